This design comes from an exercise in tuning for small area, a short achievable clock period and few clock cycles on the open sky130 flow, not from production work.
In this exercise RTL edits were held to simulation tests only and were not proved equivalent to the original.
Runs are listed by start time; runs that overlapped did not see each other's results, and the first one shown may already differ from the original design.
The series may have gaps, and a smaller design here may also do less where the tests do not look.
Power figures rest on the tool's default switching activity, not on a simulated workload.

===== flow/design.v =====
`timescale 1ns/1ns
module cpu(
        input Clk,
        input Reset_N,
        output i_readM,
        output i_writeM,
        output [15:0] i_address,
        input [15:0] i_data,
        output d_readM,
        output d_writeM,
        output [15:0] d_address,
        input [15:0] d_data_in,
        output [15:0] d_data_out,
        output reg [15:0] num_inst,
        output reg [15:0] output_port,
        output is_halted
);
    assign i_readM = 1'b1;
    assign i_writeM = 1'b0;
    reg [7:0]  pc;
    reg [15:0] ir;
    reg        v_ex;
    reg [8:0]  pcp1_ex;
    reg [15:0] res;
    reg [1:0]  rd_m;
    reg [1:0]  rt_m;
    reg        we_m, ld_m, st_m, wwd_m, hlt_m, cnt_m;
    reg [15:0] r0, r1, r2, r3;
    wire [8:0] pcp1 = {1'b0, pc} + 9'd1;
    wire if_jump = i_data[15] & ~i_data[14] & (i_data[13] | i_data[12]);
    wire [3:0] op  = ir[15:12];
    wire [5:0] fn  = ir[5:0];
    wire [1:0] rs  = ir[11:10];
    wire [1:0] rt  = ir[9:8];
    wire [1:0] rdf = ir[7:6];
    wire [7:0] imm = ir[7:0];
    wire [15:0] simm = {{8{imm[7]}}, imm};
    wire isR    = (op == 4'd15);
    wire r_alu  = isR & ~fn[4];
    wire r_jr   = isR & fn[4] & ~fn[2];           
    wire r_jrl  = r_jr & fn[1];
    wire r_wwd  = isR & fn[4] & fn[2] & ~fn[0];
    wire r_hlt  = isR & fn[4] & fn[2] & fn[0];
    wire isBr   = (op[3:2] == 2'b00);             
    wire isADI  = (op == 4'd4);
    wire isORI  = (op == 4'd5);
    wire isLHI  = (op == 4'd6);
    wire isLWD  = (op == 4'd7);
    wire isSWD  = (op == 4'd8);
    wire isJAL  = (op == 4'd10);
    wire isNOP  = (op == 4'd14);
    wire use_rs = ~(isLHI | isNOP | (op == 4'd9) | isJAL | r_hlt);
    wire use_rt = (r_alu & ~fn[2]) | (isBr & ~op[1]);
    reg [15:0] rf_a, rf_b;
    always @(*) begin
        case (rs)
            2'd0: rf_a = r0;
            2'd1: rf_a = r1;
            2'd2: rf_a = r2;
            default: rf_a = r3;
        endcase
        case (rt)
            2'd0: rf_b = r0;
            2'd1: rf_b = r1;
            2'd2: rf_b = r2;
            default: rf_b = r3;
        endcase
    end
    wire fwd_a = we_m & (rd_m == rs);
    wire fwd_b = we_m & (rd_m == rt);
    wire [15:0] A = fwd_a ? res : rf_a;
    wire [15:0] B = fwd_b ? res : rf_b;
    wire stall = v_ex & ld_m & ((use_rs & (rd_m == rs)) | (use_rt & (rd_m == rt)));
    wire is_sub = r_alu & (fn[2:0] == 3'd1);
    wire is_tcp = r_alu & (fn[2:0] == 3'd5);
    wire [15:0] opb = isR ? B : simm;
    wire [15:0] add_x = is_tcp ? 16'd0 : A;
    wire [15:0] add_y = is_sub ? ~B : is_tcp ? ~A : opb;
    wire [15:0] sum = add_x + add_y + {15'd0, is_sub | is_tcp};
    reg [15:0] alu;
    always @(*) begin
        if (isR) begin
            if (fn[4]) alu = fn[1] ? {7'd0, pcp1_ex} : A;    
            else case (fn[2:0])
                3'd2: alu = A & B;
                3'd3: alu = A | B;
                3'd4: alu = ~A;
                3'd6: alu = {A[14:0], 1'b0};
                3'd7: alu = {A[15], A[15:1]};
                default: alu = sum;                           
            endcase
        end else if (isORI) alu = A | simm;
        else if (isLHI) alu = {imm, 8'h00};
        else if (isJAL) alu = {7'd0, pcp1_ex};
        else alu = sum;                                       
    end
    wire a_eq_b = (A == B);
    wire a_nz = |A;
    reg br_cond;
    always @(*) begin
        case (op[1:0])
            2'd0: br_cond = ~a_eq_b;           
            2'd1: br_cond = a_eq_b;            
            2'd2: br_cond = ~A[15] & a_nz;     
            default: br_cond = A[15];          
        endcase
    end
    wire [7:0] br_target = pcp1_ex[7:0] + imm;
    wire go = v_ex & ~stall;
    wire redirect = go & ((isBr & br_cond) | r_jr);
    wire [7:0] target = r_jr ? A[7:0] : br_target;
    wire we_ex = r_alu | isADI | isORI | isLHI | isLWD | isJAL | r_jrl;
    wire [1:0] dst_ex = (isJAL | r_jrl) ? 2'd2 : isR ? rdf : rt;
    always @(posedge Clk) begin
        if (!Reset_N) pc <= 8'd0;
        else if (!stall) begin
            if (redirect) pc <= target;
            else if (if_jump) pc <= i_data[7:0];
            else pc <= pcp1[7:0];
        end
    end
    always @(posedge Clk) begin
        if (!Reset_N) v_ex <= 1'b0;
        else if (!stall) v_ex <= ~redirect;
        if (!stall) begin
            ir <= i_data;
            pcp1_ex <= pcp1;
        end
    end
    always @(posedge Clk) begin
        res   <= alu;
        rd_m  <= dst_ex;
        rt_m  <= rt;
        we_m  <= go & we_ex;
        ld_m  <= go & isLWD;
        st_m  <= go & isSWD;
        wwd_m <= go & r_wwd;
        hlt_m <= go & r_hlt;
        cnt_m <= go & ~isNOP & ~r_hlt;
    end
    wire [15:0] wdata = Reset_N ? (ld_m ? d_data_in : res) : 16'd0;
    always @(posedge Clk) begin
        if (!Reset_N || (we_m && rd_m == 2'd0)) r0 <= wdata;
        if (!Reset_N || (we_m && rd_m == 2'd1)) r1 <= wdata;
        if (!Reset_N || (we_m && rd_m == 2'd2)) r2 <= wdata;
        if (!Reset_N || (we_m && rd_m == 2'd3)) r3 <= wdata;
    end
    always @(posedge Clk) begin
        if (!Reset_N) num_inst <= 16'd0;
        else num_inst <= num_inst + {15'd0, cnt_m};
        if (wwd_m) output_port <= res;
    end
    reg [15:0] st_data;
    always @(*) begin
        case (rt_m)
            2'd0: st_data = r0;
            2'd1: st_data = r1;
            2'd2: st_data = r2;
            default: st_data = r3;
        endcase
    end
    assign i_address = {8'd0, pc};
    assign d_readM = ld_m;
    assign d_writeM = st_m;
    assign d_address = res;
    assign d_data_out = st_data;
    assign is_halted = hlt_m;
endmodule

===== flow/run.sh =====
#!/bin/bash
# synth_recipe.tcl (not shown) runs the flow's synth.tcl, then flattens the netlist and writes it again
# the make line also repeats each setting of config.mk as NAME=value (left out here)
make -C /OpenROAD-flow-scripts/flow DESIGN_CONFIG=/design/flow/config.mk WORK_HOME=/design/flow/orfs CLKGATE_MAP_FILE= SYNTH_SCRIPT=/design/flow/synth_recipe.tcl finish

===== flow/config.mk =====
export PLATFORM = sky130hd
export DESIGN_NAME = cpu
export DESIGN_NICKNAME = cpu
export VERILOG_FILES = /design/flow/design.v
export SDC_FILE = /design/flow/constraint.sdc
export NUM_CORES = 4
export LEC_CHECK = 0
export CAP_MARGIN = 20
export CORE_MARGIN = 2
export CORE_UTILIZATION = 40
export SLEW_MARGIN = 20

===== flow/constraint.sdc =====
create_clock -name core_clock -period 12.0 [get_ports {Clk}]
set_input_delay 2.4000 -clock core_clock [delete_from_list [all_inputs] [get_ports {Clk}]]
set_output_delay 2.4000 -clock core_clock [all_outputs]
set_load 0.01 [all_outputs]

==> impl_metrics.tcl, run 1 <==
set metrics [dict create \
    synth_edf_count 105 \
    clock_latency_ps 450 \
    cts_tree "yes" \
    ant_nets 0 \
    grt_pass1_vias 8899 \
    power_frac_comb_pct 35.4 \
    wl_per_cell_um 22.7 \
    drc_errors 0 \
    hold_viol_final 0 \
    start_util_pct 40.4 \
    post_cts_buffers 0 \
    cts_sinks 156 \
    final_common_cell "clkdlybuf4s50_1" \
    htree_num_levels 4 \
    port-buffer-count 108 \
    crit_type "reg -> reg" \
    cpPeakStageDelay_ps 790 \
    vdd_drop_max_v 0.0000806 \
    cap_violations 0 \
    drt_iter0_markers 921 \
    dpl.hpwl_um 24700 \
    grtUsageTotal_pct 24.1 \
    die_y_um 168 \
    path_buf_inv 0 \
    cp_data_arrival_time_ps 5840 \
    syn_area_mm2 0.0108 \
    status "no timing/DRC/antenna violations" \
    root_buffer "clkbuf_16" \
    syn_inst 1070 \
    seqPwrFrac_pct 37.8 \
    slew_headroom_pct 28.1 \
    netSwitchingFraction_pct 37.6 \
    fin_crit_sh_pct 45.8 \
    leakagePower_uw 0.00491 \
    worstSetupStartpointType "register" \
    cts_inserted_buffers 17 \
    p_total_uw 2080 \
    routed_wl_um 34300 \
    intPower_uw 1300 \
    pin_count 119 \
    drive_gt1_share_pct 11.9 \
    gr-total-overflow 0 \
    ys_ff_latch 156 \
    path_clk_slew_ps 90 \
    synthArstFlopShare_pct 0 \
    power_frac_clock_pct 26.7 \
    period_needed_ps 5500 \
    layout_common_cells "clkdlybuf4s50_1, edfxtp_1, o21ai_0" \
    p_per_area_mw_per_mm2 163 \
    grt_max_degree 52 \
    syn_to_final_growth_pct 18.2 \
    rsz0062_at_grt "no" \
    worst_pin_slew_ps 1080 \
    layout_setup_ws_ps 6500 \
    slowest_stage "nor2_1" \
    crit_chain "nand4_1 > nor2_1 > nand3_1 > nor2_1 > nand2_1 > o211ai_1 > ha_1 > o21a_1 > a21oi_1 > nor2_1 > a41oi_1 > o21ai_0 > xor2_1 > a31oi_1 > a211o_1 > o311ai_0" \
    diodes 0 \
    ys_warn_count 1 \
    crit_required_ps 12350 \
    setup_violations 0 \
    syn_area_per_cell_um2 10.1 \
    vias 9063 \
    endpoint_kind "register" \
    fin_worst_skew_ps 18.5 \
    worstHoldPathType "reg -> reg" \
    grt_pass1_wl_um 51800 \
    dr.pass1.iters 6 \
    crit_family "simple AND/OR/NAND/NOR gates" \
    finalNetCount 1249 \
    cts_resized 0 \
    synth_cell_type_count 77 \
    die_area_mm2 0.0283 \
    core_area_mm2 0.0267 \
    setup_tns_ps 0 \
    synth_flop_cell "edfxtp_1" \
    cts_buffer_depth 2 \
    die_w_um 168 \
    crit_path_frequent_cell "nor2_1" \
    vias_per_cell 6.00 \
    fp-row-count 60 \
    slew_violations 0 \
    ys_seq_area_share_pct 38.6 \
    antenna_found_initial 0 \
    place_ws_ps 6670 \
    cts_hold_buf 0 \
    fillers 2470 \
    power_switching_uw 783 \
    fmax_mhz 182 \
    crit_fanout 19 \
    gp_congestion 0.959 \
]
## tightest hold or removal path, delay by kind of cell (launching register included)
| kind | cells | cell delay, ps |
|---|---|---|
| AO/OA/AOI/OAI | 2 | 140 |
| flip-flops | 1 | 340 |
## registers in the layout, indices dropped and copies added, names as in the netlist, 8 cells and up
signal       count
r0              16
r1              16
res             16
pcp1_ex          9
num_inst        16
r2              16
ir              16
pc               8
r3              16
output_port     16
## cell type report
| type | instances | area (µm²) | share of cell area, % |
|---|---|---|---|
| clock buffer | 17 | 425 | 3.33 |
| clock inverter | 15 | 169 | 1.32 |
| inverter | 59 | 221 | 1.73 |
| multi-input combinational | 788 | 6080 | 47.6 |
| tap | 341 | 427 | 3.34 |
| sequential | 156 | 4170 | 32.7 |
| timing repair buffer | 134 | 1280 | 9.99 |
## final timing paths
path / start / to / slack (ps) / cells past startpoint
setup / recovery: ir[12]$_DFFE_PN_ / res[13]$_DFF_P_ / 6500 / 16
hold / removal: num_inst[10]$_SDFF_PN0_ / num_inst[10]$_SDFF_PN0_ / 530 / 2
setup reg to reg: ir[12]$_DFFE_PN_ / res[13]$_DFF_P_ / 6500 / 16
hold reg to reg: num_inst[10]$_SDFF_PN0_ / num_inst[10]$_SDFF_PN0_ / 530 / 2
## power by group through the flow
stage | logic, µW | clock network [µW] | registers (µW)
2_1_floorplan | 465 | 0 | 761
3_3_place_gp | 724 | 0 | 793
3_5_place_dp | 725 | 0 | 798
4_1_cts | 730 | 562 | 786
5_1_grt | 798 | 581 | 798
6_report | 737 | 556 | 787
## synth_stat cells, types with 3 or more instances
cell / number / area share (%)
edfxtp_1: 105 / 29
o21ai_0: 97 / 4.5
nand2_1: 74 / 2.6
nor2_1: 74 / 2.6
a21oi_1: 68 / 3.2
inv_1: 58 / 2.0
ha_1: 56 / 6.5
dfxtp_1: 51 / 9.5
mux4_2: 48 / 10
clkbuf_1: 45 / 1.6
mux2i_1: 41 / 3.8
xnor2_1: 33 / 2.7
nor2b_1: 25 / 1.4
nand3_1: 24 / 1.1
mux2_2: 19 / 2.0
and2_1: 16 / 0.93
o22ai_1: 15 / 0.87
nor4_1: 14 / 0.81
o211ai_1: 14 / 0.97
xor2_1: 14 / 1.1
a22oi_1: 13 / 0.90
buf_4: 12 / 0.83
nor3_1: 12 / 0.56
a21o_1: 11 / 0.76
nand2b_1: 11 / 0.64
a31oi_1: 8 / 0.46
buf_2: 7 / 0.32
buf_1: 6 / 0.21
nand4_1: 6 / 0.35
a221oi_1: 5 / 0.41
o21a_1: 5 / 0.35
a211oi_1: 4 / 0.28
a32oi_1: 4 / 0.32
and4_1: 4 / 0.32
buf_6: 4 / 0.42
o221ai_1: 4 / 0.32
a21boi_0: 3 / 0.21
and3_1: 3 / 0.17
fa_1: 3 / 0.56
o2111ai_1: 3 / 0.24
or3_1: 3 / 0.17
## metrics by stage
step / hold WS [ps] / utilization, % / instance area (µm²) / std cells
2_1_floorplan: 343 / - / 10800 / 1078
3_3_place_gp: 505 / 45.5 / 12200 / 1478
3_5_place_dp: 524 / 45.5 / 12200 / 1478
4_1_cts: 536 / 47.8 / 12800 / 1510
5_1_grt: 573 / 47.8 / 12800 / 1510
6_report: 531 / 47.8 / 12800 / 1510
## kinds of logic (layout without fill, tap and decap cells)
family | Yosys count | count (layout) | share of synthesized area, %
flip-flops | 156 | 156 | 38.6
XOR/XNOR | 47 | 47 | 3.81
adder cells (fa/ha/maj) | 59 | 59 | 7.04
other | 2 | 10 | 0.0695
buffers and inverters | 134 | 225 | 5.54
AO/OA/AOI/OAI | 286 | 286 | 16.5
multiplexers | 109 | 109 | 15.9
AND/OR/NAND/NOR | 277 | 277 | 12.5
## per-layer routing
metal  global-route usage, %  vias to the layer above  share of wire [%]
met2                    39.1                      390                 47
met3                    4.96                       87                7.2
li1                        -                     4153                  -
met5                       0                        -                  0
met4                    11.2                        0                4.0
met1                    31.0                     4433                 42
Testbench counts, summed over its fixed seeds: cycles 43,001.
==> inputs of run 2 (changes only) <==
==> flow/design.v (replaced) <==
`timescale 1ns/1ns
module cpu(
        input Clk,
        input Reset_N,
        output i_readM,
        output i_writeM,
        output [15:0] i_address,
        input [15:0] i_data,
        output d_readM,
        output d_writeM,
        output [15:0] d_address,
        input [15:0] d_data_in,
        output [15:0] d_data_out,
        output reg [15:0] num_inst,
        output reg [15:0] output_port,
        output is_halted
);
    assign i_readM = 1'b1;
    assign i_writeM = 1'b0;
    reg [7:0]  pc;
    reg [15:0] ir;
    reg        v_ex;
    reg [8:0]  pcp1_ex;
    reg        x_bimm, x_sub, x_tcp, x_br, x_jr;    
    reg        fwd_a, fwd_b;                        
    reg        haz;                                 
    reg [15:0] res;
    reg [15:0] sdata;
    reg [1:0]  rd_m;
    reg        we_m, ld_m, st_m, wwd_m, hlt_m, cnt_m;
    reg [15:0] r0, r1, r2, r3;
    wire [3:0] f_op = i_data[15:12];
    wire [5:0] f_fn = i_data[5:0];
    wire [1:0] f_rs = i_data[11:10];
    wire [1:0] f_rt = i_data[9:8];
    wire f_isR   = (f_op == 4'd15);
    wire f_r_alu = f_isR & ~f_fn[4];
    wire f_r_jr  = f_isR & f_fn[4] & ~f_fn[2];
    wire f_r_hlt = f_isR & f_fn[4] & f_fn[2] & f_fn[0];
    wire f_isBr  = (f_op[3:2] == 2'b00);
    wire f_jump  = f_op[3] & ~f_op[2] & (f_op[1] | f_op[0]);
    wire f_use_rs = ~((f_op == 4'd6) | (f_op == 4'd14) | f_jump | f_r_hlt);
    wire f_use_rt = (f_r_alu & ~f_fn[2]) | (f_isBr & ~f_op[1]) | (f_op == 4'd8);
    wire [8:0] pcp1 = {1'b0, pc} + 9'd1;
    wire [3:0] op  = ir[15:12];
    wire [5:0] fn  = ir[5:0];
    wire [1:0] rs  = ir[11:10];
    wire [1:0] rt  = ir[9:8];
    wire [1:0] rdf = ir[7:6];
    wire [7:0] imm = ir[7:0];
    wire [15:0] simm = {{8{imm[7]}}, imm};
    wire isR    = (op == 4'd15);
    wire r_alu  = isR & ~fn[4];
    wire r_jrl  = isR & fn[4] & ~fn[2] & fn[1];
    wire r_wwd  = isR & fn[4] & fn[2] & ~fn[0];
    wire r_hlt  = isR & fn[4] & fn[2] & fn[0];
    wire isADI  = (op == 4'd4);
    wire isORI  = (op == 4'd5);
    wire isLHI  = (op == 4'd6);
    wire isLWD  = (op == 4'd7);
    wire isSWD  = (op == 4'd8);
    wire isJAL  = (op == 4'd10);
    wire isNOP  = (op == 4'd14);
    wire stall = v_ex & haz;
    wire go = v_ex & ~haz;
    reg [15:0] rf_a, rf_b;
    always @(*) begin
        case (rs)
            2'd0: rf_a = r0;
            2'd1: rf_a = r1;
            2'd2: rf_a = r2;
            default: rf_a = r3;
        endcase
        case (rt)
            2'd0: rf_b = r0;
            2'd1: rf_b = r1;
            2'd2: rf_b = r2;
            default: rf_b = r3;
        endcase
    end
    wire [15:0] A = fwd_a ? res : rf_a;
    wire [15:0] B = fwd_b ? res : rf_b;
    wire [15:0] opb = x_bimm ? simm : B;
    wire [15:0] add_x = x_tcp ? 16'd0 : A;
    wire [15:0] add_y = x_sub ? ~B : x_tcp ? ~A : opb;
    wire cin = x_sub | x_tcp;
    wire [15:0] pg = add_x ^ add_y;
    wire [15:0] gg0 = (add_x & add_y) | {15'd0, pg[0] & cin};
    wire [15:0] gp0 = {pg[15:1], 1'b0};
    wire [15:0] gg1, gp1, gg2, gp2, gg3, gp3, gg4;
    genvar gi;
    generate
        for (gi = 0; gi < 16; gi = gi + 1) begin : pfx
            if (gi >= 1) begin : l1
                assign gg1[gi] = gg0[gi] | (gp0[gi] & gg0[gi-1]);
                assign gp1[gi] = gp0[gi] & gp0[gi-1];
            end else begin : l1n
                assign gg1[gi] = gg0[gi];
                assign gp1[gi] = gp0[gi];
            end
            if (gi >= 2) begin : l2
                assign gg2[gi] = gg1[gi] | (gp1[gi] & gg1[gi-2]);
                assign gp2[gi] = gp1[gi] & gp1[gi-2];
            end else begin : l2n
                assign gg2[gi] = gg1[gi];
                assign gp2[gi] = gp1[gi];
            end
            if (gi >= 4) begin : l3
                assign gg3[gi] = gg2[gi] | (gp2[gi] & gg2[gi-4]);
                assign gp3[gi] = gp2[gi] & gp2[gi-4];
            end else begin : l3n
                assign gg3[gi] = gg2[gi];
                assign gp3[gi] = gp2[gi];
            end
            if (gi >= 8) begin : l4
                assign gg4[gi] = gg3[gi] | (gp3[gi] & gg3[gi-8]);
            end else begin : l4n
                assign gg4[gi] = gg3[gi];
            end
        end
    endgenerate
    wire [15:0] sum = pg ^ {gg4[14:0], cin};
    reg [15:0] other;
    reg sel_sum;
    always @(*) begin
        sel_sum = 1'b0;
        other = A;                                             
        if (isR) begin
            if (fn[4]) begin
                if (fn[1]) other = {7'd0, pcp1_ex};            
            end else case (fn[2:0])
                3'd2: other = A & B;
                3'd3: other = A | B;
                3'd4: other = ~A;
                3'd6: other = {A[14:0], 1'b0};
                3'd7: other = {A[15], A[15:1]};
                default: sel_sum = 1'b1;                       
            endcase
        end else if (isORI) other = A | simm;
        else if (isLHI) other = {imm, 8'h00};
        else if (isJAL) other = {7'd0, pcp1_ex};
        else sel_sum = 1'b1;                                   
    end
    wire [15:0] alu = sel_sum ? sum : other;
    wire a_eq_b = (A == B);
    wire a_nz = |A;
    reg br_cond;
    always @(*) begin
        case (op[1:0])
            2'd0: br_cond = ~a_eq_b;           
            2'd1: br_cond = a_eq_b;            
            2'd2: br_cond = ~A[15] & a_nz;     
            default: br_cond = A[15];          
        endcase
    end
    wire [7:0] br_target = pcp1_ex[7:0] + imm;
    wire redirect = go & ((x_br & br_cond) | x_jr);
    wire [7:0] target = x_jr ? A[7:0] : br_target;
    wire we_ex = r_alu | isADI | isORI | isLHI | isLWD | isJAL | r_jrl;
    wire [1:0] dst_ex = (isJAL | r_jrl) ? 2'd2 : isR ? rdf : rt;
    always @(posedge Clk) begin
        if (!Reset_N) pc <= 8'd0;
        else if (redirect) pc <= target;
        else if (!stall) pc <= f_jump ? i_data[7:0] : pcp1[7:0];
    end
    always @(posedge Clk) begin
        if (!Reset_N) v_ex <= 1'b0;
        else if (!stall) v_ex <= ~redirect;
        if (!stall) begin
            ir <= i_data;
            pcp1_ex <= pcp1;
            x_bimm <= ~f_isR;
            x_sub <= f_r_alu & (f_fn[2:0] == 3'd1);
            x_tcp <= f_r_alu & (f_fn[2:0] == 3'd5);
            x_br <= f_isBr;
            x_jr <= f_r_jr;
        end
        fwd_a <= go & we_ex & (dst_ex == f_rs);
        fwd_b <= go & we_ex & (dst_ex == f_rt);
        haz <= go & isLWD & ((f_use_rs & (dst_ex == f_rs)) | (f_use_rt & (dst_ex == f_rt)));
    end
    always @(posedge Clk) begin
        res   <= alu;
        sdata <= B;
        rd_m  <= dst_ex;
        we_m  <= go & we_ex;
        ld_m  <= go & isLWD;
        st_m  <= go & isSWD;
        wwd_m <= go & r_wwd;
        hlt_m <= go & r_hlt;
        cnt_m <= go & ~isNOP & ~r_hlt;
    end
    wire [15:0] wdata = Reset_N ? (ld_m ? d_data_in : res) : 16'd0;
    always @(posedge Clk) begin
        if (!Reset_N || (we_m && rd_m == 2'd0)) r0 <= wdata;
        if (!Reset_N || (we_m && rd_m == 2'd1)) r1 <= wdata;
        if (!Reset_N || (we_m && rd_m == 2'd2)) r2 <= wdata;
        if (!Reset_N || (we_m && rd_m == 2'd3)) r3 <= wdata;
    end
    always @(posedge Clk) begin
        if (!Reset_N) num_inst <= 16'd0;
        else num_inst <= num_inst + {15'd0, cnt_m};
        if (wwd_m) output_port <= res;
    end
    assign i_address = {8'd0, pc};
    assign d_readM = ld_m;
    assign d_writeM = st_m;
    assign d_address = res;
    assign d_data_out = sdata;
    assign is_halted = hlt_m;
endmodule
--- a/flow/config.mk
+++ b/flow/config.mk
@@ -5,6 +5,7 @@
 export SDC_FILE = /design/flow/constraint.sdc
 export NUM_CORES = 4
 export LEC_CHECK = 0
+export ABC_CLOCK_PERIOD_IN_PS = 3000
 export CAP_MARGIN = 20
 export CORE_MARGIN = 2
 export CORE_UTILIZATION = 40
==> run 2 against run 1 <==
  * Die area is 1.3% lower
  * Sequential power up 11%
  * Via count decreased by 4.1%
  * Total power up 2.2%
  * Core utilization grew 0.42 points
  * Sequential share of layout area increased by 4.4 points
  * Synthesized area decreased by 1.4%
  * Final cell count decreased by 3.8%
  * Critical path type unchanged
  * Highest routed layer unchanged
==> impl_metrics.tcl, run 2 <==
set metrics [dict create \
    path_clk_slew_ps 80 \
    crit_type "reg -> reg" \
    vdd_drop_max_v 0.0000800 \
    syn_inst 1020 \
    drc_errors 0 \
    p_total_uw 2130 \
    hold_viol_final 0 \
    slew_violations 0 \
    start_util_pct 40.8 \
    fin_worst_skew_ps 17.4 \
    post_cts_buffers 0 \
    gp_congestion 0.949 \
    leakagePower_uw 0.00467 \
    cts_tree "yes" \
    drt_iter0_markers 851 \
    ys_top_cells_by_count "nor2_1, edfxtp_1, dfxtp_1, a21oi_1, nand2_1" \
    setup_tns_ps 0 \
    synth_edf_count 110 \
    slowest_stage "mux4_2" \
    fmax_mhz 223 \
    routed_wl_um 32300 \
    root_buffer "clkbuf_16" \
    worstHoldPathType "reg -> reg" \
    yosysTopAreaCellShare_pct 31.0 \
    synth_flop_cell "edfxtp_1" \
    grt_pass1_vias 8429 \
    cts_hold_buf 0 \
    synthArstFlopShare_pct 0 \
    syn_area_mm2 0.0107 \
    crit_family "compound AO/OA/AOI/OAI gates" \
    port-buffer-count 108 \
    ant_nets 0 \
    wl_per_cell_um 22.2 \
    cp_data_arrival_time_ps 4850 \
    cts_sinks 178 \
    dp.cells 1420 \
    slew_headroom_pct 35.2 \
    die_w_um 167 \
    grtUsageTotal_pct 23.3 \
    fin_crit_sh_pct 37.3 \
    cts_buffer_depth 2 \
    grt_pass1_wl_um 50200 \
    period_needed_ps 4480 \
    layout_common_cells "nor2_1, edfxtp_1, clkdlybuf4s50_1" \
    fp-row-count 59 \
    crit_path_frequent_cell "a21oi_1" \
    vias_per_cell 5.99 \
    fillers 2451 \
    hold_slack_ps 517 \
    worstSetupStartpointType "register" \
    synth_largest_area_cell "edfxtp_1" \
    p_per_area_mw_per_mm2 169 \
    drive_gt1_share_pct 11.8 \
    pin_count 119 \
    syn_to_final_growth_pct 18.2 \
    core_area_mm2 0.0261 \
    endpoint_kind "register" \
    cap_violations 0 \
    cpPeakStageDelay_ps 590 \
    final_common_cell "nor2_1" \
    cts_resized 0 \
    clock_latency_ps 440 \
    crit_chain "buf_4 > mux4_2 > mux2i_1 > nand2_1 > o21ai_0 > o21ai_1 > fa_1 > nand2b_1 > a21oi_1 > o211ai_1 > a21oi_1 > a211oi_1 > a21oi_1 > xnor2_1 > a22oi_1" \
    crit_required_ps 12370 \
    gr-total-overflow 0 \
    dpl.hpwl_um 22500 \
    fin_cells 1452 \
    antenna_found_initial 0 \
    ys_seq_area_share_pct 43.8 \
    setup_violations 0 \
    htree_num_levels 4 \
    worst_pin_slew_ps 970 \
    status "no timing/DRC/antenna violations" \
    synth_area_leaders "edfxtp_1, dfxtp_1, mux4_2, ha_1, nor2_1" \
    ys_ff_latch 178 \
    grt_max_degree 50 \
    die_y_um 167 \
    crit_fanout 25 \
    finalNetCount 1181 \
    synth_cell_type_count 81 \
    diodes 0 \
    vias 8694 \
    syn_area_per_cell_um2 10.4 \
    die_area_mm2 0.0280 \
    cts_inserted_buffers 17 \
    dr.pass1.iters 26 \
    synth_most_common_cell "nor2_1" \
    rsz0062_at_grt "no" \
    path_buf_inv 1 \
    ys_warn_count 1 \
]
run 2: changes by cell type in the layout (fill, tap and decap cells not counted), moves of 20 or more:
cell      change
nor3_1       +24
nor2_1       +52
inv_1        -38
nand2_1      -20
o21ai_0      -62
a211oi_1     +29
run 2: power by group:
group | internal [µW] | total (µW) | switching [µW]
sequential | 770 | 874 | 103
combinational | 309 | 688 | 379
clock | 299 | 564 | 265
total | 1380 | 2130 | 747
run 2: cells by family (layout without fill, tap and decap cells):
kind of cell    after synthesis  after routing  synth area share (%)
xor+xnor                     45             45                  3.70
flops                       178            178                  43.8
other cells                   2             10                0.0705
fa+ha+maj                    43             43                  5.26
buf+inv                     101            190                  4.23
simple gates                303            303                  13.2
compound gates              246            246                  15.7
mux                         102            102                  14.0
run 2: layer usage:
| metal | routed length (µm) | part of all wire (%) | global-route usage (%) |
|---|---|---|---|
| met1 | 14100 | 44 | 31.9 |
| met2 | 14700 | 46 | 36.2 |
| met3 | 2440 | 7.6 | 4.85 |
| met4 | 1060 | 3.3 | 9.26 |
| met5 | 0 | 0 | 0 |
run 2: worst register-to-register path: cells and delay by family (launching register included):
family                     cells  cell delay, ps
AOI/OAI and AO/OA              8            1640
xor gates and xnor gates       1             110
adders and majority gates      1             490
buffers and inverters          1             370
DFF                            1             320
muxes                          2            1180
and+or+nand+nor                2             300
run 2: final timing paths:
kind / end / slack (ps) / start / cells past startpoint
setup / recovery: res[15]$_DFF_P_ / 7520 / ir[10]$_DFFE_PN_ / 15
hold / removal: num_inst[15]$_SDFF_PN0_ / 520 / num_inst[15]$_SDFF_PN0_ / 2
setup reg to reg: res[15]$_DFF_P_ / 7520 / ir[10]$_DFFE_PN_ / 15
hold reg to reg: num_inst[15]$_SDFF_PN0_ / 520 / num_inst[15]$_SDFF_PN0_ / 2
run 2: through the flow:
step	worst slack (ps)	cell area [µm²]	util, %
after CTS	7570	12600	48.2
after detailed placement	7590	12000	45.9
after global routing	7090	12600	48.2
after floorplan	8040	10700	-
after global placement	7610	12000	45.9
final	7520	12600	48.2
run 2: area by class of cell:
class                   count  area [µm²]  area share [%]
clock inverters            11         111           0.884
inverters                  30         113           0.894
clock buffers              21         483            3.83
multi-input cells         749        5570            44.2
well taps                 335         419            3.33
flip-flops and latches    178        4670            37.0
repair buffers            128        1230            9.77
Testbench counts for the RTL of run 2, summed over its fixed seeds: cycles 43,033.
==> inputs of run 3 (changes only) <==
--- a/flow/design.v
+++ b/flow/design.v
@@ -21,18 +21,20 @@
     reg [15:0] ir;
     reg        v_ex;
     reg [8:0]  pcp1_ex;
-    reg        x_bimm, x_sub, x_tcp, x_br, x_jr;    
-    reg        fwd_a, fwd_b;                        
+    reg        m_b, m_nb, m_imm, m_tcp, m_cin;      
+    reg        x_br, x_jr, x_pt;                    
+    reg [4:0]  sel_a, sel_b;                        
     reg        haz;                                 
     reg [15:0] res;
     reg [15:0] sdata;
     reg [1:0]  rd_m;
-    reg        we_m, ld_m, st_m, wwd_m, hlt_m, cnt_m;
+    reg        we_m, ld_m, mem_m, st_m, wwd_m, hlt_m, cnt_m;
     reg [15:0] r0, r1, r2, r3;
     wire [3:0] f_op = i_data[15:12];
     wire [5:0] f_fn = i_data[5:0];
     wire [1:0] f_rs = i_data[11:10];
     wire [1:0] f_rt = i_data[9:8];
+    wire [7:0] f_imm = i_data[7:0];
     wire f_isR   = (f_op == 4'd15);
     wire f_r_alu = f_isR & ~f_fn[4];
     wire f_r_jr  = f_isR & f_fn[4] & ~f_fn[2];
@@ -41,7 +43,50 @@
     wire f_jump  = f_op[3] & ~f_op[2] & (f_op[1] | f_op[0]);
     wire f_use_rs = ~((f_op == 4'd6) | (f_op == 4'd14) | f_jump | f_r_hlt);
     wire f_use_rt = (f_r_alu & ~f_fn[2]) | (f_isBr & ~f_op[1]) | (f_op == 4'd8);
+    wire f_pt = f_isBr & f_imm[7];
     wire [8:0] pcp1 = {1'b0, pc} + 9'd1;
+    wire [7:0] t_p = pc ^ f_imm;
+    wire [7:0] t_g = pc & f_imm;
+    wire [7:0] tg0 = {t_g[7:1], pc[0] | f_imm[0]};
+    wire [7:0] tp0 = {t_p[7:1], 1'b0};
+    wire [7:0] tg1, tp1, tg2, tp2, tg3;
+    genvar ti;
+    generate
+        for (ti = 0; ti < 8; ti = ti + 1) begin : tpfx
+            if (ti >= 2) begin : l1
+                assign tg1[ti] = tg0[ti] | (tp0[ti] & tg0[ti-1]);
+                assign tp1[ti] = tp0[ti] & tp0[ti-1];
+            end else if (ti == 1) begin : l1b
+                assign tg1[ti] = t_g[1] | (t_p[1] & pc[0]) | (t_p[1] & f_imm[0]);
+                assign tp1[ti] = 1'b0;
+            end else begin : l1n
+                assign tg1[ti] = tg0[ti];
+                assign tp1[ti] = tp0[ti];
+            end
+            if (ti >= 2) begin : l2
+                assign tg2[ti] = tg1[ti] | (tp1[ti] & tg1[ti-2]);
+                assign tp2[ti] = tp1[ti] & tp1[ti-2];
+            end else begin : l2n
+                assign tg2[ti] = tg1[ti];
+                assign tp2[ti] = tp1[ti];
+            end
+            if (ti >= 4) begin : l3
+                assign tg3[ti] = tg2[ti] | (tp2[ti] & tg2[ti-4]);
+            end else begin : l3n
+                assign tg3[ti] = tg2[ti];
+            end
+        end
+    endgenerate
+    wire [7:0] f_btgt = {t_p[7:1], ~t_p[0]} ^ {tg3[6:0], 1'b0};
+    reg [7:0] f_rsv;
+    always @(*) begin
+        case (f_rs)
+            2'd0: f_rsv = r0[7:0];
+            2'd1: f_rsv = r1[7:0];
+            2'd2: f_rsv = r2[7:0];
+            default: f_rsv = r3[7:0];
+        endcase
+    end
     wire [3:0] op  = ir[15:12];
     wire [5:0] fn  = ir[5:0];
     wire [1:0] rs  = ir[11:10];
@@ -63,29 +108,14 @@
     wire isNOP  = (op == 4'd14);
     wire stall = v_ex & haz;
     wire go = v_ex & ~haz;
-    reg [15:0] rf_a, rf_b;
-    always @(*) begin
-        case (rs)
-            2'd0: rf_a = r0;
-            2'd1: rf_a = r1;
-            2'd2: rf_a = r2;
-            default: rf_a = r3;
-        endcase
-        case (rt)
-            2'd0: rf_b = r0;
-            2'd1: rf_b = r1;
-            2'd2: rf_b = r2;
-            default: rf_b = r3;
-        endcase
-    end
-    wire [15:0] A = fwd_a ? res : rf_a;
-    wire [15:0] B = fwd_b ? res : rf_b;
-    wire [15:0] opb = x_bimm ? simm : B;
-    wire [15:0] add_x = x_tcp ? 16'd0 : A;
-    wire [15:0] add_y = x_sub ? ~B : x_tcp ? ~A : opb;
-    wire cin = x_sub | x_tcp;
-    wire [15:0] pg = add_x ^ add_y;
-    wire [15:0] gg0 = (add_x & add_y) | {15'd0, pg[0] & cin};
+    wire [15:0] A = ({16{sel_a[0]}} & r0) | ({16{sel_a[1]}} & r1) | ({16{sel_a[2]}} & r2)
+                  | ({16{sel_a[3]}} & r3) | ({16{sel_a[4]}} & res);
+    wire [15:0] B = ({16{sel_b[0]}} & r0) | ({16{sel_b[1]}} & r1) | ({16{sel_b[2]}} & r2)
+                  | ({16{sel_b[3]}} & r3) | ({16{sel_b[4]}} & res);
+    wire [15:0] y = ({16{m_b}} & B) | ({16{m_nb}} & ~B) | ({16{m_imm}} & simm) | {16{m_tcp}};
+    wire [15:0] pg = A ^ y;
+    wire [15:0] gb = ({16{m_b}} & A & B) | ({16{m_nb}} & A & ~B) | ({16{m_imm}} & A & simm);
+    wire [15:0] gg0 = {gb[15:1], gb[0] | (pg[0] & m_cin)};
     wire [15:0] gp0 = {pg[15:1], 1'b0};
     wire [15:0] gg1, gp1, gg2, gp2, gg3, gp3, gg4;
     genvar gi;
@@ -119,7 +149,7 @@
             end
         end
     endgenerate
-    wire [15:0] sum = pg ^ {gg4[14:0], cin};
+    wire [15:0] sum = pg ^ {gg4[14:0], m_cin};
     reg [15:0] other;
     reg sel_sum;
     always @(*) begin
@@ -142,7 +172,7 @@
         else sel_sum = 1'b1;                                   
     end
     wire [15:0] alu = sel_sum ? sum : other;
-    wire a_eq_b = (A == B);
+    wire a_eq_b = &pg;
     wire a_nz = |A;
     reg br_cond;
     always @(*) begin
@@ -154,29 +184,39 @@
         endcase
     end
     wire [7:0] br_target = pcp1_ex[7:0] + imm;
-    wire redirect = go & ((x_br & br_cond) | x_jr);
-    wire [7:0] target = x_jr ? A[7:0] : br_target;
+    wire redirect = go & ((x_br & (br_cond ^ x_pt)) | (x_jr & (A[7:0] != pc)));
+    wire [7:0] target = x_jr ? A[7:0] : x_pt ? pcp1_ex[7:0] : br_target;
     wire we_ex = r_alu | isADI | isORI | isLHI | isLWD | isJAL | r_jrl;
     wire [1:0] dst_ex = (isJAL | r_jrl) ? 2'd2 : isR ? rdf : rt;
+    wire [7:0] f_next = f_pt ? f_btgt : f_jump ? f_imm : f_r_jr ? f_rsv : pcp1[7:0];
     always @(posedge Clk) begin
         if (!Reset_N) pc <= 8'd0;
         else if (redirect) pc <= target;
-        else if (!stall) pc <= f_jump ? i_data[7:0] : pcp1[7:0];
-    end
+        else if (!stall) pc <= f_next;
+    end
+    wire fwd_a_nx = go & we_ex & (dst_ex == f_rs);
+    wire fwd_b_nx = go & we_ex & (dst_ex == f_rt);
+    wire [1:0] nx_rs = stall ? rs : f_rs;
+    wire [1:0] nx_rt = stall ? rt : f_rt;
+    wire f_sub = f_isR & (f_fn[2:0] == 3'd1);
+    wire f_tcp = f_isR & (f_fn[2:0] == 3'd5);
     always @(posedge Clk) begin
         if (!Reset_N) v_ex <= 1'b0;
         else if (!stall) v_ex <= ~redirect;
         if (!stall) begin
             ir <= i_data;
             pcp1_ex <= pcp1;
-            x_bimm <= ~f_isR;
-            x_sub <= f_r_alu & (f_fn[2:0] == 3'd1);
-            x_tcp <= f_r_alu & (f_fn[2:0] == 3'd5);
-            x_br <= f_isBr;
+            m_b <= f_isR & (f_fn[2:0] == 3'd0);
+            m_nb <= f_sub | (f_isBr & ~f_op[1]);
+            m_imm <= ~f_isR & ~f_isBr;
+            m_tcp <= f_tcp;
+            m_cin <= f_sub | f_tcp;
+            x_br <= f_isBr & (|f_imm);
+            x_pt <= f_pt;
             x_jr <= f_r_jr;
         end
-        fwd_a <= go & we_ex & (dst_ex == f_rs);
-        fwd_b <= go & we_ex & (dst_ex == f_rt);
+        sel_a <= fwd_a_nx ? 5'b10000 : {1'b0, nx_rs == 2'd3, nx_rs == 2'd2, nx_rs == 2'd1, nx_rs == 2'd0};
+        sel_b <= fwd_b_nx ? 5'b10000 : {1'b0, nx_rt == 2'd3, nx_rt == 2'd2, nx_rt == 2'd1, nx_rt == 2'd0};
         haz <= go & isLWD & ((f_use_rs & (dst_ex == f_rs)) | (f_use_rt & (dst_ex == f_rt)));
     end
     always @(posedge Clk) begin
@@ -185,6 +225,7 @@
         rd_m  <= dst_ex;
         we_m  <= go & we_ex;
         ld_m  <= go & isLWD;
+        mem_m <= go & (isLWD | isSWD);
         st_m  <= go & isSWD;
         wwd_m <= go & r_wwd;
         hlt_m <= go & r_hlt;
@@ -203,7 +244,7 @@
         if (wwd_m) output_port <= res;
     end
     assign i_address = {8'd0, pc};
-    assign d_readM = ld_m;
+    assign d_readM = mem_m;
     assign d_writeM = st_m;
     assign d_address = res;
     assign d_data_out = sdata;
==> flow/flow/run.sh (new file) <==
#!/bin/bash
# The standard layout (standard.sh: ORFS from synthesis to the final
# layout, with config.mk's settings), with one change: every repair_timing
# step aims at a setup slack of 8.5 ns at the design's clock period, so gate
# sizing and buffering work on the paths that set the period the design
# achieves. The SDC, the clock period and the synthesis are the standard ones.
# make's output goes to standard_flow.log; each ORFS step writes its own log
# under orfs/logs/.
set -euo pipefail
bash standard.sh SETUP_SLACK_MARGIN=8.5 finish > standard_flow.log 2>&1
==> flow/standard.sh (new file) <==
#!/bin/bash
# synth_recipe.tcl (not shown) runs the flow's synth.tcl, then flattens the netlist and writes it again
# the make line also repeats each setting of config.mk as NAME=value (left out here)
make -C /OpenROAD-flow-scripts/flow DESIGN_CONFIG=/design/flow/config.mk WORK_HOME=/design/flow/orfs CLKGATE_MAP_FILE= SYNTH_SCRIPT=/design/flow/synth_recipe.tcl "${@:-finish}"
removed: flow/run.sh
==> run 3 against run 2 <==
  * Total power is 16% higher
  * Synthesized cell count is 22% higher
  * Clock power is 4.3% higher
  * Critical path type unchanged
==> impl_metrics.tcl, run 3 <==
set metrics [dict create \
    cts_inserted_buffers 17 \
    grtUsageTotal_pct 28.0 \
    vias_per_cell 6.33 \
    fin_worst_skew_ps 16.0 \
    setup_violations 0 \
    cpPeakStageDelay_ps 680 \
    drt_iter0_markers 1934 \
    ys_ff_latch 190 \
    crit_required_ps 12300 \
    synth_mux_area_share_pct 5.28 \
    period_needed_ps 3780 \
    worstHoldPathType "reg -> reg" \
    gp_congestion 0.978 \
    crit_type "reg -> reg" \
    multi_input_area_mm2 0.00674 \
    fin_crit_sh_pct 31.5 \
    die_area_mm2 0.0305 \
    ys_top_cells_by_count "nand2_1, edfxtp_1, dfxtp_1, a21oi_1, nor2_1" \
    leakagePower_uw 0.00558 \
    antenna_found_initial 0 \
    synth_edf_count 113 \
    final_common_cell "nand2_1" \
    slew_headroom_pct 40.8 \
    yosys.area_share.simple_pct 17.5 \
    cts_sinks 190 \
    fillers 2666 \
    hold_viol_final 0 \
    grt_pass1_vias 10300 \
    placed_area_mm2 0.0130 \
    syn_to_final_growth_pct 27.9 \
    seqCellArea_mm2 0.00506 \
    syn_inst 1243 \
    place_ws_ps 6780 \
    synth_most_common_cell "nand2_1" \
    synth_largest_area_cell "edfxtp_1" \
    grt_pass1_wl_um 64800 \
    synth_area_leaders "edfxtp_1, dfxtp_1, xnor2_1, nand2_1, a21oi_1" \
    gr-total-overflow 0 \
    root_buffer "clkbuf_16" \
    grt_max_degree 57 \
    dp.cells 1667 \
    clock_latency_ps 450 \
    synthXorXnorAreaFrac_pct 5.27 \
    layout_setup_ws_ps 8220 \
    yosysTopAreaCellShare_pct 29.1 \
    crit_chain "a22oi_1 > and3_1 > o21ai_1 > a2111o_1 > a32oi_2 > o32ai_2 > a211oi_4 > mux2_4 > nand2_8 > mux2i_1 > a21oi_1" \
    fin_cells 1796 \
    wl_per_cell_um 24.2 \
    final_design_area_no_fill_mm2 0.0149 \
    htree_num_levels 4 \
    start_util_pct 40.6 \
    syn_area_per_cell_um2 9.37 \
    cts_hold_buf 0 \
    cp_data_arrival_time_ps 4090 \
    finalNetCount 1453 \
    setup_tns_ps 0 \
    drive_gt1_share_pct 23.4 \
    synth_top_family_by_area "compound AO/OA/AOI/OAI gates" \
    cap_violations 0 \
    synthAdderAreaFrac_pct 2.21 \
    synth_flop_cell "edfxtp_1" \
    worstSetupStartpointType "register" \
    ant_nets 0 \
    fp-row-count 62 \
    diodes 0 \
    ys_warn_count 1 \
    endpoint_kind "register" \
    rsz0062_at_grt "yes" \
    port-buffer-count 108 \
    pin_count 119 \
    vias 11400 \
    ff2ff_setup_slack_ps 8220 \
    cts_buffer_depth 2 \
    syn_area_mm2 0.0116 \
    drc_errors 0 \
    core_area_mm2 0.0287 \
    die_y_um 175 \
    dr.pass1.iters 9 \
    synthArstFlopShare_pct 0 \
    path_clk_slew_ps 80 \
    worst_pin_slew_ps 885 \
    r2r-start "sel_b[0]$_SDFF_PP0_" \
    crit_fanout 13 \
    slew_violations 0 \
    cts_tree "yes" \
    slowest_stage "a22oi_1" \
    routed_wl_um 43500 \
    fmax_mhz 264 \
    status "no timing/DRC/antenna violations" \
    ys_seq_area_share_pct 42.4 \
    synth_compound_area_share_pct 22.9 \
    die_w_um 175 \
    p_per_area_mw_per_mm2 165 \
    hold_start "res[12]$_DFF_P_" \
    startpoint "sel_b[0]$_SDFF_PP0_" \
    vdd_drop_max_v 0.0000850 \
    layout_common_cells "nand2_1, edfxtp_1, buf_4" \
    synth_cell_type_count 73 \
    dpl.hpwl_um 29900 \
]
[run 3: cell types whose count changed after synthesis, moves of 16 or more]
cell	before	now
and2_1	7	26
mux4_2	33	9
mux2_2	18	2
o21ai_0	35	70
a222oi_1	5	36
xnor2_1	19	55
nand2_1	54	127
nand3_1	21	51
clkbuf_1	40	66
ha_1	40	19
nor2_1	126	72
a211oi_1	33	17
nor2b_1	8	25
a22oi_1	7	38
[run 3: path summary, 6_finish.rpt]
path | end | cells after the start
setup / recovery | pc[3]$_SDFFE_PN0P_ | 11
hold / removal | output_port[12]$_DFFE_PP_ | 0
setup reg to reg | pc[3]$_SDFFE_PN0P_ | 11
hold reg to reg | output_port[12]$_DFFE_PP_ | 0
[run 3: worst max-delay path: cells and delay by family, from the launching register on]
kind | cells | cell delay (ps)
flip-flops | 1 | 420
AND/OR/NAND/NOR | 2 | 440
AO/OA/AOI/OAI | 7 | 2180
multiplexers | 2 | 600
[run 3: metrics by stage]
stage	hold slack (ps)	util (%)	power, µW
2_1_floorplan	520	-	1390
3_3_place_gp	509	45.2	1710
3_5_place_dp	506	45.2	1710
4_1_cts	498	50.5	2380
5_1_grt	502	51.9	2560
6_report	499	51.9	2460
[run 3: layer usage]
metal	up-vias	wire length [µm]	track usage [%]
met2	784	18900	41.3
met5	-	0	0
li1	5048	-	-
met4	0	1420	9.90
met3	98	4730	5.16
met1	5440	18500	41.1
[run 3: what timing repair did]
item	in CTS	in global routing
pin swaps	53	32
gates resized for setup	298	103
endpoints found under the setup margin	107	126
setup buffers	71	26
[run 3: logic make-up (layout without fill, tap and decap cells)]
kind of cell / count (synthesis) / in the layout
DFF: 190 / 190
AOI/OAI and AO/OA: 382 / 382
xor gates and xnor gates: 70 / 70
muxes: 49 / 49
adders and majority gates: 20 / 20
buffers and inverters: 119 / 280
and+or+nand+nor: 411 / 411
other: 2 / 10
[run 3: power breakdown]
| group | switching [µW] | total [µW] | internal (µW) |
|---|---|---|---|
| registers | 124 | 959 | 835 |
| clock network | 282 | 588 | 306 |
| logic | 525 | 911 | 386 |
[run 3: layout make-up]
cell class	instances	share of cell area, %
clock buffers	20	3.29
clock inverters	12	0.782
inverters	25	0.630
multi-input cells	942	45.3
flip-flops and latches	190	34.0
well taps	384	3.23
repair buffers	223	12.8
Testbench counts for the RTL of run 3, summed over its fixed seeds: cycles 39,466.
==> inputs of run 4 (changes only) <==
==> flow/run.sh (new file) <==
#!/bin/bash
# synth_recipe.tcl (not shown) runs the flow's synth.tcl, then flattens the netlist and writes it again
# the make line also repeats each setting of config.mk as NAME=value (left out here)
make -C /OpenROAD-flow-scripts/flow DESIGN_CONFIG=/design/flow/config.mk WORK_HOME=/design/flow/orfs CLKGATE_MAP_FILE= SYNTH_SCRIPT=/design/flow/synth_recipe.tcl finish
removed: flow/flow/run.sh
removed: flow/standard.sh
==> run 4 against run 3 <==
  * Still clean
  * Via count fell by 5.6%
  * Sequential power fell by 0.4%
  * Total power fell by 6.4%
  * Setup slack got worse by 940 ps
  * Synthesized cell count did not move
  * Clock skew rose by 8.5 ps
  * Critical path type unchanged
==> impl_metrics.tcl, run 4 <==
set metrics [dict create \
    status "no timing/DRC/antenna violations" \
    cts_resized 0 \
    start_util_pct 40.6 \
    placed_area_mm2 0.0130 \
    die_area_mm2 0.0305 \
    fin_worst_skew_ps 24.6 \
    grt_max_degree 57 \
    grtUsageTotal_pct 27.0 \
    synthAdderAreaFrac_pct 2.21 \
    synthXorXnorAreaFrac_pct 5.27 \
    endpoint_kind "register" \
    reg2reg_depth 11 \
    worstHoldPathType "reg -> reg" \
    slew_violations 0 \
    syn_area_mm2 0.0116 \
    crit_path_frequent_cell "a32oi_1" \
    antenna_found_initial 2 \
    routed_wl_um 41700 \
    yosys.area_share.simple_pct 17.5 \
    hold_start "num_inst[10]$_SDFF_PN0_" \
    crit_chain "a222oi_1 > a32oi_1 > a311o_1 > o22a_1 > a32oi_1 > o32ai_1 > a211oi_2 > mux2_4 > nand2_4 > mux2i_1 > a21oi_1" \
    path_buf_inv 0 \
    synth_compound_area_share_pct 22.9 \
    met1_length_um 17600 \
    fp-row-count 62 \
    setup_violations 0 \
    route.met2.wl_um 18100 \
    cts_sinks 190 \
    diodes 0 \
    synth_mux_area_share_pct 5.28 \
    cts_tree "yes" \
    worst_pin_slew_ps 1110 \
    hold_viol_final 0 \
    rsz0062_at_grt "no" \
    hold_depth 2 \
    fmax_mhz 212 \
    final_design_area_no_fill_mm2 0.0136 \
    final_common_cell "nand2_1" \
    gp_congestion 0.949 \
    root_buffer "clkbuf_16" \
    synth_area_leaders "edfxtp_1, dfxtp_1, xnor2_1, nand2_1, a21oi_1" \
    pin_count 119 \
    htree_num_levels 4 \
    synth_flop_cell "edfxtp_1" \
    ys_top_cells_by_count "nand2_1, edfxtp_1, dfxtp_1, a21oi_1, nor2_1" \
    syn_to_final_growth_pct 16.4 \
    crit_type "reg -> reg" \
    cts_hold_buf 0 \
    period_needed_ps 4720 \
    drc_errors 0 \
    ys_ff_latch 190 \
    grt_pass1_vias 9821 \
    cts_buffer_depth 2 \
    cp.depth 11 \
    hold_slack_ps 531 \
    worstSetupStartpointType "register" \
    p_per_area_mw_per_mm2 170 \
    ant_nets 0 \
    synth_edf_count 113 \
    startpoint "sel_b[1]$_SDFF_PP0_" \
    vias_per_cell 6.32 \
    die_y_um 175 \
    syn_area_per_cell_um2 9.37 \
    layout_common_cells "nand2_1, edfxtp_1, clkdlybuf4s50_1" \
    synth_top_family_by_area "compound AO/OA/AOI/OAI gates" \
    crit_family "compound AO/OA/AOI/OAI gates" \
    synth_largest_area_cell "edfxtp_1" \
    dr.pass1.iters 9 \
    die_w_um 175 \
    crit_required_ps 12310 \
    grt_pass1_wl_um 62200 \
    core_area_mm2 0.0287 \
    vdd_drop_max_v 0.0000799 \
    wl_met3_um 4770 \
    fin_crit_sh_pct 39.3 \
    post_cts_buffers 0 \
    highest_layer "met5" \
    r2r-start "sel_b[1]$_SDFF_PP0_" \
    finalNetCount 1357 \
    synthArstFlopShare_pct 0 \
    crit_fanout 16 \
    path_clk_slew_ps 80 \
    leakagePower_uw 0.00484 \
    ys_warn_count 1 \
    port-buffer-count 108 \
    vias 10700 \
    drive_gt1_share_pct 5.93 \
    wl_per_cell_um 24.5 \
    setup_tns_ps 0 \
    clock_latency_ps 450 \
    cpPeakStageDelay_ps 1050 \
    synth_most_common_cell "nand2_1" \
    slew_headroom_pct 25.8 \
    yosysTopAreaCellShare_pct 29.1 \
    cts_inserted_buffers 17 \
    ys_seq_area_share_pct 42.4 \
    gr-total-overflow 0 \
    synth_cell_type_count 73 \
    dpl.hpwl_um 30000 \
    drt_iter0_markers 1851 \
    cp_data_arrival_time_ps 5030 \
    cap_violations 0 \
    syn_inst 1243 \
    slowest_stage "a222oi_1" \
]
run 4: path summary, 6_finish.rpt:
kind / to / slack (ps)
max: pc[4]$_SDFFE_PN0P_ / 7280
min: num_inst[10]$_SDFF_PN0_ / 530
max reg2reg: pc[4]$_SDFFE_PN0P_ / 7280
min reg2reg: num_inst[10]$_SDFF_PN0_ / 530
run 4: area by class of cell:
| class | instances | area, µm² |
|---|---|---|
| clock buffers | 17 | 425 |
| clock inverters | 15 | 168 |
| flip-flops and latches | 190 | 4940 |
| fillers | 2757 | 15100 |
| multi-input cells | 942 | 6230 |
| repair buffers | 127 | 1220 |
| inverters | 25 | 93.8 |
| well taps | 384 | 480 |
run 4: through the flow:
| stage | std cells | util (%) | setup slack [ps] | total power (µW) |
|---|---|---|---|---|
| finish | 1700 | 47.2 | 7280 | 2300 |
| global route | 1700 | 47.2 | 7130 | 2390 |
| CTS | 1699 | 47.2 | 7450 | 2280 |
| detailed placement | 1667 | 45.1 | 7010 | 1710 |
| global placement | 1667 | 45.1 | 7060 | 1700 |
| floorplan | 1251 | - | 7650 | 1380 |
run 4: power by group:
part           switching (µW)  internal [µW]
Sequential                138            817
Clock                     295            281
Combinational             450            319
Total                     884           1420
run 4: worst min-delay path: cells and delay by family, from the launching register on:
kind           cells  cell delay [ps]
flip-flops         1              340
AO/OA/AOI/OAI      2              140
run 4: kinds of logic (layout without fill, tap and decap cells):
logic type,after synthesis,after routing
AO/OA/AOI/OAI,382,382
XOR/XNOR,70,70
adder cells (fa/ha/maj),20,20
buffers and inverters,119,184
flip-flops,190,190
multiplexers,49,49
other,2,10
AND/OR/NAND/NOR,411,411
run 4: metal layers:
layer	up-vias	track usage, %
li1	4847	-
met1	5081	38.9
met2	725	40.5
met3	81	5.53
met4	2	9.31
met5	-	0
==> inputs of run 5 (changes only) <==
--- a/flow/design.v
+++ b/flow/design.v
@@ -24,7 +24,6 @@
     reg        m_b, m_nb, m_imm, m_tcp, m_cin;      
     reg        x_br, x_jr, x_pt;                    
     reg [4:0]  sel_a, sel_b;                        
-    reg        haz;                                 
     reg [15:0] res;
     reg [15:0] sdata;
     reg [1:0]  rd_m;
@@ -106,8 +105,7 @@
     wire isSWD  = (op == 4'd8);
     wire isJAL  = (op == 4'd10);
     wire isNOP  = (op == 4'd14);
-    wire stall = v_ex & haz;
-    wire go = v_ex & ~haz;
+    wire go = v_ex;
     wire [15:0] A = ({16{sel_a[0]}} & r0) | ({16{sel_a[1]}} & r1) | ({16{sel_a[2]}} & r2)
                   | ({16{sel_a[3]}} & r3) | ({16{sel_a[4]}} & res);
     wire [15:0] B = ({16{sel_b[0]}} & r0) | ({16{sel_b[1]}} & r1) | ({16{sel_b[2]}} & r2)
@@ -159,20 +157,20 @@
             if (fn[4]) begin
                 if (fn[1]) other = {7'd0, pcp1_ex};            
             end else case (fn[2:0])
-                3'd2: other = A & B;
-                3'd3: other = A | B;
+                3'd2: other = gb;
+                3'd3: other = gb | pg;
                 3'd4: other = ~A;
                 3'd6: other = {A[14:0], 1'b0};
                 3'd7: other = {A[15], A[15:1]};
                 default: sel_sum = 1'b1;                       
             endcase
-        end else if (isORI) other = A | simm;
+        end else if (isORI) other = gb | pg;
         else if (isLHI) other = {imm, 8'h00};
         else if (isJAL) other = {7'd0, pcp1_ex};
         else sel_sum = 1'b1;                                   
     end
     wire [15:0] alu = sel_sum ? sum : other;
-    wire a_eq_b = &pg;
+    wire a_eq_b = (A == B);
     wire a_nz = |A;
     reg br_cond;
     always @(*) begin
@@ -188,36 +186,37 @@
     wire [7:0] target = x_jr ? A[7:0] : x_pt ? pcp1_ex[7:0] : br_target;
     wire we_ex = r_alu | isADI | isORI | isLHI | isLWD | isJAL | r_jrl;
     wire [1:0] dst_ex = (isJAL | r_jrl) ? 2'd2 : isR ? rdf : rt;
-    wire [7:0] f_next = f_pt ? f_btgt : f_jump ? f_imm : f_r_jr ? f_rsv : pcp1[7:0];
-    always @(posedge Clk) begin
-        if (!Reset_N) pc <= 8'd0;
-        else if (redirect) pc <= target;
-        else if (!stall) pc <= f_next;
+    wire f_seq = ~(f_pt | f_jump | f_r_jr);
+    wire keep = ~redirect & ~haz;
+    wire s_red = Reset_N & redirect;
+    wire s_hold = Reset_N & ~redirect & haz;
+    wire s_bt = Reset_N & keep & f_pt;
+    wire s_j = Reset_N & keep & f_jump;
+    wire s_jr = Reset_N & keep & f_r_jr;
+    wire s_seq = Reset_N & keep & f_seq;
+    always @(posedge Clk) begin
+        pc <= ({8{s_red}} & target) | ({8{s_hold}} & pc) | ({8{s_bt}} & f_btgt)
+            | ({8{s_j}} & f_imm) | ({8{s_jr}} & f_rsv) | ({8{s_seq}} & pcp1[7:0]);
     end
     wire fwd_a_nx = go & we_ex & (dst_ex == f_rs);
     wire fwd_b_nx = go & we_ex & (dst_ex == f_rt);
-    wire [1:0] nx_rs = stall ? rs : f_rs;
-    wire [1:0] nx_rt = stall ? rt : f_rt;
+    wire haz = go & isLWD & ((f_use_rs & (dst_ex == f_rs)) | (f_use_rt & (dst_ex == f_rt)));
     wire f_sub = f_isR & (f_fn[2:0] == 3'd1);
     wire f_tcp = f_isR & (f_fn[2:0] == 3'd5);
     always @(posedge Clk) begin
-        if (!Reset_N) v_ex <= 1'b0;
-        else if (!stall) v_ex <= ~redirect;
-        if (!stall) begin
-            ir <= i_data;
-            pcp1_ex <= pcp1;
-            m_b <= f_isR & (f_fn[2:0] == 3'd0);
-            m_nb <= f_sub | (f_isBr & ~f_op[1]);
-            m_imm <= ~f_isR & ~f_isBr;
-            m_tcp <= f_tcp;
-            m_cin <= f_sub | f_tcp;
-            x_br <= f_isBr & (|f_imm);
-            x_pt <= f_pt;
-            x_jr <= f_r_jr;
-        end
-        sel_a <= fwd_a_nx ? 5'b10000 : {1'b0, nx_rs == 2'd3, nx_rs == 2'd2, nx_rs == 2'd1, nx_rs == 2'd0};
-        sel_b <= fwd_b_nx ? 5'b10000 : {1'b0, nx_rt == 2'd3, nx_rt == 2'd2, nx_rt == 2'd1, nx_rt == 2'd0};
-        haz <= go & isLWD & ((f_use_rs & (dst_ex == f_rs)) | (f_use_rt & (dst_ex == f_rt)));
+        v_ex <= Reset_N & ~redirect & ~haz;
+        ir <= i_data;
+        pcp1_ex <= pcp1;
+        m_b <= f_isR & ~f_fn[2] & (f_fn[1:0] != 2'd1);
+        m_nb <= f_sub;
+        m_imm <= ~f_isR & ~f_isBr;
+        m_tcp <= f_tcp;
+        m_cin <= f_sub | f_tcp;
+        x_br <= f_isBr & (|f_imm);
+        x_pt <= f_pt;
+        x_jr <= f_r_jr;
+        sel_a <= fwd_a_nx ? 5'b10000 : {1'b0, f_rs == 2'd3, f_rs == 2'd2, f_rs == 2'd1, f_rs == 2'd0};
+        sel_b <= fwd_b_nx ? 5'b10000 : {1'b0, f_rt == 2'd3, f_rt == 2'd2, f_rt == 2'd1, f_rt == 2'd0};
     end
     always @(posedge Clk) begin
         res   <= alu;
==> flow/flow/run.sh (new file) <==
#!/bin/bash
# The standard layout (standard.sh: ORFS from synthesis to the final
# layout, with config.mk's settings), with one change: every repair_timing
# step aims at a setup slack of 8.5 ns at the design's clock period, so gate
# sizing and buffering work on the paths that set the period the design
# achieves. The SDC, the clock period and the synthesis are the standard ones.
# make's output goes to standard_flow.log; each ORFS step writes its own log
# under orfs/logs/.
set -euo pipefail
bash standard.sh SETUP_SLACK_MARGIN=8.5 finish > standard_flow.log 2>&1
==> flow/standard.sh (new file) <==
#!/bin/bash
# synth_recipe.tcl (not shown) runs the flow's synth.tcl, then flattens the netlist and writes it again
# the make line also repeats each setting of config.mk as NAME=value (left out here)
make -C /OpenROAD-flow-scripts/flow DESIGN_CONFIG=/design/flow/config.mk WORK_HOME=/design/flow/orfs CLKGATE_MAP_FILE= SYNTH_SCRIPT=/design/flow/synth_recipe.tcl "${@:-finish}"
removed: flow/run.sh
==> run 5 against run 4 <==
  * Clock skew decreased by 3.7 ps
  * Register-to-register slack gained 860 ps
  * Non-clock buffer count up 92
  * Combinational power is about 10% higher
  * Sequential share of layout area decreased by 4.8 points
  * Clock power is 4.9% higher
  * Worst hold slack got worse by 40 ps
  * Wire length is 3.4% higher
  * Sequential power shrank 5.5%
==> impl_metrics.tcl, run 5 <==
set metrics [dict create \
    met1_length_um 17600 \
    dr.pass1.iters 8 \
    setup_tns_ps 0 \
    hold_viol_final 0 \
    setup_violations 0 \
    port-buffer-count 108 \
    grt_max_degree 59 \
    synth_largest_area_cell "edfxtp_1" \
    path_clk_slew_ps 80 \
    synth_area_leaders "edfxtp_1, dfxtp_1, xnor2_1, nand2_1, a21oi_1" \
    fp-row-count 61 \
    p_total_uw 2350 \
    vias_per_cell 6.22 \
    highest_layer "met5" \
    cts_inserted_buffers 17 \
    synth_flop_cell "dfxtp_1" \
    crit_chain "buf_4 > inv_1 > ha_4 > nor2b_4 > o21ai_1 > nand2b_1 > a21o_1 > a21o_1 > a21o_1 > a21oi_2 > xor2_1 > nor2_1 > o21ai_1 > a221o_1" \
    wl_per_cell_um 23.4 \
    fin_cells 1841 \
    path_buf_inv 2 \
    power_switching_uw 894 \
    cts_buffer_depth 2 \
    fin_crit_sh_pct 32.2 \
    grtUsageTotal_pct 27.8 \
    drive_gt1_share_pct 23.1 \
    synthArstFlopShare_pct 0 \
    slew_violations 0 \
    core_area_mm2 0.0280 \
    worstSetupStartpointType "input pin" \
    die_y_um 173 \
    power_frac_clock_pct 25.7 \
    power_frac_comb_pct 36.0 \
    die_area_mm2 0.0300 \
    route.met2.wl_um 19400 \
    rsz0062_at_grt "yes" \
    worst_pin_slew_ps 1060 \
    vdd_drop_max_v 0.000107 \
    fmax_mhz 258 \
    antenna_found_initial 2 \
    synth_cell_type_count 77 \
    finalNetCount 1504 \
    gp_congestion 0.911 \
    intPower_uw 1460 \
    ys_seq_area_share_pct 39.7 \
    syn_inst 1307 \
    fin_worst_skew_ps 20.9 \
    cp_data_arrival_time_ps 4210 \
    slowest_stage "a221o_1" \
    cpPeakStageDelay_ps 290 \
    crit_required_ps 12340 \
    leakagePower_uw 0.00562 \
    routed_wl_um 43100 \
    syn_to_final_growth_pct 29.0 \
    crit_path_frequent_cell "a21o_1" \
    cts_sinks 187 \
    synth_edf_count 80 \
    vias 11400 \
    cts_tree "yes" \
    netSwitchingFraction_pct 38.0 \
    drt_iter0_markers 1532 \
    crit_fanout 7 \
    clock_latency_ps 460 \
    drc_errors 0 \
    slew_headroom_pct 29.2 \
    crit_family "compound AO/OA/AOI/OAI gates" \
    syn_area_per_cell_um2 8.76 \
    synth_most_common_cell "nand2_1" \
    final_common_cell "nand2_1" \
    syn_area_mm2 0.0115 \
    wl_met3_um 4320 \
    start_util_pct 40.9 \
    diodes 0 \
    htree_num_levels 4 \
    placed_area_mm2 0.0128 \
    cap_violations 0 \
    p_per_area_mw_per_mm2 159 \
    grt_pass1_vias 10700 \
    crit_type "in -> reg" \
    ys_top_cells_by_count "nand2_1, dfxtp_1, nor2_1, a21oi_1, o21ai_0" \
    ant_nets 0 \
    dp.cells 1710 \
    endpoint_kind "register" \
    worstHoldPathType "reg -> reg" \
    yosysTopAreaCellShare_pct 21.0 \
    root_buffer "clkbuf_16" \
    die_w_um 173 \
    ys_ff_latch 187 \
    status "no timing/DRC/antenna violations" \
    layout_common_cells "nand2_1, nor2_1, buf_4" \
    pin_count 119 \
    seqPwrFrac_pct 38.3 \
    period_needed_ps 3870 \
    dpl.hpwl_um 29500 \
    ys_warn_count 1 \
    final_design_area_no_fill_mm2 0.0148 \
    gr-total-overflow 0 \
    grt_pass1_wl_um 64600 \
]
run 5: through the flow:
stage	util, %	worst slack [ps]	hold slack (ps)
floorplan	-	7880	521
global placement	45.7	7110	497
detailed placement	45.7	7050	508
CTS	51.0	8140	497
global route	52.8	8050	496
finish	52.8	8130	491
run 5: layout make-up:
| type | instances | area [µm²] |
|---|---|---|
| clock inverter | 14 | 190 |
| fill | 2585 | 13200 |
| inverter | 20 | 87.6 |
| tap | 378 | 473 |
| multi-input combinational | 1004 | 6970 |
| timing repair inverter | 1 | 5.00 |
| timing repair buffer | 219 | 1930 |
| clock buffer | 18 | 450 |
| sequential | 187 | 4670 |
run 5: what timing repair did:
| item | 4_1_cts | 5_1_grt |
|---|---|---|
| gates cloned | 2 | 1 |
| pin swaps | 45 | 52 |
| resized for setup | 318 | 104 |
| hold buffers | 0 | 0 |
| endpoints found under the setup margin | 168 | 57 |
| setup buffers | 62 | 34 |
run 5: cell families (layout without fill, tap and decap cells):
family,count (synthesis),after routing,synth area share [%]
simple gates,446,446,18.9
compound gates,397,398,23.4
flops,187,187,39.7
buf+inv,125,272,4.52
xor+xnor,93,93,7.11
mux,35,35,3.94
fa+ha+maj,22,22,2.44
other cells,2,10,0.0656
run 5: worst paths after layout:
kind                   startpoint                       end  slack, ps  cells past startpoint
hold reg to reg    res[1]$_DFF_P_  output_port[1]$_DFFE_PP_        490                      0
setup / recovery        i_data[0]             pc[7]$_DFF_P_       8130                     14
setup reg to reg  r1[0]$_DFFE_PP_             pc[7]$_DFF_P_       8140                     16
hold / removal     res[1]$_DFF_P_  output_port[1]$_DFFE_PP_        490                      0
run 5: power by group through the flow:
stage | Combinational [µW] | Clock [µW] | Sequential, µW
2_1_floorplan | 458 | 0 | 869
3_3_place_gp | 689 | 0 | 912
3_5_place_dp | 693 | 0 | 910
4_1_cts | 773 | 607 | 897
5_1_grt | 908 | 639 | 911
6_report | 848 | 604 | 902
run 5: layer usage:
| layer | up-vias | track usage, % |
|---|---|---|
| met5 | - | 0 |
| met3 | 134 | 5.94 |
| met1 | 5433 | 37.4 |
| met4 | 2 | 12.4 |
| li1 | 5142 | - |
| met2 | 738 | 42.8 |
Testbench counts for the RTL of run 5, summed over its fixed seeds: cycles 39,466.
==> inputs of run 6 (changes only) <==
--- a/flow/config.mk
+++ b/flow/config.mk
@@ -5,7 +5,7 @@
 export SDC_FILE = /design/flow/constraint.sdc
 export NUM_CORES = 4
 export LEC_CHECK = 0
-export ABC_CLOCK_PERIOD_IN_PS = 3000
+export ABC_CLOCK_PERIOD_IN_PS = 1500
 export CAP_MARGIN = 20
 export CORE_MARGIN = 2
 export CORE_UTILIZATION = 40
==> run 6 against run 5 <==
  * Still clean on timing, DRC and antenna
  * Maximum frequency unchanged
  * Largest cell class unchanged
  * Non-clock buffer count unchanged
  * Clock power about the same
  * Largest power group unchanged
  * Final cell count stayed put
  * Setup slack unchanged
  * Worst hold slack did not move
  * Register-to-register slack about the same
  * Critical endpoint unchanged
==> impl_metrics.tcl, run 6 <==
set metrics [dict create \
    syn_inst 1307 \
    antenna_found_initial 2 \
    routed_wl_um 43100 \
    syn_area_mm2 0.0115 \
    ys_seq_area_share_pct 39.7 \
    crit_required_ps 12340 \
    power_frac_clock_pct 25.7 \
    dr.pass1.iters 8 \
    diodes 0 \
    p_per_area_mw_per_mm2 159 \
    power_frac_comb_pct 36.0 \
    fin_worst_skew_ps 20.9 \
    die_w_um 173 \
    cts_tree "yes" \
    worst_pin_slew_ps 1060 \
    gr-total-overflow 0 \
    pin_count 119 \
    htree_num_levels 4 \
    slew_violations 0 \
    intPower_uw 1460 \
    cap_violations 0 \
    hold_depth 0 \
    ys_top_cells_by_count "nand2_1, dfxtp_1, nor2_1, a21oi_1, o21ai_0" \
    seqPwrFrac_pct 38.3 \
    synthArstFlopShare_pct 0 \
    syn_area_per_cell_um2 8.76 \
    clock_latency_ps 460 \
    period_needed_ps 3870 \
    wl_per_cell_um 23.4 \
    vdd_drop_max_v 0.000107 \
    yosysTopAreaCellShare_pct 21.0 \
    rsz0062_at_grt "yes" \
    cts_sinks 187 \
    worstHoldPathType "reg -> reg" \
    ys_ff_latch 187 \
    core_area_mm2 0.0280 \
    ant_nets 0 \
    ys_warn_count 1 \
    cts_inserted_buffers 17 \
    endpoint_kind "register" \
    grt_pass1_vias 10700 \
    power_switching_uw 894 \
    drt_iter0_markers 1532 \
    setup_violations 0 \
    die_y_um 173 \
    synth_flop_cell "dfxtp_1" \
    root_buffer "clkbuf_16" \
    synth_area_leaders "edfxtp_1, dfxtp_1, xnor2_1, nand2_1, a21oi_1" \
    vias_per_cell 6.22 \
    final_common_cell "nand2_1" \
    slew_headroom_pct 29.2 \
    cp_data_arrival_time_ps 4210 \
    fmax_mhz 258 \
    cts_hold_buf 0 \
    die_area_mm2 0.0300 \
    grt_max_degree 59 \
    grt_pass1_wl_um 64600 \
    start_util_pct 40.9 \
    synth_most_common_cell "nand2_1" \
    leakagePower_uw 0.00562 \
    crit_type "in -> reg" \
    cts_buffer_depth 2 \
    gp_congestion 0.911 \
    syn_to_final_growth_pct 29.0 \
    drive_gt1_share_pct 23.1 \
    path_clk_slew_ps 80 \
    hold_viol_final 0 \
    synth_cell_type_count 77 \
    status "no timing/DRC/antenna violations" \
    layout_common_cells "nand2_1, nor2_1, buf_4" \
    fin_crit_sh_pct 32.2 \
    hold_slack_ps 491 \
    crit_fanout 7 \
    vias 11400 \
    setup_tns_ps 0 \
    port-buffer-count 108 \
    drc_errors 0 \
    grtUsageTotal_pct 27.8 \
    worstSetupStartpointType "input pin" \
    synth_largest_area_cell "edfxtp_1" \
    fp-row-count 61 \
    finalNetCount 1504 \
    dpl.hpwl_um 29500 \
    reg2reg_depth 16 \
    netSwitchingFraction_pct 38.0 \
    synth_edf_count 80 \
]
[run 6: what timing repair did]
action / in CTS / in global routing
pin swaps: 45 / 52
gates cloned: 2 / 1
endpoints found under the setup margin: 168 / 57
buffers inserted: 62 / 34
gates resized for setup: 318 / 104
[run 6: worst max-delay path, stage by stage]
cell and delay (ps):
buf_4 150, inv_1 90, ha_4 160, nor2b_4 40
o21ai_1 120, nand2b_1 100, a21o_1 170, a21o_1 190
a21o_1 170, a21oi_2 120, xor2_1 70, nor2_1 90
o21ai_1 60, a221o_1 290
[run 6: power groups by stage]
stage / clock network (µW) / logic (µW) / registers (µW)
after floorplan: 0 / 458 / 869
after global placement: 0 / 689 / 912
after detailed placement: 0 / 693 / 910
after CTS: 607 / 773 / 897
after global routing: 639 / 908 / 911
final: 604 / 848 / 902
[run 6: per-stage QoR]
step                power (µW)  util, %  cell area (µm²)  std cells  worst slack [ps]
floorplan                 1330        -            11600       1315              7880
global placement          1600     45.7            12800       1710              7110
detailed placement        1600     45.7            12800       1710              7050
CTS                       2280     51.0            14300       1806              8140
global route              2460     52.8            14800       1841              8050
finish                    2350     52.8            14800       1841              8130
[run 6: cell type report]
class	instances	area, µm²
tap	378	473
clock inverter	14	190
timing repair buffer	219	1930
inverter	20	87.6
multi-input combinational	1004	6970
timing repair inverter	1	5.00
sequential	187	4670
fill	2585	13200
clock buffer	18	450
[run 6: cell families (layout without fill, tap and decap cells)]
group | count (synthesis) | in the layout | share of synthesized area (%)
AND/OR/NAND/NOR | 446 | 446 | 18.9
other | 2 | 10 | 0.0656
adder cells (fa/ha/maj) | 22 | 22 | 2.44
multiplexers | 35 | 35 | 3.94
flip-flops | 187 | 187 | 39.7
XOR/XNOR | 93 | 93 | 7.11
AO/OA/AOI/OAI | 397 | 398 | 23.4
buffers and inverters | 125 | 272 | 4.52
[run 6: path summary, 6_finish.rpt]
kind                                 startpoint                       end  slack (ps)
worst max-delay path                  i_data[0]             pc[7]$_DFF_P_        8130
worst min-delay path             res[1]$_DFF_P_  output_port[1]$_DFFE_PP_         490
worst max register to register  r1[0]$_DFFE_PP_             pc[7]$_DFF_P_        8140
worst min register to register   res[1]$_DFF_P_  output_port[1]$_DFFE_PP_         490
[run 6: layer usage]
| metal | vias to the layer above | global-route usage, % | wire, µm |
|---|---|---|---|
| met5 | - | 0 | 11 |
| met4 | 2 | 12.4 | 1900 |
| met3 | 134 | 5.94 | 4320 |
| met2 | 738 | 42.8 | 19400 |
| met1 | 5433 | 37.4 | 17600 |
| li1 | 5142 | - | - |
==> inputs of run 7 (changes only) <==
--- a/flow/design.v
+++ b/flow/design.v
@@ -42,41 +42,19 @@
     wire f_jump  = f_op[3] & ~f_op[2] & (f_op[1] | f_op[0]);
     wire f_use_rs = ~((f_op == 4'd6) | (f_op == 4'd14) | f_jump | f_r_hlt);
     wire f_use_rt = (f_r_alu & ~f_fn[2]) | (f_isBr & ~f_op[1]) | (f_op == 4'd8);
-    wire f_pt = f_isBr & f_imm[7];
+    wire f_pt = f_isBr & (f_imm[7:5] == 3'b111);
     wire [8:0] pcp1 = {1'b0, pc} + 9'd1;
-    wire [7:0] t_p = pc ^ f_imm;
-    wire [7:0] t_g = pc & f_imm;
-    wire [7:0] tg0 = {t_g[7:1], pc[0] | f_imm[0]};
-    wire [7:0] tp0 = {t_p[7:1], 1'b0};
-    wire [7:0] tg1, tp1, tg2, tp2, tg3;
-    genvar ti;
-    generate
-        for (ti = 0; ti < 8; ti = ti + 1) begin : tpfx
-            if (ti >= 2) begin : l1
-                assign tg1[ti] = tg0[ti] | (tp0[ti] & tg0[ti-1]);
-                assign tp1[ti] = tp0[ti] & tp0[ti-1];
-            end else if (ti == 1) begin : l1b
-                assign tg1[ti] = t_g[1] | (t_p[1] & pc[0]) | (t_p[1] & f_imm[0]);
-                assign tp1[ti] = 1'b0;
-            end else begin : l1n
-                assign tg1[ti] = tg0[ti];
-                assign tp1[ti] = tp0[ti];
-            end
-            if (ti >= 2) begin : l2
-                assign tg2[ti] = tg1[ti] | (tp1[ti] & tg1[ti-2]);
-                assign tp2[ti] = tp1[ti] & tp1[ti-2];
-            end else begin : l2n
-                assign tg2[ti] = tg1[ti];
-                assign tp2[ti] = tp1[ti];
-            end
-            if (ti >= 4) begin : l3
-                assign tg3[ti] = tg2[ti] | (tp2[ti] & tg2[ti-4]);
-            end else begin : l3n
-                assign tg3[ti] = tg2[ti];
-            end
-        end
-    endgenerate
-    wire [7:0] f_btgt = {t_p[7:1], ~t_p[0]} ^ {tg3[6:0], 1'b0};
+    wire [4:0] t_p = pc[4:0] ^ f_imm[4:0];
+    wire [4:0] t_g = pc[4:0] & f_imm[4:0];
+    wire c1 = pc[0] | f_imm[0];
+    wire c2 = t_g[1] | (t_p[1] & pc[0]) | (t_p[1] & f_imm[0]);
+    wire g32 = t_g[3] | (t_p[3] & t_g[2]);
+    wire p32 = t_p[3] & t_p[2];
+    wire c3 = t_g[2] | (t_p[2] & c2);
+    wire c4 = g32 | (p32 & c2);
+    wire c5 = t_g[4] | (t_p[4] & g32) | (t_p[4] & p32 & c2);
+    wire [2:0] pc_hi_m1 = pc[7:5] - 3'd1;
+    wire [7:0] f_btgt = {c5 ? pc[7:5] : pc_hi_m1, t_p ^ {c4, c3, c2, c1, 1'b1}};
     reg [7:0] f_rsv;
     always @(*) begin
         case (f_rs)
==> run 7 against run 6 <==
  * Maximum frequency is 2.0% lower
  * Wire length decreased by 3.8%
  * Non-clock buffer count decreased by 53
  * Clock skew fell by 9.4 ps
  * Final cell count is 2.9% lower
  * Sequential cell count unchanged
  * Sequential share of layout area up 1.6 points
==> impl_metrics.tcl, run 7 <==
set metrics [dict create \
    status "no timing/DRC/antenna violations" \
    ys_seq_area_share_pct 39.3 \
    fillers 2667 \
    finalNetCount 1444 \
    drt_iter0_markers 1337 \
    synth_edf_count 80 \
    port-buffer-count 108 \
    routed_wl_um 41500 \
    slew_headroom_pct 25.7 \
    clock_latency_ps 440 \
    fp-row-count 62 \
    dp.cells 1703 \
    power_switching_uw 843 \
    synth_cell_type_count 77 \
    grt_max_degree 55 \
    endpoint_kind "register" \
    synth_largest_area_cell "edfxtp_1" \
    pin_count 119 \
    synth_flop_cell "dfxtp_1" \
    cap_violations 0 \
    hold_slack_ps 479 \
    ys_top_cells_by_count "nand2_1, dfxtp_1, o21ai_0, a21oi_1, xnor2_1" \
    crit_type "reg -> reg" \
    rsz0062_at_grt "yes" \
    seqPwrFrac_pct 40.5 \
    syn_to_final_growth_pct 21.1 \
    final_design_area_no_fill_mm2 0.0140 \
    cts_hold_buf 0 \
    wl_per_cell_um 23.2 \
    cp_data_arrival_time_ps 4260 \
    crit_fanout 3 \
    fin_cells 1788 \
    die_w_um 174 \
    fin_worst_skew_ps 11.5 \
    grt_pass1_vias 10400 \
    cts_tree "yes" \
    fin_crit_sh_pct 32.9 \
    slew_violations 0 \
    yosysTopAreaCellShare_pct 20.8 \
    syn_area_per_cell_um2 8.88 \
    dpl.hpwl_um 30100 \
    intPower_uw 1410 \
    vias_per_cell 6.16 \
    grt_pass1_wl_um 63700 \
    leakagePower_uw 0.00518 \
    grt_use_met3_pct 4.40 \
    gr-usage-met1_pct 38.3 \
    synth_most_common_cell "nand2_1" \
    placed_area_mm2 0.0128 \
    power_frac_comb_pct 34.6 \
    syn_area_mm2 0.0116 \
    gp_congestion 0.927 \
    synthArstFlopShare_pct 0 \
    drive_gt1_share_pct 17.3 \
    cts_sinks 187 \
    die_area_mm2 0.0303 \
    grtUsageTotal_pct 27.2 \
    p_per_area_mw_per_mm2 161 \
    worstSetupStartpointType "register" \
    syn_inst 1303 \
    layout_setup_ws_ps 8050 \
    ys_warn_count 1 \
    grt_busiest_layer "met2" \
    netSwitchingFraction_pct 37.3 \
    worst_pin_slew_ps 1110 \
    ys_ff_latch 187 \
    antenna_found_initial 1 \
    grtUsageMet2_pct 41.7 \
    worstHoldPathType "reg -> reg" \
    place_ws_ps 7120 \
    die_y_um 174 \
    crit_required_ps 12310 \
    htree_num_levels 4 \
    power_frac_clock_pct 24.9 \
    setup_tns_ps 0 \
    final_common_cell "nand2_1" \
    core_area_mm2 0.0286 \
    vias 11000 \
    root_buffer "clkbuf_16" \
    setup_violations 0 \
    dr.pass1.iters 8 \
    cts_buffer_depth 2 \
    path_clk_slew_ps 80 \
    start_util_pct 40.4 \
    ff2ff_setup_slack_ps 8050 \
    layout_common_cells "nand2_1, o21ai_0, xnor2_1" \
    ant_nets 0 \
    fmax_mhz 253 \
    cts_inserted_buffers 17 \
    gr-total-overflow 0 \
    period_needed_ps 3950 \
    hold_viol_final 0 \
    vdd_drop_max_v 0.0000946 \
    drc_errors 0 \
    synth_area_leaders "edfxtp_1, dfxtp_1, xnor2_1, nand2_1, o21ai_0" \
]
## run 7: changes by cell type in the layout (fill, tap and decap cells not counted), sizes merged, moves of 7 or more
cell,delta
xnor2,+8
nand2,+15
nand3,-10
buf,-59
o21ai,+7
nor2,-19
## run 7: worst max-delay path: stages (launching register included)
cell	delay (ps)
edfxtp_1	440
a222oi_1	380
nand2_1	160
a221o_1	350
nor2_2	100
xnor2_1	130
ha_2	210
a21o_1	90
ha_2	170
inv_2	40
o31ai_4	60
o221ai_2	160
a22o_1	260
a311o_1	340
nor2_2	170
a31oi_4	120
a221oi_2	300
nor2_2	100
xnor2_1	160
a21oi_1	80
## run 7: repair_timing
action,CTS,global route
setup endpoints to repair,167,120
setup buffers,35,14
gates cloned,1,1
resized for setup,248,50
pin swaps,35,27
## run 7: layer usage
layer  wire length [µm]  share of wire, %  vias to the layer above
met5                  0                 0                        -
met4               1390               3.4                        0
met3               3690               8.9                       86
met2              18500                44                      684
met1              18000                43                     5229
li1                   -                 -                     5016
## run 7: layout make-up
type | count | area [µm²] | share of cell area [%]
Sequential cell | 187 | 4640 | 33.1
Tap cell | 384 | 480 | 3.43
Timing Repair inverter | 1 | 5.00 | 0.0357
Clock buffer | 20 | 447 | 3.19
Antenna cell | 2 | 5.00 | 0.0357
Clock inverter | 12 | 130 | 0.928
Multi-Input combinational cell | 997 | 6810 | 48.6
Inverter | 19 | 76.3 | 0.544
Timing Repair Buffer | 166 | 1420 | 10.1
## run 7: path summary, 6_finish.rpt
check,start,cells past startpoint,endpoint
max,r3[0]$_DFFE_PP_,19,res[12]$_DFF_P_
min,res[15]$_DFF_P_,0,output_port[15]$_DFFE_PP_
max reg2reg,r3[0]$_DFFE_PP_,19,res[12]$_DFF_P_
min reg2reg,res[15]$_DFF_P_,0,output_port[15]$_DFFE_PP_
## run 7: power by group through the flow
stage / logic, µW / registers (µW) / clock network (µW)
3_5_place_dp: 711 / 921 / 0
2_1_floorplan: 473 / 873 / 0
6_report: 780 / 915 / 563
4_1_cts: 745 / 914 / 574
5_1_grt: 837 / 925 / 598
3_3_place_gp: 709 / 924 / 0
## run 7: through the flow
stage | utilization, % | total power, µW
final | 49.0 | 2260
after global routing | 49.0 | 2360
after CTS | 48.6 | 2230
after detailed placement | 44.8 | 1630
after global placement | 44.8 | 1630
after floorplan | - | 1350
## run 7: cell families (layout without fill, tap and decap cells)
family	count (synthesis)	count (layout)	synth area share (%)
and+or+nand+nor	421	421	17.7
adders and majority gates	21	21	2.40
DFF	187	187	39.3
buffers and inverters	128	218	4.92
xor gates and xnor gates	101	101	7.64
AOI/OAI and AO/OA	408	409	24.1
muxes	35	35	3.95
other	2	12	0.0649
Testbench counts for the RTL of run 7, summed over its fixed seeds: cycles 39,466.
==> inputs of run 8 (changes only) <==
--- a/flow/design.v
+++ b/flow/design.v
@@ -23,12 +23,13 @@
     reg [8:0]  pcp1_ex;
     reg        m_b, m_nb, m_imm, m_tcp, m_cin;      
     reg        x_br, x_jr, x_pt;                    
-    reg [4:0]  sel_a, sel_b;                        
+    reg [15:0] A, B;                                
     reg [15:0] res;
     reg [15:0] sdata;
     reg [1:0]  rd_m;
     reg        we_m, ld_m, mem_m, st_m, wwd_m, hlt_m, cnt_m;
     reg [15:0] r0, r1, r2, r3;
+    wire [15:0] wdata = Reset_N ? (ld_m ? d_data_in : res) : 16'd0;
     wire [3:0] f_op = i_data[15:12];
     wire [5:0] f_fn = i_data[5:0];
     wire [1:0] f_rs = i_data[11:10];
@@ -55,15 +56,22 @@
     wire c5 = t_g[4] | (t_p[4] & g32) | (t_p[4] & p32 & c2);
     wire [2:0] pc_hi_m1 = pc[7:5] - 3'd1;
     wire [7:0] f_btgt = {c5 ? pc[7:5] : pc_hi_m1, t_p ^ {c4, c3, c2, c1, 1'b1}};
-    reg [7:0] f_rsv;
+    reg [15:0] rf_a, rf_b;
     always @(*) begin
         case (f_rs)
-            2'd0: f_rsv = r0[7:0];
-            2'd1: f_rsv = r1[7:0];
-            2'd2: f_rsv = r2[7:0];
-            default: f_rsv = r3[7:0];
+            2'd0: rf_a = r0;
+            2'd1: rf_a = r1;
+            2'd2: rf_a = r2;
+            default: rf_a = r3;
         endcase
-    end
+        case (f_rt)
+            2'd0: rf_b = r0;
+            2'd1: rf_b = r1;
+            2'd2: rf_b = r2;
+            default: rf_b = r3;
+        endcase
+    end
+    wire [7:0] f_rsv = rf_a[7:0];
     wire [3:0] op  = ir[15:12];
     wire [5:0] fn  = ir[5:0];
     wire [1:0] rs  = ir[11:10];
@@ -84,10 +92,6 @@
     wire isJAL  = (op == 4'd10);
     wire isNOP  = (op == 4'd14);
     wire go = v_ex;
-    wire [15:0] A = ({16{sel_a[0]}} & r0) | ({16{sel_a[1]}} & r1) | ({16{sel_a[2]}} & r2)
-                  | ({16{sel_a[3]}} & r3) | ({16{sel_a[4]}} & res);
-    wire [15:0] B = ({16{sel_b[0]}} & r0) | ({16{sel_b[1]}} & r1) | ({16{sel_b[2]}} & r2)
-                  | ({16{sel_b[3]}} & r3) | ({16{sel_b[4]}} & res);
     wire [15:0] y = ({16{m_b}} & B) | ({16{m_nb}} & ~B) | ({16{m_imm}} & simm) | {16{m_tcp}};
     wire [15:0] pg = A ^ y;
     wire [15:0] gb = ({16{m_b}} & A & B) | ({16{m_nb}} & A & ~B) | ({16{m_imm}} & A & simm);
@@ -176,8 +180,10 @@
         pc <= ({8{s_red}} & target) | ({8{s_hold}} & pc) | ({8{s_bt}} & f_btgt)
             | ({8{s_j}} & f_imm) | ({8{s_jr}} & f_rsv) | ({8{s_seq}} & pcp1[7:0]);
     end
-    wire fwd_a_nx = go & we_ex & (dst_ex == f_rs);
-    wire fwd_b_nx = go & we_ex & (dst_ex == f_rt);
+    wire fwd_ea = go & we_ex & (dst_ex == f_rs);
+    wire fwd_eb = go & we_ex & (dst_ex == f_rt);
+    wire fwd_ma = we_m & (rd_m == f_rs);
+    wire fwd_mb = we_m & (rd_m == f_rt);
     wire haz = go & isLWD & ((f_use_rs & (dst_ex == f_rs)) | (f_use_rt & (dst_ex == f_rt)));
     wire f_sub = f_isR & (f_fn[2:0] == 3'd1);
     wire f_tcp = f_isR & (f_fn[2:0] == 3'd5);
@@ -193,8 +199,8 @@
         x_br <= f_isBr & (|f_imm);
         x_pt <= f_pt;
         x_jr <= f_r_jr;
-        sel_a <= fwd_a_nx ? 5'b10000 : {1'b0, f_rs == 2'd3, f_rs == 2'd2, f_rs == 2'd1, f_rs == 2'd0};
-        sel_b <= fwd_b_nx ? 5'b10000 : {1'b0, f_rt == 2'd3, f_rt == 2'd2, f_rt == 2'd1, f_rt == 2'd0};
+        A <= fwd_ea ? alu : fwd_ma ? wdata : rf_a;
+        B <= fwd_eb ? alu : fwd_mb ? wdata : rf_b;
     end
     always @(posedge Clk) begin
         res   <= alu;
@@ -208,7 +214,6 @@
         hlt_m <= go & r_hlt;
         cnt_m <= go & ~isNOP & ~r_hlt;
     end
-    wire [15:0] wdata = Reset_N ? (ld_m ? d_data_in : res) : 16'd0;
     always @(posedge Clk) begin
         if (!Reset_N || (we_m && rd_m == 2'd0)) r0 <= wdata;
         if (!Reset_N || (we_m && rd_m == 2'd1)) r1 <= wdata;
==> run 8 against run 7 <==
  * Design area increased by 15%
  * Still clean on timing, DRC and antenna
  * Setup slack got worse by 37 ps
  * Synthesized cell count increased by 11%
==> impl_metrics.tcl, run 8 <==
set metrics [dict create \
    core_area_mm2 0.0323 \
    grt_pass1_wl_um 67100 \
    crit_required_ps 12350 \
    vias 11800 \
    fmax_mhz 251 \
    routed_wl_um 44300 \
    cap_violations 0 \
    slew_headroom_pct 25.6 \
    synth_edf_count 80 \
    syn_to_final_growth_pct 24.4 \
    cts_tree "yes" \
    p_per_area_mw_per_mm2 166 \
    die_area_mm2 0.0340 \
    cp_data_arrival_time_ps 4330 \
    dpl.hpwl_um 30300 \
    synth_flop_cell "dfxtp_1" \
    setup_tns_ps 0 \
    port-buffer-count 108 \
    grt_max_degree 56 \
    syn_inst 1445 \
    drive_gt1_share_pct 27.2 \
    rsz0062_at_grt "yes" \
    multi_input_area_mm2 0.00788 \
    die_w_um 184 \
    synth_area_leaders "dfxtp_1, edfxtp_1, mux4_2, xnor2_1, a21oi_1" \
    crit_chain "mux2i_4 > nand2_2 > nor2_4 > xnor2_1 > ha_2 > or2_4 > ha_4 > nor3_2 > a31oi_1 > o211a_1 > o211ai_4 > a2111o_1 > a211oi_4 > o211ai_4 > a311oi_4 > or2b_4 > a221oi_4" \
    clock_latency_ps 530 \
    leakagePower_uw 0.00623 \
    gr-total-overflow 0 \
    grt_pass1_vias 11100 \
    status "no timing/DRC/antenna violations" \
    vdd_drop_max_v 0.000130 \
    cts_inserted_buffers 22 \
    dr.pass1.iters 6 \
    yosysTopAreaCellShare_pct 19.9 \
    slew_violations 0 \
    drc_errors 0 \
    crit_family "compound AO/OA/AOI/OAI gates" \
    start_util_pct 40.3 \
    p_total_uw 2680 \
    crit_path_frequent_cell "o211ai_4" \
    diodes 0 \
    antenna_found_initial 0 \
    placed_area_mm2 0.0145 \
    cts_hold_buf 0 \
    slowest_stage "a311oi_4" \
    cpPeakStageDelay_ps 460 \
    path_buf_inv 0 \
    drt_iter0_markers 1656 \
    htree_num_levels 1 \
    cts_buffer_depth 3 \
    ys_warn_count 1 \
    period_needed_ps 3980 \
    syn_area_mm2 0.0130 \
    synth_most_common_cell "nor2_1" \
    root_buffer "clkbuf_16" \
    ant_nets 0 \
    die_y_um 184 \
    grtUsageTotal_pct 25.6 \
    fin_worst_skew_ps 36.5 \
    seqCellArea_mm2 0.00509 \
    fin_crit_sh_pct 33.2 \
    setup_violations 0 \
    endpoint_kind "register" \
    worstSetupStartpointType "register" \
    finalNetCount 1611 \
    pin_count 119 \
    layout_common_cells "nor2_1, nand2_1, a21oi_1" \
    ys_top_cells_by_count "nor2_1, dfxtp_1, nand2_1, a21oi_1, o21ai_0" \
    hold_slack_ps 407 \
    synth_cell_type_count 90 \
    hold_viol_final 0 \
    synth_largest_area_cell "dfxtp_1" \
    syn_area_per_cell_um2 9.00 \
    crit_fanout 4 \
    wl_per_cell_um 22.0 \
    cts_sinks 209 \
    synthArstFlopShare_pct 0 \
    gp_congestion 0.914 \
    worstHoldPathType "reg -> reg" \
    crit_type "reg -> reg" \
    fp-row-count 66 \
    path_clk_slew_ps 60 \
    ys_seq_area_share_pct 38.3 \
    fillers 2970 \
    final_design_area_no_fill_mm2 0.0162 \
    final_common_cell "nor2_1" \
    vias_per_cell 5.87 \
    ys_ff_latch 209 \
    worst_pin_slew_ps 1110 \
]
==> run 8: cell count changes after synthesis, moves of 15 or more <==
cell      change
a21oi_1      +21
a222oi_1     -25
a22oi_1      -41
and2_1       -15
dfxtp_1      +22
inv_1        +31
mux2_2       +23
mux2i_1      +16
mux4_2       +24
nand2_1      -37
nor2_1       +60
o211ai_1     +16
xnor2_1      -25
==> run 8: final timing paths <==
kind | start | to | slack [ps] | cells after the start
setup reg to reg | B[0]$_DFF_P_ | res[12]$_DFF_P_ | 8020 | 17
setup / recovery | B[0]$_DFF_P_ | res[12]$_DFF_P_ | 8020 | 17
hold / removal | B[13]$_DFF_P_ | sdata[13]$_DFF_P_ | 410 | 0
hold reg to reg | B[13]$_DFF_P_ | sdata[13]$_DFF_P_ | 410 | 0
==> run 8: layout make-up <==
class | count | area share (%)
Multi-Input combinational cell | 1072 | 48.8
Sequential cell | 209 | 31.5
Timing Repair Buffer | 199 | 10.2
Clock buffer | 26 | 3.56
Tap cell | 442 | 3.42
Clock inverter | 14 | 1.33
Inverter | 51 | 1.22
Timing Repair inverter | 1 | 0.0310
==> run 8: repair_timing <==
item	CTS	global route
endpoints found under the setup margin	132	73
resized for setup	448	55
hold endpoints to repair	0	0
buffers inserted	60	6
cloned	3	1
pin swaps	44	20
==> run 8: kinds of logic (layout without fill, tap and decap cells) <==
kind of cell,count (synthesis),after routing,share of synthesized area (%)
AO/OA/AOI/OAI,411,412,20.3
XOR/XNOR,91,91,6.25
adder cells (fa/ha/maj),21,21,2.14
buffers and inverters,173,291,6.09
flip-flops,209,209,38.3
multiplexers,98,98,10.9
other,2,10,0.0578
AND/OR/NAND/NOR,440,440,15.9
==> run 8: routing by layer <==
layer / global-route usage, % / vias to the layer above / wire length, µm
li1: - / 5478 / -
met1: 35.6 / 5705 / 19100
met2: 41.4 / 555 / 20700
met3: 3.71 / 75 / 3310
met4: 7.74 / 0 / 1140
met5: 0 / - / 0
==> run 8: stage by stage <==
step	setup WS, ps	util [%]	std cells
after floorplan	7960	-	1453
after global placement	6800	44.8	1904
after global routing	7880	50.1	2014
after detailed placement	6790	44.8	1904
final	8020	50.1	2014
after CTS	8080	49.8	2007
==> run 8: where the power goes <==
part	switching (µW)	total [µW]	internal [µW]
Clock	286	740	454
Combinational	501	902	401
Sequential	153	1040	890
==> run 8: worst reg2reg max path: stages, from the launching register on <==
cell	delay (ps)
dfxtp_4	380
mux2i_4	280
nand2_2	110
nor2_4	90
xnor2_1	120
ha_2	220
or2_4	130
ha_4	150
nor3_2	40
a31oi_1	210
o211a_1	230
o211ai_4	90
a2111o_1	430
a211oi_4	390
o211ai_4	180
a311oi_4	470
or2b_4	220
a221oi_4	70
Testbench counts for the RTL of run 8, summed over its fixed seeds: cycles 39,466.
==> inputs of run 9 (changes only) <==
--- a/flow/design.v
+++ b/flow/design.v
@@ -23,13 +23,12 @@
     reg [8:0]  pcp1_ex;
     reg        m_b, m_nb, m_imm, m_tcp, m_cin;      
     reg        x_br, x_jr, x_pt;                    
-    reg [15:0] A, B;                                
+    reg [4:0]  sel_a, sel_b;                        
     reg [15:0] res;
     reg [15:0] sdata;
     reg [1:0]  rd_m;
-    reg        we_m, ld_m, mem_m, st_m, wwd_m, hlt_m, cnt_m;
+    reg        we_m, ld_m, st_m, wwd_m, hlt_m, cnt_m;
     reg [15:0] r0, r1, r2, r3;
-    wire [15:0] wdata = Reset_N ? (ld_m ? d_data_in : res) : 16'd0;
     wire [3:0] f_op = i_data[15:12];
     wire [5:0] f_fn = i_data[5:0];
     wire [1:0] f_rs = i_data[11:10];
@@ -51,27 +50,20 @@
     wire c2 = t_g[1] | (t_p[1] & pc[0]) | (t_p[1] & f_imm[0]);
     wire g32 = t_g[3] | (t_p[3] & t_g[2]);
     wire p32 = t_p[3] & t_p[2];
-    wire c3 = t_g[2] | (t_p[2] & c2);
+    wire c3 = t_g[2] | (t_p[2] & t_g[1]) | (t_p[2] & t_p[1] & pc[0]) | (t_p[2] & t_p[1] & f_imm[0]);
     wire c4 = g32 | (p32 & c2);
     wire c5 = t_g[4] | (t_p[4] & g32) | (t_p[4] & p32 & c2);
     wire [2:0] pc_hi_m1 = pc[7:5] - 3'd1;
     wire [7:0] f_btgt = {c5 ? pc[7:5] : pc_hi_m1, t_p ^ {c4, c3, c2, c1, 1'b1}};
-    reg [15:0] rf_a, rf_b;
+    reg [7:0] f_rsv;
     always @(*) begin
         case (f_rs)
-            2'd0: rf_a = r0;
-            2'd1: rf_a = r1;
-            2'd2: rf_a = r2;
-            default: rf_a = r3;
+            2'd0: f_rsv = r0[7:0];
+            2'd1: f_rsv = r1[7:0];
+            2'd2: f_rsv = r2[7:0];
+            default: f_rsv = r3[7:0];
         endcase
-        case (f_rt)
-            2'd0: rf_b = r0;
-            2'd1: rf_b = r1;
-            2'd2: rf_b = r2;
-            default: rf_b = r3;
-        endcase
-    end
-    wire [7:0] f_rsv = rf_a[7:0];
+    end
     wire [3:0] op  = ir[15:12];
     wire [5:0] fn  = ir[5:0];
     wire [1:0] rs  = ir[11:10];
@@ -92,16 +84,25 @@
     wire isJAL  = (op == 4'd10);
     wire isNOP  = (op == 4'd14);
     wire go = v_ex;
+    wire [15:0] A = ({16{sel_a[0]}} & r0) | ({16{sel_a[1]}} & r1) | ({16{sel_a[2]}} & r2)
+                  | ({16{sel_a[3]}} & r3) | ({16{sel_a[4]}} & res);
+    wire [15:0] B = ({16{sel_b[0]}} & r0) | ({16{sel_b[1]}} & r1) | ({16{sel_b[2]}} & r2)
+                  | ({16{sel_b[3]}} & r3) | ({16{sel_b[4]}} & res);
     wire [15:0] y = ({16{m_b}} & B) | ({16{m_nb}} & ~B) | ({16{m_imm}} & simm) | {16{m_tcp}};
     wire [15:0] pg = A ^ y;
     wire [15:0] gb = ({16{m_b}} & A & B) | ({16{m_nb}} & A & ~B) | ({16{m_imm}} & A & simm);
-    wire [15:0] gg0 = {gb[15:1], gb[0] | (pg[0] & m_cin)};
+    wire c0x = (m_nb & (A[0] | ~B[0])) | (m_tcp & ~A[0]);
+    wire c1x = gb[0] | c0x;
+    wire [15:0] gg0 = {gb[15:1], c1x};
     wire [15:0] gp0 = {pg[15:1], 1'b0};
     wire [15:0] gg1, gp1, gg2, gp2, gg3, gp3, gg4;
     genvar gi;
     generate
         for (gi = 0; gi < 16; gi = gi + 1) begin : pfx
-            if (gi >= 1) begin : l1
+            if (gi == 1) begin : l1b
+                assign gg1[gi] = gb[1] | (pg[1] & gb[0]) | (pg[1] & c0x);
+                assign gp1[gi] = 1'b0;
+            end else if (gi >= 2) begin : l1
                 assign gg1[gi] = gg0[gi] | (gp0[gi] & gg0[gi-1]);
                 assign gp1[gi] = gp0[gi] & gp0[gi-1];
             end else begin : l1n
@@ -180,10 +181,8 @@
         pc <= ({8{s_red}} & target) | ({8{s_hold}} & pc) | ({8{s_bt}} & f_btgt)
             | ({8{s_j}} & f_imm) | ({8{s_jr}} & f_rsv) | ({8{s_seq}} & pcp1[7:0]);
     end
-    wire fwd_ea = go & we_ex & (dst_ex == f_rs);
-    wire fwd_eb = go & we_ex & (dst_ex == f_rt);
-    wire fwd_ma = we_m & (rd_m == f_rs);
-    wire fwd_mb = we_m & (rd_m == f_rt);
+    wire fwd_a_nx = go & we_ex & (dst_ex == f_rs);
+    wire fwd_b_nx = go & we_ex & (dst_ex == f_rt);
     wire haz = go & isLWD & ((f_use_rs & (dst_ex == f_rs)) | (f_use_rt & (dst_ex == f_rt)));
     wire f_sub = f_isR & (f_fn[2:0] == 3'd1);
     wire f_tcp = f_isR & (f_fn[2:0] == 3'd5);
@@ -199,8 +198,8 @@
         x_br <= f_isBr & (|f_imm);
         x_pt <= f_pt;
         x_jr <= f_r_jr;
-        A <= fwd_ea ? alu : fwd_ma ? wdata : rf_a;
-        B <= fwd_eb ? alu : fwd_mb ? wdata : rf_b;
+        sel_a <= fwd_a_nx ? 5'b10000 : {1'b0, f_rs == 2'd3, f_rs == 2'd2, f_rs == 2'd1, f_rs == 2'd0};
+        sel_b <= fwd_b_nx ? 5'b10000 : {1'b0, f_rt == 2'd3, f_rt == 2'd2, f_rt == 2'd1, f_rt == 2'd0};
     end
     always @(posedge Clk) begin
         res   <= alu;
@@ -208,12 +207,12 @@
         rd_m  <= dst_ex;
         we_m  <= go & we_ex;
         ld_m  <= go & isLWD;
-        mem_m <= go & (isLWD | isSWD);
         st_m  <= go & isSWD;
         wwd_m <= go & r_wwd;
         hlt_m <= go & r_hlt;
         cnt_m <= go & ~isNOP & ~r_hlt;
     end
+    wire [15:0] wdata = Reset_N ? (ld_m ? d_data_in : res) : 16'd0;
     always @(posedge Clk) begin
         if (!Reset_N || (we_m && rd_m == 2'd0)) r0 <= wdata;
         if (!Reset_N || (we_m && rd_m == 2'd1)) r1 <= wdata;
@@ -226,7 +225,7 @@
         if (wwd_m) output_port <= res;
     end
     assign i_address = {8'd0, pc};
-    assign d_readM = mem_m;
+    assign d_readM = ld_m;
     assign d_writeM = st_m;
     assign d_address = res;
     assign d_data_out = sdata;
==> run 9 against run 8 <==
  * Register-to-register slack better by 60 ps
  * Clock skew is 25 ps lower
  * Total power fell by 19%
  * Wire length shrank 7.6%
  * Sequential cell count decreased by 23
  * Setup slack improved by 29 ps
  * Largest cell class unchanged
  * Synthesized area decreased by 13%
  * Core utilization increased by 0.77 points
  * Via count is 7.0% lower
  * First-iteration DRC count is 9.9% lower
==> impl_metrics.tcl, run 9 <==
set metrics [dict create \
    crit_required_ps 12320 \
    cts_sinks 186 \
    gr-total-overflow 0 \
    pin_count 119 \
    diodes 0 \
    worstSetupStartpointType "input pin" \
    hold_slack_ps 479 \
    ys_ff_latch 186 \
    dpl.hpwl_um 28100 \
    path_clk_slew_ps 80 \
    grt_max_degree 48 \
    worstHoldPathType "reg -> reg" \
    fmax_mhz 253 \
    layout_setup_ws_ps 8050 \
    grtUsageTotal_pct 27.5 \
    dr.pass1.iters 6 \
    syn_area_mm2 0.0112 \
    grt_pass1_wl_um 60700 \
    crit_fanout 13 \
    wl_per_cell_um 23.0 \
    start_util_pct 40.6 \
    multi_input_area_mm2 0.00662 \
    gp_congestion 0.945 \
    grt_pass1_vias 10200 \
    cp_data_arrival_time_ps 4280 \
    routed_wl_um 41000 \
    status "no timing/DRC/antenna violations" \
    seqCellArea_mm2 0.00466 \
    layout_common_cells "nand2_1, nor2_1, edfxtp_1" \
    fillers 2631 \
    synth_flop_cell "dfxtp_1" \
    slowest_stage "or4_1" \
    port-buffer-count 108 \
    crit_type "in -> reg" \
    die_w_um 172 \
    leakagePower_uw 0.00541 \
    die_y_um 172 \
    vias 11000 \
    cap_violations 0 \
    ys_top_cells_by_count "nand2_1, dfxtp_1, nor2_1, o21ai_0, edfxtp_1" \
    fin_worst_skew_ps 11.6 \
    final_common_cell "nand2_1" \
    worst_pin_slew_ps 1060 \
    path_buf_inv 2 \
    setup_violations 0 \
    period_needed_ps 3950 \
    clock_latency_ps 450 \
    p_total_uw 2190 \
    drc_errors 0 \
    ant_nets 0 \
    syn_inst 1259 \
    hold_viol_final 0 \
    rsz0062_at_grt "yes" \
    syn_to_final_growth_pct 25.2 \
    slew_violations 0 \
    setup_tns_ps 0 \
    final_util_pct 50.8 \
    fp-row-count 61 \
    cts_tree "yes" \
    die_area_mm2 0.0295 \
    crit_chain "buf_2 > a22o_1 > o211ai_1 > a21boi_4 > o31ai_4 > nand3_2 > buf_6 > o21ai_1 > or4_1" \
    p_per_area_mw_per_mm2 155 \
    drt_iter0_markers 1492 \
    fin_crit_sh_pct 32.9 \
    cts_buffer_depth 2 \
    slew_headroom_pct 29.0 \
    synth_most_common_cell "nand2_1" \
    vias_per_cell 6.18 \
    htree_num_levels 4 \
    synthArstFlopShare_pct 0 \
    vdd_drop_max_v 0.0000867 \
    synth_edf_count 80 \
    cpPeakStageDelay_ps 500 \
    yosysTopAreaCellShare_pct 21.4 \
    root_buffer "clkbuf_16" \
    ys_seq_area_share_pct 40.2 \
    synth_area_leaders "edfxtp_1, dfxtp_1, xnor2_1, nand2_1, o21ai_0" \
    place_ws_ps 6230 \
    crit_family "compound AO/OA/AOI/OAI gates" \
    finalNetCount 1441 \
    ys_warn_count 1 \
    syn_area_per_cell_um2 8.93 \
    cts_inserted_buffers 17 \
    endpoint_kind "register" \
    antenna_found_initial 3 \
    synth_cell_type_count 82 \
    synth_largest_area_cell "edfxtp_1" \
    core_area_mm2 0.0277 \
    drive_gt1_share_pct 22.1 \
]
==> run 9: power by group <==
part           internal (µW)  switching, µW
sequential               785            111
clock                    299            280
combinational            304            408
==> run 9: timing repair <==
item	4_1_cts	5_1_grt
setup buffers	50	29
endpoints found under the setup margin	171	65
hold buffers	0	0
pin swaps	38	18
gates resized for setup	297	95
==> run 9: worst register-to-register path: cells and delay by family, from the launching register on <==
family                    cells  cell delay, ps
AOI/OAI and AO/OA             4            1470
xor gates and xnor gates      2             440
DFF                           1             470
and+or+nand+nor               4            1430
==> run 9: cell families after synthesis <==
kind of cell               share of synthesized area, %
AOI/OAI and AO/OA                                  24.0
xor gates and xnor gates                           6.38
adders and majority gates                          2.18
buffers and inverters                              4.84
DFF                                                40.2
muxes                                              3.83
other                                            0.0668
and+or+nand+nor                                    18.5
==> run 9: worst paths after layout <==
check	startpoint	endpoint	slack, ps	cells after the start
setup / recovery	i_data[11]	pc[7]$_DFF_P_	8050	9
setup reg to reg	sel_b[0]$_SDFF_PP0_	pc[7]$_DFF_P_	8080	10
hold / removal	res[1]$_DFF_P_	output_port[1]$_DFFE_PP_	480	0
hold reg to reg	res[1]$_DFF_P_	output_port[1]$_DFFE_PP_	480	0
==> run 9: metrics by stage <==
stage | std cells | area (µm²)
6_report | 1779 | 14100
3_5_place_dp | 1667 | 12500
3_3_place_gp | 1667 | 12500
5_1_grt | 1779 | 14100
2_1_floorplan | 1267 | 11300
4_1_cts | 1749 | 13800
==> run 9: routing by layer <==
layer  up-vias  global-route usage, %  share of wire, %
met2       647                   43.0                45
met1      5246                   36.3                41
met5         -                      0             0.066
met3       123                   5.80                10
li1       4967                      -                 -
met4         4                   12.9               4.3
==> run 9: cell type report <==
class	count	area share (%)
clock inverters	12	0.862
clock buffers	20	3.39
repair buffers	197	11.5
multi-input cells	959	47.0
well taps	378	3.36
inverters	27	0.862
flip-flops and latches	186	33.1
Testbench counts for the RTL of run 9, summed over its fixed seeds: cycles 39,466.
==> inputs of run 10 (changes only) <==
==> flow/flow/run.sh (replaced) <==
#!/bin/bash
# The standard layout (standard.sh: ORFS from synthesis to the final
# layout, with config.mk's settings), with one change: every repair_timing
# step aims at a setup slack of 8.0 ns at the design's clock period, so gate
# sizing and buffering work on the paths that set the period the design
# achieves. The SDC, the clock period and the synthesis are the standard ones.
# make's output goes to standard_flow.log; each ORFS step writes its own log
# under orfs/logs/.
set -euo pipefail
bash standard.sh SETUP_SLACK_MARGIN=8.0 finish > standard_flow.log 2>&1
==> run 10 against run 9 <==
  * Register-to-register slack got worse by 70 ps
  * Die area unchanged
  * Highest routed layer is now met4
  * Sequential cell count unchanged
  * Non-clock buffer count decreased by 51
  * Design area decreased by 4.5%
  * Largest power group unchanged
  * Critical path depth increased by 2
  * Final cell count decreased by 2.8%
  * Sequential power about the same
  * Setup slack got worse by 76 ps
  * Worst hold slack improved by 45 ps
  * Via count decreased by 3.4%
  * Still clean
  * Count of clock-buffer cells in the layout decreased by 3
==> impl_metrics.tcl, run 10 <==
set metrics [dict create \
    hold_viol_final 0 \
    synth_most_common_cell "nand2_1" \
    ant_nets 0 \
    core_area_mm2 0.0277 \
    fin_worst_skew_ps 21.9 \
    synth_flop_cell "dfxtp_1" \
    fmax_mhz 248 \
    final_common_cell "nand2_1" \
    power_switching_uw 786 \
    ys_ff_latch 186 \
    setup_tns_ps 0 \
    grt_pass1_wl_um 59500 \
    synth_edf_count 80 \
    final_design_area_no_fill_mm2 0.0134 \
    pin_count 119 \
    fin_crit_sh_pct 33.6 \
    dpl.hpwl_um 27800 \
    cts_inserted_buffers 17 \
    vias_per_cell 6.14 \
    gp_congestion 0.941 \
    cts_hold_buf 0 \
    cap_violations 0 \
    worst_pin_slew_ps 999 \
    crit_fanout 6 \
    endpoint_kind "register" \
    p_total_uw 2120 \
    power_frac_clock_pct 27.1 \
    drt_iter0_markers 1508 \
    layout_common_cells "nand2_1, clkdlybuf4s50_1, nor2_1, dfxtp_1, o21ai_0" \
    intPower_uw 1340 \
    synth_cell_type_count 82 \
    cpPeakStageDelay_ps 520 \
    clock_latency_ps 460 \
    crit_family "compound AO/OA/AOI/OAI gates" \
    htree_num_levels 4 \
    crit_required_ps 12330 \
    grtUsageTotal_pct 26.8 \
    cts_sinks 186 \
    ys_seq_area_share_pct 40.2 \
    cp_data_arrival_time_ps 4360 \
    vdd_drop_max_v 0.0000769 \
    dp.cells 1675 \
    slowest_stage "or4_1" \
    netSwitchingFraction_pct 37.0 \
    slew_violations 0 \
    leakagePower_uw 0.00496 \
    worstHoldPathType "reg -> reg" \
    period_needed_ps 4030 \
    drc_errors 0 \
    placed_area_mm2 0.0125 \
    synth_area_leaders "edfxtp_1, dfxtp_1, xnor2_1, nand2_1, o21ai_0" \
    yosysTopAreaCellShare_pct 21.4 \
    seqPwrFrac_pct 42.1 \
    fp-row-count 61 \
    path_clk_slew_ps 90 \
    antenna_found_initial 1 \
    slew_headroom_pct 33.4 \
    p_per_area_mw_per_mm2 158 \
    routed_wl_um 39400 \
    syn_to_final_growth_pct 19.6 \
    hold_slack_ps 525 \
    fin_cells 1729 \
    die_area_mm2 0.0295 \
    cts_tree "yes" \
    grt_max_degree 48 \
    wl_per_cell_um 22.8 \
    path_buf_inv 1 \
    synthArstFlopShare_pct 0 \
    rsz0062_at_grt "yes" \
    ys_top_cells_by_count "nand2_1, dfxtp_1, nor2_1, o21ai_0, edfxtp_1" \
    crit_type "in -> reg" \
    die_w_um 172 \
    syn_area_per_cell_um2 8.93 \
    power_frac_comb_pct 30.8 \
    ys_warn_count 1 \
    crit_chain "buf_8 > xor2_1 > a32o_1 > a32oi_2 > o21bai_4 > a21boi_4 > o31ai_4 > nand2_2 > nor2_4 > a22o_1 > or4_1" \
    synth_largest_area_cell "edfxtp_1" \
    gr-total-overflow 0 \
    dr.pass1.iters 8 \
    finalNetCount 1390 \
    status "no timing/DRC/antenna violations" \
    vias 10600 \
    ff2ff_setup_slack_ps 8010 \
    setup_violations 0 \
    drive_gt1_share_pct 11.3 \
    syn_inst 1259 \
    die_y_um 172 \
    grt_pass1_vias 9967 \
    syn_area_mm2 0.0112 \
    port-buffer-count 108 \
    worstSetupStartpointType "input pin" \
    root_buffer "clkbuf_16" \
    start_util_pct 40.6 \
    cts_buffer_depth 2 \
]
run 10: cell counts after synthesis:
No cell type changed its count.
run 10: worst min-delay path: stages, from the launching register on:
cell	delay [ps]
dfxtp_1	340
o21ai_0	70
a21boi_0	70
run 10: cell families after synthesis:
family                   share of synthesized area [%]
multiplexers                                      3.83
flip-flops                                        40.2
XOR/XNOR                                          6.38
other                                           0.0668
AO/OA/AOI/OAI                                     24.0
buffers and inverters                             4.84
AND/OR/NAND/NOR                                   18.5
adder cells (fa/ha/maj)                           2.18
run 10: repair_timing:
action / in CTS / in global routing
endpoints found under the setup margin: 24 / 18
pin swaps: 19 / 12
resized for setup: 71 / 36
setup buffers: 15 / 6
run 10: final cells by class:
class	instances	area, µm²
well taps	378	473
fillers	2610	14300
inverters	27	104
clock inverters	15	173
clock buffers	17	425
flip-flops and latches	186	4560
multi-input cells	959	6340
diodes	1	2.50
repair buffers	146	1370
run 10: worst paths after layout:
path	start	to	cells after the start
worst min-delay path	num_inst[13]$_SDFF_PN0_	num_inst[13]$_SDFF_PN0_	2
worst max-delay path	i_data[9]	pc[7]$_DFF_P_	11
worst max register to register	sel_a[1]$_SDFF_PP0_	pc[7]$_DFF_P_	12
worst min register to register	num_inst[13]$_SDFF_PN0_	num_inst[13]$_SDFF_PN0_	2
run 10: through the flow:
stage,setup slack (ps),utilization (%)
final,7970,48.5
after global routing,7900,48.5
after CTS,7950,48.2
after detailed placement,6150,45.3
after global placement,6190,45.3
after floorplan,7790,-
run 10: power groups by stage:
| stage | Sequential, µW | Clock (µW) | Combinational [µW] |
|---|---|---|---|
| after floorplan | 859 | 0 | 403 |
| after global placement | 902 | 0 | 621 |
| after detailed placement | 901 | 0 | 624 |
| after CTS | 889 | 582 | 635 |
| after global routing | 905 | 606 | 702 |
| final | 894 | 576 | 653 |
run 10: per-layer routing:
metal / up-vias / track usage, % / part of all wire (%)
li1: 4845 / - / -
met5: - / 0 / 0
met1: 5110 / 36.5 / 42
met3: 46 / 5.27 / 9.6
met4: 0 / 7.33 / 1.8
met2: 608 / 43.3 / 47
==> inputs of run 11 (changes only) <==
--- a/flow/design.v
+++ b/flow/design.v
@@ -42,7 +42,7 @@
     wire f_jump  = f_op[3] & ~f_op[2] & (f_op[1] | f_op[0]);
     wire f_use_rs = ~((f_op == 4'd6) | (f_op == 4'd14) | f_jump | f_r_hlt);
     wire f_use_rt = (f_r_alu & ~f_fn[2]) | (f_isBr & ~f_op[1]) | (f_op == 4'd8);
-    wire f_pt = f_isBr & (f_imm[7:5] == 3'b111);
+    wire f_pt = f_isBr & ((f_imm[7:5] == 3'b111) | ((f_imm[7:5] == 3'b000) & ~f_op[0]));
     wire [8:0] pcp1 = {1'b0, pc} + 9'd1;
     wire [4:0] t_p = pc[4:0] ^ f_imm[4:0];
     wire [4:0] t_g = pc[4:0] & f_imm[4:0];
@@ -54,7 +54,9 @@
     wire c4 = g32 | (p32 & c2);
     wire c5 = t_g[4] | (t_p[4] & g32) | (t_p[4] & p32 & c2);
     wire [2:0] pc_hi_m1 = pc[7:5] - 3'd1;
-    wire [7:0] f_btgt = {c5 ? pc[7:5] : pc_hi_m1, t_p ^ {c4, c3, c2, c1, 1'b1}};
+    wire [2:0] pc_hi_p1 = pc[7:5] + 3'd1;
+    wire [2:0] t_hi = f_imm[7] ? (c5 ? pc[7:5] : pc_hi_m1) : (c5 ? pc_hi_p1 : pc[7:5]);
+    wire [7:0] f_btgt = {t_hi, t_p ^ {c4, c3, c2, c1, 1'b1}};
     reg [7:0] f_rsv;
     always @(*) begin
         case (f_rs)
==> flow/flow/run.sh (replaced) <==
#!/bin/bash
# The standard layout (standard.sh: ORFS from synthesis to the final
# layout, with config.mk's settings), with one change: every repair_timing
# step aims at a setup slack of 8.5 ns at the design's clock period, so gate
# sizing and buffering work on the paths that set the period the design
# achieves. The SDC, the clock period and the synthesis are the standard ones.
# make's output goes to standard_flow.log; each ORFS step writes its own log
# under orfs/logs/.
set -euo pipefail
bash standard.sh SETUP_SLACK_MARGIN=8.5 finish > standard_flow.log 2>&1
==> run 11 against run 10 <==
  * Clock power fell by 2%
  * Worst hold slack worse by 31 ps
  * Final cell count rose by 2.5%
  * Die area down 0.31%
  * Non-clock buffer count up 33
  * Largest power group unchanged
==> impl_metrics.tcl, run 11 <==
set metrics [dict create \
    port-buffer-count 108 \
    htree_num_levels 4 \
    r2r_end "pc[2]$_DFF_P_" \
    die_w_um 171 \
    hold_slack_ps 494 \
    period_needed_ps 3920 \
    syn_inst 1271 \
    placed_area_mm2 0.0125 \
    final_common_cell "nand2_1" \
    crit_fanout 3 \
    setup_violations 0 \
    cts_sinks 186 \
    path_clk_slew_ps 80 \
    die_y_um 171 \
    die_area_mm2 0.0294 \
    synth_edf_count 80 \
    syn_area_per_cell_um2 8.82 \
    ys_ff_latch 186 \
    p_total_uw 2180 \
    grt_pass1_wl_um 60800 \
    cts_buffer_depth 2 \
    pin_count 119 \
    gr-total-overflow 0 \
    drive_gt1_share_pct 16.9 \
    grt_pass1_vias 10300 \
    slew_violations 0 \
    worstSetupStartpointType "input pin" \
    grtUsageTotal_pct 27.2 \
    grt_max_degree 54 \
    dr.pass1.iters 8 \
    hold_start "res[10]$_DFF_P_" \
    final_design_area_no_fill_mm2 0.0138 \
    p_per_area_mw_per_mm2 158 \
    diodes 0 \
    finalNetCount 1434 \
    antenna_found_initial 1 \
    fp-row-count 61 \
    syn_to_final_growth_pct 23.1 \
    vdd_drop_max_v 0.0000943 \
    core_area_mm2 0.0277 \
    gp_congestion 0.924 \
    synth_area_leaders "edfxtp_1, dfxtp_1, nand2_1, xnor2_1, a21oi_1" \
    hold_viol_final 0 \
    drt_iter0_markers 1365 \
    ys_seq_area_share_pct 40.4 \
    synth_most_common_cell "nand2_1" \
    cap_violations 0 \
    synth_flop_cell "dfxtp_1" \
    rsz0062_at_grt "yes" \
    yosysTopAreaCellShare_pct 21.4 \
    wl_per_cell_um 22.6 \
    setup_tns_ps 0 \
    ys_top_cells_by_count "nand2_1, nor2_1, dfxtp_1, a21oi_1, edfxtp_1" \
    leakagePower_uw 0.00520 \
    drc_errors 0 \
    worst_pin_slew_ps 991 \
    reg2reg_depth 10 \
    synth_largest_area_cell "edfxtp_1" \
    r2r-start "sel_a[1]$_SDFF_PP0_" \
    start_util_pct 40.5 \
    fmax_mhz 255 \
    cts_inserted_buffers 17 \
    crit_type "in -> reg" \
    synthArstFlopShare_pct 0 \
    layout_common_cells "nand2_1, nor2_1, a21oi_1" \
    synth_cell_type_count 71 \
    routed_wl_um 40000 \
    fin_crit_sh_pct 32.7 \
    clock_latency_ps 440 \
    worstHoldPathType "reg -> reg" \
    fillers 2665 \
    syn_area_mm2 0.0112 \
    status "no timing/DRC/antenna violations" \
    vias_per_cell 6.19 \
    ff2ff_setup_slack_ps 8500 \
    ant_nets 0 \
    hold_end "output_port[10]$_DFFE_PP_" \
    vias 11000 \
    fin_worst_skew_ps 13.4 \
    root_buffer "clkbuf_16" \
    endpoint_kind "register" \
    slew_headroom_pct 33.7 \
    cp_data_arrival_time_ps 4270 \
    dpl.hpwl_um 28000 \
    cts_tree "yes" \
    hold_depth 0 \
    ys_warn_count 1 \
    crit_required_ps 12340 \
]
==> run 11: changes by cell type after synthesis, moves of 9 or more <==
cell | before | now
nor2b_1 | 25 | 8
buf_2 | 9 | 0
xor2_1 | 13 | 26
clkbuf_1 | 66 | 76
and2_1 | 26 | 12
nand2_1 | 155 | 143
xnor2_1 | 69 | 59
nor2_1 | 87 | 117
a21oi_1 | 73 | 102
nand3_1 | 24 | 35
==> run 11: logic make-up after synthesis <==
group,share of synthesized area (%)
XOR/XNOR,6.64
multiplexers,4.12
other,0.0670
AND/OR/NAND/NOR,17.2
AO/OA/AOI/OAI,25.1
buffers and inverters,4.42
flip-flops,40.4
adder cells (fa/ha/maj),2.19
==> run 11: layout make-up <==
type,instances,area (µm²),area share [%]
multi-input cells,973,6480,46.9
flip-flops and latches,186,4630,33.5
repair buffers,179,1540,11.2
well taps,378,473,3.43
clock buffers,18,429,3.11
clock inverters,14,153,1.11
inverters,24,101,0.734
==> run 11: repair_timing <==
action,in CTS,in global routing
hold buffers,0,0
gates resized for setup,284,62
pin swaps,40,28
buffers inserted,39,17
gates cloned,0,0
setup endpoints to repair,236,51
==> run 11: per-layer routing <==
metal / vias to the layer above / track usage, % / routed length (µm)
li1: 5011 / - / -
met5: - / 0 / 13
met1: 5222 / 37.9 / 17300
met3: 99 / 4.35 / 3600
met4: 2 / 9.17 / 1110
met2: 639 / 42.8 / 18000
==> run 11: worst max-delay path: stages <==
cell	delay [ps]
buf_8	100
ha_4	200
o21a_1	110
o21a_1	180
o21ai_1	120
nand2b_1	130
a21oi_4	190
buf_4	130
nor3b_1	40
a21oi_1	110
o21ai_1	80
a221o_1	330
and3_1	140
==> run 11: power breakdown <==
group	internal, µW	switching, µW	leakage, µW	total, µW
clock network	279	283	0.000278	562
logic	300	419	0.00322	719
registers	787	113	0.00170	900
==> run 11: through the flow <==
| step | utilization, % | worst slack, ps | cells |
|---|---|---|---|
| floorplan | - | 7780 | 1279 |
| global placement | 45.3 | 6810 | 1684 |
| detailed placement | 45.3 | 6740 | 1684 |
| CTS | 49.1 | 8070 | 1755 |
| global route | 49.8 | 7920 | 1772 |
| finish | 49.8 | 8080 | 1772 |
==> run 11: worst max path at each step <==
stage                from             to  slack (ps)  depth (start not counted)
2_1_floorplan   i_data[7]  pc[6]$_DFF_P_        7780                         10
3_3_place_gp   i_data[10]  pc[6]$_DFF_P_        6810                          7
3_5_place_dp   i_data[10]  pc[6]$_DFF_P_        6740                          7
4_1_cts         i_data[1]  pc[7]$_DFF_P_        8070                         11
5_1_grt         i_data[1]  pc[7]$_DFF_P_        7920                         11
6_report        i_data[1]  pc[6]$_DFF_P_        8080                         13
Testbench counts for the RTL of run 11, summed over its fixed seeds: cycles 38,905.
==> inputs of run 12 (changes only) <==
==> flow/flow/run.sh (replaced) <==
#!/bin/bash
# The standard layout (standard.sh: ORFS from synthesis to the final
# layout, with config.mk's settings), with one change: every repair_timing
# step aims at a setup slack of 7.5 ns at the design's clock period, so gate
# sizing and buffering work on the paths that set the period the design
# achieves. The SDC, the clock period and the synthesis are the standard ones.
# make's output goes to standard_flow.log; each ORFS step writes its own log
# under orfs/logs/.
set -euo pipefail
bash standard.sh SETUP_SLACK_MARGIN=7.5 finish > standard_flow.log 2>&1
==> run 12 against run 11 <==
  * Setup slack got worse by 460 ps
  * Synthesized area stayed put
  * Maximum frequency shrank 10%
  * Combinational power decreased by 4.5%
  * Non-clock buffer count decreased by 54
  * Sequential power shrank 1%
  * Highest routed layer is now met4
  * Via count shrank 1.9%
==> impl_metrics.tcl, run 12 <==
set metrics [dict create \
    synth_flop_cell "dfxtp_1" \
    clock_latency_ps 440 \
    grt_max_degree 54 \
    vias 10800 \
    synthArstFlopShare_pct 0 \
    setup_tns_ps 0 \
    endpoint_kind "register" \
    fmax_mhz 228 \
    synth_mux_area_share_pct 4.12 \
    syn_area_mm2 0.0112 \
    cts_hold_buf 0 \
    setup_violations 0 \
    seqPwrFrac_pct 40.9 \
    synthAdderAreaFrac_pct 2.19 \
    status "no timing/DRC/antenna violations" \
    worst_pin_slew_ps 1060 \
    synth_largest_area_cell "edfxtp_1" \
    crit_required_ps 12350 \
    rsz0062_at_grt "no" \
    ys_top_cells_by_count "nand2_1, nor2_1, dfxtp_1, a21oi_1, edfxtp_1" \
    die_y_um 171 \
    final_common_cell "nand2_1" \
    syn_area_per_cell_um2 8.82 \
    synth_most_common_cell "nand2_1" \
    grt_pass1_wl_um 59500 \
    p_per_area_mw_per_mm2 165 \
    slew_headroom_pct 29.5 \
    intPower_uw 1380 \
    synth_compound_area_share_pct 25.1 \
    die_w_um 171 \
    grt_pass1_vias 9997 \
    period_needed_ps 4380 \
    gp_congestion 0.947 \
    antenna_found_initial 0 \
    ant_nets 0 \
    yosysTopAreaCellShare_pct 21.4 \
    crit_family "compound AO/OA/AOI/OAI gates" \
    netSwitchingFraction_pct 36.6 \
    crit_type "in -> reg" \
    synthXorXnorAreaFrac_pct 6.64 \
    dr.pass1.iters 9 \
    worstHoldPathType "reg -> reg" \
    ys_seq_area_share_pct 40.4 \
    drt_iter0_markers 1805 \
    die_area_mm2 0.0294 \
    cp.depth 10 \
    cpPeakStageDelay_ps 470 \
    wl_per_cell_um 22.5 \
    fin_cells 1718 \
    synth_area_leaders "edfxtp_1, dfxtp_1, nand2_1, xnor2_1, a21oi_1" \
    path_buf_inv 2 \
    synth_edf_count 80 \
    layout_common_cells "nand2_1, nor2_1, clkdlybuf4s50_1" \
    port-buffer-count 108 \
    htree_num_levels 4 \
    hold_depth 2 \
    fp-row-count 61 \
    grtUsageTotal_pct 26.5 \
    crit_fanout 9 \
    vdd_drop_max_v 0.0000973 \
    cp_data_arrival_time_ps 4730 \
    dp.cells 1684 \
    leakagePower_uw 0.00474 \
    finalNetCount 1380 \
    yosys.area_share.simple_pct 17.2 \
    hold_viol_final 0 \
    fin_crit_sh_pct 36.5 \
    crit_chain "clkdlybuf4s50_1 > or3_1 > o21ai_1 > nand2_2 > inv_4 > nor3_2 > a222oi_1 > o21ai_0 > a221o_1 > and3_1" \
    cts_inserted_buffers 17 \
    slew_violations 0 \
    drive_gt1_share_pct 5.82 \
    reg2reg_depth 10 \
    worstSetupStartpointType "input pin" \
    cts_tree "yes" \
    fin_worst_skew_ps 13.9 \
    dpl.hpwl_um 27700 \
    drc_errors 0 \
    cts_sinks 186 \
    gr-total-overflow 0 \
    pin_count 119 \
    diodes 0 \
    synth_top_family_by_area "compound AO/OA/AOI/OAI gates" \
    synth_cell_type_count 71 \
    cts_buffer_depth 2 \
    fillers 2661 \
    core_area_mm2 0.0277 \
    ys_warn_count 1 \
    cap_violations 0 \
    syn_to_final_growth_pct 17.4 \
    start_util_pct 40.5 \
    power_frac_comb_pct 31.6 \
    ff2ff_setup_slack_ps 7760 \
    power_frac_clock_pct 27.5 \
    root_buffer "clkbuf_16" \
    routed_wl_um 38600 \
    slowest_stage "clkdlybuf4s50_1" \
    path_clk_slew_ps 80 \
    final_util_pct 47.5 \
    syn_inst 1271 \
    ys_ff_latch 186 \
    vias_per_cell 6.27 \
    power_switching_uw 797 \
]
run 12: cell counts after synthesis:
Identical to the previous run, type by type.
run 12: power groups by stage:
stage | Sequential [µW] | Combinational, µW | Clock (µW)
4_1_cts | 888 | 677 | 606
5_1_grt | 903 | 749 | 629
3_3_place_gp | 901 | 666 | 0
3_5_place_dp | 900 | 669 | 0
6_report | 891 | 687 | 598
2_1_floorplan | 865 | 438 | 0
run 12: cell type report:
class	count	area, µm²	area share, %
inverters	24	92.6	0.703
well taps	378	473	3.59
repair buffers	125	1210	9.18
flip-flops and latches	186	4530	34.4
clock inverters	14	171	1.30
multi-input cells	973	6240	47.4
clock buffers	18	450	3.42
run 12: final timing paths:
kind,from,endpoint
min,num_inst[15]$_SDFF_PN0_,num_inst[15]$_SDFF_PN0_
min reg2reg,num_inst[15]$_SDFF_PN0_,num_inst[15]$_SDFF_PN0_
max,i_data[5],pc[6]$_DFF_P_
max reg2reg,sel_a[1]$_SDFF_PP0_,res[14]$_DFF_P_
run 12: cells by family (layout without fill, tap and decap cells):
family,count (synthesis),after routing
simple gates,414,414
compound gates,409,409
flops,186,186
buf+inv,120,181
xor+xnor,85,85
mux,36,36
fa+ha+maj,19,19
other cells,2,10
run 12: routing by layer:
metal  part of all wire (%)  vias up  global-route usage [%]
met1                     44     5164                    38.5
met4                    2.5        0                    7.81
met5                      0        -                       0
met2                     44      632                    40.3
li1                       -     4898                       -
met3                    9.8       71                    4.42
run 12: worst min-delay path: cells and delay by family (launching register included):
kind	cells	cell delay, ps
flops	1	350
xor+xnor	1	70
simple gates	1	70
run 12: stage by stage:
stage               instance area, µm²  power, µW  setup slack (ps)  hold WS [ps]
floorplan                        11200       1300              7540           474
global placement                 12500       1570              6780           499
detailed placement               12500       1570              6730           497
CTS                              13100       2170              7530           519
global route                     13200       2280              7500           565
finish                           13200       2180              7620           522
run 12: repair_timing:
| action | in CTS | in global routing |
|---|---|---|
| pin swaps | 1 | 1 |
| gates resized for setup | 8 | 11 |
| buffers inserted | 1 | 1 |
| setup endpoints to repair | 7 | 10 |
| cloned | 0 | 0 |
==> inputs of run 13 (changes only) <==
==> flow/flow/run.sh (replaced) <==
#!/bin/bash
# The standard layout (standard.sh: ORFS from synthesis to the final
# layout, with config.mk's settings), with two changes:
#  - every repair_timing step aims at a setup slack of 8.0 ns at the design's
#    clock period, so gate sizing and buffering work on the paths that set the
#    period the design achieves;
#  - the port buffers that buffer_ports puts on every input and output are
#    buf_1 cells (resized later as timing needs) instead of the delay-buffer
#    cells it picks by default.
# The SDC, the clock period and the synthesis are the standard ones.
# make's output goes to standard_flow.log; each ORFS step writes its own log
# under orfs/logs/.
set -euo pipefail
bash standard.sh SETUP_SLACK_MARGIN=8.0 "BUFFER_PORTS_ARGS=-buffer_cell sky130_fd_sc_hd__buf_1" finish > standard_flow.log 2>&1
==> run 13 against run 12 <==
  * Still clean
  * Clock power rose by 3%
  * Register-to-register slack better by 410 ps
  * Die area unchanged
  * Sequential power rose by 0.4%
  * Setup slack better by 390 ps
  * Via count up 0.14%
  * Largest cell class unchanged
  * Highest routed layer unchanged
==> impl_metrics.tcl, run 13 <==
set metrics [dict create \
    synthArstFlopShare_pct 0 \
    fin_worst_skew_ps 18.4 \
    cts_buffer_depth 2 \
    synth_cell_type_count 71 \
    fin_crit_sh_pct 33.3 \
    grt_max_degree 54 \
    grtUsageTotal_pct 26.4 \
    hold_viol_final 0 \
    drive_gt1_share_pct 8.55 \
    vias_per_cell 6.21 \
    cp_data_arrival_time_ps 4360 \
    crit_family "compound AO/OA/AOI/OAI gates" \
    setup_violations 0 \
    synth_most_common_cell "nand2_1" \
    p_per_area_mw_per_mm2 169 \
    crit_required_ps 12370 \
    period_needed_ps 3990 \
    die_area_mm2 0.0294 \
    synth_area_leaders "edfxtp_1, dfxtp_1, nand2_1, xnor2_1, a21oi_1" \
    hold_depth 2 \
    die_w_um 171 \
    synthAdderAreaFrac_pct 2.19 \
    ys_top_cells_by_count "nand2_1, nor2_1, dfxtp_1, a21oi_1, edfxtp_1" \
    cts_inserted_buffers 17 \
    path_buf_inv 1 \
    clock_latency_ps 450 \
    fp-row-count 61 \
    syn_area_per_cell_um2 8.82 \
    ff2ff_setup_slack_ps 8170 \
    drc_errors 0 \
    slew_violations 0 \
    wl_per_cell_um 22.4 \
    synth_top_family_by_area "compound AO/OA/AOI/OAI gates" \
    gr-total-overflow 0 \
    synth_edf_count 80 \
    leakagePower_uw 0.00456 \
    synth_mux_area_share_pct 4.12 \
    crit_chain "buf_8 > ha_4 > o21a_1 > o21a_1 > o21ai_1 > nand2b_1 > a21oi_4 > mux2_4 > o31ai_4 > a21oi_2 > o31ai_1" \
    cpPeakStageDelay_ps 350 \
    ys_warn_count 1 \
    layout_common_cells "nand2_1, nor2_1, buf_1" \
    final_common_cell "nand2_1" \
    start_util_pct 40.5 \
    grt_pass1_wl_um 58800 \
    core_area_mm2 0.0277 \
    reg2reg_depth 13 \
    syn_to_final_growth_pct 13.9 \
    synth_compound_area_share_pct 25.1 \
    cts_tree "yes" \
    routed_wl_um 38900 \
    hold_start "num_inst[15]$_SDFF_PN0_" \
    vdd_drop_max_v 0.000126 \
    r2r_end "res[14]$_DFF_P_" \
    dr.pass1.iters 6 \
    worstHoldPathType "reg -> reg" \
    root_buffer "clkbuf_16" \
    crit_type "in -> reg" \
    rsz0062_at_grt "yes" \
    dpl.hpwl_um 27500 \
    slew_headroom_pct 36.0 \
    pin_count 119 \
    drt_iter0_markers 1477 \
    placed_area_mm2 0.0119 \
    hold_end "num_inst[15]$_SDFF_PN0_" \
    slowest_stage "mux2_4" \
    ys_seq_area_share_pct 40.4 \
    crit_path_frequent_cell "o21a_1" \
    cap_violations 0 \
    syn_inst 1271 \
    yosysTopAreaCellShare_pct 21.4 \
    grt_pass1_vias 9831 \
    crit_fanout 5 \
    yosys.area_share.simple_pct 17.2 \
    gp_congestion 0.938 \
    fmax_mhz 250 \
    htree_num_levels 4 \
    synthXorXnorAreaFrac_pct 6.64 \
    path_clk_slew_ps 80 \
    status "no timing/DRC/antenna violations" \
    port-buffer-count 108 \
    vias 10800 \
    antenna_found_initial 0 \
    cts_sinks 186 \
    final_design_area_no_fill_mm2 0.0128 \
    endpoint_kind "register" \
    synth_largest_area_cell "edfxtp_1" \
    finalNetCount 1396 \
    r2r-start "sel_a[3]$_SDFF_PP0_" \
    worst_pin_slew_ps 959 \
    worstSetupStartpointType "input pin" \
    die_y_um 171 \
    setup_tns_ps 0 \
    fillers 2699 \
    ys_ff_latch 186 \
    synth_flop_cell "dfxtp_1" \
    syn_area_mm2 0.0112 \
    ant_nets 0 \
]
run 13: where the power goes:
part,internal (µW),switching [µW]
sequential,775,120
clock,355,262
combinational,248,397
run 13: worst register-to-register path, stage by stage (launching register included):
cell       delay [ps]
dfxtp_2           590
a22oi_1           140
nand2_2           250
inv_2             170
ha_1              220
a21boi_0          130
o211a_1           270
a222oi_1          390
a21oi_1           240
o31ai_4           430
a2bb2oi_4         270
o21ai_2           140
and3_1            210
o31a_1            260
run 13: worst max-delay path by stage:
stage | startpoint | cells past startpoint | endpoint | slack [ps]
after global placement | i_data[10] | 6 | pc[6]$_DFF_P_ | 7310
after CTS | sel_b[0]$_SDFF_PP0_ | 10 | res[14]$_DFF_P_ | 8000
final | i_data[1] | 11 | pc[7]$_DFF_P_ | 8010
after global routing | i_data[1] | 11 | pc[7]$_DFF_P_ | 7920
after detailed placement | i_data[10] | 6 | pc[6]$_DFF_P_ | 7240
after floorplan | i_data[7] | 10 | pc[6]$_DFF_P_ | 7770
run 13: final cells by class:
class	instances	area (µm²)	area share, %
Inverter	24	95.1	0.745
Sequential cell	186	4550	35.6
Clock buffer	18	429	3.36
Timing Repair Buffer	141	674	5.28
Antenna cell	1	2.50	0.0196
Clock inverter	14	209	1.64
Multi-Input combinational cell	973	6340	49.6
Tap cell	378	473	3.70
run 13: cells by family after synthesis:
family                     after synthesis
xor gates and xnor gates                85
AOI/OAI and AO/OA                      409
buffers and inverters                  120
DFF                                    186
other                                    2
adders and majority gates               19
and+or+nand+nor                        414
muxes                                   36
run 13: what timing repair did:
action	CTS	global route
hold buffers	0	0
pin swaps	3	14
gates cloned	0	0
setup buffers	3	10
gates resized for setup	19	27
endpoints found under the setup margin	15	17
endpoints found under the hold margin	0	0
run 13: per-stage QoR:
stage / hold WS (ps) / util (%) / total power (µW) / std cells / setup WS (ps)
final: 518 / 46.1 / 2160 / 1735 / 8010
after global routing: 550 / 46.1 / 2260 / 1734 / 7920
after CTS: 530 / 45.5 / 2140 / 1724 / 8000
after detailed placement: 510 / 43.0 / 1510 / 1689 / 7240
after global placement: 494 / 43.0 / 1510 / 1689 / 7310
after floorplan: 474 / - / 1310 / 1279 / 7770
run 13: per-layer routing:
| layer | track usage, % | up-vias | part of all wire (%) |
|---|---|---|---|
| met5 | 0 | - | 0 |
| met4 | 10.8 | 0 | 2.9 |
| met3 | 5.18 | 87 | 9.7 |
| met2 | 39.1 | 592 | 44 |
| met1 | 37.6 | 5168 | 44 |
| li1 | - | 4933 | - |
==> inputs of run 14 (changes only) <==
--- a/flow/config.mk
+++ b/flow/config.mk
@@ -9,4 +9,5 @@
 export CAP_MARGIN = 20
 export CORE_MARGIN = 2
 export CORE_UTILIZATION = 40
+export CTS_BUF_LIST = sky130_fd_sc_hd__clkbuf_8
 export SLEW_MARGIN = 20
==> run 14 against run 13 <==
  * Die area stayed put
  * Largest cell class unchanged
  * Clock skew up 7.9 ps
  * Core utilization fell by 0.97 points
  * Largest power group unchanged
  * Clock power decreased by 23%
  * Highest routed layer unchanged
  * Non-clock buffer count shrank 5
  * Maximum frequency grew 0.85%
==> impl_metrics.tcl, run 14 <==
set metrics [dict create \
    hold_viol_final 0 \
    worst_pin_slew_ps 1000 \
    fin_worst_skew_ps 26.2 \
    fin_crit_sh_pct 33.0 \
    path_clk_slew_ps 120 \
    multi_input_area_mm2 0.00631 \
    leakagePower_uw 0.00444 \
    rsz0062_at_grt "yes" \
    syn_area_mm2 0.0112 \
    die_w_um 171 \
    antenna_found_initial 1 \
    placed_area_mm2 0.0119 \
    hold_end "num_inst[15]$_SDFF_PN0_" \
    setup_tns_ps 0 \
    fp-row-count 61 \
    cts_inserted_buffers 17 \
    cp_data_arrival_time_ps 4370 \
    ant_nets 0 \
    syn_to_final_growth_pct 11.5 \
    startpoint "i_data[1]" \
    syn_area_per_cell_um2 8.82 \
    layout_setup_ws_ps 8040 \
    die_y_um 171 \
    cts_tree "yes" \
    drive_gt1_share_pct 7.92 \
    synth_cell_type_count 71 \
    syn_inst 1271 \
    drc_errors 0 \
    dr.pass1.iters 9 \
    grt_max_degree 54 \
    ff2ff_setup_slack_ps 8110 \
    fmax_mhz 253 \
    port-buffer-count 108 \
    grtUsageTotal_pct 26.3 \
    ys_warn_count 1 \
    endpoint_kind "register" \
    cap_violations 0 \
    final_design_area_no_fill_mm2 0.0125 \
    vias 10700 \
    dpl.hpwl_um 27500 \
    gp_congestion 0.938 \
    synthArstFlopShare_pct 0 \
    crit_fanout 5 \
    worstHoldPathType "reg -> reg" \
    routed_wl_um 38600 \
    cts_sinks 186 \
    ys_top_cells_by_count "nand2_1, nor2_1, dfxtp_1, a21oi_1, edfxtp_1" \
    yosysTopAreaCellShare_pct 21.4 \
    start_util_pct 40.5 \
    slew_headroom_pct 32.9 \
    seqCellArea_mm2 0.00455 \
    vdd_drop_max_v 0.000107 \
    vias_per_cell 6.16 \
    place_ws_ps 7240 \
    gr-total-overflow 0 \
    pin_count 119 \
    r2r-start "sel_a[3]$_SDFF_PP0_" \
    htree_num_levels 4 \
    root_buffer "clkbuf_8" \
    slew_violations 0 \
    cts_buffer_depth 2 \
    final_common_cell "nand2_1" \
    crit_type "in -> reg" \
    synth_edf_count 80 \
    synth_most_common_cell "nand2_1" \
    synth_flop_cell "dfxtp_1" \
    drt_iter0_markers 1497 \
    period_needed_ps 3960 \
    status "no timing/DRC/antenna violations" \
    hold_depth 2 \
    grt_pass1_vias 9704 \
    p_per_area_mw_per_mm2 161 \
    clock_latency_ps 500 \
    finalNetCount 1391 \
    r2r_end "res[14]$_DFF_P_" \
    reg2reg_depth 13 \
    grt_pass1_wl_um 58500 \
    hold_start "num_inst[15]$_SDFF_PN0_" \
    wl_per_cell_um 22.3 \
    layout_common_cells "nand2_1, nor2_1, buf_1" \
    synth_area_leaders "edfxtp_1, dfxtp_1, nand2_1, xnor2_1, a21oi_1" \
    setup_violations 0 \
    die_area_mm2 0.0294 \
    synth_largest_area_cell "edfxtp_1" \
    worstSetupStartpointType "input pin" \
    fin_cells 1730 \
    crit_required_ps 12410 \
    ys_ff_latch 186 \
    cts_hold_buf 0 \
    fillers 2735 \
    core_area_mm2 0.0277 \
    ys_seq_area_share_pct 40.4 \
    dp.cells 1689 \
]
[run 14: final cells by class]
class,count,share of cell area [%]
multi-input combinational,973,50.5
sequential,186,36.4
timing repair buffer,136,5.00
tap,378,3.78
clock buffer,17,1.87
clock inverter,15,1.70
inverter,24,0.761
antenna,1,0.0200
[run 14: critical path, cell delays in order]
cell      delay (ps)
buf_4            140
ha_4             210
o21a_1           110
o21a_1           200
o21ai_1          120
nand2b_1         140
a21oi_4          210
buf_4            140
nor3b_1           40
a21oi_1          130
o21ai_1           80
a221o_1          310
and3_1           140
[run 14: cells by family after synthesis]
group / Yosys count / share of synthesized area (%)
other cells: 2 / 0.0670
fa+ha+maj: 19 / 2.19
buf+inv: 120 / 4.42
xor+xnor: 85 / 6.64
simple gates: 414 / 17.2
mux: 36 / 4.12
compound gates: 409 / 25.1
flops: 186 / 40.4
[run 14: timing repair]
action / in CTS / in global routing
pin swaps: 2 / 10
endpoints found under the setup margin: 15 / 17
setup buffers: 1 / 7
resized for setup: 16 / 22
[run 14: power by group]
part | internal [µW] | leakage (µW) | switching [µW]
Combinational | 245 | 0.00253 | 394
Sequential | 774 | 0.00168 | 119
Clock | 232 | 0.000227 | 245
[run 14: routing by layer]
layer | routed length (µm) | global-route usage (%)
met3 | 3600 | 4.90
met2 | 16700 | 38.8
met1 | 17000 | 37.5
met4 | 1230 | 11.2
met5 | 0 | 0
[run 14: worst max-delay path by stage]
stage,endpoint,slack [ps]
finish,pc[6]$_DFF_P_,8040
global route,pc[6]$_DFF_P_,7950
CTS,res[14]$_DFF_P_,8000
detailed placement,pc[6]$_DFF_P_,7240
global placement,pc[6]$_DFF_P_,7310
floorplan,pc[6]$_DFF_P_,7770
[run 14: stage by stage]
step	total power (µW)	utilization (%)	hold WS (ps)
after floorplan	1310	-	474
after global placement	1510	43.0	494
after detailed placement	1510	43.0	510
after CTS	2000	44.7	537
after global routing	2110	45.1	550
final	2010	45.1	525
==> inputs of run 15 (changes only) <==
==> flow/flow/run.sh (replaced) <==
#!/bin/bash
# The standard layout (standard.sh: ORFS from synthesis to the final
# layout, with config.mk's settings), with two changes:
#  - every repair_timing step aims at a setup slack of 8.5 ns at the design's
#    clock period, so gate sizing and buffering work on the paths that set the
#    period the design achieves;
#  - the port buffers that buffer_ports puts on every input and output are
#    buf_1 cells (resized later as timing needs) instead of the delay-buffer
#    cells it picks by default.
# The SDC, the clock period and the synthesis are the standard ones.
# make's output goes to standard_flow.log; each ORFS step writes its own log
# under orfs/logs/.
set -euo pipefail
bash standard.sh SETUP_SLACK_MARGIN=8.5 "BUFFER_PORTS_ARGS=-buffer_cell sky130_fd_sc_hd__buf_1" finish > standard_flow.log 2>&1
--- a/flow/config.mk
+++ b/flow/config.mk
@@ -9,5 +9,4 @@
 export CAP_MARGIN = 20
 export CORE_MARGIN = 2
 export CORE_UTILIZATION = 40
-export CTS_BUF_LIST = sky130_fd_sc_hd__clkbuf_8
 export SLEW_MARGIN = 20
==> run 15 against run 14 <==
  * Count of clock-buffer cells in the layout stayed put
  * Critical path depth down 1
  * Maximum frequency increased by 0.92%
  * Wire length up 1.9%
  * Largest cell class unchanged
  * Still clean
  * Largest power group unchanged
==> impl_metrics.tcl, run 15 <==
set metrics [dict create \
    status "no timing/DRC/antenna violations" \
    ys_warn_count 1 \
    setup_violations 0 \
    hold_viol_final 0 \
    synth_most_common_cell "nand2_1" \
    vias_per_cell 6.18 \
    cp_data_arrival_time_ps 4240 \
    hold_slack_ps 507 \
    synth_area_leaders "edfxtp_1, dfxtp_1, nand2_1, xnor2_1, a21oi_1" \
    cap_violations 0 \
    gp_congestion 0.900 \
    die_w_um 171 \
    yosysTopAreaCellShare_pct 21.4 \
    die_y_um 171 \
    setup_tns_ps 0 \
    path_clk_slew_ps 80 \
    root_buffer "clkbuf_16" \
    reg2reg_depth 9 \
    dr.pass1.iters 9 \
    crit_fanout 4 \
    fp-row-count 61 \
    synth_flop_cell "dfxtp_1" \
    wl_per_cell_um 22.2 \
    synth_largest_area_cell "edfxtp_1" \
    drc_errors 0 \
    core_area_mm2 0.0277 \
    drive_gt1_share_pct 15.3 \
    fillers 2665 \
    p_per_area_mw_per_mm2 162 \
    antenna_found_initial 0 \
    routed_wl_um 39300 \
    synthArstFlopShare_pct 0 \
    htree_num_levels 4 \
    die_area_mm2 0.0294 \
    leakagePower_uw 0.00480 \
    clock_latency_ps 450 \
    dp.cells 1686 \
    hold_depth 0 \
    fmax_mhz 255 \
    endpoint_kind "register" \
    placed_area_mm2 0.0119 \
    start_util_pct 40.5 \
    fin_crit_sh_pct 32.7 \
    gr-total-overflow 0 \
    synth_compound_area_share_pct 25.1 \
    dpl.hpwl_um 27400 \
    slew_violations 0 \
    synth_edf_count 80 \
    syn_inst 1271 \
    syn_area_mm2 0.0112 \
    crit_type "in -> reg" \
    fin_worst_skew_ps 14.5 \
    final_common_cell "nand2_1" \
    rsz0062_at_grt "yes" \
    synthAdderAreaFrac_pct 2.19 \
    ys_seq_area_share_pct 40.4 \
    slew_headroom_pct 34.2 \
    syn_to_final_growth_pct 18.7 \
    port-buffer-count 108 \
    layout_common_cells "nand2_1, nor2_1, a21oi_1" \
    syn_area_per_cell_um2 8.82 \
    synth_cell_type_count 71 \
    vdd_drop_max_v 0.0000830 \
    grt_pass1_vias 10100 \
    synth_mux_area_share_pct 4.12 \
    cts_inserted_buffers 17 \
    ys_ff_latch 186 \
    ant_nets 0 \
    vias 10900 \
    p_total_uw 2160 \
    grt_pass1_wl_um 59800 \
    final_design_area_no_fill_mm2 0.0133 \
    worstHoldPathType "reg -> reg" \
    yosys.area_share.simple_pct 17.2 \
    worst_pin_slew_ps 984 \
    grtUsageTotal_pct 26.8 \
    cts_hold_buf 0 \
    fin_cells 1770 \
    drt_iter0_markers 1597 \
    synth_top_family_by_area "compound AO/OA/AOI/OAI gates" \
    worstSetupStartpointType "input pin" \
    cts_tree "yes" \
    finalNetCount 1430 \
    crit_required_ps 12320 \
    cts_buffer_depth 2 \
    grt_max_degree 54 \
    synthXorXnorAreaFrac_pct 6.64 \
    period_needed_ps 3920 \
    cts_sinks 186 \
    pin_count 119 \
    ys_top_cells_by_count "nand2_1, nor2_1, dfxtp_1, a21oi_1, edfxtp_1" \
]
==> run 15: cell counts after synthesis <==
Identical to the previous run, type by type.
==> run 15: cell families (layout without fill, tap and decap cells) <==
kind of cell | count (synthesis) | in the layout
xor+xnor | 85 | 85
other cells | 2 | 12
compound gates | 409 | 410
flops | 186 | 186
buf+inv | 120 | 230
fa+ha+maj | 19 | 19
simple gates | 414 | 414
mux | 36 | 36
==> run 15: cell type report <==
class	instances	area (µm²)	area share (%)
clock buffer	17	425	3.20
clock inverter	15	135	1.02
timing repair buffer	174	1030	7.75
antenna	2	5.00	0.0376
tap	378	473	3.55
multi-input combinational	974	6550	49.2
sequential	186	4590	34.5
inverter	24	97.6	0.733
==> run 15: critical path: stages <==
cell	delay (ps)
buf_8	100
ha_4	200
o21a_1	110
o21a_1	200
o21ai_1	130
nand2b_1	120
a21oi_4	220
mux2_4	340
a21boi_0	180
nor2b_1	60
a21oi_1	120
o31ai_1	70
==> run 15: report_power, final <==
part | switching, µW | internal, µW | total, µW
combinational | 418 | 287 | 706
clock | 281 | 274 | 554
sequential | 118 | 781 | 899
total | 817 | 1340 | 2160
==> run 15: final timing paths <==
check | end | start | slack (ps)
worst max register to register | pc[6]$_DFF_P_ | ir[12]$_DFF_P_ | 8450
worst min register to register | output_port[8]$_DFFE_PP_ | res[8]$_DFF_P_ | 510
worst min-delay path | output_port[8]$_DFFE_PP_ | res[8]$_DFF_P_ | 510
worst max-delay path | pc[7]$_DFF_P_ | i_data[1] | 8080
==> run 15: layer usage <==
layer,up-vias,global-route usage [%],routed length (µm)
met3,87,4.53,3480
met5,-,2.09,0
met2,619,40.9,17500
li1,5014,-,-
met1,5212,38.1,17300
met4,0,9.51,1080
==> run 15: repair_timing <==
action	CTS	global route
buffers inserted	27	22
cloned	1	0
resized for setup	103	56
setup endpoints to repair	42	36
pin swaps	36	48
==> run 15: metrics by stage <==
step	worst slack (ps)	utilization (%)
final	8080	48.1
after global routing	7970	48.0
after CTS	8080	46.7
after detailed placement	7080	42.9
after global placement	7100	42.9
after floorplan	7780	-
==> inputs of run 16 (changes only) <==
==> flow/flow/run.sh (replaced) <==
#!/bin/bash
# The standard layout (standard.sh: ORFS from synthesis to the final
# layout, with config.mk's settings), with two changes:
#  - every repair_timing step aims at a setup slack of 8.0 ns at the design's
#    clock period, so gate sizing and buffering work on the paths that set the
#    period the design achieves;
#  - the port buffers that buffer_ports puts on every input and output are
#    buf_1 cells (resized later as timing needs) instead of the delay-buffer
#    cells it picks by default.
# The SDC, the clock period and the synthesis are the standard ones.
# make's output goes to standard_flow.log; each ORFS step writes its own log
# under orfs/logs/.
set -euo pipefail
bash standard.sh SETUP_SLACK_MARGIN=8.0 "BUFFER_PORTS_ARGS=-buffer_cell sky130_fd_sc_hd__buf_1" finish > standard_flow.log 2>&1
--- a/flow/config.mk
+++ b/flow/config.mk
@@ -8,5 +8,6 @@
 export ABC_CLOCK_PERIOD_IN_PS = 1500
 export CAP_MARGIN = 20
 export CORE_MARGIN = 2
-export CORE_UTILIZATION = 40
+export CORE_UTILIZATION = 55
+export CTS_BUF_LIST = sky130_fd_sc_hd__clkbuf_8
 export SLEW_MARGIN = 20
==> run 16 against run 15 <==
  * Sequential share of layout area rose by 2.4 points
  * Sequential cell count did not move
  * Via count rose by 0.41%
  * Critical path type unchanged
  * Design area fell by 7.4%
  * Worst hold slack improved by 34 ps
  * Largest cell class unchanged
  * First-iteration DRC count fell by 8.6%
  * Maximum frequency fell by 0.44%
  * Highest routed layer unchanged
  * Combinational power fell by 7.8%
  * Core utilization rose by 13 points
  * Die area fell by 27%
==> impl_metrics.tcl, run 16 <==
set metrics [dict create \
    syn_area_per_cell_um2 8.82 \
    drt_iter0_markers 1460 \
    worstHoldPathType "reg -> reg" \
    syn_inst 1271 \
    htree_num_levels 4 \
    ys_seq_area_share_pct 40.4 \
    vias 11000 \
    status "no timing/DRC/antenna violations" \
    fp-row-count 52 \
    synthArstFlopShare_pct 0 \
    clock_latency_ps 480 \
    gr-total-overflow 0 \
    p_total_uw 2000 \
    slowest_stage "mux2_4" \
    p_per_area_mw_per_mm2 162 \
    rsz0062_at_grt "yes" \
    fmax_mhz 254 \
    ys_top_cells_by_count "nand2_1, nor2_1, dfxtp_1, a21oi_1, edfxtp_1" \
    crit_path_frequent_cell "o21a_1" \
    final_common_cell "nand2_1" \
    path_buf_inv 1 \
    fin_worst_skew_ps 19.0 \
    grtUsageTotal_pct 37.8 \
    syn_to_final_growth_pct 10.0 \
    wl_per_cell_um 25.3 \
    grt_pass1_wl_um 61400 \
    port-buffer-count 108 \
    die_w_um 147 \
    r2r-start "sel_b[0]$_SDFF_PP0_" \
    crit_fanout 5 \
    leakagePower_uw 0.00442 \
    yosysTopAreaCellShare_pct 21.4 \
    cp.depth 11 \
    finalNetCount 1391 \
    pin_count 119 \
    synth_cell_type_count 71 \
    setup_tns_ps 0 \
    crit_family "compound AO/OA/AOI/OAI gates" \
    fillers 1798 \
    die_y_um 147 \
    syn_area_mm2 0.0112 \
    cts_inserted_buffers 17 \
    synth_flop_cell "dfxtp_1" \
    worstSetupStartpointType "input pin" \
    core_area_mm2 0.0201 \
    antenna_found_initial 0 \
    synth_largest_area_cell "edfxtp_1" \
    cpPeakStageDelay_ps 330 \
    drive_gt1_share_pct 7.92 \
    r2r_end "res[12]$_DFF_P_" \
    die_area_mm2 0.0215 \
    cts_buffer_depth 2 \
    synth_edf_count 80 \
    slew_violations 0 \
    endpoint_kind "register" \
    cp_data_arrival_time_ps 4340 \
    dpl.hpwl_um 28900 \
    synth_most_common_cell "nand2_1" \
    gp_congestion 0.998 \
    period_needed_ps 3940 \
    hold_viol_final 0 \
    grt_pass1_vias 10000 \
    path_clk_slew_ps 110 \
    vias_per_cell 6.77 \
    synth_area_leaders "edfxtp_1, dfxtp_1, nand2_1, xnor2_1, a21oi_1" \
    cap_violations 0 \
    setup_violations 0 \
    cts_tree "yes" \
    start_util_pct 55.8 \
    startpoint "i_data[1]" \
    diodes 0 \
    layout_common_cells "nand2_1, nor2_1, a21oi_1, buf_1, dfxtp_1" \
    reg2reg_depth 12 \
    routed_wl_um 41100 \
    ys_warn_count 1 \
    crit_chain "buf_8 > ha_4 > o21a_1 > o21a_1 > o21ai_2 > nand2b_1 > a21oi_4 > mux2_4 > o31ai_2 > a21oi_1 > o31ai_1" \
    dr.pass1.iters 9 \
    final_util_pct 61.3 \
    ff2ff_setup_slack_ps 8200 \
    cts_hold_buf 0 \
    crit_end "pc[7]$_DFF_P_" \
    crit_required_ps 12390 \
    drc_errors 0 \
    ant_nets 0 \
    grt_max_degree 54 \
    root_buffer "clkbuf_8" \
    crit_type "in -> reg" \
    slew_headroom_pct 33.3 \
    worst_pin_slew_ps 999 \
    ys_ff_latch 186 \
    vdd_drop_max_v 0.0000956 \
    cts_sinks 186 \
    fin_crit_sh_pct 32.8 \
]
==> run 16: changes by cell type in the layout (fill, tap and decap cells not counted), moves of 6 or more <==
cell | previous run | this run
o21ai_1 | 13 | 7
dfxtp_2 | 22 | 5
dfxtp_1 | 73 | 96
buf_6 | 15 | 0
buf_1 | 94 | 101
dfxtp_4 | 11 | 5
o21ai_0 | 64 | 72
buf_4 | 58 | 28
clkbuf_16 | 17 | 0
clkbuf_8 | 0 | 17
==> run 16: logic make-up after synthesis <==
| kind of cell | share of synthesized area, % |
|---|---|
| flops | 40.4 |
| compound gates | 25.1 |
| simple gates | 17.2 |
| mux | 4.12 |
| xor+xnor | 6.64 |
| fa+ha+maj | 2.19 |
| buf+inv | 4.42 |
| other cells | 0.0670 |
==> run 16: layout make-up <==
cell class                 instances  area (µm²)  area share [%]
tap                              270         338            2.74
sequential                       186        4550            36.9
inverter                          24        95.1           0.771
timing repair buffer             136         643            5.21
clock inverter                    15         170            1.38
multi-input combinational        973        6300            51.1
clock buffer                      17         234            1.90
==> run 16: routing by layer <==
| layer | GRT usage [%] | vias to the layer above | share of wire [%] |
|---|---|---|---|
| met5 | 0 | - | 0 |
| met4 | 15.7 | 0 | 4.3 |
| met3 | 6.89 | 121 | 11 |
| met2 | 62.5 | 802 | 47 |
| met1 | 49.2 | 5139 | 38 |
| li1 | - | 4915 | - |
==> run 16: worst reg2reg max path, delay by kind of cell (launching register included) <==
family | cells | cell delay [ps]
AND/OR/NAND/NOR | 3 | 730
flip-flops | 1 | 490
AO/OA/AOI/OAI | 8 | 2240
adder cells (fa/ha/maj) | 1 | 250
==> run 16: power by group <==
part | internal, µW | switching (µW) | total [µW]
clock | 177 | 265 | 442
combinational | 248 | 403 | 651
sequential | 774 | 128 | 903
==> run 16: repair_timing <==
action | 4_1_cts | 5_1_grt
pin swaps | 3 | 11
gates cloned | 0 | 0
buffers inserted | 3 | 9
setup endpoints to repair | 14 | 10
resized for setup | 16 | 24
==> run 16: worst min-delay path by stage <==
| stage | start | to | depth (start not counted) |
|---|---|---|---|
| after global placement | num_inst[15]$_SDFF_PN0_ | num_inst[15]$_SDFF_PN0_ | 2 |
| after global routing | res[4]$_DFF_P_ | output_port[4]$_DFFE_PP_ | 0 |
| after CTS | num_inst[15]$_SDFF_PN0_ | num_inst[15]$_SDFF_PN0_ | 2 |
| after detailed placement | num_inst[15]$_SDFF_PN0_ | num_inst[15]$_SDFF_PN0_ | 2 |
| after floorplan | ir[13]$_DFF_P_ | ld_m$_DFF_P_ | 2 |
| final | num_inst[15]$_SDFF_PN0_ | num_inst[15]$_SDFF_PN0_ | 2 |
==> run 16: stage by stage <==
stage / instance area [µm²] / hold WS (ps) / setup slack (ps) / instances
3_5_place_dp: 11700 / 521 / 7320 / 1577
3_3_place_gp: 11700 / 494 / 7330 / 1577
5_1_grt: 12300 / 557 / 7950 / 1621
6_report: 12300 / 541 / 8060 / 1621
2_1_floorplan: 11300 / 474 / 7770 / 1279
4_1_cts: 12200 / 553 / 8010 / 1612
==> inputs of run 17 (changes only) <==
--- a/flow/design.v
+++ b/flow/design.v
@@ -132,7 +132,7 @@
             end
         end
     endgenerate
-    wire [15:0] sum = pg ^ {gg4[14:0], m_cin};
+    wire [15:0] cy = {gg4[14:0], m_cin};
     reg [15:0] other;
     reg sel_sum;
     always @(*) begin
@@ -154,7 +154,9 @@
         else if (isJAL) other = {7'd0, pcp1_ex};
         else sel_sum = 1'b1;                                   
     end
-    wire [15:0] alu = sel_sum ? sum : other;
+    wire [15:0] alu_c0 = sel_sum ? pg : other;
+    wire [15:0] alu_c1 = sel_sum ? ~pg : other;
+    wire [15:0] alu = (cy & alu_c1) | (~cy & alu_c0);
     wire a_eq_b = (A == B);
     wire a_nz = |A;
     reg br_cond;
--- a/flow/config.mk
+++ b/flow/config.mk
@@ -8,6 +8,6 @@
 export ABC_CLOCK_PERIOD_IN_PS = 1500
 export CAP_MARGIN = 20
 export CORE_MARGIN = 2
-export CORE_UTILIZATION = 55
+export CORE_UTILIZATION = 40
 export CTS_BUF_LIST = sky130_fd_sc_hd__clkbuf_8
 export SLEW_MARGIN = 20
==> run 17 against run 16 <==
  * Critical endpoint unchanged
  * Total power shrank 2.3%
  * Combinational power is 1% lower
  * Design area up 1.1%
  * Critical path type unchanged
  * Critical path depth up 1
  * Worst hold slack worse by 9.1 ps
  * Largest power group unchanged
  * Synthesized area fell by 0.52%
  * Synthesized cell count shrank 2.3%
==> impl_metrics.tcl, run 17 <==
set metrics [dict create \
    synth_largest_area_cell "edfxtp_1" \
    fmax_mhz 250 \
    cts_buffer_depth 2 \
    syn_to_final_growth_pct 11.7 \
    fp-row-count 61 \
    route.met2.wl_um 16900 \
    start_util_pct 40.4 \
    yosys.area_share.simple_pct 17.4 \
    ant_nets 0 \
    p_per_area_mw_per_mm2 157 \
    ys_ff_latch 186 \
    synthArstFlopShare_pct 0 \
    vias 10300 \
    drc_errors 0 \
    wl_per_cell_um 22.5 \
    worstSetupStartpointType "input pin" \
    seqCellArea_mm2 0.00454 \
    slew_headroom_pct 44.4 \
    hold_end "num_inst[13]$_SDFF_PN0_" \
    ys_warn_count 1 \
    pin_count 119 \
    synth_edf_count 80 \
    gp_congestion 0.959 \
    hold_start "num_inst[13]$_SDFF_PN0_" \
    vias_per_cell 6.02 \
    rsz0062_at_grt "yes" \
    setup_violations 0 \
    grtUsageTotal_pct 26.0 \
    ys_seq_area_share_pct 40.6 \
    synth_top_family_by_area "compound AO/OA/AOI/OAI gates" \
    synth_compound_area_share_pct 23.3 \
    antenna_found_initial 1 \
    period_needed_ps 3990 \
    final_common_cell "nand2_1" \
    synthAdderAreaFrac_pct 2.39 \
    port-buffer-count 108 \
    fin_cells 1703 \
    gr-total-overflow 0 \
    placed_area_mm2 0.0118 \
    die_area_mm2 0.0292 \
    dpl.hpwl_um 27500 \
    cp_data_arrival_time_ps 4380 \
    routed_wl_um 38400 \
    cts_sinks 186 \
    cts_hold_buf 0 \
    setup_tns_ps 0 \
    drt_iter0_markers 1336 \
    synth_area_leaders "edfxtp_1, dfxtp_1, xnor2_1, nand2_1, o21ai_0" \
    vdd_drop_max_v 0.0000814 \
    cap_violations 0 \
    endpoint_kind "register" \
    yosysTopAreaCellShare_pct 21.5 \
    finalNetCount 1364 \
    r2r-start "sel_a[4]$_DFF_P_" \
    highest_layer "met4" \
    hold_depth 2 \
    met1_length_um 16300 \
    worstHoldPathType "reg -> reg" \
    syn_area_mm2 0.0112 \
    fin_crit_sh_pct 33.3 \
    cts_inserted_buffers 17 \
    dr.pass1.iters 9 \
    grt_max_degree 54 \
    synthXorXnorAreaFrac_pct 7.61 \
    r2r_end "pc[6]$_DFF_P_" \
    crit_fanout 4 \
    path_clk_slew_ps 100 \
    clock_latency_ps 500 \
    root_buffer "clkbuf_8" \
    htree_num_levels 4 \
    multi_input_area_mm2 0.00630 \
    reg2reg_depth 13 \
    ff2ff_setup_slack_ps 8090 \
    cts_tree "yes" \
    die_y_um 171 \
    grt_pass1_vias 9300 \
    syn_inst 1242 \
    hold_slack_ps 532 \
    worst_pin_slew_ps 834 \
    synth_most_common_cell "nand2_1" \
    fin_worst_skew_ps 27.8 \
    final_design_area_no_fill_mm2 0.0125 \
    layout_common_cells "nand2_1, buf_1, dfxtp_1" \
    wl_met3_um 3940 \
    p_total_uw 1950 \
    crit_type "in -> reg" \
    hold_viol_final 0 \
    syn_area_per_cell_um2 8.98 \
    status "no timing/DRC/antenna violations" \
    fillers 2731 \
    leakagePower_uw 0.00443 \
    drive_gt1_share_pct 10.6 \
    crit_required_ps 12390 \
    core_area_mm2 0.0276 \
    slew_violations 0 \
    synth_cell_type_count 83 \
    die_w_um 171 \
    ys_top_cells_by_count "nand2_1, dfxtp_1, nor2_1, o21ai_0, a21oi_1" \
    dp.cells 1653 \
    synth_mux_area_share_pct 3.96 \
    grt_pass1_wl_um 56700 \
    synth_flop_cell "dfxtp_1" \
]
==> run 17: cell families (layout without fill, tap and decap cells) <==
logic type / Yosys count / in the layout
AND/OR/NAND/NOR: 401 / 401
multiplexers: 34 / 34
flip-flops: 186 / 186
adder cells (fa/ha/maj): 21 / 21
buffers and inverters: 121 / 195
XOR/XNOR: 96 / 96
AO/OA/AOI/OAI: 381 / 381
other: 2 / 11
==> run 17: how the worst max path moves through the flow <==
stage	start	to
final	i_data[1]	pc[7]$_DFF_P_
after global routing	i_data[1]	pc[7]$_DFF_P_
after CTS	i_data[1]	pc[6]$_DFF_P_
after detailed placement	i_data[1]	pc[6]$_DFF_P_
after global placement	i_data[1]	pc[6]$_DFF_P_
after floorplan	i_data[1]	pc[6]$_DFF_P_
==> run 17: worst max-delay path, cell delays in order <==
cell and delay (ps):
buf_8 110, ha_4 230, o21ai_2 50, nand2b_1 90, a21o_1 210, a21o_1 230
a21oi_4 230, nor3b_2 70, a31oi_1 180, xor2_1 160, o21ai_1 90, a221o_1 320
==> run 17: what timing repair did <==
item,4_1_cts,5_1_grt
pin swaps,2,17
hold endpoints to repair,0,0
resized for setup,14,41
endpoints found under the setup margin,11,12
buffers inserted,2,15
==> run 17: final cells by class <==
type | count | area share [%]
antenna | 1 | 0.0201
clock buffer | 17 | 1.88
clock inverter | 15 | 1.19
inverter | 22 | 0.713
multi-input combinational | 943 | 50.6
sequential | 186 | 36.4
tap | 378 | 3.79
timing repair buffer | 141 | 5.45
==> run 17: layer usage <==
| metal | track usage, % | vias to the layer above |
|---|---|---|
| met5 | 0 | - |
| met4 | 9.76 | 0 |
| met3 | 6.36 | 85 |
| met2 | 39.2 | 598 |
| met1 | 36.1 | 4834 |
| li1 | - | 4739 |
==> run 17: report_power, final <==
part           leakage (µW)  switching, µW  internal [µW]
Sequential          0.00168            122            774
Combinational       0.00254            395            247
Clock              0.000205            243            169
Total               0.00443            760           1190
==> run 17: stage by stage <==
stage / util (%) / setup slack, ps
after global routing: 45.1 / 7940
after CTS: 44.2 / 8010
after floorplan: - / 7800
after detailed placement: 42.6 / 7280
final: 45.1 / 8010
after global placement: 42.6 / 7340
Testbench counts for the RTL of run 17, summed over its fixed seeds: cycles 38,905.
==> inputs of run 18 (changes only) <==
--- a/flow/config.mk
+++ b/flow/config.mk
@@ -8,6 +8,6 @@
 export ABC_CLOCK_PERIOD_IN_PS = 1500
 export CAP_MARGIN = 20
 export CORE_MARGIN = 2
-export CORE_UTILIZATION = 40
+export CORE_UTILIZATION = 65
 export CTS_BUF_LIST = sky130_fd_sc_hd__clkbuf_8
 export SLEW_MARGIN = 20
==> run 18 against run 17 <==
  * Worst hold slack lost 7.9 ps
  * Synthesized cell count unchanged
  * Non-clock buffer count is 1 higher
  * Core utilization is 28 points higher
==> impl_metrics.tcl, run 18 <==
set metrics [dict create \
    crit_type "in -> reg" \
    slew_headroom_pct 33.0 \
    power_frac_clock_pct 20.3 \
    vias_per_cell 6.84 \
    worst_pin_slew_ps 1000 \
    fmax_mhz 248 \
    grtUsageTotal_pct 39.4 \
    drive_gt1_share_pct 10.1 \
    power_switching_uw 759 \
    grt_max_degree 54 \
    synth_edf_count 80 \
    layout_common_cells "nand2_1, buf_1, dfxtp_1" \
    dpl.hpwl_um 25600 \
    die_y_um 135 \
    setup_violations 0 \
    hold_end "output_port[2]$_DFFE_PP_" \
    die_w_um 135 \
    syn_inst 1242 \
    diodes 0 \
    die_area_mm2 0.0182 \
    ys_warn_count 1 \
    cp_data_arrival_time_ps 4390 \
    root_buffer "clkbuf_8" \
    synth_largest_area_cell "edfxtp_1" \
    netSwitchingFraction_pct 39.2 \
    worstSetupStartpointType "input pin" \
    hold_start "res[2]$_DFF_P_" \
    ys_top_cells_by_count "nand2_1, dfxtp_1, nor2_1, o21ai_0, a21oi_1" \
    final_common_cell "nand2_1" \
    syn_area_mm2 0.0112 \
    ant_nets 0 \
    antenna_found_initial 0 \
    vdd_drop_max_v 0.000141 \
    syn_to_final_growth_pct 9.50 \
    grt_pass1_wl_um 54000 \
    drc_errors 0 \
    grt_pass1_vias 9410 \
    ys_ff_latch 186 \
    p_total_uw 1940 \
    htree_num_levels 4 \
    cts_hold_buf 0 \
    fillers 1282 \
    synthArstFlopShare_pct 0 \
    intPower_uw 1180 \
    fp-row-count 47 \
    seqPwrFrac_pct 46.4 \
    yosysTopAreaCellShare_pct 21.5 \
    gp_congestion 1.06 \
    cts_inserted_buffers 17 \
    synth_most_common_cell "nand2_1" \
    leakagePower_uw 0.00442 \
    dr.pass1.iters 10 \
    start_util_pct 66.8 \
    cts_buffer_depth 2 \
    hold_slack_ps 524 \
    crit_required_ps 12360 \
    port-buffer-count 108 \
    final_util_pct 73.1 \
    path_clk_slew_ps 100 \
    finalNetCount 1365 \
    synth_cell_type_count 83 \
    cap_violations 0 \
    syn_area_per_cell_um2 8.98 \
    vias 10600 \
    period_needed_ps 4030 \
    cts_sinks 186 \
    r2r-start "sel_b[0]$_SDFF_PP0_" \
    power_frac_comb_pct 33.3 \
    ff2ff_setup_slack_ps 8090 \
    crit_fanout 5 \
    fin_crit_sh_pct 33.6 \
    endpoint_kind "register" \
    reg2reg_depth 13 \
    hold_viol_final 0 \
    gr-total-overflow 0 \
    p_per_area_mw_per_mm2 159 \
    worstHoldPathType "reg -> reg" \
    core_area_mm2 0.0167 \
    status "no timing/DRC/antenna violations" \
    routed_wl_um 36200 \
    wl_per_cell_um 23.4 \
    fin_worst_skew_ps 23.7 \
    slew_violations 0 \
    startpoint "i_data[1]" \
    hold_depth 0 \
    synth_area_leaders "edfxtp_1, dfxtp_1, xnor2_1, nand2_1, o21ai_0" \
    ys_seq_area_share_pct 40.6 \
    setup_tns_ps 0 \
    rsz0062_at_grt "yes" \
    pin_count 119 \
    synth_flop_cell "dfxtp_1" \
    cts_tree "yes" \
    drt_iter0_markers 2119 \
    clock_latency_ps 480 \
    r2r_end "res[10]$_DFF_P_" \
]
run 18: cell type report:
cell class / count / area, µm² / share of cell area [%]
Clock buffer: 18 / 248 / 2.03
Clock inverter: 14 / 115 / 0.943
Inverter: 22 / 91.3 / 0.748
Multi-Input combinational cell: 943 / 6270 / 51.3
Sequential cell: 186 / 4540 / 37.2
Tap cell: 220 / 275 / 2.25
Timing Repair Buffer: 142 / 676 / 5.53
run 18: stage by stage:
| step | instance area, µm² | instances | worst slack (ps) |
|---|---|---|---|
| after CTS | 11900 | 1523 | 7900 |
| after floorplan | 11200 | 1250 | 7800 |
| after global routing | 12200 | 1545 | 7900 |
| final | 12200 | 1545 | 7970 |
| after global placement | 11600 | 1491 | 7410 |
| after detailed placement | 11600 | 1491 | 7300 |
run 18: repair_timing:
| item | 4_1_cts | 5_1_grt |
|---|---|---|
| pin swaps | 0 | 22 |
| resized for setup | 11 | 37 |
| setup buffers | 0 | 22 |
| endpoints found under the setup margin | 12 | 14 |
run 18: power groups by stage:
stage,Sequential [µW],Clock (µW),Combinational (µW)
floorplan,863,0,431
global placement,903,0,581
detailed placement,905,0,590
CTS,892,398,598
global route,905,422,695
finish,900,394,646
run 18: kinds of logic after synthesis:
kind of cell,count (synthesis),share of synthesized area (%)
compound gates,381,23.3
xor+xnor,96,7.61
fa+ha+maj,21,2.39
buf+inv,121,4.66
flops,186,40.6
mux,34,3.96
other cells,2,0.0673
simple gates,401,17.4
run 18: how the worst max path moves through the flow:
| stage | endpoint | slack [ps] | cells after the start |
|---|---|---|---|
| after global placement | pc[6]$_DFF_P_ | 7410 | 11 |
| final | pc[6]$_DFF_P_ | 7970 | 11 |
| after detailed placement | pc[6]$_DFF_P_ | 7300 | 11 |
| after CTS | res[11]$_DFF_P_ | 7900 | 14 |
| after floorplan | pc[6]$_DFF_P_ | 7800 | 10 |
| after global routing | res[10]$_DFF_P_ | 7900 | 13 |
run 18: critical path, stage by stage:
cell and delay, ps:
buf_8 100, ha_4 230, o21ai_2 50, nand2b_1 100
a21o_1 210, a21o_1 230, a21oi_4 230, xor2_2 120
a221oi_2 250, o21ai_1 90, a221o_1 380
run 18: metal layers:
metal	track usage, %	vias to the layer above	wire (µm)
met2	57.9	858	15500
met1	56.6	4832	14100
met3	9.05	140	4910
met4	16.1	0	1680
li1	-	4733	-
met5	0	-	0
==> inputs of run 19 (changes only) <==
--- a/flow/config.mk
+++ b/flow/config.mk
@@ -8,6 +8,5 @@
 export ABC_CLOCK_PERIOD_IN_PS = 1500
 export CAP_MARGIN = 20
 export CORE_MARGIN = 2
-export CORE_UTILIZATION = 65
-export CTS_BUF_LIST = sky130_fd_sc_hd__clkbuf_8
+export CORE_UTILIZATION = 55
 export SLEW_MARGIN = 20
==> run 19 against run 18 <==
  * Synthesized area did not move
  * Setup slack improved by 22 ps
  * Count of clock-buffer cells in the layout rose by 2
  * Non-clock buffer count rose by 7
  * Register-to-register slack improved by 50 ps
  * Total power rose by 9.6%
  * Combinational power rose by 0.8%
  * Highest routed layer is now met5
  * Synthesized cell count did not move
  * Wire length rose by 4.7%
  * Still clean
  * Core utilization fell by 10 points
  * Sequential share of layout area fell by 1.1 points
  * Clock power rose by 45%
==> impl_metrics.tcl, run 19 <==
set metrics [dict create \
    status "no timing/DRC/antenna violations" \
    r2r-start "r3[6]$_DFFE_PP_" \
    power_frac_clock_pct 26.9 \
    setup_violations 0 \
    cts_hold_buf 0 \
    clock_latency_ps 450 \
    crit_fanout 4 \
    vdd_drop_max_v 0.000101 \
    worstHoldPathType "reg -> reg" \
    cp_data_arrival_time_ps 4330 \
    cap_violations 0 \
    fmax_mhz 249 \
    grt_max_degree 54 \
    cpPeakStageDelay_ps 350 \
    setup_tns_ps 0 \
    wl_per_cell_um 23.6 \
    htree_num_levels 4 \
    synth_largest_area_cell "edfxtp_1" \
    synthXorXnorAreaFrac_pct 7.61 \
    placed_area_mm2 0.0116 \
    die_w_um 146 \
    crit_type "in -> reg" \
    grtUsageTotal_pct 34.5 \
    vias 10400 \
    start_util_pct 55.7 \
    synth_edf_count 80 \
    synth_mux_area_share_pct 3.96 \
    synthAdderAreaFrac_pct 2.39 \
    cts_buffer_depth 2 \
    syn_area_mm2 0.0112 \
    layout_common_cells "nand2_1, buf_1, dfxtp_1" \
    yosys.area_share.simple_pct 17.4 \
    die_area_mm2 0.0214 \
    seqPwrFrac_pct 42.5 \
    synthArstFlopShare_pct 0 \
    netSwitchingFraction_pct 37.7 \
    syn_to_final_growth_pct 12.7 \
    cts_sinks 186 \
    endpoint_kind "register" \
    antenna_found_initial 1 \
    worstSetupStartpointType "input pin" \
    synth_flop_cell "dfxtp_1" \
    diodes 0 \
    synth_most_common_cell "nand2_1" \
    drc_errors 0 \
    pin_count 119 \
    hold_viol_final 0 \
    fp-row-count 52 \
    die_y_um 146 \
    hold_start "num_inst[13]$_SDFF_PN0_" \
    syn_area_per_cell_um2 8.98 \
    drive_gt1_share_pct 10.5 \
    synth_area_leaders "edfxtp_1, dfxtp_1, xnor2_1, nand2_1, o21ai_0" \
    gr-total-overflow 0 \
    vias_per_cell 6.51 \
    syn_inst 1242 \
    synth_cell_type_count 83 \
    power_switching_uw 802 \
    routed_wl_um 37800 \
    crit_path_frequent_cell "a21o_1" \
    place_ws_ps 7360 \
    hold_depth 2 \
    ff2ff_setup_slack_ps 8140 \
    cts_inserted_buffers 17 \
    final_common_cell "nand2_1" \
    power_frac_comb_pct 30.6 \
    core_area_mm2 0.0200 \
    root_buffer "clkbuf_16" \
    finalNetCount 1372 \
    slew_violations 0 \
    p_per_area_mw_per_mm2 169 \
    r2r_end "res[11]$_DFF_P_" \
    ant_nets 0 \
    hold_end "num_inst[13]$_SDFF_PN0_" \
    path_clk_slew_ps 80 \
    ys_ff_latch 186 \
    port-buffer-count 108 \
    path_buf_inv 2 \
    ys_seq_area_share_pct 40.6 \
    period_needed_ps 4010 \
    intPower_uw 1320 \
    final_util_pct 62.7 \
    grt_pass1_vias 9251 \
    ys_warn_count 1 \
    crit_family "compound AO/OA/AOI/OAI gates" \
    fin_worst_skew_ps 29.0 \
    cts_tree "yes" \
    slowest_stage "a221o_1" \
    reg2reg_depth 13 \
    dpl.hpwl_um 26900 \
    ys_top_cells_by_count "nand2_1, dfxtp_1, nor2_1, o21ai_0, a21oi_1" \
    grt_pass1_wl_um 56500 \
    leakagePower_uw 0.00455 \
    final_design_area_no_fill_mm2 0.0126 \
    fin_crit_sh_pct 33.4 \
    layout_setup_ws_ps 7990 \
    drt_iter0_markers 1639 \
    synth_compound_area_share_pct 23.3 \
    yosysTopAreaCellShare_pct 21.5 \
    worst_pin_slew_ps 1120 \
    slew_headroom_pct 25.2 \
    synth_top_family_by_area "compound AO/OA/AOI/OAI gates" \
    crit_required_ps 12320 \
    rsz0062_at_grt "yes" \
    dr.pass1.iters 8 \
    crit_chain "buf_8 > ha_4 > o21ai_2 > nand2b_1 > a21o_1 > a21o_1 > a21oi_4 > buf_6 > nor2b_4 > a221oi_2 > o21ai_1 > a221o_1" \
    gp_congestion 0.914 \
    fillers 1790 \
]
[run 19: metal layers]
| metal | share of wire, % | track usage (%) |
|---|---|---|
| met1 | 42 | 50.5 |
| met5 | 0.029 | 0 |
| met4 | 3.3 | 11.7 |
| met2 | 44 | 51.5 |
| met3 | 11 | 6.78 |
[run 19: how the worst max path moves through the flow]
stage,start,to,slack [ps],depth (start not counted)
finish,i_data[1],pc[6]$_DFF_P_,7990,12
global route,i_data[1],pc[7]$_DFF_P_,7930,12
CTS,i_data[1],pc[6]$_DFF_P_,8010,11
detailed placement,i_data[1],pc[6]$_DFF_P_,7360,11
global placement,i_data[2],pc[6]$_DFF_P_,7360,9
floorplan,i_data[1],pc[6]$_DFF_P_,7800,10
[run 19: what timing repair did]
action,CTS,global route
setup buffers,1,24
pin swaps,2,18
resized for setup,14,39
cloned,0,0
endpoints found under the hold margin,0,0
endpoints found under the setup margin,11,13
[run 19: power groups by stage]
stage | Combinational (µW) | Sequential (µW) | Clock [µW]
2_1_floorplan | 431 | 863 | 0
3_3_place_gp | 596 | 911 | 0
3_5_place_dp | 599 | 909 | 0
4_1_cts | 609 | 896 | 574
5_1_grt | 701 | 909 | 598
6_report | 651 | 903 | 572
[run 19: logic make-up after synthesis]
logic type	Yosys count
flip-flops	186
adder cells (fa/ha/maj)	21
other	2
multiplexers	34
AO/OA/AOI/OAI	381
XOR/XNOR	96
AND/OR/NAND/NOR	401
buffers and inverters	121
[run 19: final cells by class]
cell class              instances  area, µm²  area share [%]
multi-input cells             943       6280            50.0
flip-flops and latches        186       4530            36.1
repair buffers                149        738            5.87
clock buffers                  20        468            3.72
well taps                     270        338            2.69
clock inverters                12        121           0.965
inverters                      22       91.3           0.726
[run 19: worst reg2reg max path: stages, from the launching register on]
cell,delay [ps]
edfxtp_1,460
a222oi_1,540
a21boi_1,170
or4_4,580
xnor2_4,190
a311oi_2,340
buf_4,160
nor2_1,40
a41oi_2,320
o21ai_0,130
a21boi_0,140
o211ai_1,220
mux2_2,370
a31oi_1,130
[run 19: through the flow]
stage,power [µW],hold WS (ps),std cells
6_report,2130,524,1602
5_1_grt,2210,555,1602
4_1_cts,2080,531,1578
3_5_place_dp,1510,519,1545
3_3_place_gp,1510,504,1545
2_1_floorplan,1290,468,1250

## afterwards: timing with drivers on the ports
Ports are ideal in the flow. The routed layouts listed here were re-timed in OpenROAD. Step 1 assumes that a clkbuf_16 drives the clock port and a buf_2 every other input. Step 2 also shifts input and output timing later by t, the mid clock arrival at the registers, as if the neighbouring blocks saw the same clock. a / b / c = ideal / step 1 / step 2; a / b = the first two.
run | shift t [ns] | setup slack, ns | worst setup path at the end | latest minus earliest clock arrival (ns) | slew at the worst register clock pin (ns)
run 1 | 0.490 | 6.504 / 6.504 / 6.504 | register to register | 0.018 / 0.019 | 0.09 / 0.09
run 2 | 0.482 | 7.518 / 7.518 / 7.518 | register to register | 0.018 / 0.017 | 0.08 / 0.08
run 3 | 0.492 | 8.217 / 8.217 / 7.802 | input to register | 0.017 / 0.018 | 0.09 / 0.09
run 4 | 0.486 | 7.279 / 7.279 / 7.000 | input to register | 0.025 / 0.025 | 0.09 / 0.09
run 5 | 0.500 | 8.131 / 8.141 / 7.644 | input to register | 0.021 / 0.022 | 0.09 / 0.09
run 6 | 0.500 | 8.131 / 8.141 / 7.644 | input to register | 0.021 / 0.022 | 0.09 / 0.09
run 7 | 0.489 | 8.054 / 8.043 / 7.646 | input to register | 0.011 / 0.012 | 0.08 / 0.08
run 8 | 0.565 | 8.018 / 8.018 / 7.705 | input to register | 0.037 / 0.037 | 0.07 / 0.07
run 9 | 0.490 | 8.047 / 8.060 / 7.570 | input to register | 0.012 / 0.012 | 0.08 / 0.08
run 10 | 0.497 | 7.970 / 7.969 / 7.472 | input to register | 0.022 / 0.023 | 0.09 / 0.09
run 11 | 0.485 | 8.077 / 8.063 / 7.602 | input to register | 0.017 / 0.017 | 0.08 / 0.08
run 12 | 0.485 | 7.620 / 7.644 / 7.159 | input to register | 0.014 / 0.014 | 0.08 / 0.08
run 13 | 0.487 | 8.007 / 8.009 / 7.522 | input to register | 0.019 / 0.019 | 0.08 / 0.08
run 14 | 0.532 | 8.041 / 8.051 / 7.519 | input to register | 0.026 / 0.026 | 0.12 / 0.12
run 15 | 0.492 | 8.077 / 8.089 / 7.597 | input to register | 0.015 / 0.015 | 0.08 / 0.08
run 16 | 0.514 | 8.060 / 8.064 / 7.550 | input to register | 0.019 / 0.019 | 0.11 / 0.11
run 17 | 0.533 | 8.006 / 8.016 / 7.483 | input to register | 0.028 / 0.028 | 0.11 / 0.11
run 18 | 0.508 | 7.967 / 7.972 / 7.463 | input to register | 0.024 / 0.023 | 0.11 / 0.11
run 19 | 0.484 | 7.989 / 8.003 / 7.519 | input to register | 0.029 / 0.030 | 0.09 / 0.09
After both steps every run listed still meets setup and hold. For run 17, which loses most, drivers alone change the setup slack by +0.010 ns; drivers and shift together by -0.523 ns.
